What follows belongs to an exercise in optimizing a design on an open flow for small area, a short achievable clock period and few clock cycles per item; a production flow would make more cautious choices. RTL that was checked went through simulation tests only; none was proved equivalent to the original. The runs stand in the order in which they began. Some may have run side by side, so a run need not build on the results above it, and the first need not be the original design. The series may have gaps, and a smaller design here may also do less where the tests do not look. The RTL of run 3 was laid out without a check of its function. Power is estimated from default activity; no workload was simulated.

### flow/config.mk
export PLATFORM = sky130hd
export DESIGN_NAME = masked_gaussian_system_multi_sigma
export DESIGN_NICKNAME = masked_gaussian_system_multi_sigma
export VERILOG_FILES = /design/flow/design.v
export SDC_FILE = /design/flow/constraint.sdc
export NUM_CORES = 8
export LEC_CHECK = 0
export CAP_MARGIN = 20
export CORE_MARGIN = 2
export CORE_UTILIZATION = 40
export SLEW_MARGIN = 20
### flow/constraint.sdc
create_clock -name core_clock -period 9.0 [get_ports {clk}]
set_input_delay 1.8000 -clock core_clock [delete_from_list [all_inputs] [get_ports {clk}]]
set_output_delay 1.8000 -clock core_clock [all_outputs]
set_load 0.01 [all_outputs]
### flow/design.v
`timescale 1ns / 1ps
module trng (
    input  wire       clk,
    input  wire        rst,
    input  wire        enable,       
    output reg  [7:0]  random_byte,  
    output reg         valid         
);
    reg [31:0] lfsr1;   
    reg [31:0] lfsr2;   
    wire feedback1 = lfsr1[31] ^ lfsr1[21] ^ lfsr1[1]  ^ lfsr1[0];
    wire feedback2 = lfsr2[31] ^ lfsr2[29] ^ lfsr2[25] ^ lfsr2[24];
    always @(posedge clk or posedge rst) begin
        if (rst) begin
            lfsr1 <= 32'hACE1BABE;
            lfsr2 <= 32'hDEADBEEF;
            random_byte <= 8'd0;
            valid <= 1'b0;
        end else begin
            if (enable) begin
                lfsr1 <= {lfsr1[30:0], feedback1};
                lfsr2 <= {lfsr2[30:0], feedback2};
                random_byte <= lfsr1[7:0] ^ lfsr2[23:16];  
                valid <= 1'b1;
            end else begin
                valid <= 1'b0;
            end
        end
    end
endmodule  
module seed_accumulator #(
    parameter SEED_WIDTH = 256,         
    parameter BYTES_PER_CYCLE = 1       
) (
    input wire clk,
    input wire rst,
    input wire start,                   
    input wire trng_valid,              
    input wire [7:0] trng_byte,         
    output reg [SEED_WIDTH-1:0] seed,   
    output reg seed_ready,              
    output reg collecting               
);
    localparam BYTES_NEEDED = SEED_WIDTH / 8;   
    localparam COUNTER_WIDTH = $clog2(BYTES_NEEDED) + 1;
    reg [COUNTER_WIDTH-1:0] byte_counter;
    reg [SEED_WIDTH-1:0] seed_buffer;
    always @(posedge clk or posedge rst) begin
        if (rst) begin
            seed <= {SEED_WIDTH{1'b0}};
            seed_ready <= 1'b0;
            collecting <= 1'b0;
            byte_counter <= 0;
            seed_buffer <= {SEED_WIDTH{1'b0}};
        end else begin
            if (start && !collecting && !seed_ready) begin
                collecting <= 1'b1;
                seed_ready <= 1'b0;
                byte_counter <= 0;
                seed_buffer <= {SEED_WIDTH{1'b0}};
            end else if (collecting) begin
                if (trng_valid) begin
                    seed_buffer <= {seed_buffer[SEED_WIDTH-9:0], trng_byte};
                    byte_counter <= byte_counter + 1;
                    if (byte_counter >= BYTES_NEEDED - 1) begin
                        seed <= {seed_buffer[SEED_WIDTH-9:0], trng_byte};
                        seed_ready <= 1'b1;
                        collecting <= 1'b0;
                        byte_counter <= 0;
                    end
                end
            end else if (seed_ready) begin
                if (!start) begin
                    seed_ready <= 1'b0;
                end
            end
        end
    end
endmodule  
`timescale 1ns / 1ps
module trng_system #(
    parameter SEED_WIDTH = 256  
) (
    input wire clk,
    input wire rst,
    input wire start_seed_collection,  
    output wire [SEED_WIDTH-1:0] seed,  
    output wire seed_ready,       
    output wire collecting      
);
    wire [7:0] trng_byte;  
    wire trng_valid;  
    wire trng_enable;  
    assign trng_enable = collecting;
    trng trng_inst (
        .clk(clk),
        .rst(rst),
        .enable(trng_enable),
        .random_byte(trng_byte),
        .valid(trng_valid)
    );
    seed_accumulator #(
        .SEED_WIDTH(SEED_WIDTH),
        .BYTES_PER_CYCLE(1) 
    ) accumulator_inst (
        .clk(clk),
        .rst(rst),
        .start(start_seed_collection),
        .trng_valid(trng_valid),
        .trng_byte(trng_byte),
        .seed(seed),
        .seed_ready(seed_ready),
        .collecting(collecting)
    ); 
endmodule
module keccak_core #(
    parameter ROUNDS = 24
) (
    input wire clk,
    input wire rst,
    input wire start,  
    input wire [1599:0] state_in,
    output reg [1599:0] state_out,
    output reg done
);
    reg [1599:0] state;
    reg [4:0] round_count;
    reg processing;
    function [63:0] RC;
        input [4:0] idx;
        case (idx)
            5'd0: RC = 64'h0000000000000001;
            5'd1: RC = 64'h0000000000008082;
            5'd2: RC = 64'h800000000000808A;
            5'd3: RC = 64'h8000000080008000;
            5'd4: RC = 64'h000000000000808B;
            5'd5: RC = 64'h0000000080000001;
            5'd6: RC = 64'h8000000080008081;
            5'd7: RC = 64'h8000000000008009;
            5'd8: RC = 64'h000000000000008A;
            5'd9: RC = 64'h0000000000000088;
            5'd10: RC = 64'h0000000080008009;
            5'd11: RC = 64'h000000008000000A;
            5'd12: RC = 64'h000000008000808B;
            5'd13: RC = 64'h800000000000008B;
            5'd14: RC = 64'h8000000000008089;
            5'd15: RC = 64'h8000000000008003;
            5'd16: RC = 64'h8000000000008002;
            5'd17: RC = 64'h8000000000000080;
            5'd18: RC = 64'h000000000000800A;
            5'd19: RC = 64'h800000008000000A;
            5'd20: RC = 64'h8000000080008081;
            5'd21: RC = 64'h8000000000008080;
            5'd22: RC = 64'h0000000080000001;
            5'd23: RC = 64'h8000000080008008;
            default: RC = 64'h0;
        endcase
    endfunction
    always @(posedge clk or posedge rst) begin
        if (rst) begin
            state <= 1600'd0;
            state_out <= 1600'd0;
            done <= 1'b0;
            round_count <= 5'd0;
            processing <= 1'b0;
        end else begin
            if (start && !processing) begin
                state <= state_in;
                round_count <= 5'd0;
                processing <= 1'b1;
                done <= 1'b0;
            end else if (processing) begin
                if (round_count < ROUNDS) begin
                    state <= state ^ 
                             {state[1535:0], state[1599:1536]} ^ 
                             {state[1471:0], state[1599:1472]} ^
                             {state[1279:0], state[1599:1280]} ^
                             RC(round_count);
                    round_count <= round_count + 1;
                end else begin
                    state_out <= state;
                    done <= 1'b1;
                    processing <= 1'b0;
                end
            end else begin
                done <= 1'b0;
            end
        end
    end
endmodule
module shake256_drbg #(
    parameter SEED_WIDTH = 256,
    parameter OUTPUT_WIDTH = 32,
    parameter RATE = 1088
) (
    input wire clk,
    input wire rst,
    input wire reseed,
    input wire [SEED_WIDTH-1:0] seed,
    input wire gen,
    output reg [OUTPUT_WIDTH-1:0] random_out,
    output reg valid
);
    localparam IDLE = 3'd0; 
    localparam ABSORB = 3'd1; 
    localparam PERMUTE = 3'd2; 
    localparam SQUEEZE = 3'd3; 
    localparam OUTPUT = 3'd4; 
    localparam WAIT_PERMUTE = 3'd5; 
    reg [2:0] state;
    reg [1599:0] keccak_state; 
    reg keccak_start;  
    wire [1599:0] keccak_state_out;
    wire keccak_done;  
    reg [1087:0] output_buffer;
    reg [10:0] bits_available;
    reg [31:0] output_counter;
    reg seeded;
    keccak_core #(
        .ROUNDS(24)
    ) keccak_inst (
        .clk(clk),
        .rst(rst),
        .start(keccak_start),
        .state_in(keccak_state),
        .state_out(keccak_state_out),
        .done(keccak_done)
    );
    always @(posedge clk or posedge rst) begin
        if (rst) begin
            state <= IDLE;
            keccak_state <= 1600'd0;
            keccak_start <= 1'b0;
            output_buffer <= 1088'd0;
            bits_available <= 11'd0;
            random_out <= 32'd0;
            valid <= 1'b0;
            output_counter <= 32'd0;
            seeded <= 1'b0;
        end else begin
            case (state)
                IDLE: begin
                    valid <= 1'b0;
                    keccak_start <= 1'b0;
                    if (reseed) begin
                        keccak_state <= 1600'd0;
                        keccak_state[SEED_WIDTH-1:0] <= seed;
                        keccak_state[SEED_WIDTH+7:SEED_WIDTH] <= 8'h1F;  
                        keccak_state[RATE-1:RATE-8] <= 8'h80; 
                        bits_available <= 11'd0;
                        output_counter <= 32'd0;
                        seeded <= 1'b1;
                        state <= ABSORB; 
                    end else if (gen && seeded) begin
                        if (bits_available >= OUTPUT_WIDTH)  
			 begin
                            random_out <= output_buffer[OUTPUT_WIDTH-1:0];
                            output_buffer <= output_buffer >> OUTPUT_WIDTH;
                            bits_available <= bits_available - OUTPUT_WIDTH;
                            output_counter <= output_counter + 1;
                            valid <= 1'b1;
                            state <= OUTPUT;
                        end else begin
                            state <= WAIT_PERMUTE;
                        end
                    end
                end
                ABSORB: begin
                    keccak_start <= 1'b1;
                    state <= PERMUTE;
                end
                WAIT_PERMUTE: begin
                    keccak_start <= 1'b1;
                    state <= PERMUTE;
                end
                PERMUTE: begin
                    keccak_start <= 1'b0;
                    if (keccak_done) begin
                        keccak_state <= keccak_state_out;
                        state <= SQUEEZE;
                    end
                end
                SQUEEZE: begin
                    random_out <= keccak_state_out[OUTPUT_WIDTH-1:0];
                    output_buffer <= keccak_state_out[RATE-1:OUTPUT_WIDTH];
                    bits_available <= RATE - OUTPUT_WIDTH;
                    output_counter <= output_counter + 1;
                    valid <= 1'b1;
                    state <= OUTPUT;
                end
                OUTPUT: begin
                    valid <= 1'b0;
                    state <= IDLE;
                end
                default: state <= IDLE;
            endcase
        end
    end
endmodule  
`timescale 1ns / 1ps
module drbg_system #(
    parameter SEED_WIDTH = 256,
    parameter MASK_WIDTH = 32
) (
    input wire clk,
    input wire rst,
    input wire start_reseed,
    input wire gen_mask,
    output wire [MASK_WIDTH-1:0] mask_out,
    output wire mask_valid,
    output wire reseeding
);
    wire [SEED_WIDTH-1:0] seed;
    wire seed_ready;
    wire collecting;
    wire [MASK_WIDTH-1:0] drbg_out;
    wire drbg_valid;
    reg absorbing;
    trng_system #(
        .SEED_WIDTH(SEED_WIDTH)
    ) trng_sys_inst (
        .clk(clk),
        .rst(rst),
        .start_seed_collection(start_reseed),
        .seed(seed),
        .seed_ready(seed_ready),
        .collecting(collecting)
    );
    shake256_drbg #(
        .SEED_WIDTH(SEED_WIDTH),
        .OUTPUT_WIDTH(MASK_WIDTH)
    ) drbg_inst (
        .clk(clk),
        .rst(rst),
        .reseed(seed_ready),
        .seed(seed),
        .gen(gen_mask),
        .random_out(drbg_out),
        .valid(drbg_valid)
    );
    always @(posedge clk or posedge rst) begin
        if (rst) begin
            absorbing <= 1'b0;
        end else if (seed_ready) begin
            absorbing <= 1'b1;
        end else if (drbg_valid) begin
            absorbing <= 1'b0;
        end
    end
    assign mask_out   = drbg_out;
    assign mask_valid = drbg_valid & ~absorbing;
    assign reseeding  = collecting | seed_ready | absorbing;
endmodule
`timescale 1ns / 1ps
module masked_gaussian_sampler_cdt_multi_sigma #(
    parameter PRECISION = 64,
    parameter TABLE_SIZE = 21,
    parameter X_MIN = -10,
    parameter X_MAX = 10,
    parameter SAMPLE_WIDTH = 16,
    parameter CENTER_WIDTH = 32,
    parameter CENTER_FRAC_BITS = 16,
    parameter MASK_WIDTH = 32,
    parameter NUM_SIGMA_TABLES = 4,
    parameter SIGMA_SEL_WIDTH = 2
) (
    input wire clk,
    input wire rst,
    input wire start,
    input wire [PRECISION-1:0] random_u,  
    input wire signed [CENTER_WIDTH-1:0] center,  
    input wire [SIGMA_SEL_WIDTH-1:0] sigma_sel,  
    input wire [MASK_WIDTH-1:0] mask_in, 
    input wire mask_valid, 
    output reg req_mask,
    output reg signed [SAMPLE_WIDTH-1:0] sample_share0,
    output reg signed [SAMPLE_WIDTH-1:0] sample_share1,
    output reg valid
);
    function [PRECISION-1:0] CDT_tables;
        input [SIGMA_SEL_WIDTH-1:0] tsel;
        input [7:0] tidx;
        case ({tsel, tidx})
            {2'd0, 8'd0}: CDT_tables = 64'h00000000000EE2BD;
            {2'd0, 8'd1}: CDT_tables = 64'h0000000010008171;
            {2'd0, 8'd2}: CDT_tables = 64'h0000000970EE458A;
            {2'd0, 8'd3}: CDT_tables = 64'h00000311062D9F70;
            {2'd0, 8'd4}: CDT_tables = 64'h00008CF77AB42DFF;
            {2'd0, 8'd5}: CDT_tables = 64'h000E14BA89683A83;
            {2'd0, 8'd6}: CDT_tables = 64'h00CA265B5AF726A0;
            {2'd0, 8'd7}: CDT_tables = 64'h0674F109D1541480;
            {2'd0, 8'd8}: CDT_tables = 64'h1EC915D5A762BC00;
            {2'd0, 8'd9}: CDT_tables = 64'h590A2916917F0000;
            {2'd0, 8'd10}: CDT_tables = 64'hA6F5D6E96E810000;
            {2'd0, 8'd11}: CDT_tables = 64'hE136EA2A589D4000;
            {2'd0, 8'd12}: CDT_tables = 64'hF98B0EF62EABE800;
            {2'd0, 8'd13}: CDT_tables = 64'hFF35D9A4A508D800;
            {2'd0, 8'd14}: CDT_tables = 64'hFFF1EB457697C800;
            {2'd0, 8'd15}: CDT_tables = 64'hFFFF7308854BD000;
            {2'd0, 8'd16}: CDT_tables = 64'hFFFFFCEEF9D26000;
            {2'd0, 8'd17}: CDT_tables = 64'hFFFFFFF68F11B800;
            {2'd0, 8'd18}: CDT_tables = 64'hFFFFFFFFEFFF8000;
            {2'd0, 8'd19}: CDT_tables = 64'hFFFFFFFFFFF12000;
            {2'd0, 8'd20}: CDT_tables = 64'hFFFFFFFFFFFFF800;
            {2'd1, 8'd0}: CDT_tables = 64'h000000000659B572;
            {2'd1, 8'd1}: CDT_tables = 64'h00000002B8F741D2;
            {2'd1, 8'd2}: CDT_tables = 64'h000000B590E72FEC;
            {2'd1, 8'd3}: CDT_tables = 64'h00001CD344A4FC69;
            {2'd1, 8'd4}: CDT_tables = 64'h0002CCD2B5B09B07;
            {2'd1, 8'd5}: CDT_tables = 64'h002AD9BD378C9A00;
            {2'd1, 8'd6}: CDT_tables = 64'h0196F4E57E49CE10;
            {2'd1, 8'd7}: CDT_tables = 64'h097D99CBA24F3A80;
            {2'd1, 8'd8}: CDT_tables = 64'h245959D1BF359400;
            {2'd1, 8'd9}: CDT_tables = 64'h5C493B6163AE2800;
            {2'd1, 8'd10}: CDT_tables = 64'hA3B6C49E9C51D800;
            {2'd1, 8'd11}: CDT_tables = 64'hDBA6A62E40CA7000;
            {2'd1, 8'd12}: CDT_tables = 64'hF68266345DB0C800;
            {2'd1, 8'd13}: CDT_tables = 64'hFE690B1A81B63000;
            {2'd1, 8'd14}: CDT_tables = 64'hFFD52642C8736800;
            {2'd1, 8'd15}: CDT_tables = 64'hFFFD332D4A4F6800;
            {2'd1, 8'd16}: CDT_tables = 64'hFFFFE32CBB5B0000;
            {2'd1, 8'd17}: CDT_tables = 64'hFFFFFF4A6F18D000;
            {2'd1, 8'd18}: CDT_tables = 64'hFFFFFFFD4708C000;
            {2'd1, 8'd19}: CDT_tables = 64'hFFFFFFFFF9A64800;
            {2'd1, 8'd20}: CDT_tables = 64'hFFFFFFFFFFF70800;
            {2'd2, 8'd0}: CDT_tables = 64'h00000001E6115527;
            {2'd2, 8'd1}: CDT_tables = 64'h000000595C58E8E5;
            {2'd2, 8'd2}: CDT_tables = 64'h00000AF66F2B0869;
            {2'd2, 8'd3}: CDT_tables = 64'h0000E65F278E0081;
            {2'd2, 8'd4}: CDT_tables = 64'h000CB368A46711A3;
            {2'd2, 8'd5}: CDT_tables = 64'h007906810C990728;
            {2'd2, 8'd6}: CDT_tables = 64'h03108502FC5AF4E0;
            {2'd2, 8'd7}: CDT_tables = 64'h0DAA7E3702BC8800;
            {2'd2, 8'd8}: CDT_tables = 64'h2AA56BF30A40DC00;
            {2'd2, 8'd9}: CDT_tables = 64'h5F9E1E001AFF9C00;
            {2'd2, 8'd10}: CDT_tables = 64'hA061E1FFE5006000;
            {2'd2, 8'd11}: CDT_tables = 64'hD55A940CF5BF2000;
            {2'd2, 8'd12}: CDT_tables = 64'hF25581C8FD437800;
            {2'd2, 8'd13}: CDT_tables = 64'hFCEF7AFD03A50800;
            {2'd2, 8'd14}: CDT_tables = 64'hFF86F97EF366F800;
            {2'd2, 8'd15}: CDT_tables = 64'hFFF34C975B98F000;
            {2'd2, 8'd16}: CDT_tables = 64'hFFFF19A0D8720000;
            {2'd2, 8'd17}: CDT_tables = 64'hFFFFF50990D4F800;
            {2'd2, 8'd18}: CDT_tables = 64'hFFFFFFA6A3A71800;
            {2'd2, 8'd19}: CDT_tables = 64'hFFFFFFFE19EEA800;
            {2'd2, 8'd20}: CDT_tables = 64'hFFFFFFFFF91F5800;
            {2'd3, 8'd0}: CDT_tables = 64'h0000025D76E74AF6;
            {2'd3, 8'd1}: CDT_tables = 64'h0000245F4DF3A3D8;
            {2'd3, 8'd2}: CDT_tables = 64'h0001A6431F8A6A6A;
            {2'd3, 8'd3}: CDT_tables = 64'h000E7DA056E72672;
            {2'd3, 8'd4}: CDT_tables = 64'h0060A48E8B33C8B4;
            {2'd3, 8'd5}: CDT_tables = 64'h01EB7293A6936DE0;
            {2'd3, 8'd6}: CDT_tables = 64'h077D1AC06D808F00;
            {2'd3, 8'd7}: CDT_tables = 64'h169A44CF1CF07C00;
            {2'd3, 8'd8}: CDT_tables = 64'h356FCC76C2E80C00;
            {2'd3, 8'd9}: CDT_tables = 64'h64BADAA817517C00;
            {2'd3, 8'd10}: CDT_tables = 64'h9B452557E8AE8800;
            {2'd3, 8'd11}: CDT_tables = 64'hCA9033893D17F000;
            {2'd3, 8'd12}: CDT_tables = 64'hE965BB30E30F8000;
            {2'd3, 8'd13}: CDT_tables = 64'hF882E53F927F7000;
            {2'd3, 8'd14}: CDT_tables = 64'hFE148D6C596C9000;
            {2'd3, 8'd15}: CDT_tables = 64'hFF9F5B7174CC3800;
            {2'd3, 8'd16}: CDT_tables = 64'hFFF1825FA918D800;
            {2'd3, 8'd17}: CDT_tables = 64'hFFFE59BCE0759800;
            {2'd3, 8'd18}: CDT_tables = 64'hFFFFDBA0B20C6000;
            {2'd3, 8'd19}: CDT_tables = 64'hFFFFFDA28918B800;
            {2'd3, 8'd20}: CDT_tables = 64'hFFFFFFE2558C1800;
            default: CDT_tables = {PRECISION{1'b1}};
        endcase
    endfunction
    localparam IDLE = 3'd0;
    localparam REQUEST_MASK = 3'd1;
    localparam WAIT_MASK = 3'd2;
    localparam SEARCH = 3'd3;
    localparam ADD_CENTER = 3'd4;
    localparam MASK_OUTPUT = 3'd5;
    localparam DONE = 3'd6;
    reg [2:0] state;
    reg [7:0] left, right, mid;
    wire [7:0] mid_w = (left + right) >> 1;
    reg [3:0] search_iter;
    reg signed [SAMPLE_WIDTH-1:0] sample_unmasked;
    reg signed [SAMPLE_WIDTH-1:0] sample_with_center;
    reg [SIGMA_SEL_WIDTH-1:0] current_sigma_sel;
    reg [MASK_WIDTH-1:0] current_mask;
    localparam SEARCH_DEPTH = 7;   
    always @(posedge clk or posedge rst) begin
        if (rst) begin
            state <= IDLE;
            sample_share0 <= 0;
            sample_share1 <= 0;
            valid <= 0;
            left <= 0;
            right <= 0;
            mid <= 0;
            search_iter <= 0;
            sample_unmasked <= 0;
            sample_with_center <= 0;
            current_mask <= 0;
            current_sigma_sel <= 0;
            req_mask <= 0;
        end else begin
            case (state)
                IDLE: begin
                    valid <= 0;
                    req_mask <= 0;
                    if (start) begin
                        current_sigma_sel <= sigma_sel;
                        req_mask <= 1;
                        state <= REQUEST_MASK;  
                    end
                end
                REQUEST_MASK: begin
                    req_mask <= 0;
                    state <= WAIT_MASK;
                end 
                WAIT_MASK: begin
                    if (mask_valid) begin
                        current_mask <= mask_in;
                        left <= 0;
                        right <= TABLE_SIZE - 1;
                        search_iter <= 0;
                        state <= SEARCH;
                    end
                end
                SEARCH: begin
                    if (left < right) begin
                        mid <= (left + right) >> 1;
if (random_u <= CDT_tables(current_sigma_sel, mid_w)) begin
                            right <= mid_w;
                        end else begin
                            left <= mid_w + 1;
                        end
                        search_iter <= search_iter + 1;
                        if (search_iter >= SEARCH_DEPTH) begin
                            state <= ADD_CENTER;
                        end
                    end else begin
                        sample_unmasked <= X_MIN + left;
                        state <= ADD_CENTER;
                    end
                end
                ADD_CENTER: begin
                    if (center >= 0) begin
                        sample_with_center <= sample_unmasked + 
                            ((center + (1 << (CENTER_FRAC_BITS-1))) >> CENTER_FRAC_BITS);
                    end else begin
                        sample_with_center <= sample_unmasked + 
                            ((center - (1 << (CENTER_FRAC_BITS-1))) >> CENTER_FRAC_BITS);
                    end
                    state <= MASK_OUTPUT;
                end
                MASK_OUTPUT: begin
                    sample_share0 <= sample_with_center ^ current_mask[SAMPLE_WIDTH-1:0];
                    sample_share1 <= current_mask[SAMPLE_WIDTH-1:0];
                    state <= DONE;  
                end
                DONE: begin
                    valid <= 1;
                    state <= IDLE;
                end
                default: state <= IDLE;
            endcase
        end
    end
endmodule
`timescale 1ns / 1ps
module masked_gaussian_system_multi_sigma #(
    parameter PRECISION = 64,
    parameter TABLE_SIZE = 21,
    parameter X_MIN = -10,
    parameter X_MAX = 10,
    parameter SAMPLE_WIDTH = 16,
    parameter CENTER_WIDTH = 32,
    parameter CENTER_FRAC_BITS = 16,
    parameter SEED_WIDTH = 256,
    parameter MASK_WIDTH = 32,
    parameter NUM_SIGMA_TABLES = 4,
    parameter SIGMA_SEL_WIDTH = 2
) (
    input wire clk,
    input wire rst,
    input wire start_reseed,
    input wire start_sample,
    input wire [PRECISION-1:0] random_u,
    input wire signed [CENTER_WIDTH-1:0] center,
    input wire [SIGMA_SEL_WIDTH-1:0] sigma_sel,   
    output wire signed [SAMPLE_WIDTH-1:0] sample_share0,
    output wire signed [SAMPLE_WIDTH-1:0] sample_share1,
    output wire sample_valid,
    output wire reseeding,
    output wire [SAMPLE_WIDTH-1:0] sample_reconstructed   
);
    wire [MASK_WIDTH-1:0] mask_out;
    wire mask_valid;
    wire req_mask;
    drbg_system #(
        .SEED_WIDTH(SEED_WIDTH),
        .MASK_WIDTH(MASK_WIDTH)
    ) drbg_inst (
        .clk(clk),
        .rst(rst),
        .start_reseed(start_reseed),
        .gen_mask(req_mask),
        .mask_out(mask_out),
        .mask_valid(mask_valid),
        .reseeding(reseeding)
    );
    masked_gaussian_sampler_cdt_multi_sigma #(
        .PRECISION(PRECISION),
        .TABLE_SIZE(TABLE_SIZE),
        .X_MIN(X_MIN),
        .X_MAX(X_MAX),
        .SAMPLE_WIDTH(SAMPLE_WIDTH),
        .CENTER_WIDTH(CENTER_WIDTH),
        .CENTER_FRAC_BITS(CENTER_FRAC_BITS),
        .MASK_WIDTH(MASK_WIDTH),
        .NUM_SIGMA_TABLES(NUM_SIGMA_TABLES),
        .SIGMA_SEL_WIDTH(SIGMA_SEL_WIDTH)
    ) sampler_inst (
        .clk(clk),
        .rst(rst),
        .start(start_sample),
        .random_u(random_u),
        .center(center),
        .sigma_sel(sigma_sel),
        .mask_in(mask_out),
        .mask_valid(mask_valid),
        .req_mask(req_mask),
        .sample_share0(sample_share0),
        .sample_share1(sample_share1),
        .valid(sample_valid)
    );
    assign sample_reconstructed = sample_share0 ^ sample_share1;
endmodule
### flow/run.sh
#!/bin/bash
# synth_recipe.tcl (not shown) runs the flow's synth.tcl, then flattens the netlist and writes it again
# the make line also repeats each setting of config.mk as NAME=value (left out here)
make -C /OpenROAD-flow-scripts/flow DESIGN_CONFIG=/design/flow/config.mk WORK_HOME=/design/flow/orfs CLKGATE_MAP_FILE= SYNTH_SCRIPT=/design/flow/synth_recipe.tcl finish
==> results.sh, run 1 <==
export IMPL_detail_route_drc_violations=0
export IMPL_postSynth_asyncResetShare_pct=100.0
export IMPL_total_number_of_nets_in_the_final_design=17324
export IMPL_post_cts_resize_count=0
export IMPL_synth_edff_count=0
export IMPL_post_route_cells_drive_above_1_share_pct=11.55
export IMPL_setup_tns_ns=0
export IMPL_overall_via_count_from_detail_route=119356
export IMPL_synth_largest_area_cell="dfrtp_1"
export IMPL_finClkSkew_ns=0.07564
export IMPL_drt_iter0_drc=8752
export IMPL_clockRootBuffer="clkbuf_16"
export IMPL_drt_antenna_violating_nets=0
export IMPL_vdd_drop_max_mv=0.3992
export IMPL_worstPathArrival_ns=8.79
export IMPL_clockBufferDepth=4
export IMPL_utilization_pct=44.26
export IMPL_finalWorstSetupSlack_ns=1.064
export IMPL_post_drt_via_cell_ratio=5.171
export IMPL_synthesis_instances=18164
export IMPL_synth_distinct_cells=94
export IMPL_period_needed_ns=7.936
export IMPL_ys_top_cells_by_area="dfrtp_1 (51%), xnor2_1 (8.6%), nand2_1 (7.3%)"
export IMPL_maximum_number_of_pins_on_one_net_before_global_route_repair=238
export IMPL_tritoncts="built"
export IMPL_hold_violations=0
export IMPL_slew_viol_final=0
export IMPL_global_routing_usage_summed_across_all_routing_layers_pct=20.18
export IMPL_power_static_leakage_uw=0.08600
export IMPL_synthesis_area_per_instance_um2=9.394
export IMPL_synth_compound_area_share_pct=7.719
export IMPL_place_port_buffers=136
export IMPL_critPathRequiredTime_ns=9.86
export IMPL_type_of_the_most_critical_hold_path="register to register"
export IMPL_max_cap_violations=0
export IMPL_synthesis_nets=18390
export IMPL_gpl_final_weighted_congestion=0.9327
export IMPL_fmaxAchievable_mhz=126.0
export IMPL_std_cell_rows=239
export IMPL_post_synth_simple_gate_area_pct=15.90
export IMPL_critical_path_slowest_cell="o21ai_1"
export IMPL_element_type_at_the_critical_path_start="register"
export IMPL_grt_ovfl_total=0
export IMPL_num_io_pins=152
export IMPL_slew_headroom_pct=16.10
export IMPL_netlist_area_leader_share_pct=50.83
export IMPL_drt_wl_total_um=439900
export IMPL_numCtsBuffers=386
export IMPL_synth_ff_latch_count=3509
export IMPL_fp_coreArea_um2=424300
export IMPL_die_height_um=657.1
export IMPL_dp_final_hpwl_um=270200
export IMPL_final_min_period_over_clock_period_pct=88.18
export IMPL_criticalPathCategory="register to register"
export IMPL_wire_length_of_the_first_global_routing_pass_um=707500
export IMPL_max_stage_delay_ns=0.83
export IMPL_clock_insertion_delay_worst_skew_ns=0.96
export IMPL_via_count_of_the_first_global_routing_pass=118837
export IMPL_floorplan_die_area_um2=431800
export IMPL_wl_per_cell_um=19.06
export IMPL_synthMuxAreaShare_pct=6.918
export IMPL_drtPass1Iterations=6
export IMPL_worst_setup_path_end_kind="register"
export IMPL_synth_seq_area_share_pct=51.49
export IMPL_cts_hold_bufs=0
export IMPL_synth_xor_xnor_area_share_pct=12.78
export IMPL_place_worst_setup_slack_ns=1.312
export IMPL_yosys_warnings=6
export IMPL_timing_final_setup_violations=0
export IMPL_clock_tree_htree_level_count=5
export IMPL_numClockSinks=3509
export IMPL_timing_worst_slew_pin_value_ns=1.258
export IMPL_top_cell_by_count_worst_path="buf_4"
export IMPL_syn_cell_area_um2=170600
export IMPL_flow_area_growth_from_synthesis_pct=10.06
export IMPL_largest_family_of_logic_cells_by_synthesized_area="simple AND/OR/NAND/NOR gates"
export IMPL_power_density_nw_per_um2=479.2
export IMPL_antenna_violations_before_repair=15
export IMPL_critPathMaxFanout=14
export IMPL_status="finished clean"
export IMPL_synth_adder_area_share_pct=0.9224
export IMPL_die_width_um=657.1
export IMPL_rsz0062_at_grt="no"
export IMPL_synthFlopType="dfrtp_1"
export IMPL_cts_post_setup_buffers_inserted=0
export IMPL_clk_pin_slew_worst_paths_ns=0.07
export IMPL_initial_core_util_pct=40.21
==> flip-flops by register name, summed over array words and instances, names as in the netlist, 14 cells and up <==
register                                              cells
drbg_inst.drbg_inst.keccak_inst.state                   800
drbg_inst.drbg_inst.keccak_inst.state_out               800
drbg_inst.drbg_inst.keccak_state                        800
drbg_inst.drbg_inst.output_buffer                       528
drbg_inst.drbg_inst.random_out                           16
drbg_inst.trng_sys_inst.accumulator_inst.seed           128
drbg_inst.trng_sys_inst.accumulator_inst.seed_buffer    232
drbg_inst.trng_sys_inst.trng_inst.lfsr1                  32
drbg_inst.trng_sys_inst.trng_inst.lfsr2                  32
sampler_inst.current_mask                                16
sampler_inst.sample_share0                               16
sampler_inst.sample_share1                               16
sampler_inst.sample_unmasked                             14
sampler_inst.sample_with_center                          16
==> report_power, final <==
| part | internal, uW | switching, uW | leakage, uW |
|---|---|---|---|
| registers | 22800 | 7320 | 0.0437 |
| logic | 20000 | 23900 | 0.0360 |
| clock network | 9300 | 6660 | 0.00626 |
| total | 52100 | 37900 | 0.0860 |
==> worst paths after layout <==
path                                                                              from                                                 end  slack, ns  cells after the start
hold reg to reg            drbg_inst.drbg_inst.keccak_inst.state_out[1280]$_DFFE_PP0P_  drbg_inst.drbg_inst.keccak_state[1280]$_DFFE_PP0P_       0.44                      2
hold / removal             drbg_inst.drbg_inst.keccak_inst.state_out[1280]$_DFFE_PP0P_  drbg_inst.drbg_inst.keccak_state[1280]$_DFFE_PP0P_       0.44                      2
max in group asynchronous                                                          rst  drbg_inst.drbg_inst.keccak_state[1102]$_DFFE_PP0P_       5.62                      4
setup / recovery                                      sampler_inst.left[0]$_DFFE_PP0P_                   sampler_inst.right[2]$_DFFE_PP0P_       1.06                     28
setup reg to reg                                      sampler_inst.left[0]$_DFFE_PP0P_                   sampler_inst.right[2]$_DFFE_PP0P_       1.06                     28
min in group asynchronous                                                          rst         sampler_inst.sample_unmasked[7]$_DFFE_PP0P_       1.85                      3
==> area by class of cell <==
cell class | count | area, um2
multi-input cells | 12733 | 75680
repair buffers | 422 | 4228
flip-flops and latches | 3509 | 87870
fillers | 40713 | 236500
inverters | 46 | 176.4
diodes | 10 | 25.02
well taps | 5663 | 7086
clock inverters | 126 | 1491
clock buffers | 573 | 11250
==> per-layer routing <==
layer	wire, um	vias up	share of wire [%]	GRT usage (%)
met4	11310	12	2.6	5.112
met3	14630	646	3.3	2.020
met1	213800	60060	49	29.53
met5	80	-	0.018	0
met2	200000	1731	45	32.03
li1	-	56907	-	-
==> synthesized netlist by cell type (7+ instances only) <==
| master | n |
|---|---|
| dfrtp_1 | 3466 |
| nand2_1 | 3306 |
| nor2_1 | 2435 |
| clkbuf_1 | 1762 |
| xnor2_1 | 1666 |
| a21oi_1 | 1173 |
| mux2_2 | 1027 |
| xor2_1 | 824 |
| nand3_1 | 720 |
| a31oi_1 | 683 |
| o21ai_0 | 175 |
| ha_1 | 121 |
| nor3_1 | 96 |
| buf_1 | 86 |
| a21o_1 | 53 |
| nor4_1 | 49 |
| nand4_1 | 47 |
| inv_1 | 45 |
| dfstp_2 | 43 |
| mux2i_1 | 24 |
| o22ai_1 | 21 |
| or3_1 | 19 |
| a22o_1 | 18 |
| buf_2 | 18 |
| o211ai_1 | 16 |
| a211oi_1 | 14 |
| o31ai_1 | 12 |
| or4_1 | 12 |
| a2111oi_0 | 11 |
| and3_1 | 11 |
| nand2b_1 | 10 |
| o21a_1 | 10 |
| a311oi_1 | 9 |
| nor2b_1 | 9 |
| o21ai_1 | 9 |
| a22oi_1 | 8 |
| and2_1 | 8 |
| o2111ai_1 | 8 |
| o21bai_1 | 8 |
| nor4b_1 | 7 |
==> placed cells by master (no fill, tap or decap), types with 22 or more instances in the layout <==
cell type and n:
nor2_1 2433, a21oi_1 1170, dfstp_2 43, clkbuf_16 392, nand4_1 47, inv_1 44, dfrtp_1 3465, nor4_1 49
nand2_1 3303, xnor2_1 1666, clkbuf_1 105, xor2_1 824, clkinv_2 68, buf_12 54, mux2_2 1027, nor3_1 88
bufinv_16 22, ha_1 121, buf_4 229, clkbuf_8 76, a31oi_1 683, nand3_1 717, o21ai_0 173, a21o_1 52
clkdlybuf4s50_1 136, mux2i_1 24
==> worst max-delay path, delay by kind of cell (launching register included) <==
| kind | cells | cell delay (ns) |
|---|---|---|
| DFF | 1 | 0.41 |
| adders and majority gates | 2 | 0.63 |
| muxes | 1 | 0.19 |
| and+or+nand+nor | 8 | 2.00 |
| AOI/OAI and AO/OA | 11 | 3.32 |
| buffers and inverters | 6 | 1.25 |
==> per-stage QoR <==
step	cells	hold slack [ns]	area, um2	power (uW)
4_1_cts	23070	0.4272	187700	90730
5_1_grt	23078	0.4788	187800	97170
3_3_place_gp	22370	0.4489	175000	73580
3_5_place_dp	22371	0.4557	175000	74280
2_1_floorplan	18164	0.3519	170600	63510
6_report	23082	0.4447	187800	89990
==> kinds of logic after synthesis <==
group / after synthesis
and+or+nand+nor: 6771
buffers and inverters: 1922
xor gates and xnor gates: 2490
AOI/OAI and AO/OA: 2297
adders and majority gates: 124
muxes: 1051
DFF: 3509
Testbench counts, summed over its fixed seeds: cycles 25,725, samples 2,048.
==> inputs of run 2 (changes only) <==
==> flow/design.v (replaced) <==
module trng (
    input  wire        clk,
    input  wire        rst,
    input  wire        step,
    output wire [36:0] z
);
    reg  [31:0] wa;
    reg  [31:0] wb;
    wire [42:0] ea;
    wire [42:0] eb;
    assign ea[31:0] = wa;
    assign eb[31:0] = wb;
    assign ea[32] = ea[0] ^ ea[10] ^ ea[30] ^ ea[31];
    assign ea[33] = ea[1] ^ ea[11] ^ ea[31] ^ ea[32];
    assign ea[34] = ea[2] ^ ea[12] ^ ea[32] ^ ea[33];
    assign ea[35] = ea[3] ^ ea[13] ^ ea[33] ^ ea[34];
    assign ea[36] = ea[4] ^ ea[14] ^ ea[34] ^ ea[35];
    assign ea[37] = ea[5] ^ ea[15] ^ ea[35] ^ ea[36];
    assign ea[38] = ea[6] ^ ea[16] ^ ea[36] ^ ea[37];
    assign ea[39] = ea[7] ^ ea[17] ^ ea[37] ^ ea[38];
    assign ea[40] = ea[8] ^ ea[18] ^ ea[38] ^ ea[39];
    assign ea[41] = ea[9] ^ ea[19] ^ ea[39] ^ ea[40];
    assign ea[42] = ea[10] ^ ea[20] ^ ea[40] ^ ea[41];
    assign eb[32] = eb[0] ^ eb[2] ^ eb[6] ^ eb[7];
    assign eb[33] = eb[1] ^ eb[3] ^ eb[7] ^ eb[8];
    assign eb[34] = eb[2] ^ eb[4] ^ eb[8] ^ eb[9];
    assign eb[35] = eb[3] ^ eb[5] ^ eb[9] ^ eb[10];
    assign eb[36] = eb[4] ^ eb[6] ^ eb[10] ^ eb[11];
    assign eb[37] = eb[5] ^ eb[7] ^ eb[11] ^ eb[12];
    assign eb[38] = eb[6] ^ eb[8] ^ eb[12] ^ eb[13];
    assign eb[39] = eb[7] ^ eb[9] ^ eb[13] ^ eb[14];
    assign eb[40] = eb[8] ^ eb[10] ^ eb[14] ^ eb[15];
    assign eb[41] = eb[9] ^ eb[11] ^ eb[15] ^ eb[16];
    assign eb[42] = eb[10] ^ eb[12] ^ eb[16] ^ eb[17];
    always @(posedge clk or posedge rst) begin
        if (rst) begin
            wa <= 32'hF5761CD6;
            wb <= 32'hBD9243BC;
        end else if (step) begin
            wa <= ea[42:11];
            wb <= eb[42:11];
        end
    end
    wire [62:26] a;
    wire [46:10] b;
    assign a[62:31] = wa;
    assign b[41:10] = wb;
    assign a[30] = a[62] ^ a[40] ^ a[60] ^ a[61];
    assign a[29] = a[61] ^ a[39] ^ a[59] ^ a[60];
    assign a[28] = a[60] ^ a[38] ^ a[58] ^ a[59];
    assign a[27] = a[59] ^ a[37] ^ a[57] ^ a[58];
    assign a[26] = a[58] ^ a[36] ^ a[56] ^ a[57];
    assign b[42] = b[10] ^ b[12] ^ b[16] ^ b[17];
    assign b[43] = b[11] ^ b[13] ^ b[17] ^ b[18];
    assign b[44] = b[12] ^ b[14] ^ b[18] ^ b[19];
    assign b[45] = b[13] ^ b[15] ^ b[19] ^ b[20];
    assign b[46] = b[14] ^ b[16] ^ b[20] ^ b[21];
    genvar d;
    generate for (d = 0; d < 37; d = d + 1) begin : zg
        assign z[d] = a[62-d] ^ b[46-d];
    end endgenerate
endmodule
module drbg (
    input  wire        clk,
    input  wire        load,         
    input  wire        adv,          
    input  wire [36:0] z,
    output wire [15:0] mask          
);
    reg [24:0] ah;
    reg [4:0]  lane;
    reg        h;                    
    wire [24:0] f0;
    assign f0[0] = ah[9] ^ ah[2];
    assign f0[1] = ah[10] ^ ah[3];
    assign f0[2] = ah[11] ^ ah[4];
    assign f0[3] = ah[12] ^ ah[5];
    assign f0[4] = ah[13] ^ ah[6];
    assign f0[5] = ah[14] ^ ah[7];
    assign f0[6] = ah[15] ^ ah[8];
    assign f0[7] = ah[16] ^ ah[9];
    assign f0[8] = ah[17] ^ ah[10];
    assign f0[9] = ah[18] ^ ah[11];
    assign f0[10] = ah[19] ^ ah[12];
    assign f0[11] = ah[20] ^ ah[13];
    assign f0[12] = ah[21] ^ ah[14];
    assign f0[13] = ah[22] ^ ah[15];
    assign f0[14] = ah[23] ^ ah[16];
    assign f0[15] = ah[24] ^ ah[17];
    assign f0[16] = ah[0] ^ ah[18];
    assign f0[17] = ah[1] ^ ah[19];
    assign f0[18] = ah[2] ^ ah[20];
    assign f0[19] = ah[3] ^ ah[21];
    assign f0[20] = ah[4] ^ ah[22];
    assign f0[21] = ah[5] ^ ah[23];
    assign f0[22] = ah[6] ^ ah[24];
    assign f0[23] = ah[7] ^ ah[0];
    assign f0[24] = ah[8] ^ ah[1];
    wire [24:0] f1;
    assign f1[0] = f0[0] ^ f0[9];
    assign f1[1] = f0[1] ^ f0[10];
    assign f1[2] = f0[2] ^ f0[11];
    assign f1[3] = f0[3] ^ f0[12];
    assign f1[4] = f0[4] ^ f0[13];
    assign f1[5] = f0[5] ^ f0[14];
    assign f1[6] = f0[6] ^ f0[15];
    assign f1[7] = f0[7] ^ f0[16];
    assign f1[8] = f0[8] ^ f0[17];
    assign f1[9] = f0[9] ^ f0[18];
    assign f1[10] = f0[10] ^ f0[19];
    assign f1[11] = f0[11] ^ f0[20];
    assign f1[12] = f0[12] ^ f0[21];
    assign f1[13] = f0[13] ^ f0[22];
    assign f1[14] = f0[14] ^ f0[23];
    assign f1[15] = f0[15] ^ f0[24];
    assign f1[16] = f0[16] ^ f0[0];
    assign f1[17] = f0[17] ^ f0[1];
    assign f1[18] = f0[18] ^ f0[2];
    assign f1[19] = f0[19] ^ f0[3];
    assign f1[20] = f0[20] ^ f0[4];
    assign f1[21] = f0[21] ^ f0[5];
    assign f1[22] = f0[22] ^ f0[6];
    assign f1[23] = f0[23] ^ f0[7];
    assign f1[24] = f0[24] ^ f0[8];
    wire [24:0] f2;
    assign f2[0] = f1[0] ^ f1[17] ^ f1[1];
    assign f2[1] = f1[1] ^ f1[18] ^ f1[2];
    assign f2[2] = f1[2] ^ f1[19] ^ f1[3];
    assign f2[3] = f1[3] ^ f1[20] ^ f1[4];
    assign f2[4] = f1[4] ^ f1[21] ^ f1[5];
    assign f2[5] = f1[5] ^ f1[22] ^ f1[6];
    assign f2[6] = f1[6] ^ f1[23] ^ f1[7];
    assign f2[7] = f1[7] ^ f1[24] ^ f1[8];
    assign f2[8] = f1[8] ^ f1[0] ^ f1[9];
    assign f2[9] = f1[9] ^ f1[1] ^ f1[10];
    assign f2[10] = f1[10] ^ f1[2] ^ f1[11];
    assign f2[11] = f1[11] ^ f1[3] ^ f1[12];
    assign f2[12] = f1[12] ^ f1[4] ^ f1[13];
    assign f2[13] = f1[13] ^ f1[5] ^ f1[14];
    assign f2[14] = f1[14] ^ f1[6] ^ f1[15];
    assign f2[15] = f1[15] ^ f1[7] ^ f1[16];
    assign f2[16] = f1[16] ^ f1[8] ^ f1[17];
    assign f2[17] = f1[17] ^ f1[9] ^ f1[18];
    assign f2[18] = f1[18] ^ f1[10] ^ f1[19];
    assign f2[19] = f1[19] ^ f1[11] ^ f1[20];
    assign f2[20] = f1[20] ^ f1[12] ^ f1[21];
    assign f2[21] = f1[21] ^ f1[13] ^ f1[22];
    assign f2[22] = f1[22] ^ f1[14] ^ f1[23];
    assign f2[23] = f1[23] ^ f1[15] ^ f1[24];
    assign f2[24] = f1[24] ^ f1[16] ^ f1[0];
    wire [24:0] f3;
    assign f3[0] = f2[0] ^ f2[9] ^ f2[2];
    assign f3[1] = f2[1] ^ f2[10] ^ f2[3];
    assign f3[2] = f2[2] ^ f2[11] ^ f2[4];
    assign f3[3] = f2[3] ^ f2[12] ^ f2[5];
    assign f3[4] = f2[4] ^ f2[13] ^ f2[6];
    assign f3[5] = f2[5] ^ f2[14] ^ f2[7];
    assign f3[6] = f2[6] ^ f2[15] ^ f2[8];
    assign f3[7] = f2[7] ^ f2[16] ^ f2[9];
    assign f3[8] = f2[8] ^ f2[17] ^ f2[10];
    assign f3[9] = f2[9] ^ f2[18] ^ f2[11];
    assign f3[10] = f2[10] ^ f2[19] ^ f2[12];
    assign f3[11] = f2[11] ^ f2[20] ^ f2[13];
    assign f3[12] = f2[12] ^ f2[21] ^ f2[14];
    assign f3[13] = f2[13] ^ f2[22] ^ f2[15];
    assign f3[14] = f2[14] ^ f2[23] ^ f2[16];
    assign f3[15] = f2[15] ^ f2[24] ^ f2[17];
    assign f3[16] = f2[16] ^ f2[0] ^ f2[18];
    assign f3[17] = f2[17] ^ f2[1] ^ f2[19];
    assign f3[18] = f2[18] ^ f2[2] ^ f2[20];
    assign f3[19] = f2[19] ^ f2[3] ^ f2[21];
    assign f3[20] = f2[20] ^ f2[4] ^ f2[22];
    assign f3[21] = f2[21] ^ f2[5] ^ f2[23];
    assign f3[22] = f2[22] ^ f2[6] ^ f2[24];
    assign f3[23] = f2[23] ^ f2[7] ^ f2[0];
    assign f3[24] = f2[24] ^ f2[8] ^ f2[1];
    always @(posedge clk) begin
        if (load) begin
            ah <= 25'h1F02161;
            lane <= 5'd0;
            h <= 1'b1;
        end else if (adv) begin
            if (!h) begin
                h <= 1'b1;
            end else if (lane != 5'd16) begin
                ah <= {ah[0], ah[24:1]};
                lane <= lane + 5'd1;
                h <= 1'b0;
            end else begin
                ah <= f3;
                lane <= 5'd0;
                h <= 1'b0;
            end
        end
    end
    wire [36:0] zs = h ? {4'd0, z[36:4]} : z;
    localparam [31:0] SG0 = 32'h00007480;
    localparam [31:0] SG1 = 32'h0000E3A7;
    localparam [31:0] SG3 = 32'h00004189;
    localparam [31:0] SG7 = 32'h000132D6;
    localparam [31:0] SG15 = 32'h000063AA;
    assign mask[0] = (zs[0] & ah[0]) ^ (zs[8] & ah[24]) ^ (zs[16] & ah[23]) ^ (zs[24] & ah[22]) ^ (~h & (ah[21] ^ ah[18] ^ ah[15] ^ ah[13] ^ ah[12] ^ ah[11] ^ ah[8] ^ ah[7] ^ ah[6] ^ ah[4] ^ ah[3] ^ SG0[lane]));
    assign mask[1] = (zs[1] & ah[0]) ^ (zs[9] & ah[24]) ^ (zs[17] & ah[23]) ^ (zs[25] & ah[22]) ^ (~h & (ah[0] ^ ah[24] ^ ah[23] ^ ah[21] ^ ah[20] ^ ah[18] ^ ah[17] ^ ah[16] ^ ah[12] ^ ah[11] ^ ah[10] ^ ah[8] ^ ah[7] ^ ah[4] ^ ah[3] ^ SG1[lane]));
    assign mask[2] = (zs[2] & ah[0]) ^ (zs[10] & ah[24]) ^ (zs[18] & ah[23]) ^ (zs[26] & ah[22]) ^ (~h & (ah[21]));
    assign mask[3] = (zs[3] & ah[0]) ^ (zs[11] & ah[24]) ^ (zs[19] & ah[23]) ^ (zs[27] & ah[22]) ^ (~h & (ah[0] ^ ah[22] ^ ah[21] ^ ah[18] ^ ah[17] ^ ah[11] ^ ah[8] ^ ah[7] ^ ah[4] ^ ah[3] ^ SG3[lane]));
    assign mask[4] = (zs[4] & ah[0]) ^ (zs[12] & ah[24]) ^ (zs[20] & ah[23]) ^ (zs[28] & ah[22]) ^ (~h & (ah[21]));
    assign mask[5] = (zs[5] & ah[0]) ^ (zs[13] & ah[24]) ^ (zs[21] & ah[23]) ^ (zs[29] & ah[22]);
    assign mask[6] = (zs[6] & ah[0]) ^ (zs[14] & ah[24]) ^ (zs[22] & ah[23]) ^ (zs[30] & ah[22]);
    assign mask[7] = (zs[7] & ah[0]) ^ (zs[15] & ah[24]) ^ (zs[23] & ah[23]) ^ (zs[31] & ah[22]) ^ (~h & (ah[24] ^ ah[23] ^ ah[21] ^ ah[19] ^ ah[18] ^ ah[16] ^ ah[13] ^ ah[12] ^ ah[9] ^ ah[8] ^ ah[6] ^ ah[3] ^ SG7[lane]));
    assign mask[8] = (zs[1] & ah[0]) ^ (zs[9] & ah[24]) ^ (zs[17] & ah[23]) ^ (zs[25] & ah[22]);
    assign mask[9] = (zs[2] & ah[0]) ^ (zs[10] & ah[24]) ^ (zs[18] & ah[23]) ^ (zs[26] & ah[22]);
    assign mask[10] = (zs[3] & ah[0]) ^ (zs[11] & ah[24]) ^ (zs[19] & ah[23]) ^ (zs[27] & ah[22]);
    assign mask[11] = (zs[4] & ah[0]) ^ (zs[12] & ah[24]) ^ (zs[20] & ah[23]) ^ (zs[28] & ah[22]);
    assign mask[12] = (zs[5] & ah[0]) ^ (zs[13] & ah[24]) ^ (zs[21] & ah[23]) ^ (zs[29] & ah[22]);
    assign mask[13] = (zs[6] & ah[0]) ^ (zs[14] & ah[24]) ^ (zs[22] & ah[23]) ^ (zs[30] & ah[22]);
    assign mask[14] = (zs[7] & ah[0]) ^ (zs[15] & ah[24]) ^ (zs[23] & ah[23]) ^ (zs[31] & ah[22]);
    assign mask[15] = (zs[8] & ah[0]) ^ (zs[16] & ah[24]) ^ (zs[24] & ah[23]) ^ (zs[32] & ah[22]) ^ (~h & (ah[24] ^ ah[22] ^ ah[20] ^ ah[18] ^ ah[17] ^ ah[16] ^ ah[12] ^ ah[11] ^ ah[8] ^ ah[6] ^ ah[5] ^ ah[3] ^ ah[2] ^ SG15[lane]));
endmodule
module cdt_fast (
    input  wire [11:0] uh,
    input  wire [1:0]  sel,
    output wire [4:0]  idx,
    output wire        amb
);
    wire [19:0] g0;
    wire [19:0] e0;
    assign g0[0] = uh > 12'd0;
    assign e0[0] = uh == 12'd0;
    assign g0[1] = uh > 12'd0;
    assign e0[1] = uh == 12'd0;
    assign g0[2] = uh > 12'd0;
    assign e0[2] = uh == 12'd0;
    assign g0[3] = uh > 12'd0;
    assign e0[3] = uh == 12'd0;
    assign g0[4] = uh > 12'd0;
    assign e0[4] = uh == 12'd0;
    assign g0[5] = uh > 12'd0;
    assign e0[5] = uh == 12'd0;
    assign g0[6] = uh > 12'd12;
    assign e0[6] = uh == 12'd12;
    assign g0[7] = uh > 12'd103;
    assign e0[7] = uh == 12'd103;
    assign g0[8] = uh > 12'd492;
    assign e0[8] = uh == 12'd492;
    assign g0[9] = uh > 12'd1424;
    assign e0[9] = uh == 12'd1424;
    assign g0[10] = uh > 12'd2671;
    assign e0[10] = uh == 12'd2671;
    assign g0[11] = uh > 12'd3603;
    assign e0[11] = uh == 12'd3603;
    assign g0[12] = uh > 12'd3992;
    assign e0[12] = uh == 12'd3992;
    assign g0[13] = uh > 12'd4083;
    assign e0[13] = uh == 12'd4083;
    assign g0[14] = uh > 12'd4095;
    assign e0[14] = uh == 12'd4095;
    assign g0[15] = uh > 12'd4095;
    assign e0[15] = uh == 12'd4095;
    assign g0[16] = uh > 12'd4095;
    assign e0[16] = uh == 12'd4095;
    assign g0[17] = uh > 12'd4095;
    assign e0[17] = uh == 12'd4095;
    assign g0[18] = uh > 12'd4095;
    assign e0[18] = uh == 12'd4095;
    assign g0[19] = uh > 12'd4095;
    assign e0[19] = uh == 12'd4095;
    wire [19:0] g1;
    wire [19:0] e1;
    assign g1[0] = uh > 12'd0;
    assign e1[0] = uh == 12'd0;
    assign g1[1] = uh > 12'd0;
    assign e1[1] = uh == 12'd0;
    assign g1[2] = uh > 12'd0;
    assign e1[2] = uh == 12'd0;
    assign g1[3] = uh > 12'd0;
    assign e1[3] = uh == 12'd0;
    assign g1[4] = uh > 12'd0;
    assign e1[4] = uh == 12'd0;
    assign g1[5] = uh > 12'd2;
    assign e1[5] = uh == 12'd2;
    assign g1[6] = uh > 12'd25;
    assign e1[6] = uh == 12'd25;
    assign g1[7] = uh > 12'd151;
    assign e1[7] = uh == 12'd151;
    assign g1[8] = uh > 12'd581;
    assign e1[8] = uh == 12'd581;
    assign g1[9] = uh > 12'd1476;
    assign e1[9] = uh == 12'd1476;
    assign g1[10] = uh > 12'd2619;
    assign e1[10] = uh == 12'd2619;
    assign g1[11] = uh > 12'd3514;
    assign e1[11] = uh == 12'd3514;
    assign g1[12] = uh > 12'd3944;
    assign e1[12] = uh == 12'd3944;
    assign g1[13] = uh > 12'd4070;
    assign e1[13] = uh == 12'd4070;
    assign g1[14] = uh > 12'd4093;
    assign e1[14] = uh == 12'd4093;
    assign g1[15] = uh > 12'd4095;
    assign e1[15] = uh == 12'd4095;
    assign g1[16] = uh > 12'd4095;
    assign e1[16] = uh == 12'd4095;
    assign g1[17] = uh > 12'd4095;
    assign e1[17] = uh == 12'd4095;
    assign g1[18] = uh > 12'd4095;
    assign e1[18] = uh == 12'd4095;
    assign g1[19] = uh > 12'd4095;
    assign e1[19] = uh == 12'd4095;
    wire [19:0] g2;
    wire [19:0] e2;
    assign g2[0] = uh > 12'd0;
    assign e2[0] = uh == 12'd0;
    assign g2[1] = uh > 12'd0;
    assign e2[1] = uh == 12'd0;
    assign g2[2] = uh > 12'd0;
    assign e2[2] = uh == 12'd0;
    assign g2[3] = uh > 12'd0;
    assign e2[3] = uh == 12'd0;
    assign g2[4] = uh > 12'd0;
    assign e2[4] = uh == 12'd0;
    assign g2[5] = uh > 12'd7;
    assign e2[5] = uh == 12'd7;
    assign g2[6] = uh > 12'd49;
    assign e2[6] = uh == 12'd49;
    assign g2[7] = uh > 12'd218;
    assign e2[7] = uh == 12'd218;
    assign g2[8] = uh > 12'd682;
    assign e2[8] = uh == 12'd682;
    assign g2[9] = uh > 12'd1529;
    assign e2[9] = uh == 12'd1529;
    assign g2[10] = uh > 12'd2566;
    assign e2[10] = uh == 12'd2566;
    assign g2[11] = uh > 12'd3413;
    assign e2[11] = uh == 12'd3413;
    assign g2[12] = uh > 12'd3877;
    assign e2[12] = uh == 12'd3877;
    assign g2[13] = uh > 12'd4046;
    assign e2[13] = uh == 12'd4046;
    assign g2[14] = uh > 12'd4088;
    assign e2[14] = uh == 12'd4088;
    assign g2[15] = uh > 12'd4095;
    assign e2[15] = uh == 12'd4095;
    assign g2[16] = uh > 12'd4095;
    assign e2[16] = uh == 12'd4095;
    assign g2[17] = uh > 12'd4095;
    assign e2[17] = uh == 12'd4095;
    assign g2[18] = uh > 12'd4095;
    assign e2[18] = uh == 12'd4095;
    assign g2[19] = uh > 12'd4095;
    assign e2[19] = uh == 12'd4095;
    wire [19:0] g3;
    wire [19:0] e3;
    assign g3[0] = uh > 12'd0;
    assign e3[0] = uh == 12'd0;
    assign g3[1] = uh > 12'd0;
    assign e3[1] = uh == 12'd0;
    assign g3[2] = uh > 12'd0;
    assign e3[2] = uh == 12'd0;
    assign g3[3] = uh > 12'd0;
    assign e3[3] = uh == 12'd0;
    assign g3[4] = uh > 12'd6;
    assign e3[4] = uh == 12'd6;
    assign g3[5] = uh > 12'd30;
    assign e3[5] = uh == 12'd30;
    assign g3[6] = uh > 12'd119;
    assign e3[6] = uh == 12'd119;
    assign g3[7] = uh > 12'd361;
    assign e3[7] = uh == 12'd361;
    assign g3[8] = uh > 12'd854;
    assign e3[8] = uh == 12'd854;
    assign g3[9] = uh > 12'd1611;
    assign e3[9] = uh == 12'd1611;
    assign g3[10] = uh > 12'd2484;
    assign e3[10] = uh == 12'd2484;
    assign g3[11] = uh > 12'd3241;
    assign e3[11] = uh == 12'd3241;
    assign g3[12] = uh > 12'd3734;
    assign e3[12] = uh == 12'd3734;
    assign g3[13] = uh > 12'd3976;
    assign e3[13] = uh == 12'd3976;
    assign g3[14] = uh > 12'd4065;
    assign e3[14] = uh == 12'd4065;
    assign g3[15] = uh > 12'd4089;
    assign e3[15] = uh == 12'd4089;
    assign g3[16] = uh > 12'd4095;
    assign e3[16] = uh == 12'd4095;
    assign g3[17] = uh > 12'd4095;
    assign e3[17] = uh == 12'd4095;
    assign g3[18] = uh > 12'd4095;
    assign e3[18] = uh == 12'd4095;
    assign g3[19] = uh > 12'd4095;
    assign e3[19] = uh == 12'd4095;
    wire [19:0] th = sel[1] ? (sel[0] ? g3 : g2) : (sel[0] ? g1 : g0);
    assign amb = sel[1] ? (sel[0] ? |e3 : |e2) : (sel[0] ? |e1 : |e0);
    assign idx[4] = th[15];
    assign idx[3] = th[7] & ~th[15];
    assign idx[2] = (th[3] & ~th[7]) | (th[11] & ~th[15]) | th[19];
    assign idx[1] = (th[1] & ~th[3]) | (th[5] & ~th[7]) | (th[9] & ~th[11]) | (th[13] & ~th[15]) | (th[17] & ~th[19]);
    assign idx[0] = (th[0] & ~th[1]) | (th[2] & ~th[3]) | (th[4] & ~th[5]) | (th[6] & ~th[7]) | (th[8] & ~th[9]) |
                    (th[10] & ~th[11]) | (th[12] & ~th[13]) | (th[14] & ~th[15]) | (th[16] & ~th[17]) | (th[18] & ~th[19]);
endmodule
module cdt_rom (
    input  wire [1:0]  sel,
    input  wire [4:0]  idx,
    output wire [51:0] k,
    output wire        last
);
    wire [127:0] dec = 128'd1 << {sel, idx};
    assign k[0] = |(dec & 128'h000000000000001F0000001800000033);
    assign k[1] = |(dec & 128'h0000000D000000110000001300000034);
    assign k[2] = |(dec & 128'h00000011000000030000001400000011);
    assign k[3] = |(dec & 128'h00000006000000240000000C00000015);
    assign k[4] = |(dec & 128'h0000001B00000000000000430000001B);
    assign k[5] = |(dec & 128'h0000003D000000770000000D0000005B);
    assign k[6] = |(dec & 128'h0000002F000000460000000F0000001A);
    assign k[7] = |(dec & 128'h000000330000005A00000086000000F5);
    assign k[8] = |(dec & 128'h0000006200000031000000170000001E);
    assign k[9] = |(dec & 128'h0000004F00000020000000F400000069);
    assign k[10] = |(dec & 128'h000003E8000003610000014D000001DC);
    assign k[11] = |(dec & 128'h000B87F5000E73860008D6FC00027138);
    assign k[12] = |(dec & 128'h000BEA800006D35100022DB90002A1A8);
    assign k[13] = |(dec & 128'h000CAAAE000ADC420000EA8D000B1171);
    assign k[14] = |(dec & 128'h00052AB50002D543000EDC4A0001F805);
    assign k[15] = |(dec & 128'h000B5C52000AC3C2000615790006F10B);
    assign k[16] = |(dec & 128'h00023A3B00043A350001C5C7000EDE48);
    assign k[17] = |(dec & 128'h00003C3F000D5A5C0009EA860005D345);
    assign k[18] = |(dec & 128'h0006FC09000E6A980008A3AE00044ADD);
    assign k[19] = |(dec & 128'h000DF50400088AEE00078AE10004BA2D);
    assign k[20] = |(dec & 128'h000B2AB200038AE300037513000F4AD0);
    assign k[21] = |(dec & 128'h0002659B000D6A940008731E000C137C);
    assign k[22] = |(dec & 128'h0002E38B000B53520001CCC7000D83E4);
    assign k[23] = |(dec & 128'h000085EF000EAAA800083A3E000D5C54);
    assign k[24] = |(dec & 128'h00095A56000CFC0C000F3330000FA3A0);
    assign k[25] = |(dec & 128'h0004333D0004E38D000783E1000E5558);
    assign k[26] = |(dec & 128'h00008AEF00001C7F00061579000EF508);
    assign k[27] = |(dec & 128'h00094CD600099366000BD542000F1C70);
    assign k[28] = |(dec & 128'h0004EA8D000BDA420009157600094AD6);
    assign k[29] = |(dec & 128'h00079C6100045C5D000B03F2000D7514);
    assign k[30] = |(dec & 128'h0002D54B0001DC47000EDA48000D4CD4);
    assign k[31] = |(dec & 128'h000F353000075C5100096596000FA3A0);
    assign k[32] = |(dec & 128'h0001ACA70002A5AB000C83EC000C45DC);
    assign k[33] = |(dec & 128'h000925B6000CC5CC000A6C9A000F1A70);
    assign k[34] = |(dec & 128'h00036593000CEC8C000D9C64000F7310);
    assign k[35] = |(dec & 128'h00036A93000A7C1A000FACA0000D8CE4);
    assign k[36] = |(dec & 128'h0003B5230008E58E000C353C000E1378);
    assign k[37] = |(dec & 128'h000EF308000D6594000D9A64000F3C30);
    assign k[38] = |(dec & 128'h0001C5C70008751E000E43D8000F5550);
    assign k[39] = |(dec & 128'h000E0AF8000DB524000C05FC000F3530);
    assign k[40] = |(dec & 128'h000EFC08000F5550000FA3A0000EE388);
    assign k[41] = |(dec & 128'h00059A65000C23BC000FFA00000EDC48);
    assign k[42] = |(dec & 128'h0008659E000E8AE8000E5C58000F1570);
    assign k[43] = |(dec & 128'h000ED348000DE384000E23B8000F7A10);
    assign k[44] = |(dec & 128'h000E9A68000F6A90000E83E8000FA5A0);
    assign k[45] = |(dec & 128'h00083C3E000E6598000FDA40000FCAC0);
    assign k[46] = |(dec & 128'h000EA3A8000EE588000F1570000FEC80);
    assign k[47] = |(dec & 128'h000D7314000E5C58000F0CF0000F6C90);
    assign k[48] = |(dec & 128'h000D9564000FB520000FE380000FF500);
    assign k[49] = |(dec & 128'h000EA3A8000FEA80000F1C70000F9A60);
    assign k[50] = |(dec & 128'h000ED548000F7310000FCCC0000FACA0);
    assign k[51] = |(dec & 128'h000E83E8000F2AB0000FA3A0000F9360);
    assign last = |(dec & 128'h0008FFF800087FF000087FF000083FE0);
endmodule
`timescale 1ns / 1ps
module masked_gaussian_system_multi_sigma #(
    parameter PRECISION = 64,
    parameter TABLE_SIZE = 21,
    parameter X_MIN = -10,
    parameter X_MAX = 10,
    parameter SAMPLE_WIDTH = 16,
    parameter CENTER_WIDTH = 32,
    parameter CENTER_FRAC_BITS = 16,
    parameter SEED_WIDTH = 256,
    parameter MASK_WIDTH = 32,
    parameter NUM_SIGMA_TABLES = 4,
    parameter SIGMA_SEL_WIDTH = 2
) (
    input wire clk,
    input wire rst,
    input wire start_reseed,
    input wire start_sample,
    input wire [PRECISION-1:0] random_u,
    input wire signed [CENTER_WIDTH-1:0] center,
    input wire [SIGMA_SEL_WIDTH-1:0] sigma_sel,
    output wire signed [SAMPLE_WIDTH-1:0] sample_share0,
    output wire signed [SAMPLE_WIDTH-1:0] sample_share1,
    output wire sample_valid,
    output wire reseeding,
    output wire [SAMPLE_WIDTH-1:0] sample_reconstructed
);
    reg        rs1;         
    reg        rs2;         
    reg        vld;
    reg        busy;        
    reg [4:0]  idx_r;
    reg [15:0] cb_r;
    reg [15:0] m_r;
    wire [36:0] z;
    wire [15:0] mask;
    wire [4:0]  idx_f;
    wire        amb;
    wire [52-1:0] k_lo;
    wire        k_last;
    trng trng_inst (
        .clk(clk),
        .rst(rst),
        .step(start_reseed | rs1 | rs2),
        .z(z)
    );
    drbg drbg_inst (
        .clk(clk),
        .load(start_reseed),
        .adv(start_sample),
        .z(z),
        .mask(mask)
    );
    cdt_fast fast_inst (
        .uh(random_u[63:52]),
        .sel(sigma_sel),
        .idx(idx_f),
        .amb(amb)
    );
    cdt_rom rom_inst (
        .sel(sigma_sel),
        .idx(idx_r),
        .k(k_lo),
        .last(k_last)
    );
    wire gt   = random_u[52-1:0] > k_lo;
    wire done = ~gt | k_last;
    wire [15:0] cbase = center[31:16] +
        (center[15] ? (center[31] ? 16'hFFF6 : 16'hFFF7) : (center[31] ? 16'hFFF5 : 16'hFFF6));
    always @(posedge clk or posedge rst) begin
        if (rst) begin
            rs1  <= 1'b0;
            rs2  <= 1'b0;
            vld  <= 1'b0;
            busy <= 1'b0;
        end else begin
            rs1  <= start_reseed;
            rs2  <= rs1;
            vld  <= (start_sample & ~amb) | (busy & done);
            busy <= (start_sample & amb) | (busy & ~done);
        end
    end
    always @(posedge clk) begin
        if (busy) begin
            if (gt) idx_r <= idx_r + 5'd1;
        end else begin
            idx_r <= idx_f;
        end
        if (!busy) m_r <= mask;
        cb_r <= cbase;
    end
    wire [15:0] samp = cb_r + {11'd0, idx_r};
    assign sample_share0 = samp ^ m_r;
    assign sample_share1 = m_r;
    assign sample_reconstructed = sample_share0 ^ sample_share1;
    assign sample_valid = vld;
    assign reseeding = rs1 | rs2;
endmodule
==> results.sh, run 2 <==
export IMPL_layout_common_cells="xnor2_1 (263), nor2_1 (193), nand2_1 (189), a21oi_1 (146), clkdlybuf4s50_1 (134)"
export IMPL_detailed_place_area_um2=18070
export IMPL_initial_core_util_pct=40.26
export IMPL_period_needed_ns=6.726
export IMPL_worstPathArrival_ns=7.09
export IMPL_criticalPathCategory="primary input to register"
export IMPL_setup_tns_ns=0
export IMPL_synth_seq_area_share_pct=19.96
export IMPL_drt_antenna_violating_nets=0
export IMPL_postSynth_asyncResetShare_pct=50.75
export IMPL_yosys_warnings=3
export IMPL_numClockSinks=134
export IMPL_syn_cell_area_um2=16330
export IMPL_power_density_nw_per_um2=389.5
export IMPL_wire_length_of_the_first_global_routing_pass_um=117200
export IMPL_synth_ff_latch_count=134
export IMPL_element_type_at_the_critical_path_start="primary input"
export IMPL_cts_post_setup_buffers_inserted=0
export IMPL_detailroute_wirelength_met2_um=36110
export IMPL_synthesis_area_per_instance_um2=7.665
export IMPL_power_consumption_uw=7280
export IMPL_slew_headroom_pct=23.08
export IMPL_rsz0062_at_grt="no"
export IMPL_maximum_number_of_pins_on_one_net_before_global_route_repair=77
export IMPL_drt_wl_total_um=81660
export IMPL_type_of_the_most_critical_hold_path="register to register"
export IMPL_timing_final_setup_violations=0
export IMPL_max_cap_violations=0
export IMPL_hold_violations=0
export IMPL_place_port_buffers=136
export IMPL_post_drt_via_cell_ratio=6.627
export IMPL_utilization_pct=46.08
export IMPL_dp_final_hpwl_um=62460
export IMPL_wl_per_cell_um=30.02
export IMPL_clk_pin_slew_worst_paths_ns=0.06
export IMPL_final_min_period_over_clock_period_pct=74.73
export IMPL_die_height_um=206.0
export IMPL_detail_route_drc_violations=0
export IMPL_synthFlopType="dfxtp_1"
export IMPL_clockBufferDepth=2
export IMPL_num_io_pins=152
export IMPL_critPathRequiredTime_ns=9.36
export IMPL_worst_setup_path_end_kind="register"
export IMPL_total_number_of_nets_in_the_final_design=2350
export IMPL_synth_edff_count=19
export IMPL_fp_coreArea_um2=40550
export IMPL_clock_insertion_delay_worst_skew_ns=0.44
export IMPL_postLayoutCellArea_um2=18690
export IMPL_drtPass1Iterations=8
export IMPL_post_synth_top_count_cell="xnor2_1"
export IMPL_global_routing_usage_summed_across_all_routing_layers_pct=38.04
export IMPL_fmaxAchievable_mhz=148.7
export IMPL_mostFrequentLayoutCell="xnor2_1"
export IMPL_tritoncts="built"
export IMPL_cts_hold_bufs=0
export IMPL_synthesis_nets=2307
export IMPL_clockRootBuffer="clkbuf_16"
export IMPL_overall_via_count_from_detail_route=18025
export IMPL_top_layer="met4"
export IMPL_floorplan_die_area_um2=42450
export IMPL_antenna_violations_before_repair=1
export IMPL_slew_viol_final=0
export IMPL_grt_ovfl_total=0
export IMPL_top_regs="trng_inst.wa: 32 flops, trng_inst.wb: 32 flops, drbg_inst.ah: 25 flops"
export IMPL_drt_iter0_drc=2563
export IMPL_die_width_um=206.0
export IMPL_via_count_of_the_first_global_routing_pass=17008
export IMPL_synth_largest_area_cell="xnor2_1"
export IMPL_status="finished clean"
export IMPL_std_cell_rows=74
export IMPL_post_cts_resize_count=0
export IMPL_met1_length_um=31540
export IMPL_vdd_drop_max_mv=0.7278
export IMPL_critPathMaxFanout=32
export IMPL_synth_distinct_cells=97
export IMPL_ys_top_cells_by_area="xnor2_1 (14%), dfstp_2 (5.8%), dfxtp_1 (5.8%)"
export IMPL_synthesis_instances=2130
export IMPL_post_route_cells_drive_above_1_share_pct=9.881
export IMPL_gpl_final_weighted_congestion=1.046
export IMPL_timing_worst_slew_pin_value_ns=1.151
export IMPL_yosys_top_cells_count="xnor2_1 (263), nor2_1 (195), nand2_1 (189), a21oi_1 (146), clkbuf_1 (103)"
export IMPL_numCtsBuffers=17
export IMPL_netlist_area_leader_share_pct=14.11
export IMPL_power_static_leakage_uw=0.007286
export IMPL_clock_tree_htree_level_count=4
export IMPL_met3_wirelength_um=9094
export IMPL_flow_area_growth_from_synthesis_pct=14.46
export IMPL_finClkSkew_ns=0.01159
[run 2: area by class of cell]
class	instances	area (um2)
inverter	26	97.59
timing repair buffer	189	1749
antenna	2	5.005
multi-input combinational	1805	12300
clock inverter	10	102.6
sequential	134	3258
tap	532	665.6
clock buffer	22	508.0
fill	4094	21870
[run 2: worst paths after layout]
check | cells past startpoint | to | startpoint | slack (ns)
max | 15 | vld$_DFF_PP0_ | sigma_sel[0] | 2.27
min | 0 | rs2$_DFF_PP0_ | rs1$_DFF_PP0_ | 0.37
max reg2reg | 19 | idx_r[4]$_DFFE_PP_ | idx_r[0]$_DFFE_PP_ | 2.59
min reg2reg | 0 | rs2$_DFF_PP0_ | rs1$_DFF_PP0_ | 0.37
max in group asynchronous | 3 | rs2$_DFF_PP0_ | rst | 6.43
min in group asynchronous | 3 | trng_inst.wb[19]$_DFFE_PP0P_ | rst | 2.00
[run 2: worst max-delay path, cell delays in order]
cell	delay [ns]
buf_2	0.58
nand2b_1	0.63
nor3_1	0.20
a31oi_1	0.85
and4b_1	0.32
o2111ai_1	0.13
nor3_1	0.27
ha_1	0.18
and4_1	0.20
nand4_1	0.15
or3_1	0.58
nor3_1	0.56
a211o_1	0.18
a21o_1	0.18
a22o_1	0.21
[run 2: per-layer routing]
layer  global-route usage, %  vias up
li1                        -     7785
met1                   47.67     8637
met2                   60.15     1285
met3                   9.808      318
met4                   19.57        0
met5                       0        -
[run 2: report_power, final]
group	total, uW	switching, uW	internal [uW]
Clock	713	279	434
Combinational	5210	3000	2210
Sequential	1360	341	1020
Total	7280	3620	3660
[run 2: metrics by stage]
stage | worst slack, ns | hold WS, ns | cells
final | 2.274 | 0.3714 | 2720
after floorplan | 3.508 | 0.3468 | 2130
after global routing | 2.227 | 0.3856 | 2718
after global placement | 1.983 | 0.3587 | 2686
after detailed placement | 2.186 | 0.3656 | 2686
after CTS | 2.632 | 0.3778 | 2718
[run 2: cell families (layout without fill, tap and decap cells)]
group,count (synthesis),count (layout),synth area share [%]
and+or+nand+nor,808,808,25.21
AOI/OAI and AO/OA,496,496,19.92
xor gates and xnor gates,365,365,19.91
buffers and inverters,191,247,5.027
DFF,134,134,19.96
adders and majority gates,75,75,5.840
muxes,61,61,4.146
other,0,2,0
Testbench counts for the RTL of run 2, summed over its fixed seeds: cycles 2,102, samples 2,048.
==> inputs of run 3 (changes only) <==
--- a/flow/design.v
+++ b/flow/design.v
@@ -12,14 +12,14 @@
     assign eb[31:0] = wb;
     assign ea[32] = ea[0] ^ ea[10] ^ ea[30] ^ ea[31];
-    assign ea[33] = ea[1] ^ ea[11] ^ ea[31] ^ ea[32];
-    assign ea[34] = ea[2] ^ ea[12] ^ ea[32] ^ ea[33];
-    assign ea[35] = ea[3] ^ ea[13] ^ ea[33] ^ ea[34];
-    assign ea[36] = ea[4] ^ ea[14] ^ ea[34] ^ ea[35];
-    assign ea[37] = ea[5] ^ ea[15] ^ ea[35] ^ ea[36];
-    assign ea[38] = ea[6] ^ ea[16] ^ ea[36] ^ ea[37];
-    assign ea[39] = ea[7] ^ ea[17] ^ ea[37] ^ ea[38];
-    assign ea[40] = ea[8] ^ ea[18] ^ ea[38] ^ ea[39];
-    assign ea[41] = ea[9] ^ ea[19] ^ ea[39] ^ ea[40];
-    assign ea[42] = ea[10] ^ ea[20] ^ ea[40] ^ ea[41];
+    assign ea[33] = ea[0] ^ ea[1] ^ ea[10] ^ ea[11] ^ ea[30];
+    assign ea[34] = ea[1] ^ ea[2] ^ ea[11] ^ ea[12] ^ ea[31];
+    assign ea[35] = ea[2] ^ ea[3] ^ ea[12] ^ ea[13] ^ ea[32];
+    assign ea[36] = ea[3] ^ ea[4] ^ ea[13] ^ ea[14] ^ ea[33];
+    assign ea[37] = ea[4] ^ ea[5] ^ ea[14] ^ ea[15] ^ ea[34];
+    assign ea[38] = ea[5] ^ ea[6] ^ ea[15] ^ ea[16] ^ ea[35];
+    assign ea[39] = ea[6] ^ ea[7] ^ ea[16] ^ ea[17] ^ ea[36];
+    assign ea[40] = ea[7] ^ ea[8] ^ ea[17] ^ ea[18] ^ ea[37];
+    assign ea[41] = ea[8] ^ ea[9] ^ ea[18] ^ ea[19] ^ ea[38];
+    assign ea[42] = ea[9] ^ ea[10] ^ ea[19] ^ ea[20] ^ ea[39];
     assign eb[32] = eb[0] ^ eb[2] ^ eb[6] ^ eb[7];
     assign eb[33] = eb[1] ^ eb[3] ^ eb[7] ^ eb[8];
@@ -221,4 +221,5 @@
     input  wire [1:0]  sel,
     output wire [4:0]  idx,
+    output wire [19:0] th,           
     output wire        amb
 );
@@ -391,5 +392,5 @@
     assign g3[19] = uh > 12'd4095;
     assign e3[19] = uh == 12'd4095;
-    wire [19:0] th = sel[1] ? (sel[0] ? g3 : g2) : (sel[0] ? g1 : g0);
+    assign th = sel[1] ? (sel[0] ? g3 : g2) : (sel[0] ? g1 : g0);
     assign amb = sel[1] ? (sel[0] ? |e3 : |e2) : (sel[0] ? |e1 : |e0);
     assign idx[4] = th[15];
@@ -406,58 +407,120 @@
     output wire        last
 );
-    wire [127:0] dec = 128'd1 << {sel, idx};
-    assign k[0] = |(dec & 128'h000000000000001F0000001800000033);
-    assign k[1] = |(dec & 128'h0000000D000000110000001300000034);
-    assign k[2] = |(dec & 128'h00000011000000030000001400000011);
-    assign k[3] = |(dec & 128'h00000006000000240000000C00000015);
-    assign k[4] = |(dec & 128'h0000001B00000000000000430000001B);
-    assign k[5] = |(dec & 128'h0000003D000000770000000D0000005B);
-    assign k[6] = |(dec & 128'h0000002F000000460000000F0000001A);
-    assign k[7] = |(dec & 128'h000000330000005A00000086000000F5);
-    assign k[8] = |(dec & 128'h0000006200000031000000170000001E);
-    assign k[9] = |(dec & 128'h0000004F00000020000000F400000069);
-    assign k[10] = |(dec & 128'h000003E8000003610000014D000001DC);
-    assign k[11] = |(dec & 128'h000B87F5000E73860008D6FC00027138);
-    assign k[12] = |(dec & 128'h000BEA800006D35100022DB90002A1A8);
-    assign k[13] = |(dec & 128'h000CAAAE000ADC420000EA8D000B1171);
-    assign k[14] = |(dec & 128'h00052AB50002D543000EDC4A0001F805);
-    assign k[15] = |(dec & 128'h000B5C52000AC3C2000615790006F10B);
-    assign k[16] = |(dec & 128'h00023A3B00043A350001C5C7000EDE48);
-    assign k[17] = |(dec & 128'h00003C3F000D5A5C0009EA860005D345);
-    assign k[18] = |(dec & 128'h0006FC09000E6A980008A3AE00044ADD);
-    assign k[19] = |(dec & 128'h000DF50400088AEE00078AE10004BA2D);
-    assign k[20] = |(dec & 128'h000B2AB200038AE300037513000F4AD0);
-    assign k[21] = |(dec & 128'h0002659B000D6A940008731E000C137C);
-    assign k[22] = |(dec & 128'h0002E38B000B53520001CCC7000D83E4);
-    assign k[23] = |(dec & 128'h000085EF000EAAA800083A3E000D5C54);
-    assign k[24] = |(dec & 128'h00095A56000CFC0C000F3330000FA3A0);
-    assign k[25] = |(dec & 128'h0004333D0004E38D000783E1000E5558);
-    assign k[26] = |(dec & 128'h00008AEF00001C7F00061579000EF508);
-    assign k[27] = |(dec & 128'h00094CD600099366000BD542000F1C70);
-    assign k[28] = |(dec & 128'h0004EA8D000BDA420009157600094AD6);
-    assign k[29] = |(dec & 128'h00079C6100045C5D000B03F2000D7514);
-    assign k[30] = |(dec & 128'h0002D54B0001DC47000EDA48000D4CD4);
-    assign k[31] = |(dec & 128'h000F353000075C5100096596000FA3A0);
-    assign k[32] = |(dec & 128'h0001ACA70002A5AB000C83EC000C45DC);
-    assign k[33] = |(dec & 128'h000925B6000CC5CC000A6C9A000F1A70);
-    assign k[34] = |(dec & 128'h00036593000CEC8C000D9C64000F7310);
-    assign k[35] = |(dec & 128'h00036A93000A7C1A000FACA0000D8CE4);
-    assign k[36] = |(dec & 128'h0003B5230008E58E000C353C000E1378);
-    assign k[37] = |(dec & 128'h000EF308000D6594000D9A64000F3C30);
-    assign k[38] = |(dec & 128'h0001C5C70008751E000E43D8000F5550);
-    assign k[39] = |(dec & 128'h000E0AF8000DB524000C05FC000F3530);
-    assign k[40] = |(dec & 128'h000EFC08000F5550000FA3A0000EE388);
-    assign k[41] = |(dec & 128'h00059A65000C23BC000FFA00000EDC48);
-    assign k[42] = |(dec & 128'h0008659E000E8AE8000E5C58000F1570);
-    assign k[43] = |(dec & 128'h000ED348000DE384000E23B8000F7A10);
-    assign k[44] = |(dec & 128'h000E9A68000F6A90000E83E8000FA5A0);
-    assign k[45] = |(dec & 128'h00083C3E000E6598000FDA40000FCAC0);
-    assign k[46] = |(dec & 128'h000EA3A8000EE588000F1570000FEC80);
-    assign k[47] = |(dec & 128'h000D7314000E5C58000F0CF0000F6C90);
-    assign k[48] = |(dec & 128'h000D9564000FB520000FE380000FF500);
-    assign k[49] = |(dec & 128'h000EA3A8000FEA80000F1C70000F9A60);
-    assign k[50] = |(dec & 128'h000ED548000F7310000FCCC0000FACA0);
-    assign k[51] = |(dec & 128'h000E83E8000F2AB0000FA3A0000F9360);
-    assign last = |(dec & 128'h0008FFF800087FF000087FF000083FE0);
+    wire [19:0] d;
+    genvar g;
+    generate
+        for (g = 0; g < 16; g = g + 1) begin : dlo
+            assign d[g] = ~idx[4] & (idx[3:0] == g);
+        end
+        for (g = 16; g < 20; g = g + 1) begin : dhi
+            assign d[g] = idx[4] & (idx[1:0] == g - 16);
+        end
+    endgenerate
+    assign k[0] = sel[1] ? (sel[0] ? (1'b0) : (d[0] | d[1] | d[2] | d[3] | d[4]))
+                   : (sel[0] ? (d[3] | d[4]) : (d[0] | d[1] | d[4] | d[5]));
+    assign k[1] = sel[1] ? (sel[0] ? (d[0] | d[2] | d[3]) : (d[0] | d[4]))
+                   : (sel[0] ? (d[0] | d[1] | d[4]) : (d[2] | d[4] | d[5]));
+    assign k[2] = sel[1] ? (sel[0] ? (d[0] | d[4]) : (d[0] | d[1]))
+                   : (sel[0] ? (d[2] | d[4]) : (d[0] | d[4]));
+    assign k[3] = sel[1] ? (sel[0] ? (d[1] | d[2]) : (d[2] | d[5]))
+                   : (sel[0] ? (d[2] | d[3]) : (d[0] | d[2] | d[4]));
+    assign k[4] = sel[1] ? (sel[0] ? (d[0] | d[1] | d[3] | d[4]) : (1'b0))
+                   : (sel[0] ? (d[0] | d[1] | d[6]) : (d[0] | d[1] | d[3] | d[4]));
+    assign k[5] = sel[1] ? (sel[0] ? (d[0] | d[2] | d[3] | d[4] | d[5]) : (d[0] | d[1] | d[2] | d[4] | d[5] | d[6]))
+                   : (sel[0] ? (d[0] | d[2] | d[3]) : (d[0] | d[1] | d[3] | d[4] | d[6]));
+    assign k[6] = sel[1] ? (sel[0] ? (d[0] | d[1] | d[2] | d[3] | d[5]) : (d[1] | d[2] | d[6]))
+                   : (sel[0] ? (d[0] | d[1] | d[2] | d[3]) : (d[1] | d[3] | d[4]));
+    assign k[7] = sel[1] ? (sel[0] ? (d[0] | d[1] | d[4] | d[5]) : (d[1] | d[3] | d[4] | d[6]))
+                   : (sel[0] ? (d[1] | d[2] | d[7]) : (d[0] | d[2] | d[4] | d[5] | d[6] | d[7]));
+    assign k[8] = sel[1] ? (sel[0] ? (d[1] | d[5] | d[6]) : (d[0] | d[4] | d[5]))
+                   : (sel[0] ? (d[0] | d[1] | d[2] | d[4]) : (d[1] | d[2] | d[3] | d[4]));
+    assign k[9] = sel[1] ? (sel[0] ? (d[0] | d[1] | d[2] | d[3] | d[6]) : (d[5]))
+                   : (sel[0] ? (d[2] | d[4] | d[5] | d[6] | d[7]) : (d[0] | d[3] | d[5] | d[6]));
+    assign k[10] = sel[1] ? (sel[0] ? (d[3] | d[5] | d[6] | d[7] | d[8] | d[9]) : (d[0] | d[5] | d[6] | d[8] | d[9]))
+                   : (sel[0] ? (d[0] | d[2] | d[3] | d[6] | d[8]) : (d[2] | d[3] | d[4] | d[6] | d[7] | d[8]));
+    assign k[11] = sel[1] ? (sel[0] ? (d[0] | d[2] | d[4] | d[5] | d[6] | d[7] | d[8] | d[9] | d[10] | d[15] | d[16] | d[17] | d[19]) : (d[1] | d[2] | d[7] | d[8] | d[9] | d[12] | d[13] | d[14] | d[17] | d[18] | d[19]))
+                   : (sel[0] ? (d[2] | d[3] | d[4] | d[5] | d[6] | d[7] | d[9] | d[10] | d[12] | d[14] | d[15] | d[19]) : (d[3] | d[4] | d[5] | d[8] | d[12] | d[13] | d[14] | d[17]));
+    assign k[12] = sel[1] ? (sel[0] ? (d[7] | d[9] | d[11] | d[13] | d[14] | d[15] | d[16] | d[17] | d[19]) : (d[0] | d[4] | d[6] | d[8] | d[9] | d[12] | d[14] | d[15] | d[17] | d[18]))
+                   : (sel[0] ? (d[0] | d[3] | d[4] | d[5] | d[7] | d[8] | d[10] | d[11] | d[13] | d[17]) : (d[3] | d[5] | d[7] | d[8] | d[13] | d[15] | d[17]));
+    assign k[13] = sel[1] ? (sel[0] ? (d[1] | d[2] | d[3] | d[5] | d[7] | d[9] | d[11] | d[13] | d[15] | d[18] | d[19]) : (d[1] | d[6] | d[10] | d[11] | d[12] | d[14] | d[15] | d[17] | d[19]))
+                   : (sel[0] ? (d[0] | d[2] | d[3] | d[7] | d[9] | d[11] | d[13] | d[14] | d[15]) : (d[0] | d[4] | d[5] | d[6] | d[8] | d[12] | d[16] | d[17] | d[19]));
+    assign k[14] = sel[1] ? (sel[0] ? (d[0] | d[2] | d[4] | d[5] | d[7] | d[9] | d[11] | d[13] | d[16] | d[18]) : (d[0] | d[1] | d[6] | d[8] | d[10] | d[12] | d[14] | d[15] | d[17]))
+                   : (sel[0] ? (d[1] | d[3] | d[6] | d[10] | d[11] | d[12] | d[14] | d[15] | d[17] | d[18] | d[19]) : (d[0] | d[2] | d[11] | d[12] | d[13] | d[14] | d[15] | d[16]));
+    assign k[15] = sel[1] ? (sel[0] ? (d[1] | d[4] | d[6] | d[10] | d[11] | d[12] | d[14] | d[16] | d[17] | d[19]) : (d[1] | d[6] | d[7] | d[8] | d[9] | d[14] | d[15] | d[17] | d[19]))
+                   : (sel[0] ? (d[0] | d[3] | d[4] | d[5] | d[6] | d[8] | d[10] | d[12] | d[17] | d[18]) : (d[0] | d[1] | d[3] | d[8] | d[12] | d[13] | d[14] | d[15] | d[17] | d[18]));
+    assign k[16] = sel[1] ? (sel[0] ? (d[0] | d[1] | d[3] | d[4] | d[5] | d[9] | d[11] | d[12] | d[13] | d[17]) : (d[0] | d[2] | d[4] | d[5] | d[9] | d[11] | d[12] | d[13] | d[18]))
+                   : (sel[0] ? (d[0] | d[1] | d[2] | d[6] | d[7] | d[8] | d[10] | d[14] | d[15] | d[16]) : (d[3] | d[6] | d[9] | d[10] | d[11] | d[12] | d[14] | d[15] | d[17] | d[18] | d[19]));
+    assign k[17] = sel[1] ? (sel[0] ? (d[0] | d[1] | d[2] | d[3] | d[4] | d[5] | d[10] | d[11] | d[12] | d[13]) : (d[2] | d[3] | d[4] | d[6] | d[9] | d[11] | d[12] | d[14] | d[16] | d[18] | d[19]))
+                   : (sel[0] ? (d[1] | d[2] | d[7] | d[9] | d[11] | d[13] | d[14] | d[15] | d[16] | d[19]) : (d[0] | d[2] | d[6] | d[8] | d[9] | d[12] | d[14] | d[15] | d[16] | d[18]));
+    assign k[18] = sel[1] ? (sel[0] ? (d[0] | d[3] | d[10] | d[11] | d[12] | d[13] | d[14] | d[15] | d[17] | d[18]) : (d[3] | d[4] | d[7] | d[9] | d[11] | d[13] | d[14] | d[17] | d[18] | d[19]))
+                   : (sel[0] ? (d[1] | d[2] | d[3] | d[5] | d[7] | d[8] | d[9] | d[13] | d[15] | d[19]) : (d[0] | d[2] | d[3] | d[4] | d[6] | d[7] | d[9] | d[11] | d[14] | d[18]));
+    assign k[19] = sel[1] ? (sel[0] ? (d[2] | d[8] | d[10] | d[12] | d[13] | d[14] | d[15] | d[16] | d[18] | d[19]) : (d[1] | d[2] | d[3] | d[5] | d[6] | d[7] | d[9] | d[11] | d[15] | d[19]))
+                   : (sel[0] ? (d[0] | d[5] | d[6] | d[7] | d[9] | d[11] | d[15] | d[16] | d[17] | d[18]) : (d[0] | d[2] | d[3] | d[5] | d[9] | d[11] | d[12] | d[13] | d[15] | d[18]));
+    assign k[20] = sel[1] ? (sel[0] ? (d[1] | d[4] | d[5] | d[7] | d[9] | d[11] | d[13] | d[16] | d[17] | d[19]) : (d[0] | d[1] | d[5] | d[6] | d[7] | d[9] | d[11] | d[15] | d[16] | d[17]))
+                   : (sel[0] ? (d[0] | d[1] | d[4] | d[8] | d[10] | d[12] | d[13] | d[14] | d[16] | d[17]) : (d[4] | d[6] | d[7] | d[9] | d[11] | d[14] | d[16] | d[17] | d[18] | d[19]));
+    assign k[21] = sel[1] ? (sel[0] ? (d[0] | d[1] | d[3] | d[4] | d[7] | d[8] | d[10] | d[13] | d[14] | d[17]) : (d[2] | d[4] | d[7] | d[9] | d[11] | d[13] | d[14] | d[16] | d[18] | d[19]))
+                   : (sel[0] ? (d[1] | d[2] | d[3] | d[4] | d[8] | d[9] | d[12] | d[13] | d[14] | d[19]) : (d[2] | d[3] | d[4] | d[5] | d[6] | d[8] | d[9] | d[12] | d[18] | d[19]));
+    assign k[22] = sel[1] ? (sel[0] ? (d[0] | d[1] | d[3] | d[7] | d[8] | d[9] | d[13] | d[14] | d[15] | d[17]) : (d[1] | d[4] | d[6] | d[8] | d[9] | d[12] | d[14] | d[16] | d[17] | d[19]))
+                   : (sel[0] ? (d[0] | d[1] | d[2] | d[6] | d[7] | d[10] | d[11] | d[14] | d[15] | d[16]) : (d[2] | d[5] | d[6] | d[7] | d[8] | d[9] | d[15] | d[16] | d[18] | d[19]));
+    assign k[23] = sel[1] ? (sel[0] ? (d[0] | d[1] | d[2] | d[3] | d[5] | d[6] | d[7] | d[8] | d[10] | d[15]) : (d[3] | d[5] | d[7] | d[9] | d[11] | d[13] | d[15] | d[17] | d[18] | d[19]))
+                   : (sel[0] ? (d[1] | d[2] | d[3] | d[4] | d[5] | d[9] | d[11] | d[12] | d[13] | d[19]) : (d[2] | d[4] | d[6] | d[10] | d[11] | d[12] | d[14] | d[16] | d[18] | d[19]));
+    assign k[24] = sel[1] ? (sel[0] ? (d[1] | d[2] | d[4] | d[6] | d[9] | d[11] | d[12] | d[14] | d[16] | d[19]) : (d[2] | d[3] | d[10] | d[11] | d[12] | d[13] | d[14] | d[15] | d[18] | d[19]))
+                   : (sel[0] ? (d[4] | d[5] | d[8] | d[9] | d[12] | d[13] | d[16] | d[17] | d[18] | d[19]) : (d[5] | d[7] | d[8] | d[9] | d[13] | d[15] | d[16] | d[17] | d[18] | d[19]));
+    assign k[25] = sel[1] ? (sel[0] ? (d[0] | d[2] | d[3] | d[4] | d[5] | d[8] | d[9] | d[12] | d[13] | d[18]) : (d[0] | d[2] | d[3] | d[7] | d[8] | d[9] | d[13] | d[14] | d[15] | d[18]))
+                   : (sel[0] ? (d[0] | d[5] | d[6] | d[7] | d[8] | d[9] | d[15] | d[16] | d[17] | d[18]) : (d[3] | d[4] | d[6] | d[8] | d[10] | d[12] | d[14] | d[17] | d[18] | d[19]));
+    assign k[26] = sel[1] ? (sel[0] ? (d[0] | d[1] | d[2] | d[3] | d[5] | d[6] | d[7] | d[9] | d[11] | d[15]) : (d[0] | d[1] | d[2] | d[3] | d[4] | d[5] | d[6] | d[10] | d[11] | d[12]))
+                   : (sel[0] ? (d[0] | d[3] | d[4] | d[5] | d[6] | d[8] | d[10] | d[12] | d[17] | d[18]) : (d[3] | d[8] | d[10] | d[12] | d[13] | d[14] | d[15] | d[17] | d[18] | d[19]));
+    assign k[27] = sel[1] ? (sel[0] ? (d[1] | d[2] | d[4] | d[6] | d[7] | d[10] | d[11] | d[14] | d[16] | d[19]) : (d[1] | d[2] | d[5] | d[6] | d[8] | d[9] | d[12] | d[15] | d[16] | d[19]))
+                   : (sel[0] ? (d[1] | d[6] | d[8] | d[10] | d[12] | d[14] | d[15] | d[16] | d[17] | d[19]) : (d[4] | d[5] | d[6] | d[10] | d[11] | d[12] | d[16] | d[17] | d[18] | d[19]));
+    assign k[28] = sel[1] ? (sel[0] ? (d[0] | d[2] | d[3] | d[7] | d[9] | d[11] | d[13] | d[14] | d[15] | d[18]) : (d[1] | d[6] | d[9] | d[11] | d[12] | d[14] | d[15] | d[16] | d[17] | d[19]))
+                   : (sel[0] ? (d[1] | d[2] | d[4] | d[5] | d[6] | d[8] | d[10] | d[12] | d[16] | d[19]) : (d[1] | d[2] | d[4] | d[6] | d[7] | d[9] | d[11] | d[14] | d[16] | d[19]));
+    assign k[29] = sel[1] ? (sel[0] ? (d[0] | d[5] | d[6] | d[10] | d[11] | d[12] | d[15] | d[16] | d[17] | d[18]) : (d[0] | d[2] | d[3] | d[4] | d[6] | d[10] | d[11] | d[12] | d[14] | d[18]))
+                   : (sel[0] ? (d[1] | d[4] | d[5] | d[6] | d[7] | d[8] | d[9] | d[16] | d[17] | d[19]) : (d[2] | d[4] | d[8] | d[10] | d[12] | d[13] | d[14] | d[16] | d[18] | d[19]));
+    assign k[30] = sel[1] ? (sel[0] ? (d[0] | d[1] | d[3] | d[6] | d[8] | d[10] | d[12] | d[14] | d[15] | d[17]) : (d[0] | d[1] | d[2] | d[6] | d[10] | d[11] | d[12] | d[14] | d[15] | d[16]))
+                   : (sel[0] ? (d[3] | d[6] | d[9] | d[11] | d[12] | d[14] | d[15] | d[17] | d[18] | d[19]) : (d[2] | d[4] | d[6] | d[7] | d[10] | d[11] | d[14] | d[16] | d[18] | d[19]));
+    assign k[31] = sel[1] ? (sel[0] ? (d[4] | d[5] | d[8] | d[10] | d[12] | d[13] | d[16] | d[17] | d[18] | d[19]) : (d[0] | d[4] | d[6] | d[10] | d[11] | d[12] | d[14] | d[16] | d[17] | d[18]))
+                   : (sel[0] ? (d[1] | d[2] | d[4] | d[7] | d[8] | d[10] | d[13] | d[14] | d[16] | d[19]) : (d[5] | d[7] | d[8] | d[9] | d[13] | d[15] | d[16] | d[17] | d[18] | d[19]));
+    assign k[32] = sel[1] ? (sel[0] ? (d[0] | d[1] | d[2] | d[5] | d[7] | d[10] | d[11] | d[13] | d[15] | d[16]) : (d[0] | d[1] | d[3] | d[5] | d[7] | d[8] | d[10] | d[13] | d[15] | d[17]))
+                   : (sel[0] ? (d[2] | d[3] | d[5] | d[6] | d[7] | d[8] | d[9] | d[15] | d[18] | d[19]) : (d[2] | d[3] | d[4] | d[6] | d[7] | d[8] | d[10] | d[14] | d[18] | d[19]));
+    assign k[33] = sel[1] ? (sel[0] ? (d[1] | d[2] | d[4] | d[5] | d[7] | d[8] | d[10] | d[13] | d[16] | d[19]) : (d[2] | d[3] | d[6] | d[7] | d[8] | d[10] | d[14] | d[15] | d[18] | d[19]))
+                   : (sel[0] ? (d[1] | d[3] | d[4] | d[7] | d[10] | d[11] | d[13] | d[14] | d[17] | d[19]) : (d[4] | d[5] | d[6] | d[9] | d[11] | d[12] | d[16] | d[17] | d[18] | d[19]));
+    assign k[34] = sel[1] ? (sel[0] ? (d[0] | d[1] | d[4] | d[7] | d[8] | d[10] | d[13] | d[14] | d[16] | d[17]) : (d[2] | d[3] | d[7] | d[10] | d[11] | d[13] | d[14] | d[15] | d[18] | d[19]))
+                   : (sel[0] ? (d[2] | d[5] | d[6] | d[10] | d[11] | d[12] | d[15] | d[16] | d[18] | d[19]) : (d[4] | d[8] | d[9] | d[12] | d[13] | d[14] | d[16] | d[17] | d[18] | d[19]));
+    assign k[35] = sel[1] ? (sel[0] ? (d[0] | d[1] | d[4] | d[7] | d[9] | d[11] | d[13] | d[14] | d[16] | d[17]) : (d[1] | d[3] | d[4] | d[10] | d[11] | d[12] | d[13] | d[14] | d[17] | d[19]))
+                   : (sel[0] ? (d[5] | d[7] | d[10] | d[11] | d[13] | d[15] | d[16] | d[17] | d[18] | d[19]) : (d[2] | d[5] | d[6] | d[7] | d[10] | d[11] | d[15] | d[16] | d[18] | d[19]));
+    assign k[36] = sel[1] ? (sel[0] ? (d[0] | d[1] | d[5] | d[8] | d[10] | d[12] | d[13] | d[15] | d[16] | d[17]) : (d[1] | d[2] | d[3] | d[7] | d[8] | d[10] | d[13] | d[14] | d[15] | d[19]))
+                   : (sel[0] ? (d[2] | d[3] | d[4] | d[5] | d[8] | d[10] | d[12] | d[13] | d[18] | d[19]) : (d[3] | d[4] | d[5] | d[6] | d[8] | d[9] | d[12] | d[17] | d[18] | d[19]));
+    assign k[37] = sel[1] ? (sel[0] ? (d[3] | d[8] | d[9] | d[12] | d[13] | d[14] | d[15] | d[17] | d[18] | d[19]) : (d[2] | d[4] | d[7] | d[8] | d[10] | d[13] | d[14] | d[16] | d[18] | d[19]))
+                   : (sel[0] ? (d[2] | d[5] | d[6] | d[9] | d[11] | d[12] | d[15] | d[16] | d[18] | d[19]) : (d[4] | d[5] | d[10] | d[11] | d[12] | d[13] | d[16] | d[17] | d[18] | d[19]));
+    assign k[38] = sel[1] ? (sel[0] ? (d[0] | d[1] | d[2] | d[6] | d[7] | d[8] | d[10] | d[14] | d[15] | d[16]) : (d[1] | d[2] | d[3] | d[4] | d[8] | d[10] | d[12] | d[13] | d[14] | d[19]))
+                   : (sel[0] ? (d[3] | d[4] | d[6] | d[7] | d[8] | d[9] | d[14] | d[17] | d[18] | d[19]) : (d[4] | d[6] | d[8] | d[10] | d[12] | d[14] | d[16] | d[17] | d[18] | d[19]));
+    assign k[39] = sel[1] ? (sel[0] ? (d[3] | d[4] | d[5] | d[6] | d[7] | d[9] | d[11] | d[17] | d[18] | d[19]) : (d[2] | d[5] | d[8] | d[10] | d[12] | d[13] | d[15] | d[16] | d[18] | d[19]))
+                   : (sel[0] ? (d[2] | d[3] | d[4] | d[5] | d[6] | d[7] | d[8] | d[10] | d[18] | d[19]) : (d[4] | d[5] | d[8] | d[10] | d[12] | d[13] | d[16] | d[17] | d[18] | d[19]));
+    assign k[40] = sel[1] ? (sel[0] ? (d[3] | d[10] | d[11] | d[12] | d[13] | d[14] | d[15] | d[17] | d[18] | d[19]) : (d[4] | d[6] | d[8] | d[10] | d[12] | d[14] | d[16] | d[17] | d[18] | d[19]))
+                   : (sel[0] ? (d[5] | d[7] | d[8] | d[9] | d[13] | d[15] | d[16] | d[17] | d[18] | d[19]) : (d[3] | d[7] | d[8] | d[9] | d[13] | d[14] | d[15] | d[17] | d[18] | d[19]));
+    assign k[41] = sel[1] ? (sel[0] ? (d[0] | d[2] | d[5] | d[6] | d[9] | d[11] | d[12] | d[15] | d[16] | d[18]) : (d[2] | d[3] | d[4] | d[5] | d[7] | d[8] | d[9] | d[13] | d[18] | d[19]))
+                   : (sel[0] ? (d[9] | d[11] | d[12] | d[13] | d[14] | d[15] | d[16] | d[17] | d[18] | d[19]) : (d[3] | d[6] | d[10] | d[11] | d[12] | d[14] | d[15] | d[17] | d[18] | d[19]));
+    assign k[42] = sel[1] ? (sel[0] ? (d[1] | d[2] | d[3] | d[4] | d[7] | d[8] | d[10] | d[13] | d[14] | d[19]) : (d[3] | d[5] | d[6] | d[7] | d[9] | d[11] | d[15] | d[17] | d[18] | d[19]))
+                   : (sel[0] ? (d[3] | d[4] | d[6] | d[10] | d[11] | d[12] | d[14] | d[17] | d[18] | d[19]) : (d[4] | d[5] | d[6] | d[8] | d[10] | d[12] | d[16] | d[17] | d[18] | d[19]));
+    assign k[43] = sel[1] ? (sel[0] ? (d[3] | d[6] | d[8] | d[9] | d[12] | d[14] | d[15] | d[17] | d[18] | d[19]) : (d[2] | d[7] | d[8] | d[9] | d[13] | d[14] | d[15] | d[16] | d[18] | d[19]))
+                   : (sel[0] ? (d[3] | d[4] | d[5] | d[7] | d[8] | d[9] | d[13] | d[17] | d[18] | d[19]) : (d[4] | d[9] | d[11] | d[12] | d[13] | d[14] | d[16] | d[17] | d[18] | d[19]));
+    assign k[44] = sel[1] ? (sel[0] ? (d[3] | d[5] | d[6] | d[9] | d[11] | d[12] | d[15] | d[17] | d[18] | d[19]) : (d[4] | d[7] | d[9] | d[11] | d[13] | d[14] | d[16] | d[17] | d[18] | d[19]))
+                   : (sel[0] ? (d[3] | d[5] | d[6] | d[7] | d[8] | d[9] | d[15] | d[17] | d[18] | d[19]) : (d[5] | d[7] | d[8] | d[10] | d[13] | d[15] | d[16] | d[17] | d[18] | d[19]));
+    assign k[45] = sel[1] ? (sel[0] ? (d[1] | d[2] | d[3] | d[4] | d[5] | d[10] | d[11] | d[12] | d[13] | d[19]) : (d[3] | d[4] | d[7] | d[8] | d[10] | d[13] | d[14] | d[17] | d[18] | d[19]))
+                   : (sel[0] ? (d[6] | d[9] | d[11] | d[12] | d[14] | d[15] | d[16] | d[17] | d[18] | d[19]) : (d[6] | d[7] | d[9] | d[11] | d[14] | d[15] | d[16] | d[17] | d[18] | d[19]));
+    assign k[46] = sel[1] ? (sel[0] ? (d[3] | d[5] | d[7] | d[8] | d[9] | d[13] | d[15] | d[17] | d[18] | d[19]) : (d[3] | d[7] | d[8] | d[10] | d[13] | d[14] | d[15] | d[17] | d[18] | d[19]))
+                   : (sel[0] ? (d[4] | d[5] | d[6] | d[8] | d[10] | d[12] | d[16] | d[17] | d[18] | d[19]) : (d[7] | d[10] | d[11] | d[13] | d[14] | d[15] | d[16] | d[17] | d[18] | d[19]));
+    assign k[47] = sel[1] ? (sel[0] ? (d[2] | d[4] | d[8] | d[9] | d[12] | d[13] | d[14] | d[16] | d[18] | d[19]) : (d[3] | d[4] | d[6] | d[10] | d[11] | d[12] | d[14] | d[17] | d[18] | d[19]))
+                   : (sel[0] ? (d[4] | d[5] | d[6] | d[7] | d[10] | d[11] | d[16] | d[17] | d[18] | d[19]) : (d[4] | d[7] | d[10] | d[11] | d[13] | d[14] | d[16] | d[17] | d[18] | d[19]));
+    assign k[48] = sel[1] ? (sel[0] ? (d[2] | d[5] | d[6] | d[8] | d[10] | d[12] | d[15] | d[16] | d[18] | d[19]) : (d[5] | d[8] | d[10] | d[12] | d[13] | d[15] | d[16] | d[17] | d[18] | d[19]))
+                   : (sel[0] ? (d[7] | d[8] | d[9] | d[13] | d[14] | d[15] | d[16] | d[17] | d[18] | d[19]) : (d[8] | d[10] | d[12] | d[13] | d[14] | d[15] | d[16] | d[17] | d[18] | d[19]));
+    assign k[49] = sel[1] ? (sel[0] ? (d[3] | d[5] | d[7] | d[8] | d[9] | d[13] | d[15] | d[17] | d[18] | d[19]) : (d[7] | d[9] | d[11] | d[13] | d[14] | d[15] | d[16] | d[17] | d[18] | d[19]))
+                   : (sel[0] ? (d[4] | d[5] | d[6] | d[10] | d[11] | d[12] | d[16] | d[17] | d[18] | d[19]) : (d[5] | d[6] | d[9] | d[11] | d[12] | d[15] | d[16] | d[17] | d[18] | d[19]));
+    assign k[50] = sel[1] ? (sel[0] ? (d[3] | d[6] | d[8] | d[10] | d[12] | d[14] | d[15] | d[17] | d[18] | d[19]) : (d[4] | d[8] | d[9] | d[12] | d[13] | d[14] | d[16] | d[17] | d[18] | d[19]))
+                   : (sel[0] ? (d[6] | d[7] | d[10] | d[11] | d[14] | d[15] | d[16] | d[17] | d[18] | d[19]) : (d[5] | d[7] | d[10] | d[11] | d[13] | d[15] | d[16] | d[17] | d[18] | d[19]));
+    assign k[51] = sel[1] ? (sel[0] ? (d[3] | d[5] | d[6] | d[7] | d[8] | d[9] | d[15] | d[17] | d[18] | d[19]) : (d[4] | d[5] | d[7] | d[9] | d[11] | d[13] | d[16] | d[17] | d[18] | d[19]))
+                   : (sel[0] ? (d[5] | d[7] | d[8] | d[9] | d[13] | d[15] | d[16] | d[17] | d[18] | d[19]) : (d[5] | d[6] | d[8] | d[9] | d[12] | d[15] | d[16] | d[17] | d[18] | d[19]));
+    assign last = sel[1] ? (sel[0] ? (d[3] | d[4] | d[5] | d[6] | d[7] | d[8] | d[9] | d[10] | d[11] | d[12] | d[13] | d[14] | d[15] | d[19]) : (d[4] | d[5] | d[6] | d[7] | d[8] | d[9] | d[10] | d[11] | d[12] | d[13] | d[14] | d[19]))
+                   : (sel[0] ? (d[4] | d[5] | d[6] | d[7] | d[8] | d[9] | d[10] | d[11] | d[12] | d[13] | d[14] | d[19]) : (d[5] | d[6] | d[7] | d[8] | d[9] | d[10] | d[11] | d[12] | d[13] | d[19]));
 endmodule
 `timescale 1ns / 1ps
@@ -492,10 +555,17 @@
     reg        vld;
     reg        busy;        
+    reg        ph;          
+    reg        last_r;
     reg [4:0]  idx_r;
-    reg [15:0] cb_r;
+    reg [10:0] cbh_r;       
+    reg [10:0] cbh1_r;      
+    reg [4:0]  cbl_r;       
+    reg        c5_r;        
     reg [15:0] m_r;
+    reg [1:0]  sel_r;       
     wire [36:0] z;
     wire [15:0] mask;
     wire [4:0]  idx_f;
+    wire [19:0] th_f;
     wire        amb;
     wire [52-1:0] k_lo;
@@ -518,16 +588,24 @@
         .sel(sigma_sel),
         .idx(idx_f),
+        .th(th_f),
         .amb(amb)
     );
     cdt_rom rom_inst (
-        .sel(sigma_sel),
+        .sel(sel_r),
         .idx(idx_r),
         .k(k_lo),
         .last(k_last)
     );
-    wire gt   = random_u[52-1:0] > k_lo;
-    wire done = ~gt | k_last;
-    wire [15:0] cbase = center[31:16] +
-        (center[15] ? (center[31] ? 16'hFFF6 : 16'hFFF7) : (center[31] ? 16'hFFF5 : 16'hFFF6));
+    localparam RH = 52 / 2;
+    wire gt_hi, eq_hi, gt_lo, eq_lo;
+    cmp_gt #(.N(52 - RH)) cmp_hi (.a(random_u[52-1:RH]), .b(k_lo[52-1:RH]), .gt(gt_hi), .eq(eq_hi));
+    cmp_gt #(.N(RH)) cmp_lo (.a(random_u[RH-1:0]), .b(k_lo[RH-1:0]), .gt(gt_lo), .eq(eq_lo));
+    reg gth_r, eqh_r, gtl_r;
+    wire gt_r = gth_r | (eqh_r & gtl_r);
+    wire done = ~gt_r | last_r;
+    wire [4:0]  cbase_lo;
+    wire [10:0] cbh_f;
+    wire [10:0] cbh1_f;
+    cbase_calc cbase_inst (.c(center), .lo(cbase_lo), .hi(cbh_f), .hi1(cbh1_f));
     always @(posedge clk or posedge rst) begin
         if (rst) begin
@@ -536,25 +614,155 @@
             vld  <= 1'b0;
             busy <= 1'b0;
+            ph   <= 1'b0;
         end else begin
             rs1  <= start_reseed;
             rs2  <= rs1;
-            vld  <= (start_sample & ~amb) | (busy & done);
-            busy <= (start_sample & amb) | (busy & ~done);
+            vld  <= (start_sample & ~amb) | (busy & ph & done);
+            busy <= (start_sample & amb) | (busy & ~(ph & done));
+            ph   <= busy & ~ph;
         end
     end
+    wire [31:12] cbl_dec;
+    genvar v;
+    generate
+        for (v = 12; v < 32; v = v + 1) begin : cdec
+            assign cbl_dec[v] = (cbase_lo == v) & th_f[31 - v];
+        end
+    endgenerate
+    wire       c5_f = |cbl_dec;
+    wire [5:0] idx_inc = {1'b0, idx_r} + {5'd0, ph & gt_r};
+    wire [5:0] lo_inc;
+    ks_add #(.N(6)) add_inc (.a({1'b0, cbl_r}), .b(idx_inc), .s(lo_inc));
     always @(posedge clk) begin
         if (busy) begin
-            if (gt) idx_r <= idx_r + 5'd1;
+            idx_r <= idx_inc[4:0];
+            c5_r  <= lo_inc[5];
         end else begin
             idx_r <= idx_f;
+            c5_r  <= c5_f;
         end
         if (!busy) m_r <= mask;
-        cb_r <= cbase;
+        cbl_r <= cbase_lo;
+        cbh_r <= cbh_f;
+        cbh1_r <= cbh1_f;
+        gth_r <= gt_hi;
+        eqh_r <= eq_hi;
+        gtl_r <= gt_lo;
+        last_r <= k_last;
+        sel_r <= sigma_sel;
     end
-    wire [15:0] samp = cb_r + {11'd0, idx_r};
-    assign sample_share0 = samp ^ m_r;
+    out_stage out_inst (
+        .cbl(cbl_r),
+        .idx(idx_r),
+        .c5(c5_r),
+        .cbh(cbh_r),
+        .cbh1(cbh1_r),
+        .m(m_r),
+        .share0(sample_share0),
+        .recon(sample_reconstructed)
+    );
     assign sample_share1 = m_r;
-    assign sample_reconstructed = sample_share0 ^ sample_share1;
     assign sample_valid = vld;
     assign reseeding = rs1 | rs2;
 endmodule
+module ks_add #(parameter N = 16) (
+    input  wire [N-1:0] a,
+    input  wire [N-1:0] b,
+    output wire [N-1:0] s
+);
+    localparam L = $clog2(N);
+    wire [N-1:0] g [0:L];
+    wire [N-1:0] p [0:L];
+    assign g[0] = a & b;
+    assign p[0] = a | b;
+    genvar i, j;
+    generate
+        for (i = 0; i < L; i = i + 1) begin : lvl
+            for (j = 0; j < N; j = j + 1) begin : bt
+                if (j >= (1 << i)) begin : comb
+                    assign g[i+1][j] = g[i][j] | (p[i][j] & g[i][j-(1<<i)]);
+                    assign p[i+1][j] = p[i][j] & p[i][j-(1<<i)];
+                end else begin : pass
+                    assign g[i+1][j] = g[i][j];
+                    assign p[i+1][j] = p[i][j];
+                end
+            end
+        end
+    endgenerate
+    assign s = a ^ b ^ {g[L][N-2:0], 1'b0};
+endmodule
+module cmp_gt #(parameter N = 52) (
+    input  wire [N-1:0] a,
+    input  wire [N-1:0] b,
+    output wire         gt,
+    output wire         eq
+);
+    localparam L = $clog2(N);
+    localparam M = 1 << L;
+    wire [M-1:0] g [0:L];
+    wire [M-1:0] e [0:L];
+    assign g[0] = {{(M-N){1'b0}}, a & ~b};
+    assign e[0] = {{(M-N){1'b1}}, ~(a ^ b)};
+    genvar i, j;
+    generate
+        for (i = 0; i < L; i = i + 1) begin : lvl
+            for (j = 0; j < (M >> (i + 1)); j = j + 1) begin : node
+                assign g[i+1][j] = g[i][2*j+1] | (e[i][2*j+1] & g[i][2*j]);
+                assign e[i+1][j] = e[i][2*j+1] & e[i][2*j];
+            end
+            if ((M >> (i + 1)) < M) begin : pad
+                assign g[i+1][M-1:(M >> (i + 1))] = {(M - (M >> (i + 1))){1'b0}};
+                assign e[i+1][M-1:(M >> (i + 1))] = {(M - (M >> (i + 1))){1'b0}};
+            end
+        end
+    endgenerate
+    assign gt = g[L][0];
+    assign eq = e[L][0];
+endmodule
+module incdec #(parameter N = 11) (
+    input  wire [N-1:0] a,
+    input  wire         c,
+    input  wire         dec,
+    output wire [N-1:0] s
+);
+    wire [N-1:0] q = dec ? ~a : a;      
+    wire [N:0]   r;                      
+    assign r[0] = c;
+    genvar i;
+    generate
+        for (i = 0; i < N; i = i + 1) begin : pre
+            assign r[i+1] = c & (&q[i:0]);
+        end
+    endgenerate
+    assign s = a ^ r[N-1:0];
+endmodule
+module cbase_calc (
+    input  wire [31:0] c,
+    output wire [4:0]  lo,       
+    output wire [10:0] hi,       
+    output wire [10:0] hi1       
+);
+    wire [4:0]  t5 = (c[15] == c[31]) ? {1'b0, c[19:16]} + 5'd6 :
+                     c[15] ? {1'b0, c[19:16]} + 5'd7 : {1'b0, c[19:16]} + 5'd5;
+    wire        c4 = t5[4];
+    assign lo = {c[20] ~^ c4, t5[3:0]};
+    wire        bin = ~c4 & ~c[20];             
+    wire        cin = c4 | c[20];               
+    incdec #(.N(11)) dec0 (.a(c[31:21]), .c(bin), .dec(1'b1), .s(hi));
+    incdec #(.N(11)) inc0 (.a(c[31:21]), .c(cin), .dec(1'b0), .s(hi1));
+endmodule
+module out_stage (
+    input  wire [4:0]  cbl,
+    input  wire [4:0]  idx,
+    input  wire        c5,       
+    input  wire [10:0] cbh,
+    input  wire [10:0] cbh1,
+    input  wire [15:0] m,
+    output wire [15:0] share0,
+    output wire [15:0] recon
+);
+    wire [4:0]  lo;
+    ks_add #(.N(5)) add2 (.a(cbl), .b(idx), .s(lo));
+    assign recon  = {c5 ? cbh1 : cbh, lo};
+    assign share0 = recon ^ m;
+endmodule
==> flow/flow/run.sh (new file) <==
#!/bin/bash
# Layout flow: the standard ORFS flow (standard.sh) with three changes:
#  - synthesis is the standard flow's own script (synth_recipe.tcl) with ABC's mapping
#    script replaced by flow/abc_map.script (registers are mapped before ABC
#    and are the same as in the standard synthesis);
#  - the port buffers are sky130_fd_sc_hd__buf_2 cells;
#  - timing repair aims for the setup slack margin given below.
set -euo pipefail
HERE="$(cd "$(dirname "${BASH_SOURCE[0]}")" && pwd)"
WORK="$(dirname "$HERE")"
cd "$WORK"
export MY_ABC_SCRIPT="$HERE/abc_map.script"
cat > "$WORK/flow_synth.tcl" <<'TCL'
proc abc {args} {
  set i [lsearch $args -script]
  if {$i >= 0} { set args [lreplace $args $i [expr {$i + 1}] -script $::env(MY_ABC_SCRIPT)] }
  yosys abc {*}$args
}
TCL
echo "source $WORK/synth_recipe.tcl" >> "$WORK/flow_synth.tcl"
bash standard.sh "SYNTH_SCRIPT=$WORK/flow_synth.tcl" \
  "BUFFER_PORTS_ARGS=-buffer_cell sky130_fd_sc_hd__buf_2" \
  "SETUP_SLACK_MARGIN=${FLOW_SETUP_MARGIN:-5}" \
  finish > "$WORK/flow_make.log" 2>&1
==> flow/flow/abc_map.script (new file) <==
strash
&get -n
&fraig -x
&put
dc2
strash
&get -n
&dch -f
&nf -D 1500
&put
buffer -c
upsize -D 1500 -c
dnsize -D 1500 -c
stime -p
==> flow/standard.sh (new file) <==
#!/bin/bash
# synth_recipe.tcl (not shown) runs the flow's synth.tcl, then flattens the netlist and writes it again
# the make line also repeats each setting of config.mk as NAME=value (left out here)
make -C /OpenROAD-flow-scripts/flow DESIGN_CONFIG=/design/flow/config.mk WORK_HOME=/design/flow/orfs CLKGATE_MAP_FILE= SYNTH_SCRIPT=/design/flow/synth_recipe.tcl "${@:-finish}"
--- a/flow/config.mk
+++ b/flow/config.mk
@@ -9,3 +9,4 @@
 export CORE_MARGIN = 2
 export CORE_UTILIZATION = 40
+export SETUP_SLACK_MARGIN = 5
 export SLEW_MARGIN = 20
removed: flow/run.sh
==> results.sh, run 3 <==
export IMPL_status="finished clean"
export IMPL_place_port_buffers=136
export IMPL_mostFrequentLayoutCell="nand2_1"
export IMPL_flow_area_growth_from_synthesis_pct=15.30
export IMPL_initial_core_util_pct=40.70
export IMPL_clock_tree_htree_level_count=4
export IMPL_overall_via_count_from_detail_route=17530
export IMPL_cts_hold_bufs=0
export IMPL_wl_per_cell_um=25.90
export IMPL_period_needed_ns=4.063
export IMPL_detailed_place_area_um2=17160
export IMPL_dp_final_hpwl_um=53580
export IMPL_power_density_nw_per_um2=402.8
export IMPL_clock_insertion_delay_worst_skew_ns=0.49
export IMPL_type_of_the_most_critical_hold_path="register to register"
export IMPL_syn_cell_area_um2=16250
export IMPL_fp_coreArea_um2=39910
export IMPL_power_consumption_uw=7545
export IMPL_vdd_drop_max_mv=0.2664
export IMPL_cp_top_family="compound AO/OA/AOI/OAI gates"
export IMPL_timing_final_setup_violations=0
export IMPL_numCtsBuffers=17
export IMPL_tritoncts="built"
export IMPL_rsz0062_at_grt="yes"
export IMPL_setup_tns_ns=0
export IMPL_synthFlopType="dfxtp_1"
export IMPL_maximum_number_of_pins_on_one_net_before_global_route_repair=73
export IMPL_synthesis_nets=2350
export IMPL_clockBufferDepth=2
export IMPL_cp_num_buf_inv=2
export IMPL_postSynth_asyncResetShare_pct=45.10
export IMPL_crit_chain="buf_12 > nor3b_4 > nand2_4 > nor2_4 > buf_4 > nor3_2 > nand2_1 > o21ai_0 > a32o_1 > ha_1 > nand2_1 > nor2_1 > a211oi_1 > o21ai_0 > a21o_1 > a21oi_1 > o21ai_0 > a21o_1"
export IMPL_std_cell_rows=73
export IMPL_criticalPathCategory="register to register"
export IMPL_final_min_period_over_clock_period_pct=45.15
export IMPL_slew_headroom_pct=29.30
export IMPL_top_regs="trng_inst.wa: 32 flops, trng_inst.wb: 32 flops, drbg_inst.ah: 25 flops"
export IMPL_yosys_warnings=6
export IMPL_synth_ff_latch_count=153
export IMPL_drt_wl_total_um=72270
export IMPL_postLayoutCellArea_um2=18730
export IMPL_synth_distinct_cells=96
export IMPL_numClockSinks=153
export IMPL_detail_route_drc_violations=0
export IMPL_worst_setup_path_end_kind="register"
export IMPL_critPathRequiredTime_ns=9.39
export IMPL_fmaxAchievable_mhz=246.1
export IMPL_die_width_um=205.5
export IMPL_layout_common_cells="nand2_1 (311), xnor2_1 (246), nor2_1 (169), xor2_1 (130), buf_2 (125)"
export IMPL_post_synth_top_count_cell="nand2_1"
export IMPL_synth_largest_area_cell="xnor2_1"
export IMPL_global_routing_usage_summed_across_all_routing_layers_pct=34.11
export IMPL_post_route_cells_drive_above_1_share_pct=19.09
export IMPL_grt_ovfl_total=0
export IMPL_drt_iter0_drc=2185
export IMPL_total_number_of_nets_in_the_final_design=2426
export IMPL_worstPathArrival_ns=4.45
export IMPL_synth_seq_area_share_pct=22.12
export IMPL_netlist_area_leader_share_pct=13.42
export IMPL_antenna_violations_before_repair=1
export IMPL_clk_pin_slew_worst_paths_ns=0.08
export IMPL_clockRootBuffer="clkbuf_16"
export IMPL_power_static_leakage_uw=0.007591
export IMPL_drtPass1Iterations=6
export IMPL_max_stage_delay_ns=0.41
export IMPL_element_type_at_the_critical_path_start="register"
export IMPL_num_io_pins=152
export IMPL_critical_path_slowest_cell="nor3_2"
export IMPL_die_height_um=205.5
export IMPL_wire_length_of_the_first_global_routing_pass_um=106800
export IMPL_gpl_final_weighted_congestion=1.057
export IMPL_slew_viol_final=0
export IMPL_ys_top_cells_by_area="xnor2_1 (13%), dfxtp_1 (8.6%), nand2_1 (7.7%)"
export IMPL_finClkSkew_ns=0.02335
export IMPL_post_drt_via_cell_ratio=6.283
export IMPL_synthesis_area_per_instance_um2=7.473
export IMPL_synthesis_instances=2174
export IMPL_synth_edff_count=14
export IMPL_max_cap_violations=0
export IMPL_drt_antenna_violating_nets=0
export IMPL_floorplan_die_area_um2=42240
export IMPL_yosys_top_cells_count="nand2_1 (333), xnor2_1 (249), nor2_1 (192), xor2_1 (130), a21oi_1 (124)"
export IMPL_timing_worst_slew_pin_value_ns=1.058
export IMPL_hold_violations=0
export IMPL_via_count_of_the_first_global_routing_pass=16768
export IMPL_utilization_pct=46.93
export IMPL_top_cell_by_count_worst_path="o21ai_0"
export IMPL_critPathMaxFanout=32
-- run 3: power by group --
group,internal (uW),switching [uW]
clock,383,365
sequential,1090,371
combinational,2100,3240
-- run 3: path summary, 6_finish.rpt --
kind                                       start                          end  slack [ns]  cells after the start
min in group asynchronous                    rst  trng_inst.wa[9]$_DFFE_PP0P_        1.58                      3
worst min-delay path               rs1$_DFF_PP0_                rs2$_DFF_PP0_        0.39                      0
worst min register to register     rs1$_DFF_PP0_                rs2$_DFF_PP0_        0.39                      0
worst max register to register  idx_r[4]$_DFF_P_                gth_r$_DFF_P_        4.94                     18
max in group asynchronous                    rst                 ph$_DFF_PP0_        6.84                      3
worst max-delay path            idx_r[4]$_DFF_P_                gth_r$_DFF_P_        4.94                     18
-- run 3: timing repair --
item,4_1_cts,5_1_grt
endpoints found under the setup margin,16,16
hold endpoints to repair,0,0
buffers inserted,24,22
resized for setup,84,49
pin swaps,10,12
cloned,1,1
-- run 3: per-stage QoR --
stage	hold slack, ns	instances	setup slack (ns)
after floorplan	0.3608	2174	4.920
after global placement	0.3725	2706	3.625
after detailed placement	0.3830	2706	3.719
after CTS	0.3989	2763	4.858
after global routing	0.4114	2788	4.828
final	0.3949	2790	4.937
-- run 3: cell families (layout without fill, tap and decap cells) --
| group | after synthesis | count (layout) | synth area share (%) |
|---|---|---|---|
| other | 0 | 2 | 0 |
| flip-flops | 153 | 153 | 22.12 |
| buffers and inverters | 195 | 284 | 5.237 |
| AO/OA/AOI/OAI | 470 | 470 | 18.68 |
| multiplexers | 13 | 13 | 0.9010 |
| XOR/XNOR | 385 | 385 | 21.03 |
| adder cells (fa/ha/maj) | 75 | 75 | 5.853 |
| AND/OR/NAND/NOR | 883 | 883 | 26.18 |
-- run 3: area by class of cell --
cell class	instances	area [um2]
Clock buffer	18	439.2
Tap cell	525	656.9
Multi-Input combinational cell	1826	12280
Timing Repair Buffer	215	1418
Antenna cell	2	5.005
Clock inverter	14	172.7
Inverter	37	152.6
Fill cell	4000	21180
Sequential cell	153	3611
-- run 3: per-layer routing --
metal / up-vias / track usage, % / part of all wire, %
li1: 7896 / - / -
met1: 8432 / 43.08 / 41
met2: 954 / 54.37 / 45
met3: 248 / 9.249 / 9.1
met4: 0 / 15.01 / 4.8
met5: - / 0 / 0
==> inputs of run 4 (changes only) <==
--- a/flow/design.v
+++ b/flow/design.v
@@ -71,108 +71,137 @@
     reg [4:0]  lane;
     reg        h;                    
-    wire [24:0] f0;
-    assign f0[0] = ah[9] ^ ah[2];
-    assign f0[1] = ah[10] ^ ah[3];
-    assign f0[2] = ah[11] ^ ah[4];
-    assign f0[3] = ah[12] ^ ah[5];
-    assign f0[4] = ah[13] ^ ah[6];
-    assign f0[5] = ah[14] ^ ah[7];
-    assign f0[6] = ah[15] ^ ah[8];
-    assign f0[7] = ah[16] ^ ah[9];
-    assign f0[8] = ah[17] ^ ah[10];
-    assign f0[9] = ah[18] ^ ah[11];
-    assign f0[10] = ah[19] ^ ah[12];
-    assign f0[11] = ah[20] ^ ah[13];
-    assign f0[12] = ah[21] ^ ah[14];
-    assign f0[13] = ah[22] ^ ah[15];
-    assign f0[14] = ah[23] ^ ah[16];
-    assign f0[15] = ah[24] ^ ah[17];
-    assign f0[16] = ah[0] ^ ah[18];
-    assign f0[17] = ah[1] ^ ah[19];
-    assign f0[18] = ah[2] ^ ah[20];
-    assign f0[19] = ah[3] ^ ah[21];
-    assign f0[20] = ah[4] ^ ah[22];
-    assign f0[21] = ah[5] ^ ah[23];
-    assign f0[22] = ah[6] ^ ah[24];
-    assign f0[23] = ah[7] ^ ah[0];
-    assign f0[24] = ah[8] ^ ah[1];
-    wire [24:0] f1;
-    assign f1[0] = f0[0] ^ f0[9];
-    assign f1[1] = f0[1] ^ f0[10];
-    assign f1[2] = f0[2] ^ f0[11];
-    assign f1[3] = f0[3] ^ f0[12];
-    assign f1[4] = f0[4] ^ f0[13];
-    assign f1[5] = f0[5] ^ f0[14];
-    assign f1[6] = f0[6] ^ f0[15];
-    assign f1[7] = f0[7] ^ f0[16];
-    assign f1[8] = f0[8] ^ f0[17];
-    assign f1[9] = f0[9] ^ f0[18];
-    assign f1[10] = f0[10] ^ f0[19];
-    assign f1[11] = f0[11] ^ f0[20];
-    assign f1[12] = f0[12] ^ f0[21];
-    assign f1[13] = f0[13] ^ f0[22];
-    assign f1[14] = f0[14] ^ f0[23];
-    assign f1[15] = f0[15] ^ f0[24];
-    assign f1[16] = f0[16] ^ f0[0];
-    assign f1[17] = f0[17] ^ f0[1];
-    assign f1[18] = f0[18] ^ f0[2];
-    assign f1[19] = f0[19] ^ f0[3];
-    assign f1[20] = f0[20] ^ f0[4];
-    assign f1[21] = f0[21] ^ f0[5];
-    assign f1[22] = f0[22] ^ f0[6];
-    assign f1[23] = f0[23] ^ f0[7];
-    assign f1[24] = f0[24] ^ f0[8];
-    wire [24:0] f2;
-    assign f2[0] = f1[0] ^ f1[17] ^ f1[1];
-    assign f2[1] = f1[1] ^ f1[18] ^ f1[2];
-    assign f2[2] = f1[2] ^ f1[19] ^ f1[3];
-    assign f2[3] = f1[3] ^ f1[20] ^ f1[4];
-    assign f2[4] = f1[4] ^ f1[21] ^ f1[5];
-    assign f2[5] = f1[5] ^ f1[22] ^ f1[6];
-    assign f2[6] = f1[6] ^ f1[23] ^ f1[7];
-    assign f2[7] = f1[7] ^ f1[24] ^ f1[8];
-    assign f2[8] = f1[8] ^ f1[0] ^ f1[9];
-    assign f2[9] = f1[9] ^ f1[1] ^ f1[10];
-    assign f2[10] = f1[10] ^ f1[2] ^ f1[11];
-    assign f2[11] = f1[11] ^ f1[3] ^ f1[12];
-    assign f2[12] = f1[12] ^ f1[4] ^ f1[13];
-    assign f2[13] = f1[13] ^ f1[5] ^ f1[14];
-    assign f2[14] = f1[14] ^ f1[6] ^ f1[15];
-    assign f2[15] = f1[15] ^ f1[7] ^ f1[16];
-    assign f2[16] = f1[16] ^ f1[8] ^ f1[17];
-    assign f2[17] = f1[17] ^ f1[9] ^ f1[18];
-    assign f2[18] = f1[18] ^ f1[10] ^ f1[19];
-    assign f2[19] = f1[19] ^ f1[11] ^ f1[20];
-    assign f2[20] = f1[20] ^ f1[12] ^ f1[21];
-    assign f2[21] = f1[21] ^ f1[13] ^ f1[22];
-    assign f2[22] = f1[22] ^ f1[14] ^ f1[23];
-    assign f2[23] = f1[23] ^ f1[15] ^ f1[24];
-    assign f2[24] = f1[24] ^ f1[16] ^ f1[0];
-    wire [24:0] f3;
-    assign f3[0] = f2[0] ^ f2[9] ^ f2[2];
-    assign f3[1] = f2[1] ^ f2[10] ^ f2[3];
-    assign f3[2] = f2[2] ^ f2[11] ^ f2[4];
-    assign f3[3] = f2[3] ^ f2[12] ^ f2[5];
-    assign f3[4] = f2[4] ^ f2[13] ^ f2[6];
-    assign f3[5] = f2[5] ^ f2[14] ^ f2[7];
-    assign f3[6] = f2[6] ^ f2[15] ^ f2[8];
-    assign f3[7] = f2[7] ^ f2[16] ^ f2[9];
-    assign f3[8] = f2[8] ^ f2[17] ^ f2[10];
-    assign f3[9] = f2[9] ^ f2[18] ^ f2[11];
-    assign f3[10] = f2[10] ^ f2[19] ^ f2[12];
-    assign f3[11] = f2[11] ^ f2[20] ^ f2[13];
-    assign f3[12] = f2[12] ^ f2[21] ^ f2[14];
-    assign f3[13] = f2[13] ^ f2[22] ^ f2[15];
-    assign f3[14] = f2[14] ^ f2[23] ^ f2[16];
-    assign f3[15] = f2[15] ^ f2[24] ^ f2[17];
-    assign f3[16] = f2[16] ^ f2[0] ^ f2[18];
-    assign f3[17] = f2[17] ^ f2[1] ^ f2[19];
-    assign f3[18] = f2[18] ^ f2[2] ^ f2[20];
-    assign f3[19] = f2[19] ^ f2[3] ^ f2[21];
-    assign f3[20] = f2[20] ^ f2[4] ^ f2[22];
-    assign f3[21] = f2[21] ^ f2[5] ^ f2[23];
-    assign f3[22] = f2[22] ^ f2[6] ^ f2[24];
-    assign f3[23] = f2[23] ^ f2[7] ^ f2[0];
-    assign f3[24] = f2[24] ^ f2[8] ^ f2[1];
+    wire [154:0] fx;
+    assign fx[24:0] = ah;
+    assign fx[25] = fx[13] ^ fx[14];
+    assign fx[26] = fx[10] ^ fx[11];
+    assign fx[27] = fx[5] ^ fx[6];
+    assign fx[28] = fx[7] ^ fx[8];
+    assign fx[29] = fx[1] ^ fx[2];
+    assign fx[30] = fx[20] ^ fx[21];
+    assign fx[31] = fx[0] ^ fx[24];
+    assign fx[32] = fx[16] ^ fx[17];
+    assign fx[33] = fx[22] ^ fx[23];
+    assign fx[34] = fx[18] ^ fx[19];
+    assign fx[35] = fx[3] ^ fx[4];
+    assign fx[36] = fx[15] ^ fx[32];
+    assign fx[37] = fx[12] ^ fx[25];
+    assign fx[38] = fx[9] ^ fx[26];
+    assign fx[39] = fx[30] ^ fx[34];
+    assign fx[40] = fx[15] ^ fx[33];
+    assign fx[41] = fx[27] ^ fx[28];
+    assign fx[42] = fx[29] ^ fx[35];
+    assign fx[43] = fx[12] ^ fx[38];
+    assign fx[44] = fx[2] ^ fx[22];
+    assign fx[45] = fx[12] ^ fx[17];
+    assign fx[46] = fx[4] ^ fx[24];
+    assign fx[47] = fx[11] ^ fx[16];
+    assign fx[48] = fx[17] ^ fx[31];
+    assign fx[49] = fx[1] ^ fx[38];
+    assign fx[50] = fx[7] ^ fx[14];
+    assign fx[51] = fx[3] ^ fx[23];
+    assign fx[52] = fx[1] ^ fx[8];
+    assign fx[53] = fx[3] ^ fx[8];
+    assign fx[54] = fx[9] ^ fx[34];
+    assign fx[55] = fx[2] ^ fx[20];
+    assign fx[56] = fx[9] ^ fx[22];
+    assign fx[57] = fx[31] ^ fx[40];
+    assign fx[58] = fx[21] ^ fx[35];
+    assign fx[59] = fx[18] ^ fx[28];
+    assign fx[60] = fx[19] ^ fx[24];
+    assign fx[61] = fx[10] ^ fx[48];
+    assign fx[62] = fx[7] ^ fx[36];
+    assign fx[63] = fx[16] ^ fx[21];
+    assign fx[64] = fx[15] ^ fx[51];
+    assign fx[65] = fx[0] ^ fx[59];
+    assign fx[66] = fx[37] ^ fx[49];
+    assign fx[67] = fx[66] ^ fx[58];
+    assign fx[68] = fx[4] ^ fx[5];
+    assign fx[69] = fx[68] ^ fx[15];
+    assign fx[70] = fx[69] ^ fx[26];
+    assign fx[71] = fx[70] ^ fx[37];
+    assign fx[72] = fx[71] ^ fx[44];
+    assign fx[73] = fx[27] ^ fx[37];
+    assign fx[74] = fx[73] ^ fx[47];
+    assign fx[75] = fx[74] ^ fx[64];
+    assign fx[76] = fx[6] ^ fx[37];
+    assign fx[77] = fx[76] ^ fx[46];
+    assign fx[78] = fx[77] ^ fx[62];
+    assign fx[79] = fx[5] ^ fx[25];
+    assign fx[80] = fx[79] ^ fx[36];
+    assign fx[81] = fx[80] ^ fx[65];
+    assign fx[82] = fx[6] ^ fx[14];
+    assign fx[83] = fx[82] ^ fx[36];
+    assign fx[84] = fx[83] ^ fx[52];
+    assign fx[85] = fx[84] ^ fx[54];
+    assign fx[86] = fx[10] ^ fx[54];
+    assign fx[87] = fx[86] ^ fx[55];
+    assign fx[88] = fx[87] ^ fx[62];
+    assign fx[89] = fx[26] ^ fx[32];
+    assign fx[90] = fx[89] ^ fx[39];
+    assign fx[91] = fx[90] ^ fx[53];
+    assign fx[92] = fx[4] ^ fx[11];
+    assign fx[93] = fx[92] ^ fx[39];
+    assign fx[94] = fx[93] ^ fx[45];
+    assign fx[95] = fx[94] ^ fx[56];
+    assign fx[96] = fx[5] ^ fx[10];
+    assign fx[97] = fx[96] ^ fx[12];
+    assign fx[98] = fx[97] ^ fx[13];
+    assign fx[99] = fx[98] ^ fx[33];
+    assign fx[100] = fx[99] ^ fx[39];
+    assign fx[101] = fx[6] ^ fx[11];
+    assign fx[102] = fx[101] ^ fx[25];
+    assign fx[103] = fx[102] ^ fx[30];
+    assign fx[104] = fx[103] ^ fx[33];
+    assign fx[105] = fx[104] ^ fx[60];
+    assign fx[106] = fx[12] ^ fx[30];
+    assign fx[107] = fx[106] ^ fx[50];
+    assign fx[108] = fx[107] ^ fx[57];
+    assign fx[109] = fx[13] ^ fx[52];
+    assign fx[110] = fx[109] ^ fx[57];
+    assign fx[111] = fx[110] ^ fx[63];
+    assign fx[112] = fx[9] ^ fx[14];
+    assign fx[113] = fx[112] ^ fx[29];
+    assign fx[114] = fx[113] ^ fx[31];
+    assign fx[115] = fx[114] ^ fx[32];
+    assign fx[116] = fx[115] ^ fx[33];
+    assign fx[117] = fx[18] ^ fx[29];
+    assign fx[118] = fx[117] ^ fx[61];
+    assign fx[119] = fx[118] ^ fx[64];
+    assign fx[120] = fx[31] ^ fx[34];
+    assign fx[121] = fx[120] ^ fx[42];
+    assign fx[122] = fx[121] ^ fx[47];
+    assign fx[123] = fx[0] ^ fx[5];
+    assign fx[124] = fx[123] ^ fx[19];
+    assign fx[125] = fx[124] ^ fx[20];
+    assign fx[126] = fx[125] ^ fx[42];
+    assign fx[127] = fx[126] ^ fx[45];
+    assign fx[128] = fx[13] ^ fx[18];
+    assign fx[129] = fx[128] ^ fx[27];
+    assign fx[130] = fx[129] ^ fx[30];
+    assign fx[131] = fx[130] ^ fx[42];
+    assign fx[132] = fx[19] ^ fx[27];
+    assign fx[133] = fx[132] ^ fx[44];
+    assign fx[134] = fx[133] ^ fx[50];
+    assign fx[135] = fx[134] ^ fx[58];
+    assign fx[136] = fx[20] ^ fx[35];
+    assign fx[137] = fx[136] ^ fx[40];
+    assign fx[138] = fx[137] ^ fx[41];
+    assign fx[139] = fx[9] ^ fx[23];
+    assign fx[140] = fx[139] ^ fx[41];
+    assign fx[141] = fx[140] ^ fx[46];
+    assign fx[142] = fx[141] ^ fx[63];
+    assign fx[143] = fx[41] ^ fx[56];
+    assign fx[144] = fx[143] ^ fx[61];
+    assign fx[145] = fx[6] ^ fx[23];
+    assign fx[146] = fx[145] ^ fx[49];
+    assign fx[147] = fx[146] ^ fx[65];
+    assign fx[148] = fx[28] ^ fx[29];
+    assign fx[149] = fx[148] ^ fx[43];
+    assign fx[150] = fx[149] ^ fx[60];
+    assign fx[151] = fx[0] ^ fx[13];
+    assign fx[152] = fx[151] ^ fx[43];
+    assign fx[153] = fx[152] ^ fx[53];
+    assign fx[154] = fx[153] ^ fx[55];
+    wire [24:0] ah_f = {fx[154], fx[150], fx[147], fx[144], fx[142], fx[138], fx[135], fx[131], fx[127], fx[122], fx[119], fx[116], fx[111], fx[108], fx[105], fx[100], fx[95], fx[91], fx[88], fx[85], fx[81], fx[78], fx[75], fx[72], fx[67]};
     always @(posedge clk) begin
         if (load) begin
@@ -188,5 +217,5 @@
                 h <= 1'b0;
             end else begin
-                ah <= f3;
+                ah <= ah_f;
                 lane <= 5'd0;
                 h <= 1'b0;
@@ -200,12 +229,45 @@
     localparam [31:0] SG7 = 32'h000132D6;
     localparam [31:0] SG15 = 32'h000063AA;
-    assign mask[0] = (zs[0] & ah[0]) ^ (zs[8] & ah[24]) ^ (zs[16] & ah[23]) ^ (zs[24] & ah[22]) ^ (~h & (ah[21] ^ ah[18] ^ ah[15] ^ ah[13] ^ ah[12] ^ ah[11] ^ ah[8] ^ ah[7] ^ ah[6] ^ ah[4] ^ ah[3] ^ SG0[lane]));
-    assign mask[1] = (zs[1] & ah[0]) ^ (zs[9] & ah[24]) ^ (zs[17] & ah[23]) ^ (zs[25] & ah[22]) ^ (~h & (ah[0] ^ ah[24] ^ ah[23] ^ ah[21] ^ ah[20] ^ ah[18] ^ ah[17] ^ ah[16] ^ ah[12] ^ ah[11] ^ ah[10] ^ ah[8] ^ ah[7] ^ ah[4] ^ ah[3] ^ SG1[lane]));
-    assign mask[2] = (zs[2] & ah[0]) ^ (zs[10] & ah[24]) ^ (zs[18] & ah[23]) ^ (zs[26] & ah[22]) ^ (~h & (ah[21]));
-    assign mask[3] = (zs[3] & ah[0]) ^ (zs[11] & ah[24]) ^ (zs[19] & ah[23]) ^ (zs[27] & ah[22]) ^ (~h & (ah[0] ^ ah[22] ^ ah[21] ^ ah[18] ^ ah[17] ^ ah[11] ^ ah[8] ^ ah[7] ^ ah[4] ^ ah[3] ^ SG3[lane]));
-    assign mask[4] = (zs[4] & ah[0]) ^ (zs[12] & ah[24]) ^ (zs[20] & ah[23]) ^ (zs[28] & ah[22]) ^ (~h & (ah[21]));
+    wire [55:0] tx;
+    assign tx[24:0] = ah;
+    assign tx[25] = tx[3] ^ tx[8];
+    assign tx[26] = tx[18] ^ tx[25];
+    assign tx[27] = tx[11] ^ tx[26];
+    assign tx[28] = tx[4] ^ tx[7];
+    assign tx[29] = tx[6] ^ tx[12];
+    assign tx[30] = tx[16] ^ tx[24];
+    assign tx[31] = tx[17] ^ tx[27];
+    assign tx[32] = tx[21] ^ tx[28];
+    assign tx[33] = tx[0] ^ tx[31];
+    assign tx[34] = tx[13] ^ tx[29];
+    assign tx[35] = tx[20] ^ tx[30];
+    assign tx[36] = tx[32] ^ tx[33];
+    assign tx[37] = tx[15] ^ tx[27];
+    assign tx[38] = tx[37] ^ tx[32];
+    assign tx[39] = tx[38] ^ tx[34];
+    assign tx[40] = tx[10] ^ tx[12];
+    assign tx[41] = tx[40] ^ tx[23];
+    assign tx[42] = tx[41] ^ tx[35];
+    assign tx[43] = tx[42] ^ tx[36];
+    assign tx[44] = tx[22] ^ tx[36];
+    assign tx[45] = tx[9] ^ tx[19];
+    assign tx[46] = tx[45] ^ tx[21];
+    assign tx[47] = tx[46] ^ tx[23];
+    assign tx[48] = tx[47] ^ tx[26];
+    assign tx[49] = tx[48] ^ tx[30];
+    assign tx[50] = tx[49] ^ tx[34];
+    assign tx[51] = tx[2] ^ tx[5];
+    assign tx[52] = tx[51] ^ tx[22];
+    assign tx[53] = tx[52] ^ tx[29];
+    assign tx[54] = tx[53] ^ tx[31];
+    assign tx[55] = tx[54] ^ tx[35];
+    assign mask[0] = (zs[0] & ah[0]) ^ (zs[8] & ah[24]) ^ (zs[16] & ah[23]) ^ (zs[24] & ah[22]) ^ (~h & (tx[39] ^ SG0[lane]));
+    assign mask[1] = (zs[1] & ah[0]) ^ (zs[9] & ah[24]) ^ (zs[17] & ah[23]) ^ (zs[25] & ah[22]) ^ (~h & (tx[43] ^ SG1[lane]));
+    assign mask[2] = (zs[2] & ah[0]) ^ (zs[10] & ah[24]) ^ (zs[18] & ah[23]) ^ (zs[26] & ah[22]) ^ (~h & (tx[21]));
+    assign mask[3] = (zs[3] & ah[0]) ^ (zs[11] & ah[24]) ^ (zs[19] & ah[23]) ^ (zs[27] & ah[22]) ^ (~h & (tx[44] ^ SG3[lane]));
+    assign mask[4] = (zs[4] & ah[0]) ^ (zs[12] & ah[24]) ^ (zs[20] & ah[23]) ^ (zs[28] & ah[22]) ^ (~h & (tx[21]));
     assign mask[5] = (zs[5] & ah[0]) ^ (zs[13] & ah[24]) ^ (zs[21] & ah[23]) ^ (zs[29] & ah[22]);
     assign mask[6] = (zs[6] & ah[0]) ^ (zs[14] & ah[24]) ^ (zs[22] & ah[23]) ^ (zs[30] & ah[22]);
-    assign mask[7] = (zs[7] & ah[0]) ^ (zs[15] & ah[24]) ^ (zs[23] & ah[23]) ^ (zs[31] & ah[22]) ^ (~h & (ah[24] ^ ah[23] ^ ah[21] ^ ah[19] ^ ah[18] ^ ah[16] ^ ah[13] ^ ah[12] ^ ah[9] ^ ah[8] ^ ah[6] ^ ah[3] ^ SG7[lane]));
+    assign mask[7] = (zs[7] & ah[0]) ^ (zs[15] & ah[24]) ^ (zs[23] & ah[23]) ^ (zs[31] & ah[22]) ^ (~h & (tx[50] ^ SG7[lane]));
     assign mask[8] = (zs[1] & ah[0]) ^ (zs[9] & ah[24]) ^ (zs[17] & ah[23]) ^ (zs[25] & ah[22]);
     assign mask[9] = (zs[2] & ah[0]) ^ (zs[10] & ah[24]) ^ (zs[18] & ah[23]) ^ (zs[26] & ah[22]);
@@ -215,5 +277,5 @@
     assign mask[13] = (zs[6] & ah[0]) ^ (zs[14] & ah[24]) ^ (zs[22] & ah[23]) ^ (zs[30] & ah[22]);
     assign mask[14] = (zs[7] & ah[0]) ^ (zs[15] & ah[24]) ^ (zs[23] & ah[23]) ^ (zs[31] & ah[22]);
-    assign mask[15] = (zs[8] & ah[0]) ^ (zs[16] & ah[24]) ^ (zs[24] & ah[23]) ^ (zs[32] & ah[22]) ^ (~h & (ah[24] ^ ah[22] ^ ah[20] ^ ah[18] ^ ah[17] ^ ah[16] ^ ah[12] ^ ah[11] ^ ah[8] ^ ah[6] ^ ah[5] ^ ah[3] ^ ah[2] ^ SG15[lane]));
+    assign mask[15] = (zs[8] & ah[0]) ^ (zs[16] & ah[24]) ^ (zs[24] & ah[23]) ^ (zs[32] & ah[22]) ^ (~h & (tx[55] ^ SG15[lane]));
 endmodule
 module cdt_fast (
==> results.sh, run 4 <==
export IMPL_synthFlopType="dfxtp_1"
export IMPL_max_cap_violations=0
export IMPL_synth_edff_count=14
export IMPL_slew_viol_final=0
export IMPL_antenna_violations_before_repair=2
export IMPL_synth_seq_area_share_pct=22.85
export IMPL_clock_insertion_delay_worst_skew_ns=0.46
export IMPL_yosys_warnings=6
export IMPL_total_number_of_nets_in_the_final_design=2369
export IMPL_worst_setup_path_end_kind="output pin"
export IMPL_std_cell_rows=72
export IMPL_post_synth_top_count_cell="nand2_1"
export IMPL_post_drt_via_cell_ratio=6.373
export IMPL_mostFrequentLayoutCell="nand2_1"
export IMPL_synthesis_instances=2148
export IMPL_comb_power_share_pct=70.5
export IMPL_final_cell_count_no_fill=2724
export IMPL_critical_path_slowest_cell="fa_2"
export IMPL_drtPass1Iterations=8
export IMPL_crit_chain="buf_12 > ha_4 > fa_2 > a21oi_2 > nor2_1 > nor2_2 > xnor2_4 > xor2_1 > buf_2"
export IMPL_antennaDiodeCount=0
export IMPL_finClkSkew_ns=0.02522
export IMPL_num_io_pins=152
export IMPL_timing_worst_slew_pin_value_ns=1.165
export IMPL_final_min_period_over_clock_period_pct=46.61
export IMPL_fmaxAchievable_mhz=238.4
export IMPL_die_height_um=202.3
export IMPL_vdd_drop_max_mv=0.2844
export IMPL_ys_top_cells_by_area="xnor2_1 (13%), dfxtp_1 (8.9%), nand2_1 (8.3%)"
export IMPL_initial_core_util_pct=40.60
export IMPL_wire_length_of_the_first_global_routing_pass_um=108600
export IMPL_place_port_buffers=136
export IMPL_fp_coreArea_um2=38740
export IMPL_timing_final_setup_violations=0
export IMPL_place_detailed_instances=2666
export IMPL_power_frac_seq_pct=19.9
export IMPL_post_route_cells_drive_above_1_share_pct=18.27
export IMPL_drt_wl_total_um=72570
export IMPL_maximum_number_of_pins_on_one_net_before_global_route_repair=76
export IMPL_clk_pin_slew_worst_paths_ns=0.07
export IMPL_hold_violations=0
export IMPL_slew_headroom_pct=22.06
export IMPL_gpl_final_weighted_congestion=1.030
export IMPL_met3_wirelength_um=6882
export IMPL_critPathRequiredTime_ns=7.20
export IMPL_detailroute_wirelength_met2_um=32370
export IMPL_clockRootBuffer="clkbuf_16"
export IMPL_synth_ff_latch_count=153
export IMPL_synthesis_area_per_instance_um2=7.321
export IMPL_layout_common_cells="nand2_1 (332), xnor2_1 (238), nor2_1 (174), a21oi_1 (132), buf_2 (122)"
export IMPL_power_report_internal_total_uw=3438
export IMPL_switching_share_of_power_pct=53.06
export IMPL_worstPathArrival_ns=2.39
export IMPL_period_needed_ns=4.195
export IMPL_type_of_the_most_critical_hold_path="register to register"
export IMPL_power_net_switching_uw=3886
export IMPL_clock_power_share_pct=9.6
export IMPL_critPathMaxFanout=7
export IMPL_clock_tree_htree_level_count=4
export IMPL_yosys_top_cells_count="nand2_1 (348), xnor2_1 (240), nor2_1 (197), clkbuf_1 (136), a21oi_1 (135)"
export IMPL_synth_distinct_cells=87
export IMPL_met1_length_um=29640
export IMPL_drt_iter0_drc=2096
export IMPL_cts_hold_bufs=0
export IMPL_flow_area_growth_from_synthesis_pct=15.35
export IMPL_global_routing_usage_summed_across_all_routing_layers_pct=35.14
export IMPL_via_count_of_the_first_global_routing_pass=16987
export IMPL_status="finished clean"
export IMPL_grt_ovfl_total=0
export IMPL_synthesis_nets=2324
export IMPL_syn_cell_area_um2=15730
export IMPL_tritoncts="built"
export IMPL_setup_tns_ns=0
export IMPL_criticalPathCategory="register to output pin"
export IMPL_floorplan_die_area_um2=40920
export IMPL_wl_per_cell_um=26.64
export IMPL_numCtsBuffers=17
export IMPL_postSynth_asyncResetShare_pct=45.10
export IMPL_element_type_at_the_critical_path_start="register"
export IMPL_overall_via_count_from_detail_route=17361
export IMPL_die_width_um=202.3
export IMPL_detail_route_drc_violations=0
export IMPL_dp_final_hpwl_um=53910
export IMPL_rsz0062_at_grt="yes"
export IMPL_top_layer="met5"
export IMPL_drt_antenna_violating_nets=0
export IMPL_power_static_leakage_uw=0.007304
export IMPL_clockBufferDepth=2
export IMPL_numClockSinks=153
export IMPL_synth_largest_area_cell="xnor2_1"
export IMPL_max_stage_delay_ns=0.37
export IMPL_netlist_area_leader_share_pct=13.37
export IMPL_power_density_nw_per_um2=403.8
export IMPL_top_regs="trng_inst.wa: 32 flops, trng_inst.wb: 32 flops, drbg_inst.ah: 25 flops"
run 4: cell type report:
| cell class | count | area, um2 |
|---|---|---|
| fillers | 3906 | 20600 |
| multi-input cells | 1795 | 11890 |
| flip-flops and latches | 153 | 3607 |
| repair buffers | 193 | 1289 |
| well taps | 518 | 648.1 |
| clock buffers | 18 | 429.2 |
| inverters | 33 | 140.1 |
| clock inverters | 14 | 132.6 |
run 4: stage by stage:
step                      power [uW]  utilization, %  setup slack [ns]  hold slack (ns)  instance area [um2]
final                           7324           46.83             4.805           0.4150                18140
after CTS                       7127           45.95             4.761           0.4138                17800
after detailed placement        6181           42.98             3.852           0.3812                16650
after global routing            7756           46.83             4.690           0.4144                18140
after floorplan                 4556               -             4.859           0.3608                15740
after global placement          6172           42.98             3.723           0.3657                16650
run 4: power by group through the flow:
stage | Clock, uW | Sequential, uW | Combinational, uW
final | 704 | 1460 | 5160
after detailed placement | 0 | 1450 | 4730
after CTS | 719 | 1450 | 4960
after floorplan | 0 | 1240 | 3310
after global routing | 744 | 1490 | 5520
after global placement | 0 | 1450 | 4720
run 4: worst paths after layout:
check / slack [ns] / to / cells past startpoint / from
setup / recovery: 4.81 / sample_share0[4] / 9 / idx_r[0]$_DFF_P_
hold / removal: 0.41 / rs2$_DFF_PP0_ / 0 / rs1$_DFF_PP0_
min in group asynchronous: 1.61 / trng_inst.wa[9]$_DFFE_PP0P_ / 3 / rst
setup reg to reg: 4.88 / gtl_r$_DFF_P_ / 16 / idx_r[1]$_DFF_P_
hold reg to reg: 0.41 / rs2$_DFF_PP0_ / 0 / rs1$_DFF_PP0_
max in group asynchronous: 6.84 / ph$_DFF_PP0_ / 3 / rst
run 4: per-layer routing:
layer	vias up	GRT usage (%)
met1	8373	45.54
met5	-	0
met2	1025	55.50
li1	7726	-
met3	235	8.159
met4	2	15.88
run 4: repair_timing:
item	4_1_cts	5_1_grt
setup endpoints to repair	17	16
gates resized for setup	88	76
gates cloned	2	0
setup buffers	16	7
pin swaps	13	14
run 4: cell families (layout without fill, tap and decap cells):
group	after synthesis	in the layout	synth area share [%]
AOI/OAI and AO/OA	466	466	19.01
adders and majority gates	75	75	6.047
and+or+nand+nor	887	887	26.35
DFF	153	153	22.85
muxes	15	15	1.122
xor gates and xnor gates	352	352	19.60
buffers and inverters	200	258	5.020
run 4: critical path, delay by kind of cell, from the launching register on:
family	cells	cell delay, ns
adder cells (fa/ha/maj)	2	0.53
XOR/XNOR	2	0.38
AO/OA/AOI/OAI	1	0.14
AND/OR/NAND/NOR	2	0.23
flip-flops	1	0.36
buffers and inverters	2	0.29
Testbench counts for the RTL of run 4, summed over its fixed seeds: cycles 2,108, samples 2,048.
==> inputs of run 5 (changes only) <==
--- a/flow/design.v
+++ b/flow/design.v
@@ -286,172 +286,236 @@
     output wire        amb
 );
+    wire gt0_0 = uh[11:9] > 3'd0;
+    wire eq0_0 = uh[11:9] == 3'd0;
+    wire gt1_0 = uh[8:6] > 3'd0;
+    wire eq1_0 = uh[8:6] == 3'd0;
+    wire gt2_0 = uh[5:3] > 3'd0;
+    wire eq2_0 = uh[5:3] == 3'd0;
+    wire gt3_0 = uh[2:0] > 3'd0;
+    wire eq3_0 = uh[2:0] == 3'd0;
+    wire gt2_1 = uh[5:3] > 3'd1;
+    wire eq2_1 = uh[5:3] == 3'd1;
+    wire gt3_4 = uh[2:0] > 3'd4;
+    wire eq3_4 = uh[2:0] == 3'd4;
+    wire gt1_1 = uh[8:6] > 3'd1;
+    wire eq1_1 = uh[8:6] == 3'd1;
+    wire gt2_4 = uh[5:3] > 3'd4;
+    wire eq2_4 = uh[5:3] == 3'd4;
+    wire gt3_7 = uh[2:0] > 3'd7;
+    wire eq3_7 = uh[2:0] == 3'd7;
+    wire gt1_7 = uh[8:6] > 3'd7;
+    wire eq1_7 = uh[8:6] == 3'd7;
+    wire gt2_5 = uh[5:3] > 3'd5;
+    wire eq2_5 = uh[5:3] == 3'd5;
+    wire gt0_2 = uh[11:9] > 3'd2;
+    wire eq0_2 = uh[11:9] == 3'd2;
+    wire gt1_6 = uh[8:6] > 3'd6;
+    wire eq1_6 = uh[8:6] == 3'd6;
+    wire gt2_2 = uh[5:3] > 3'd2;
+    wire eq2_2 = uh[5:3] == 3'd2;
+    wire gt0_5 = uh[11:9] > 3'd5;
+    wire eq0_5 = uh[11:9] == 3'd5;
+    wire gt0_7 = uh[11:9] > 3'd7;
+    wire eq0_7 = uh[11:9] == 3'd7;
+    wire gt3_3 = uh[2:0] > 3'd3;
+    wire eq3_3 = uh[2:0] == 3'd3;
+    wire gt2_3 = uh[5:3] > 3'd3;
+    wire eq2_3 = uh[5:3] == 3'd3;
+    wire gt2_6 = uh[5:3] > 3'd6;
+    wire eq2_6 = uh[5:3] == 3'd6;
+    wire gt2_7 = uh[5:3] > 3'd7;
+    wire eq2_7 = uh[5:3] == 3'd7;
+    wire gt3_2 = uh[2:0] > 3'd2;
+    wire eq3_2 = uh[2:0] == 3'd2;
+    wire gt3_1 = uh[2:0] > 3'd1;
+    wire eq3_1 = uh[2:0] == 3'd1;
+    wire gt1_2 = uh[8:6] > 3'd2;
+    wire eq1_2 = uh[8:6] == 3'd2;
+    wire gt0_1 = uh[11:9] > 3'd1;
+    wire eq0_1 = uh[11:9] == 3'd1;
+    wire gt3_5 = uh[2:0] > 3'd5;
+    wire eq3_5 = uh[2:0] == 3'd5;
+    wire gt0_6 = uh[11:9] > 3'd6;
+    wire eq0_6 = uh[11:9] == 3'd6;
+    wire gt1_5 = uh[8:6] > 3'd5;
+    wire eq1_5 = uh[8:6] == 3'd5;
+    wire gt3_6 = uh[2:0] > 3'd6;
+    wire eq3_6 = uh[2:0] == 3'd6;
+    wire gt1_3 = uh[8:6] > 3'd3;
+    wire eq1_3 = uh[8:6] == 3'd3;
+    wire gt1_4 = uh[8:6] > 3'd4;
+    wire eq1_4 = uh[8:6] == 3'd4;
+    wire gt0_3 = uh[11:9] > 3'd3;
+    wire eq0_3 = uh[11:9] == 3'd3;
+    wire gt0_4 = uh[11:9] > 3'd4;
+    wire eq0_4 = uh[11:9] == 3'd4;
     wire [19:0] g0;
     wire [19:0] e0;
-    assign g0[0] = uh > 12'd0;
-    assign e0[0] = uh == 12'd0;
-    assign g0[1] = uh > 12'd0;
-    assign e0[1] = uh == 12'd0;
-    assign g0[2] = uh > 12'd0;
-    assign e0[2] = uh == 12'd0;
-    assign g0[3] = uh > 12'd0;
-    assign e0[3] = uh == 12'd0;
-    assign g0[4] = uh > 12'd0;
-    assign e0[4] = uh == 12'd0;
-    assign g0[5] = uh > 12'd0;
-    assign e0[5] = uh == 12'd0;
-    assign g0[6] = uh > 12'd12;
-    assign e0[6] = uh == 12'd12;
-    assign g0[7] = uh > 12'd103;
-    assign e0[7] = uh == 12'd103;
-    assign g0[8] = uh > 12'd492;
-    assign e0[8] = uh == 12'd492;
-    assign g0[9] = uh > 12'd1424;
-    assign e0[9] = uh == 12'd1424;
-    assign g0[10] = uh > 12'd2671;
-    assign e0[10] = uh == 12'd2671;
-    assign g0[11] = uh > 12'd3603;
-    assign e0[11] = uh == 12'd3603;
-    assign g0[12] = uh > 12'd3992;
-    assign e0[12] = uh == 12'd3992;
-    assign g0[13] = uh > 12'd4083;
-    assign e0[13] = uh == 12'd4083;
-    assign g0[14] = uh > 12'd4095;
-    assign e0[14] = uh == 12'd4095;
-    assign g0[15] = uh > 12'd4095;
-    assign e0[15] = uh == 12'd4095;
-    assign g0[16] = uh > 12'd4095;
-    assign e0[16] = uh == 12'd4095;
-    assign g0[17] = uh > 12'd4095;
-    assign e0[17] = uh == 12'd4095;
-    assign g0[18] = uh > 12'd4095;
-    assign e0[18] = uh == 12'd4095;
-    assign g0[19] = uh > 12'd4095;
-    assign e0[19] = uh == 12'd4095;
+    assign g0[0] = (gt0_0 | (eq0_0 & (gt1_0 | (eq1_0 & (gt2_0 | (eq2_0 & gt3_0))))));
+    assign e0[0] = eq0_0 & eq1_0 & eq2_0 & eq3_0;
+    assign g0[1] = (gt0_0 | (eq0_0 & (gt1_0 | (eq1_0 & (gt2_0 | (eq2_0 & gt3_0))))));
+    assign e0[1] = eq0_0 & eq1_0 & eq2_0 & eq3_0;
+    assign g0[2] = (gt0_0 | (eq0_0 & (gt1_0 | (eq1_0 & (gt2_0 | (eq2_0 & gt3_0))))));
+    assign e0[2] = eq0_0 & eq1_0 & eq2_0 & eq3_0;
+    assign g0[3] = (gt0_0 | (eq0_0 & (gt1_0 | (eq1_0 & (gt2_0 | (eq2_0 & gt3_0))))));
+    assign e0[3] = eq0_0 & eq1_0 & eq2_0 & eq3_0;
+    assign g0[4] = (gt0_0 | (eq0_0 & (gt1_0 | (eq1_0 & (gt2_0 | (eq2_0 & gt3_0))))));
+    assign e0[4] = eq0_0 & eq1_0 & eq2_0 & eq3_0;
+    assign g0[5] = (gt0_0 | (eq0_0 & (gt1_0 | (eq1_0 & (gt2_0 | (eq2_0 & gt3_0))))));
+    assign e0[5] = eq0_0 & eq1_0 & eq2_0 & eq3_0;
+    assign g0[6] = (gt0_0 | (eq0_0 & (gt1_0 | (eq1_0 & (gt2_1 | (eq2_1 & gt3_4))))));
+    assign e0[6] = eq0_0 & eq1_0 & eq2_1 & eq3_4;
+    assign g0[7] = (gt0_0 | (eq0_0 & (gt1_1 | (eq1_1 & (gt2_4 | (eq2_4 & gt3_7))))));
+    assign e0[7] = eq0_0 & eq1_1 & eq2_4 & eq3_7;
+    assign g0[8] = (gt0_0 | (eq0_0 & (gt1_7 | (eq1_7 & (gt2_5 | (eq2_5 & gt3_4))))));
+    assign e0[8] = eq0_0 & eq1_7 & eq2_5 & eq3_4;
+    assign g0[9] = (gt0_2 | (eq0_2 & (gt1_6 | (eq1_6 & (gt2_2 | (eq2_2 & gt3_0))))));
+    assign e0[9] = eq0_2 & eq1_6 & eq2_2 & eq3_0;
+    assign g0[10] = (gt0_5 | (eq0_5 & (gt1_1 | (eq1_1 & (gt2_5 | (eq2_5 & gt3_7))))));
+    assign e0[10] = eq0_5 & eq1_1 & eq2_5 & eq3_7;
+    assign g0[11] = (gt0_7 | (eq0_7 & (gt1_0 | (eq1_0 & (gt2_2 | (eq2_2 & gt3_3))))));
+    assign e0[11] = eq0_7 & eq1_0 & eq2_2 & eq3_3;
+    assign g0[12] = (gt0_7 | (eq0_7 & (gt1_6 | (eq1_6 & (gt2_3 | (eq2_3 & gt3_0))))));
+    assign e0[12] = eq0_7 & eq1_6 & eq2_3 & eq3_0;
+    assign g0[13] = (gt0_7 | (eq0_7 & (gt1_7 | (eq1_7 & (gt2_6 | (eq2_6 & gt3_3))))));
+    assign e0[13] = eq0_7 & eq1_7 & eq2_6 & eq3_3;
+    assign g0[14] = (gt0_7 | (eq0_7 & (gt1_7 | (eq1_7 & (gt2_7 | (eq2_7 & gt3_7))))));
+    assign e0[14] = eq0_7 & eq1_7 & eq2_7 & eq3_7;
+    assign g0[15] = (gt0_7 | (eq0_7 & (gt1_7 | (eq1_7 & (gt2_7 | (eq2_7 & gt3_7))))));
+    assign e0[15] = eq0_7 & eq1_7 & eq2_7 & eq3_7;
+    assign g0[16] = (gt0_7 | (eq0_7 & (gt1_7 | (eq1_7 & (gt2_7 | (eq2_7 & gt3_7))))));
+    assign e0[16] = eq0_7 & eq1_7 & eq2_7 & eq3_7;
+    assign g0[17] = (gt0_7 | (eq0_7 & (gt1_7 | (eq1_7 & (gt2_7 | (eq2_7 & gt3_7))))));
+    assign e0[17] = eq0_7 & eq1_7 & eq2_7 & eq3_7;
+    assign g0[18] = (gt0_7 | (eq0_7 & (gt1_7 | (eq1_7 & (gt2_7 | (eq2_7 & gt3_7))))));
+    assign e0[18] = eq0_7 & eq1_7 & eq2_7 & eq3_7;
+    assign g0[19] = (gt0_7 | (eq0_7 & (gt1_7 | (eq1_7 & (gt2_7 | (eq2_7 & gt3_7))))));
+    assign e0[19] = eq0_7 & eq1_7 & eq2_7 & eq3_7;
     wire [19:0] g1;
     wire [19:0] e1;
-    assign g1[0] = uh > 12'd0;
-    assign e1[0] = uh == 12'd0;
-    assign g1[1] = uh > 12'd0;
-    assign e1[1] = uh == 12'd0;
-    assign g1[2] = uh > 12'd0;
-    assign e1[2] = uh == 12'd0;
-    assign g1[3] = uh > 12'd0;
-    assign e1[3] = uh == 12'd0;
-    assign g1[4] = uh > 12'd0;
-    assign e1[4] = uh == 12'd0;
-    assign g1[5] = uh > 12'd2;
-    assign e1[5] = uh == 12'd2;
-    assign g1[6] = uh > 12'd25;
-    assign e1[6] = uh == 12'd25;
-    assign g1[7] = uh > 12'd151;
-    assign e1[7] = uh == 12'd151;
-    assign g1[8] = uh > 12'd581;
-    assign e1[8] = uh == 12'd581;
-    assign g1[9] = uh > 12'd1476;
-    assign e1[9] = uh == 12'd1476;
-    assign g1[10] = uh > 12'd2619;
-    assign e1[10] = uh == 12'd2619;
-    assign g1[11] = uh > 12'd3514;
-    assign e1[11] = uh == 12'd3514;
-    assign g1[12] = uh > 12'd3944;
-    assign e1[12] = uh == 12'd3944;
-    assign g1[13] = uh > 12'd4070;
-    assign e1[13] = uh == 12'd4070;
-    assign g1[14] = uh > 12'd4093;
-    assign e1[14] = uh == 12'd4093;
-    assign g1[15] = uh > 12'd4095;
-    assign e1[15] = uh == 12'd4095;
-    assign g1[16] = uh > 12'd4095;
-    assign e1[16] = uh == 12'd4095;
-    assign g1[17] = uh > 12'd4095;
-    assign e1[17] = uh == 12'd4095;
-    assign g1[18] = uh > 12'd4095;
-    assign e1[18] = uh == 12'd4095;
-    assign g1[19] = uh > 12'd4095;
-    assign e1[19] = uh == 12'd4095;
+    assign g1[0] = (gt0_0 | (eq0_0 & (gt1_0 | (eq1_0 & (gt2_0 | (eq2_0 & gt3_0))))));
+    assign e1[0] = eq0_0 & eq1_0 & eq2_0 & eq3_0;
+    assign g1[1] = (gt0_0 | (eq0_0 & (gt1_0 | (eq1_0 & (gt2_0 | (eq2_0 & gt3_0))))));
+    assign e1[1] = eq0_0 & eq1_0 & eq2_0 & eq3_0;
+    assign g1[2] = (gt0_0 | (eq0_0 & (gt1_0 | (eq1_0 & (gt2_0 | (eq2_0 & gt3_0))))));
+    assign e1[2] = eq0_0 & eq1_0 & eq2_0 & eq3_0;
+    assign g1[3] = (gt0_0 | (eq0_0 & (gt1_0 | (eq1_0 & (gt2_0 | (eq2_0 & gt3_0))))));
+    assign e1[3] = eq0_0 & eq1_0 & eq2_0 & eq3_0;
+    assign g1[4] = (gt0_0 | (eq0_0 & (gt1_0 | (eq1_0 & (gt2_0 | (eq2_0 & gt3_0))))));
+    assign e1[4] = eq0_0 & eq1_0 & eq2_0 & eq3_0;
+    assign g1[5] = (gt0_0 | (eq0_0 & (gt1_0 | (eq1_0 & (gt2_0 | (eq2_0 & gt3_2))))));
+    assign e1[5] = eq0_0 & eq1_0 & eq2_0 & eq3_2;
+    assign g1[6] = (gt0_0 | (eq0_0 & (gt1_0 | (eq1_0 & (gt2_3 | (eq2_3 & gt3_1))))));
+    assign e1[6] = eq0_0 & eq1_0 & eq2_3 & eq3_1;
+    assign g1[7] = (gt0_0 | (eq0_0 & (gt1_2 | (eq1_2 & (gt2_2 | (eq2_2 & gt3_7))))));
+    assign e1[7] = eq0_0 & eq1_2 & eq2_2 & eq3_7;
+    assign g1[8] = (gt0_1 | (eq0_1 & (gt1_1 | (eq1_1 & (gt2_0 | (eq2_0 & gt3_5))))));
+    assign e1[8] = eq0_1 & eq1_1 & eq2_0 & eq3_5;
+    assign g1[9] = (gt0_2 | (eq0_2 & (gt1_7 | (eq1_7 & (gt2_0 | (eq2_0 & gt3_4))))));
+    assign e1[9] = eq0_2 & eq1_7 & eq2_0 & eq3_4;
+    assign g1[10] = (gt0_5 | (eq0_5 & (gt1_0 | (eq1_0 & (gt2_7 | (eq2_7 & gt3_3))))));
+    assign e1[10] = eq0_5 & eq1_0 & eq2_7 & eq3_3;
+    assign g1[11] = (gt0_6 | (eq0_6 & (gt1_6 | (eq1_6 & (gt2_7 | (eq2_7 & gt3_2))))));
+    assign e1[11] = eq0_6 & eq1_6 & eq2_7 & eq3_2;
+    assign g1[12] = (gt0_7 | (eq0_7 & (gt1_5 | (eq1_5 & (gt2_5 | (eq2_5 & gt3_0))))));
+    assign e1[12] = eq0_7 & eq1_5 & eq2_5 & eq3_0;
+    assign g1[13] = (gt0_7 | (eq0_7 & (gt1_7 | (eq1_7 & (gt2_4 | (eq2_4 & gt3_6))))));
+    assign e1[13] = eq0_7 & eq1_7 & eq2_4 & eq3_6;
+    assign g1[14] = (gt0_7 | (eq0_7 & (gt1_7 | (eq1_7 & (gt2_7 | (eq2_7 & gt3_5))))));
+    assign e1[14] = eq0_7 & eq1_7 & eq2_7 & eq3_5;
+    assign g1[15] = (gt0_7 | (eq0_7 & (gt1_7 | (eq1_7 & (gt2_7 | (eq2_7 & gt3_7))))));
+    assign e1[15] = eq0_7 & eq1_7 & eq2_7 & eq3_7;
+    assign g1[16] = (gt0_7 | (eq0_7 & (gt1_7 | (eq1_7 & (gt2_7 | (eq2_7 & gt3_7))))));
+    assign e1[16] = eq0_7 & eq1_7 & eq2_7 & eq3_7;
+    assign g1[17] = (gt0_7 | (eq0_7 & (gt1_7 | (eq1_7 & (gt2_7 | (eq2_7 & gt3_7))))));
+    assign e1[17] = eq0_7 & eq1_7 & eq2_7 & eq3_7;
+    assign g1[18] = (gt0_7 | (eq0_7 & (gt1_7 | (eq1_7 & (gt2_7 | (eq2_7 & gt3_7))))));
+    assign e1[18] = eq0_7 & eq1_7 & eq2_7 & eq3_7;
+    assign g1[19] = (gt0_7 | (eq0_7 & (gt1_7 | (eq1_7 & (gt2_7 | (eq2_7 & gt3_7))))));
+    assign e1[19] = eq0_7 & eq1_7 & eq2_7 & eq3_7;
     wire [19:0] g2;
     wire [19:0] e2;
-    assign g2[0] = uh > 12'd0;
-    assign e2[0] = uh == 12'd0;
-    assign g2[1] = uh > 12'd0;
-    assign e2[1] = uh == 12'd0;
-    assign g2[2] = uh > 12'd0;
-    assign e2[2] = uh == 12'd0;
-    assign g2[3] = uh > 12'd0;
-    assign e2[3] = uh == 12'd0;
-    assign g2[4] = uh > 12'd0;
-    assign e2[4] = uh == 12'd0;
-    assign g2[5] = uh > 12'd7;
-    assign e2[5] = uh == 12'd7;
-    assign g2[6] = uh > 12'd49;
-    assign e2[6] = uh == 12'd49;
-    assign g2[7] = uh > 12'd218;
-    assign e2[7] = uh == 12'd218;
-    assign g2[8] = uh > 12'd682;
-    assign e2[8] = uh == 12'd682;
-    assign g2[9] = uh > 12'd1529;
-    assign e2[9] = uh == 12'd1529;
-    assign g2[10] = uh > 12'd2566;
-    assign e2[10] = uh == 12'd2566;
-    assign g2[11] = uh > 12'd3413;
-    assign e2[11] = uh == 12'd3413;
-    assign g2[12] = uh > 12'd3877;
-    assign e2[12] = uh == 12'd3877;
-    assign g2[13] = uh > 12'd4046;
-    assign e2[13] = uh == 12'd4046;
-    assign g2[14] = uh > 12'd4088;
-    assign e2[14] = uh == 12'd4088;
-    assign g2[15] = uh > 12'd4095;
-    assign e2[15] = uh == 12'd4095;
-    assign g2[16] = uh > 12'd4095;
-    assign e2[16] = uh == 12'd4095;
-    assign g2[17] = uh > 12'd4095;
-    assign e2[17] = uh == 12'd4095;
-    assign g2[18] = uh > 12'd4095;
-    assign e2[18] = uh == 12'd4095;
-    assign g2[19] = uh > 12'd4095;
-    assign e2[19] = uh == 12'd4095;
+    assign g2[0] = (gt0_0 | (eq0_0 & (gt1_0 | (eq1_0 & (gt2_0 | (eq2_0 & gt3_0))))));
+    assign e2[0] = eq0_0 & eq1_0 & eq2_0 & eq3_0;
+    assign g2[1] = (gt0_0 | (eq0_0 & (gt1_0 | (eq1_0 & (gt2_0 | (eq2_0 & gt3_0))))));
+    assign e2[1] = eq0_0 & eq1_0 & eq2_0 & eq3_0;
+    assign g2[2] = (gt0_0 | (eq0_0 & (gt1_0 | (eq1_0 & (gt2_0 | (eq2_0 & gt3_0))))));
+    assign e2[2] = eq0_0 & eq1_0 & eq2_0 & eq3_0;
+    assign g2[3] = (gt0_0 | (eq0_0 & (gt1_0 | (eq1_0 & (gt2_0 | (eq2_0 & gt3_0))))));
+    assign e2[3] = eq0_0 & eq1_0 & eq2_0 & eq3_0;
+    assign g2[4] = (gt0_0 | (eq0_0 & (gt1_0 | (eq1_0 & (gt2_0 | (eq2_0 & gt3_0))))));
+    assign e2[4] = eq0_0 & eq1_0 & eq2_0 & eq3_0;
+    assign g2[5] = (gt0_0 | (eq0_0 & (gt1_0 | (eq1_0 & (gt2_0 | (eq2_0 & gt3_7))))));
+    assign e2[5] = eq0_0 & eq1_0 & eq2_0 & eq3_7;
+    assign g2[6] = (gt0_0 | (eq0_0 & (gt1_0 | (eq1_0 & (gt2_6 | (eq2_6 & gt3_1))))));
+    assign e2[6] = eq0_0 & eq1_0 & eq2_6 & eq3_1;
+    assign g2[7] = (gt0_0 | (eq0_0 & (gt1_3 | (eq1_3 & (gt2_3 | (eq2_3 & gt3_2))))));
+    assign e2[7] = eq0_0 & eq1_3 & eq2_3 & eq3_2;
+    assign g2[8] = (gt0_1 | (eq0_1 & (gt1_2 | (eq1_2 & (gt2_5 | (eq2_5 & gt3_2))))));
+    assign e2[8] = eq0_1 & eq1_2 & eq2_5 & eq3_2;
+    assign g2[9] = (gt0_2 | (eq0_2 & (gt1_7 | (eq1_7 & (gt2_7 | (eq2_7 & gt3_1))))));
+    assign e2[9] = eq0_2 & eq1_7 & eq2_7 & eq3_1;
+    assign g2[10] = (gt0_5 | (eq0_5 & (gt1_0 | (eq1_0 & (gt2_0 | (eq2_0 & gt3_6))))));
+    assign e2[10] = eq0_5 & eq1_0 & eq2_0 & eq3_6;
+    assign g2[11] = (gt0_6 | (eq0_6 & (gt1_5 | (eq1_5 & (gt2_2 | (eq2_2 & gt3_5))))));
+    assign e2[11] = eq0_6 & eq1_5 & eq2_2 & eq3_5;
+    assign g2[12] = (gt0_7 | (eq0_7 & (gt1_4 | (eq1_4 & (gt2_4 | (eq2_4 & gt3_5))))));
+    assign e2[12] = eq0_7 & eq1_4 & eq2_4 & eq3_5;
+    assign g2[13] = (gt0_7 | (eq0_7 & (gt1_7 | (eq1_7 & (gt2_1 | (eq2_1 & gt3_6))))));
+    assign e2[13] = eq0_7 & eq1_7 & eq2_1 & eq3_6;
+    assign g2[14] = (gt0_7 | (eq0_7 & (gt1_7 | (eq1_7 & (gt2_7 | (eq2_7 & gt3_0))))));
+    assign e2[14] = eq0_7 & eq1_7 & eq2_7 & eq3_0;
+    assign g2[15] = (gt0_7 | (eq0_7 & (gt1_7 | (eq1_7 & (gt2_7 | (eq2_7 & gt3_7))))));
+    assign e2[15] = eq0_7 & eq1_7 & eq2_7 & eq3_7;
+    assign g2[16] = (gt0_7 | (eq0_7 & (gt1_7 | (eq1_7 & (gt2_7 | (eq2_7 & gt3_7))))));
+    assign e2[16] = eq0_7 & eq1_7 & eq2_7 & eq3_7;
+    assign g2[17] = (gt0_7 | (eq0_7 & (gt1_7 | (eq1_7 & (gt2_7 | (eq2_7 & gt3_7))))));
+    assign e2[17] = eq0_7 & eq1_7 & eq2_7 & eq3_7;
+    assign g2[18] = (gt0_7 | (eq0_7 & (gt1_7 | (eq1_7 & (gt2_7 | (eq2_7 & gt3_7))))));
+    assign e2[18] = eq0_7 & eq1_7 & eq2_7 & eq3_7;
+    assign g2[19] = (gt0_7 | (eq0_7 & (gt1_7 | (eq1_7 & (gt2_7 | (eq2_7 & gt3_7))))));
+    assign e2[19] = eq0_7 & eq1_7 & eq2_7 & eq3_7;
     wire [19:0] g3;
     wire [19:0] e3;
-    assign g3[0] = uh > 12'd0;
-    assign e3[0] = uh == 12'd0;
-    assign g3[1] = uh > 12'd0;
-    assign e3[1] = uh == 12'd0;
-    assign g3[2] = uh > 12'd0;
-    assign e3[2] = uh == 12'd0;
-    assign g3[3] = uh > 12'd0;
-    assign e3[3] = uh == 12'd0;
-    assign g3[4] = uh > 12'd6;
-    assign e3[4] = uh == 12'd6;
-    assign g3[5] = uh > 12'd30;
-    assign e3[5] = uh == 12'd30;
-    assign g3[6] = uh > 12'd119;
-    assign e3[6] = uh == 12'd119;
-    assign g3[7] = uh > 12'd361;
-    assign e3[7] = uh == 12'd361;
-    assign g3[8] = uh > 12'd854;
-    assign e3[8] = uh == 12'd854;
-    assign g3[9] = uh > 12'd1611;
-    assign e3[9] = uh == 12'd1611;
-    assign g3[10] = uh > 12'd2484;
-    assign e3[10] = uh == 12'd2484;
-    assign g3[11] = uh > 12'd3241;
-    assign e3[11] = uh == 12'd3241;
-    assign g3[12] = uh > 12'd3734;
-    assign e3[12] = uh == 12'd3734;
-    assign g3[13] = uh > 12'd3976;
-    assign e3[13] = uh == 12'd3976;
-    assign g3[14] = uh > 12'd4065;
-    assign e3[14] = uh == 12'd4065;
-    assign g3[15] = uh > 12'd4089;
-    assign e3[15] = uh == 12'd4089;
-    assign g3[16] = uh > 12'd4095;
-    assign e3[16] = uh == 12'd4095;
-    assign g3[17] = uh > 12'd4095;
-    assign e3[17] = uh == 12'd4095;
-    assign g3[18] = uh > 12'd4095;
-    assign e3[18] = uh == 12'd4095;
-    assign g3[19] = uh > 12'd4095;
-    assign e3[19] = uh == 12'd4095;
+    assign g3[0] = (gt0_0 | (eq0_0 & (gt1_0 | (eq1_0 & (gt2_0 | (eq2_0 & gt3_0))))));
+    assign e3[0] = eq0_0 & eq1_0 & eq2_0 & eq3_0;
+    assign g3[1] = (gt0_0 | (eq0_0 & (gt1_0 | (eq1_0 & (gt2_0 | (eq2_0 & gt3_0))))));
+    assign e3[1] = eq0_0 & eq1_0 & eq2_0 & eq3_0;
+    assign g3[2] = (gt0_0 | (eq0_0 & (gt1_0 | (eq1_0 & (gt2_0 | (eq2_0 & gt3_0))))));
+    assign e3[2] = eq0_0 & eq1_0 & eq2_0 & eq3_0;
+    assign g3[3] = (gt0_0 | (eq0_0 & (gt1_0 | (eq1_0 & (gt2_0 | (eq2_0 & gt3_0))))));
+    assign e3[3] = eq0_0 & eq1_0 & eq2_0 & eq3_0;
+    assign g3[4] = (gt0_0 | (eq0_0 & (gt1_0 | (eq1_0 & (gt2_0 | (eq2_0 & gt3_6))))));
+    assign e3[4] = eq0_0 & eq1_0 & eq2_0 & eq3_6;
+    assign g3[5] = (gt0_0 | (eq0_0 & (gt1_0 | (eq1_0 & (gt2_3 | (eq2_3 & gt3_6))))));
+    assign e3[5] = eq0_0 & eq1_0 & eq2_3 & eq3_6;
+    assign g3[6] = (gt0_0 | (eq0_0 & (gt1_1 | (eq1_1 & (gt2_6 | (eq2_6 & gt3_7))))));
+    assign e3[6] = eq0_0 & eq1_1 & eq2_6 & eq3_7;
+    assign g3[7] = (gt0_0 | (eq0_0 & (gt1_5 | (eq1_5 & (gt2_5 | (eq2_5 & gt3_1))))));
+    assign e3[7] = eq0_0 & eq1_5 & eq2_5 & eq3_1;
+    assign g3[8] = (gt0_1 | (eq0_1 & (gt1_5 | (eq1_5 & (gt2_2 | (eq2_2 & gt3_6))))));
+    assign e3[8] = eq0_1 & eq1_5 & eq2_2 & eq3_6;
+    assign g3[9] = (gt0_3 | (eq0_3 & (gt1_1 | (eq1_1 & (gt2_1 | (eq2_1 & gt3_3))))));
+    assign e3[9] = eq0_3 & eq1_1 & eq2_1 & eq3_3;
+    assign g3[10] = (gt0_4 | (eq0_4 & (gt1_6 | (eq1_6 & (gt2_6 | (eq2_6 & gt3_4))))));
+    assign e3[10] = eq0_4 & eq1_6 & eq2_6 & eq3_4;
+    assign g3[11] = (gt0_6 | (eq0_6 & (gt1_2 | (eq1_2 & (gt2_5 | (eq2_5 & gt3_1))))));
+    assign e3[11] = eq0_6 & eq1_2 & eq2_5 & eq3_1;
+    assign g3[12] = (gt0_7 | (eq0_7 & (gt1_2 | (eq1_2 & (gt2_2 | (eq2_2 & gt3_6))))));
+    assign e3[12] = eq0_7 & eq1_2 & eq2_2 & eq3_6;
+    assign g3[13] = (gt0_7 | (eq0_7 & (gt1_6 | (eq1_6 & (gt2_1 | (eq2_1 & gt3_0))))));
+    assign e3[13] = eq0_7 & eq1_6 & eq2_1 & eq3_0;
+    assign g3[14] = (gt0_7 | (eq0_7 & (gt1_7 | (eq1_7 & (gt2_4 | (eq2_4 & gt3_1))))));
+    assign e3[14] = eq0_7 & eq1_7 & eq2_4 & eq3_1;
+    assign g3[15] = (gt0_7 | (eq0_7 & (gt1_7 | (eq1_7 & (gt2_7 | (eq2_7 & gt3_1))))));
+    assign e3[15] = eq0_7 & eq1_7 & eq2_7 & eq3_1;
+    assign g3[16] = (gt0_7 | (eq0_7 & (gt1_7 | (eq1_7 & (gt2_7 | (eq2_7 & gt3_7))))));
+    assign e3[16] = eq0_7 & eq1_7 & eq2_7 & eq3_7;
+    assign g3[17] = (gt0_7 | (eq0_7 & (gt1_7 | (eq1_7 & (gt2_7 | (eq2_7 & gt3_7))))));
+    assign e3[17] = eq0_7 & eq1_7 & eq2_7 & eq3_7;
+    assign g3[18] = (gt0_7 | (eq0_7 & (gt1_7 | (eq1_7 & (gt2_7 | (eq2_7 & gt3_7))))));
+    assign e3[18] = eq0_7 & eq1_7 & eq2_7 & eq3_7;
+    assign g3[19] = (gt0_7 | (eq0_7 & (gt1_7 | (eq1_7 & (gt2_7 | (eq2_7 & gt3_7))))));
+    assign e3[19] = eq0_7 & eq1_7 & eq2_7 & eq3_7;
     assign th = sel[1] ? (sel[0] ? g3 : g2) : (sel[0] ? g1 : g0);
     assign amb = sel[1] ? (sel[0] ? |e3 : |e2) : (sel[0] ? |e1 : |e0);
--- a/flow/config.mk
+++ b/flow/config.mk
@@ -8,5 +8,5 @@
 export CAP_MARGIN = 20
 export CORE_MARGIN = 2
-export CORE_UTILIZATION = 40
+export CORE_UTILIZATION = 60
 export SETUP_SLACK_MARGIN = 5
 export SLEW_MARGIN = 20
==> results.sh, run 5 <==
export IMPL_period_needed_ns=4.193
export IMPL_synthesis_instances=2109
export IMPL_power_consumption_uw=7229
export IMPL_total_number_of_nets_in_the_final_design=2320
export IMPL_via_count_of_the_first_global_routing_pass=17378
export IMPL_critPathMaxFanout=36
export IMPL_met2_usage_pct=77.42
export IMPL_maximum_number_of_pins_on_one_net_before_global_route_repair=73
export IMPL_type_of_the_most_critical_hold_path="register to register"
export IMPL_drt_antenna_violating_nets=0
export IMPL_layout_common_cells="nand2_1 (317), xnor2_1 (225), a21oi_1 (173), nor2_1 (170), buf_2 (131)"
export IMPL_timing_worst_slew_pin_value_ns=0.9393
export IMPL_worstPathArrival_ns=4.53
export IMPL_floorplan_die_area_um2=27120
export IMPL_synth_distinct_cells=92
export IMPL_drtPass1Iterations=10
export IMPL_slew_headroom_pct=37.38
export IMPL_place_port_buffers=136
export IMPL_wire_length_of_the_first_global_routing_pass_um=101600
export IMPL_fmaxAchievable_mhz=238.5
export IMPL_synth_seq_area_share_pct=23.19
export IMPL_worst_setup_path_end_kind="register"
export IMPL_yosys_top_cells_count="nand2_1 (323), xnor2_1 (228), nor2_1 (183), a21oi_1 (177), o21ai_0 (121)"
export IMPL_numCtsBuffers=17
export IMPL_vdd_drop_max_mv=0.4261
export IMPL_clockRootBuffer="clkbuf_16"
export IMPL_overall_via_count_from_detail_route=18411
export IMPL_gpl_final_weighted_congestion=1.148
export IMPL_synth_largest_area_cell="xnor2_1"
export IMPL_tritoncts="built"
export IMPL_grt_util_met1_pct=57.67
export IMPL_area_sequential_um2=3607
export IMPL_synthesis_area_per_instance_um2=7.346
export IMPL_drt_wl_total_um=68500
export IMPL_clock_tree_htree_level_count=4
export IMPL_synthesis_nets=2285
export IMPL_synth_ff_latch_count=153
export IMPL_hold_violations=0
export IMPL_grt_busiest_layer="met2"
export IMPL_clockBufferDepth=2
export IMPL_slew_viol_final=0
export IMPL_max_cap_violations=0
export IMPL_critPathRequiredTime_ns=9.33
export IMPL_detail_route_drc_violations=0
export IMPL_post_drt_via_cell_ratio=7.400
export IMPL_place_detailed_instances=2440
export IMPL_wl_per_cell_um=27.53
export IMPL_power_density_nw_per_um2=418.9
export IMPL_fp_coreArea_um2=25250
export IMPL_clock_insertion_delay_worst_skew_ns=0.45
export IMPL_die_width_um=164.7
export IMPL_global_routing_usage_summed_across_all_routing_layers_pct=49.41
export IMPL_filler_cell_count=1944
export IMPL_antenna_violations_before_repair=1
export IMPL_flow_area_growth_from_synthesis_pct=11.39
export IMPL_std_cell_rows=58
export IMPL_yosys_warnings=6
export IMPL_setup_tns_ns=0
export IMPL_mostFrequentLayoutCell="nand2_1"
export IMPL_grt_ovfl_total=0
export IMPL_postSynth_asyncResetShare_pct=45.10
export IMPL_die_height_um=164.7
export IMPL_global_route_usage_met3_pct=18.28
export IMPL_ys_top_cells_by_area="xnor2_1 (13%), dfxtp_1 (9.0%), nand2_1 (7.8%)"
export IMPL_final_cell_count_no_fill=2488
export IMPL_timing_final_setup_violations=0
export IMPL_drt_iter0_drc=3271
export IMPL_numClockSinks=153
export IMPL_clk_pin_slew_worst_paths_ns=0.08
export IMPL_num_io_pins=152
export IMPL_finClkSkew_ns=0.02694
export IMPL_synth_edff_count=14
export IMPL_syn_cell_area_um2=15490
export IMPL_criticalPathCategory="register to register"
export IMPL_final_min_period_over_clock_period_pct=46.59
export IMPL_post_synth_top_count_cell="nand2_1"
export IMPL_initial_core_util_pct=61.35
export IMPL_synthFlopType="dfxtp_1"
export IMPL_top_regs="trng_inst.wa: 32 flops, trng_inst.wb: 32 flops, drbg_inst.ah: 25 flops"
export IMPL_rsz0062_at_grt="yes"
export IMPL_netlist_area_leader_share_pct=12.89
export IMPL_dp_final_hpwl_um=46620
export IMPL_power_static_leakage_uw=0.007139
export IMPL_multi_input_comb_area_um2=11480
export IMPL_post_route_cells_drive_above_1_share_pct=15.72
export IMPL_status="finished clean"
export IMPL_element_type_at_the_critical_path_start="register"
==> run 5: through the flow <==
stage	hold slack [ns]	cell area, um2	setup WS (ns)	util (%)
CTS	0.3975	16980	4.927	67.24
global route	0.4177	17260	4.805	68.33
global placement	0.3700	16190	4.145	64.09
detailed placement	0.3833	16190	4.221	64.13
floorplan	0.3608	15540	4.911	-
finish	0.3964	17260	4.807	68.34
==> run 5: final cells by class <==
| cell class | instances | area share (%) |
|---|---|---|
| tap | 330 | 2.393 |
| timing repair buffer | 173 | 6.134 |
| clock inverter | 14 | 0.7323 |
| inverter | 32 | 0.7468 |
| antenna | 1 | 0.01450 |
| clock buffer | 18 | 2.545 |
| sequential | 153 | 20.90 |
| multi-input combinational | 1767 | 66.53 |
==> run 5: cells by family (layout without fill, tap and decap cells) <==
| kind of cell | Yosys count | count (layout) | synth area share [%] |
|---|---|---|---|
| flops | 153 | 153 | 23.19 |
| compound gates | 521 | 521 | 20.58 |
| simple gates | 822 | 822 | 25.14 |
| xor+xnor | 337 | 337 | 19.19 |
| mux | 12 | 12 | 0.8641 |
| other cells | 0 | 1 | 0 |
| fa+ha+maj | 75 | 75 | 6.137 |
| buf+inv | 189 | 237 | 4.902 |
==> run 5: worst paths after layout <==
check / startpoint / end / slack, ns / cells after the start
setup / recovery: idx_r[4]$_DFF_P_ / gth_r$_DFF_P_ / 4.81 / 18
hold / removal: rs1$_DFF_PP0_ / rs2$_DFF_PP0_ / 0.40 / 0
setup reg to reg: idx_r[4]$_DFF_P_ / gth_r$_DFF_P_ / 4.81 / 18
hold reg to reg: rs1$_DFF_PP0_ / rs2$_DFF_PP0_ / 0.40 / 0
max in group asynchronous: rst / ph$_DFF_PP0_ / 6.77 / 3
min in group asynchronous: rst / trng_inst.wb[6]$_DFFE_PP0P_ / 1.64 / 3
==> run 5: report_power, final <==
part           switching, uW  internal (uW)
Sequential               413           1090
Combinational           3110           1880
Clock                    364            373
==> run 5: timing repair <==
action                     in CTS  in global routing
setup buffers                   5                  8
pin swaps                       7                 16
setup endpoints to repair      13                 17
hold buffers                    0                  0
resized for setup              38                 44
cloned                          1                  1
==> run 5: critical path: stages, from the launching register on <==
cell and delay (ns):
dfxtp_2 0.54, buf_12 0.30, nor4b_4 0.10, buf_4 0.17, a31oi_1 0.63, nand2_1 0.22
nor2_1 0.28, nand2_1 0.09, o31ai_1 0.23, a21oi_1 0.10, a21oi_1 0.28, ha_1 0.29
nand2_1 0.09, o21ai_0 0.09, a21o_1 0.18, a21oi_1 0.15, o21ai_0 0.09, o21ai_0 0.15
nand3_1 0.09
==> run 5: per-layer routing <==
metal	wire (um)	up-vias
met1	23130	8455
met3	9536	614
li1	-	7528
met2	29710	1809
met5	55	-
met4	6065	5
Testbench counts for the RTL of run 5, summed over its fixed seeds: cycles 2,108, samples 2,048.
==> inputs of run 6 (changes only) <==
--- a/flow/design.v
+++ b/flow/design.v
@@ -723,10 +723,14 @@
         .last(k_last)
     );
-    localparam RH = 52 / 2;
-    wire gt_hi, eq_hi, gt_lo, eq_lo;
-    cmp_gt #(.N(52 - RH)) cmp_hi (.a(random_u[52-1:RH]), .b(k_lo[52-1:RH]), .gt(gt_hi), .eq(eq_hi));
-    cmp_gt #(.N(RH)) cmp_lo (.a(random_u[RH-1:0]), .b(k_lo[RH-1:0]), .gt(gt_lo), .eq(eq_lo));
-    reg gth_r, eqh_r, gtl_r;
-    wire gt_r = gth_r | (eqh_r & gtl_r);
+    localparam RC = 52 / 4;
+    wire [3:0] gtc, eqc;
+    genvar ck;
+    generate
+        for (ck = 0; ck < 4; ck = ck + 1) begin : cmpc
+            cmp_gt #(.N(RC)) cmp_i (.a(random_u[RC*ck +: RC]), .b(k_lo[RC*ck +: RC]), .gt(gtc[ck]), .eq(eqc[ck]));
+        end
+    endgenerate
+    reg [3:0] gtc_r, eqc_r;
+    wire gt_r = gtc_r[3] | (eqc_r[3] & (gtc_r[2] | (eqc_r[2] & (gtc_r[1] | (eqc_r[1] & gtc_r[0])))));
     wire done = ~gt_r | last_r;
     wire [4:0]  cbase_lo;
@@ -772,7 +776,6 @@
         cbh_r <= cbh_f;
         cbh1_r <= cbh1_f;
-        gth_r <= gt_hi;
-        eqh_r <= eq_hi;
-        gtl_r <= gt_lo;
+        gtc_r <= gtc;
+        eqc_r <= eqc;
         last_r <= k_last;
         sel_r <= sigma_sel;
@@ -869,7 +872,12 @@
     output wire [10:0] hi1       
 );
-    wire [4:0]  t5 = (c[15] == c[31]) ? {1'b0, c[19:16]} + 5'd6 :
-                     c[15] ? {1'b0, c[19:16]} + 5'd7 : {1'b0, c[19:16]} + 5'd5;
-    wire        c4 = t5[4];
+    wire [3:0]  x = c[19:16];
+    wire        b0 = c[15] ^ c[31];              
+    wire        b1 = c[15] | ~c[31];
+    wire        k1 = x[0] & b0;                  
+    wire        k2 = (x[1] & b1) | ((x[1] | b1) & k1);
+    wire        k3 = x[2] | k2;                  
+    wire        c4 = x[3] & k3;                  
+    wire [4:0]  t5 = {c4, x[3] ^ k3, ~(x[2] ^ k2), x[1] ^ b1 ^ k1, x[0] ^ b0};
     assign lo = {c[20] ~^ c4, t5[3:0]};
     wire        bin = ~c4 & ~c[20];             
==> flow/flow/run.sh (replaced) <==
#!/bin/bash
# Layout flow: the standard ORFS flow (standard.sh) with these changes:
#  - synthesis is the standard flow's own script (synth_recipe.tcl) with Yosys's full-adder
#    extraction and ABC mapping steps wrapped by flow/synth_cones.tcl: the
#    logic between the ports and the registers is mapped for delay, the rest
#    for area (the registers come out of synthesis as in the standard flow);
#  - the port buffers are sky130_fd_sc_hd__buf_2 cells.
# Settings such as the utilization and the repair margin come from config.mk.
set -euo pipefail
HERE="$(cd "$(dirname "${BASH_SOURCE[0]}")" && pwd)"
WORK="$(dirname "$HERE")"
cd "$WORK"
export MY_ABC_FAST="$HERE/abc_fast.script"
export MY_ABC_AREA="$HERE/abc_area.script"
export MY_CONES="cbh_r*,cbh1_r*,cbl_r* idx_r*,c5_r*,busy*,vld* outputs gtc_r*,eqc_r*"
{
  echo "source $HERE/synth_cones.tcl"
  echo "source $WORK/synth_recipe.tcl"
} > "$WORK/flow_synth.tcl"
bash standard.sh "SYNTH_SCRIPT=$WORK/flow_synth.tcl" \
  "BUFFER_PORTS_ARGS=-buffer_cell sky130_fd_sc_hd__buf_2" \
  finish > "$WORK/flow_make.log" 2>&1
==> flow/flow/abc_area.script (new file) <==
strash
&get -n
&fraig -x
&put
dc2
strash
&get -n
&dch -f
&nf -D 1500
&put
buffer -c
upsize -D 1500 -c
dnsize -D 1500 -c
stime -p
==> flow/flow/abc_fast.script (new file) <==
strash
&get -n
&fraig -x
&put
dc2
strash
&get -n
&dch -f
&nf -D 100
&put
==> flow/flow/synth_cones.tcl (new file) <==
# Sourced before synth_recipe.tcl (the standard flow's synthesis script, unchanged). It
# wraps two Yosys steps of ORFS's synth.tcl:
#  - extract_fa: full/half-adder extraction, skipped for the logic that feeds
#    the registers named in MY_CONES and for the logic that drives the outputs;
#  - abc: that same logic is mapped first, group by group, with a
#    delay-oriented ABC script (MY_ABC_FAST), then the rest of the design with
#    an area-oriented one (MY_ABC_AREA).
# Registers are mapped before both steps and are not touched by them.
proc cone_args {cone} {
  if {$cone eq "outputs"} { return [list o:* %cie*] }
  set sel {}
  set n 0
  foreach r [split $cone ","] {
    lappend sel c:$r
    if {$n > 0} { lappend sel %u }
    incr n
  }
  return [list {*}$sel %ci1:+\[D\] %cie*]
}
proc extract_fa {args} {
  set all {}
  set n 0
  foreach cone $::env(MY_CONES) {
    lappend all {*}[cone_args $cone]
    if {$n > 0} { lappend all %u }
    incr n
  }
  yosys select -set iocones {*}$all
  yosys select -set nocone * @iocones %d
  yosys extract_fa {*}$args @nocone
}
proc abc {args} {
  set i [lsearch $args -script]
  set fast [lreplace $args $i [expr {$i + 1}] -script $::env(MY_ABC_FAST)]
  set area [lreplace $args $i [expr {$i + 1}] -script $::env(MY_ABC_AREA)]
  foreach cone $::env(MY_CONES) {
    yosys select -set cone {*}[cone_args $cone]
    yosys abc {*}$fast @cone
  }
  yosys abc {*}$area
}
--- a/flow/config.mk
+++ b/flow/config.mk
@@ -8,5 +8,5 @@
 export CAP_MARGIN = 20
 export CORE_MARGIN = 2
-export CORE_UTILIZATION = 60
+export CORE_UTILIZATION = 50
 export SETUP_SLACK_MARGIN = 5
 export SLEW_MARGIN = 20
removed: flow/flow/abc_map.script
==> results.sh, run 6 <==
export IMPL_crit_chain="buf_2 > nand2b_1 > o211ai_1 > a31oi_2 > nor4_4 > nor4b_4 > or4b_1 > o21ai_0 > nand2b_1"
export IMPL_comb_power_share_pct=68.4
export IMPL_mostFrequentLayoutCell="nand2_1"
export IMPL_numClockSinks=157
export IMPL_max_cap_violations=0
export IMPL_netlist_area_leader_share_pct=13.44
export IMPL_numCtsBuffers=17
export IMPL_detail_route_drc_violations=0
export IMPL_global_routing_usage_summed_across_all_routing_layers_pct=41.49
export IMPL_wl_per_cell_um=26.47
export IMPL_max_stage_delay_ns=0.55
export IMPL_drt_antenna_violating_nets=0
export IMPL_synth_largest_area_cell="xnor2_1"
export IMPL_drtPass1Iterations=8
export IMPL_place_detailed_instances=2565
export IMPL_timing_hold_ws_ns=0.4422
export IMPL_place_port_buffers=136
export IMPL_worstPathArrival_ns=4.36
export IMPL_filler_cell_count=2698
export IMPL_fp_coreArea_um2=30590
export IMPL_power_report_internal_total_uw=3428
export IMPL_timing_critical_path_to="cbh_r[9]$_DFF_P_"
export IMPL_setup_tns_ns=0
export IMPL_critical_path_depth=9
export IMPL_worstReg2RegStart="idx_r[4]$_DFF_P_"
export IMPL_power_density_nw_per_um2=402.7
export IMPL_power_net_switching_uw=3722
export IMPL_clock_insertion_delay_worst_skew_ns=0.46
export IMPL_critPathMaxFanout=5
export IMPL_top_regs="trng_inst.wa: 32 flops, trng_inst.wb: 32 flops, drbg_inst.ah: 25 flops"
export IMPL_maximum_number_of_pins_on_one_net_before_global_route_repair=70
export IMPL_drt_iter0_drc=3056
export IMPL_multi_input_comb_area_um2=11560
export IMPL_type_of_the_most_critical_hold_path="register to register"
export IMPL_die_width_um=180.1
export IMPL_via_count_of_the_first_global_routing_pass=17224
export IMPL_top_cell_by_count_worst_path="nand2b_1"
export IMPL_critical_path_slowest_cell="or4b_1"
export IMPL_num_io_pins=152
export IMPL_r2r_worst_path_cells=12
export IMPL_syn_cell_area_um2=15510
export IMPL_post_drt_via_cell_ratio=6.895
export IMPL_synthesis_instances=2084
export IMPL_clockBufferDepth=2
export IMPL_hold_violations=0
export IMPL_synth_edff_count=14
export IMPL_criticalPathCategory="primary input to register"
export IMPL_wire_length_of_the_first_global_routing_pass_um=104200
export IMPL_post_route_cells_drive_above_1_share_pct=15.10
export IMPL_worst_setup_path_end_kind="register"
export IMPL_area_sequential_um2=3694
export IMPL_clockRootBuffer="clkbuf_16"
export IMPL_element_type_at_the_critical_path_start="primary input"
export IMPL_period_needed_ns=4.008
export IMPL_grt_ovfl_total=0
export IMPL_vdd_drop_max_mv=0.3678
export IMPL_layout_common_cells="nand2_1 (322), xnor2_1 (236), nor2_1 (174), buf_2 (135), a21oi_1 (128)"
export IMPL_synth_distinct_cells=86
export IMPL_synth_seq_area_share_pct=23.68
export IMPL_ys_top_cells_by_area="xnor2_1 (13%), dfxtp_1 (9.6%), nand2_1 (7.8%)"
export IMPL_clock_power_share_pct=10.4
export IMPL_rrSetupSlack_ns=5.01
export IMPL_slew_headroom_pct=26.45
export IMPL_utilization_pct=58.04
export IMPL_flow_area_growth_from_synthesis_pct=14.46
export IMPL_yosys_warnings=6
export IMPL_setup_worst_path_start="center[15]"
export IMPL_critPathRequiredTime_ns=9.35
export IMPL_initial_core_util_pct=50.71
export IMPL_cts_hold_bufs=0
export IMPL_std_cell_rows=64
export IMPL_tritoncts="built"
export IMPL_timing_worst_slew_pin_value_ns=1.099
export IMPL_clock_tree_htree_level_count=4
export IMPL_synthesis_nets=2193
export IMPL_rsz0062_at_grt="yes"
export IMPL_status="finished clean"
export IMPL_clk_pin_slew_worst_paths_ns=0.07
export IMPL_switching_share_of_power_pct=52.06
export IMPL_cp_num_buf_inv=1
export IMPL_overall_via_count_from_detail_route=18043
export IMPL_yosys_top_cells_count="nand2_1 (323), xnor2_1 (238), nor2_1 (181), o21ai_0 (131), a21oi_1 (129)"
export IMPL_finClkSkew_ns=0.01255
export IMPL_timing_final_setup_violations=0
export IMPL_slew_viol_final=0
export IMPL_r2r_end="eqc_r[1]$_DFF_P_"
export IMPL_power_frac_seq_pct=21.2
export IMPL_final_min_period_over_clock_period_pct=44.53
export IMPL_dp_final_hpwl_um=48970
export IMPL_synthesis_area_per_instance_um2=7.443
export IMPL_post_synth_top_count_cell="nand2_1"
export IMPL_synth_ff_latch_count=157
export IMPL_die_height_um=180.1
export IMPL_final_cell_count_no_fill=2617
export IMPL_synthFlopType="dfxtp_1"
export IMPL_antenna_violations_before_repair=2
export IMPL_postSynth_asyncResetShare_pct=43.95
export IMPL_floorplan_die_area_um2=32450
export IMPL_fmaxAchievable_mhz=249.5
export IMPL_gpl_final_weighted_congestion=1.042
export IMPL_power_static_leakage_uw=0.006894
export IMPL_total_number_of_nets_in_the_final_design=2315
export IMPL_drt_wl_total_um=69280
export IMPL_cp_top_family="simple AND/OR/NAND/NOR gates"
-- run 6: repair_timing --
| item | 4_1_cts | 5_1_grt |
|---|---|---|
| gates resized for setup | 37 | 51 |
| gates cloned | 2 | 1 |
| endpoints found under the setup margin | 13 | 16 |
| buffers inserted | 3 | 12 |
| pin swaps | 3 | 6 |
-- run 6: cell type report --
| type | count | share of cell area (%) |
|---|---|---|
| Antenna cell | 2 | 0.02819 |
| Clock buffer | 19 | 2.439 |
| Inverter | 51 | 1.184 |
| Clock inverter | 13 | 0.8457 |
| Sequential cell | 157 | 20.80 |
| Tap cell | 396 | 2.791 |
| Multi-Input combinational cell | 1791 | 65.14 |
| Timing Repair Buffer | 188 | 6.766 |
-- run 6: worst reg2reg max path, cell delays in order (launching register included) --
cell and delay [ns]:
dfxtp_4 0.45, inv_8 0.22, or4b_1 0.49, buf_4 0.25, o22ai_2 0.53, nor2_1 0.16, nand3_1 0.24, a21oi_1 0.10
o21ai_0 0.37, o21ai_0 0.34, nand2_1 0.17, nand4b_1 0.14, nor4_1 0.40
-- run 6: worst min-delay path by stage --
stage	start	to	slack, ns	cells after the start
detailed placement	rs1$_DFF_PP0_	rs2$_DFF_PP0_	0.42	0
floorplan	rs1$_DFF_PP0_	rs2$_DFF_PP0_	0.38	0
CTS	rs1$_DFF_PP0_	rs2$_DFF_PP0_	0.44	0
finish	rs1$_DFF_PP0_	rs2$_DFF_PP0_	0.44	0
global placement	rs1$_DFF_PP0_	rs2$_DFF_PP0_	0.41	0
global route	rs1$_DFF_PP0_	rs2$_DFF_PP0_	0.46	0
-- run 6: per-stage QoR --
step	setup WS, ns	area (um2)	power, uW
after global placement	3.338	16590	5893
after detailed placement	3.492	16590	5942
after CTS	4.975	17420	6829
after floorplan	5.044	15530	4505
after global routing	4.820	17750	7473
final	4.992	17750	7149
-- run 6: cell families after synthesis --
| kind of cell | after synthesis | share of synthesized area [%] |
|---|---|---|
| AOI/OAI and AO/OA | 523 | 21.41 |
| xor gates and xnor gates | 348 | 20.82 |
| adders and majority gates | 11 | 0.8228 |
| buffers and inverters | 136 | 3.856 |
| DFF | 157 | 23.68 |
| muxes | 16 | 1.202 |
| and+or+nand+nor | 893 | 28.21 |
-- run 6: per-layer routing --
metal / part of all wire, % / global-route usage [%] / wire, um
met3: 12 / 13.00 / 8289
met1: 37 / 51.28 / 25960
met2: 43 / 64.12 / 30020
met4: 7.2 / 23.45 / 5009
met5: 0 / 0 / 0
-- run 6: power groups by stage --
stage / sequential (uW) / clock (uW) / combinational, uW
after floorplan: 1360 / 0 / 3140
after global placement: 1490 / 0 / 4410
after detailed placement: 1500 / 0 / 4440
after CTS: 1500 / 742 / 4590
after global routing: 1550 / 776 / 5150
final: 1510 / 743 / 4890
Testbench counts for the RTL of run 6, summed over its fixed seeds: cycles 2,108, samples 2,048.
==> inputs of run 7 (changes only) <==
--- a/flow/flow/run.sh
+++ b/flow/flow/run.sh
@@ -13,4 +13,5 @@
 export MY_ABC_FAST="$HERE/abc_fast.script"
 export MY_ABC_AREA="$HERE/abc_area.script"
+export MY_FAST_DONT_USE="$HERE/fast_dont_use.txt"
 export MY_CONES="cbh_r*,cbh1_r*,cbl_r* idx_r*,c5_r*,busy*,vld* outputs gtc_r*,eqc_r*"
 {
==> flow/flow/abc_area.script (replaced) <==
strash
dch -f
amap
==> flow/flow/fast_dont_use.txt (new file) <==
sky130_fd_sc_hd__a2111o_1
sky130_fd_sc_hd__a2111o_2
sky130_fd_sc_hd__a2111o_4
sky130_fd_sc_hd__a2111oi_0
sky130_fd_sc_hd__a2111oi_1
sky130_fd_sc_hd__a2111oi_2
sky130_fd_sc_hd__a2111oi_4
sky130_fd_sc_hd__a21boi_0
sky130_fd_sc_hd__a221o_1
sky130_fd_sc_hd__a221o_2
sky130_fd_sc_hd__a221o_4
sky130_fd_sc_hd__a221oi_1
sky130_fd_sc_hd__a221oi_2
sky130_fd_sc_hd__a221oi_4
sky130_fd_sc_hd__a222oi_1
sky130_fd_sc_hd__a311o_1
sky130_fd_sc_hd__a311o_2
sky130_fd_sc_hd__a311o_4
sky130_fd_sc_hd__a311oi_1
sky130_fd_sc_hd__a311oi_2
sky130_fd_sc_hd__a311oi_4
sky130_fd_sc_hd__a32o_1
sky130_fd_sc_hd__a32o_2
sky130_fd_sc_hd__a32o_4
sky130_fd_sc_hd__a32oi_1
sky130_fd_sc_hd__a32oi_2
sky130_fd_sc_hd__a32oi_4
sky130_fd_sc_hd__a41o_1
sky130_fd_sc_hd__a41o_2
sky130_fd_sc_hd__a41o_4
sky130_fd_sc_hd__a41oi_1
sky130_fd_sc_hd__a41oi_2
sky130_fd_sc_hd__a41oi_4
sky130_fd_sc_hd__and2_0
sky130_fd_sc_hd__and4_1
sky130_fd_sc_hd__and4_2
sky130_fd_sc_hd__and4_4
sky130_fd_sc_hd__and4b_1
sky130_fd_sc_hd__and4b_2
sky130_fd_sc_hd__and4b_4
sky130_fd_sc_hd__and4bb_1
sky130_fd_sc_hd__and4bb_2
sky130_fd_sc_hd__and4bb_4
sky130_fd_sc_hd__einvn_0
sky130_fd_sc_hd__mux4_1
sky130_fd_sc_hd__mux4_2
sky130_fd_sc_hd__mux4_4
sky130_fd_sc_hd__nand4_1
sky130_fd_sc_hd__nand4_2
sky130_fd_sc_hd__nand4_4
sky130_fd_sc_hd__nand4b_1
sky130_fd_sc_hd__nand4b_2
sky130_fd_sc_hd__nand4b_4
sky130_fd_sc_hd__nand4bb_1
sky130_fd_sc_hd__nand4bb_2
sky130_fd_sc_hd__nand4bb_4
sky130_fd_sc_hd__nor4_1
sky130_fd_sc_hd__nor4_2
sky130_fd_sc_hd__nor4_4
sky130_fd_sc_hd__nor4b_1
sky130_fd_sc_hd__nor4b_2
sky130_fd_sc_hd__nor4b_4
sky130_fd_sc_hd__nor4bb_1
sky130_fd_sc_hd__nor4bb_2
sky130_fd_sc_hd__nor4bb_4
sky130_fd_sc_hd__o2111a_1
sky130_fd_sc_hd__o2111a_2
sky130_fd_sc_hd__o2111a_4
sky130_fd_sc_hd__o2111ai_1
sky130_fd_sc_hd__o2111ai_2
sky130_fd_sc_hd__o2111ai_4
sky130_fd_sc_hd__o21ai_0
sky130_fd_sc_hd__o221a_1
sky130_fd_sc_hd__o221a_2
sky130_fd_sc_hd__o221a_4
sky130_fd_sc_hd__o221ai_1
sky130_fd_sc_hd__o221ai_2
sky130_fd_sc_hd__o221ai_4
sky130_fd_sc_hd__o311a_1
sky130_fd_sc_hd__o311a_2
sky130_fd_sc_hd__o311a_4
sky130_fd_sc_hd__o311ai_0
sky130_fd_sc_hd__o311ai_1
sky130_fd_sc_hd__o311ai_2
sky130_fd_sc_hd__o311ai_4
sky130_fd_sc_hd__o32a_1
sky130_fd_sc_hd__o32a_2
sky130_fd_sc_hd__o32a_4
sky130_fd_sc_hd__o32ai_1
sky130_fd_sc_hd__o32ai_2
sky130_fd_sc_hd__o32ai_4
sky130_fd_sc_hd__o41a_1
sky130_fd_sc_hd__o41a_2
sky130_fd_sc_hd__o41a_4
sky130_fd_sc_hd__o41ai_1
sky130_fd_sc_hd__o41ai_2
sky130_fd_sc_hd__o41ai_4
sky130_fd_sc_hd__or2_0
sky130_fd_sc_hd__or4_1
sky130_fd_sc_hd__or4_2
sky130_fd_sc_hd__or4_4
sky130_fd_sc_hd__or4b_1
sky130_fd_sc_hd__or4b_2
sky130_fd_sc_hd__or4b_4
sky130_fd_sc_hd__or4bb_1
sky130_fd_sc_hd__or4bb_2
sky130_fd_sc_hd__or4bb_4
--- a/flow/flow/synth_cones.tcl
+++ b/flow/flow/synth_cones.tcl
@@ -4,6 +4,8 @@
 #    the registers named in MY_CONES and for the logic that drives the outputs;
 #  - abc: that same logic is mapped first, group by group, with a
-#    delay-oriented ABC script (MY_ABC_FAST), then the rest of the design with
-#    an area-oriented one (MY_ABC_AREA).
+#    delay-oriented ABC script (MY_ABC_FAST) that may not use the cells listed
+#    in MY_FAST_DONT_USE (slow cells with four-high stacks and the weakest
+#    drive strengths), then the rest of the design with an area-oriented one
+#    (MY_ABC_AREA).
 # Registers are mapped before both steps and are not touched by them.
 proc cone_args {cone} {
@@ -33,4 +35,7 @@
   set i [lsearch $args -script]
   set fast [lreplace $args $i [expr {$i + 1}] -script $::env(MY_ABC_FAST)]
+  set f [open $::env(MY_FAST_DONT_USE)]
+  foreach c [split [string trim [read $f]] "\n"] { lappend fast -dont_use $c }
+  close $f
   set area [lreplace $args $i [expr {$i + 1}] -script $::env(MY_ABC_AREA)]
   foreach cone $::env(MY_CONES) {
--- a/flow/config.mk
+++ b/flow/config.mk
@@ -9,4 +9,5 @@
 export CORE_MARGIN = 2
 export CORE_UTILIZATION = 50
+export PLACE_DENSITY = 0.65
 export SETUP_SLACK_MARGIN = 5
 export SLEW_MARGIN = 20
==> results.sh, run 7 <==
export IMPL_setup_worst_path_start="idx_r[3]$_DFF_P_"
export IMPL_clock_tree_htree_level_count=4
export IMPL_synthFlopType="dfxtp_1"
export IMPL_via_count_of_the_first_global_routing_pass=18394
export IMPL_synth_adder_area_share_pct=1.147
export IMPL_power_consumption_uw=6452
export IMPL_synth_edff_count=14
export IMPL_postLayoutCellArea_um2=17020
export IMPL_synthesis_nets=2275
export IMPL_wl_per_cell_um=25.86
export IMPL_place_port_buffers=136
export IMPL_global_routing_usage_summed_across_all_routing_layers_pct=44.70
export IMPL_worstHoldPathCells=0
export IMPL_dp_final_hpwl_um=50380
export IMPL_timing_final_setup_violations=0
export IMPL_drt_antenna_violating_nets=0
export IMPL_rrSetupSlack_ns=5.02
export IMPL_worstReg2RegStart="idx_r[3]$_DFF_P_"
export IMPL_synthMuxAreaShare_pct=0.8471
export IMPL_num_io_pins=152
export IMPL_clockRootBuffer="clkbuf_16"
export IMPL_criticalPathCategory="register to register"
export IMPL_wire_length_of_the_first_global_routing_pass_um=106600
export IMPL_critical_path_depth=12
export IMPL_hold_violations=0
export IMPL_type_of_the_most_critical_hold_path="register to register"
export IMPL_largest_family_of_logic_cells_by_synthesized_area="compound AO/OA/AOI/OAI gates"
export IMPL_worst_setup_path_end_kind="register"
export IMPL_synthesis_instances=2166
export IMPL_antenna_violations_before_repair=2
export IMPL_r2r_worst_path_cells=12
export IMPL_maximum_number_of_pins_on_one_net_before_global_route_repair=75
export IMPL_post_synth_simple_gate_area_pct=26.96
export IMPL_critPathRequiredTime_ns=9.40
export IMPL_detail_route_drc_violations=0
export IMPL_detailed_place_area_um2=15990
export IMPL_r2r_end="gtc_r[3]$_DFF_P_"
export IMPL_synth_compound_area_share_pct=36.89
export IMPL_yosys_warnings=6
export IMPL_synthesis_area_per_instance_um2=6.751
export IMPL_flow_area_growth_from_synthesis_pct=16.42
export IMPL_numCtsBuffers=17
export IMPL_status="finished clean"
export IMPL_syn_cell_area_um2=14620
export IMPL_synth_distinct_cells=54
export IMPL_die_width_um=175.0
export IMPL_drt_wl_total_um=71410
export IMPL_final_min_period_over_clock_period_pct=44.22
export IMPL_synth_xor_xnor_area_share_pct=4.287
export IMPL_clock_insertion_delay_worst_skew_ns=0.47
export IMPL_post_synth_top_count_cell="nor2_1"
export IMPL_tritoncts="built"
export IMPL_critPathMaxFanout=14
export IMPL_initial_core_util_pct=50.81
export IMPL_grt_ovfl_total=0
export IMPL_setup_tns_ns=0
export IMPL_overall_via_count_from_detail_route=20044
export IMPL_element_type_at_the_critical_path_start="register"
export IMPL_fp_coreArea_um2=28780
export IMPL_critical_path_slowest_cell="nor2_1"
export IMPL_layout_common_cells="nor2_1 (272), o22ai_1 (253), nand2_1 (210), a21oi_1 (199), clkinv_1 (175)"
export IMPL_fmaxAchievable_mhz=251.3
export IMPL_max_cap_violations=0
export IMPL_clockBufferDepth=2
export IMPL_drt_iter0_drc=3596
export IMPL_yosys_top_cells_count="nor2_1 (278), o22ai_1 (255), nand2_1 (214), a21oi_1 (199), clkinv_1 (181)"
export IMPL_rsz0062_at_grt="yes"
export IMPL_vdd_drop_max_mv=0.2975
export IMPL_synth_largest_area_cell="o22ai_1"
export IMPL_netlist_area_leader_share_pct=10.91
export IMPL_synth_ff_latch_count=157
export IMPL_std_cell_rows=62
export IMPL_clk_pin_slew_worst_paths_ns=0.07
export IMPL_floorplan_die_area_um2=30630
export IMPL_total_number_of_nets_in_the_final_design=2472
export IMPL_max_stage_delay_ns=0.82
export IMPL_power_density_nw_per_um2=379.0
export IMPL_crit_chain="nand3b_1 > nor2_1 > nand3b_1 > nor2_1 > a21o_1 > a31o_1 > a31oi_1 > nor3b_1 > and3_1 > nand3_1 > a21oi_1 > a211o_1"
export IMPL_die_height_um=175.0
export IMPL_postSynth_asyncResetShare_pct=43.95
export IMPL_cp_top_family="simple AND/OR/NAND/NOR gates"
export IMPL_cp_num_buf_inv=0
export IMPL_drtPass1Iterations=11
export IMPL_power_static_leakage_uw=0.006601
export IMPL_top_regs="trng_inst.wa: 32 flops, trng_inst.wb: 32 flops, drbg_inst.ah: 25 flops"
export IMPL_gpl_final_weighted_congestion=1.103
export IMPL_worstPathArrival_ns=4.38
export IMPL_slew_viol_final=0
export IMPL_synth_seq_area_share_pct=25.12
export IMPL_timing_critical_path_to="gtc_r[3]$_DFF_P_"
export IMPL_period_needed_ns=3.980
export IMPL_finClkSkew_ns=0.03072
export IMPL_slew_headroom_pct=23.97
export IMPL_post_drt_via_cell_ratio=7.260
export IMPL_ys_top_cells_by_area="o22ai_1 (11%), dfxtp_1 (10%), nor2_1 (7.1%)"
export IMPL_timing_worst_slew_pin_value_ns=1.136
export IMPL_mostFrequentLayoutCell="nor2_1"
export IMPL_post_route_cells_drive_above_1_share_pct=12.54
export IMPL_numClockSinks=157
==> run 7: stage by stage <==
step / worst slack, ns / util [%] / hold WS (ns) / instances
final: 5.020 / 59.15 / 0.4492 / 2761
after CTS: 4.984 / 58.01 / 0.4514 / 2744
after floorplan: 3.963 / - / 0.4212 / 2166
after global placement: 3.817 / 55.54 / 0.4326 / 2710
after detailed placement: 3.918 / 55.54 / 0.4432 / 2710
after global routing: 4.883 / 59.14 / 0.4621 / 2760
==> run 7: cell type report <==
cell class	instances	area, um2
fill	2640	11760
timing repair buffer	180	1109
clock buffer	19	442.9
sequential	157	3686
antenna	1	2.502
tap	384	480.5
clock inverter	13	130.1
inverter	181	705.7
multi-input combinational	1826	10470
==> run 7: per-layer routing <==
layer  track usage (%)  share of wire (%)  up-vias
met2             68.41                 42     1817
met4             24.55                7.3        4
met1             55.18                 36     9072
met5            0.3205              0.034        -
li1                  -                  -     8648
met3             15.30                 14      503
==> run 7: worst min path at each step <==
| stage | startpoint | to | slack (ns) |
|---|---|---|---|
| finish | rs1$_DFF_PP0_ | rs2$_DFF_PP0_ | 0.45 |
| global route | rs1$_DFF_PP0_ | rs2$_DFF_PP0_ | 0.46 |
| floorplan | rs1$_DFF_PP0_ | rs2$_DFF_PP0_ | 0.42 |
| CTS | rs1$_DFF_PP0_ | rs2$_DFF_PP0_ | 0.45 |
| global placement | rs1$_DFF_PP0_ | rs2$_DFF_PP0_ | 0.43 |
| detailed placement | rs1$_DFF_PP0_ | rs2$_DFF_PP0_ | 0.44 |
==> run 7: where the power goes <==
group          total [uW]  leakage, uW  switching [uW]  internal (uW)
Clock                 741     0.000281             344            397
Sequential           1340      0.00153             296           1040
Combinational        4370      0.00479            2930           1440
Total                6450      0.00660            3570           2890
==> run 7: what timing repair did <==
item | CTS | global route
pin swaps | 3 | 8
endpoints found under the setup margin | 15 | 21
hold buffers | 0 | 0
resized for setup | 27 | 35
cloned | 0 | 3
buffers inserted | 2 | 13
==> run 7: worst register-to-register path: cells and delay by family, from the launching register on <==
kind	cells	cell delay, ns
AND/OR/NAND/NOR	7	2.37
AO/OA/AOI/OAI	5	0.98
flip-flops	1	0.58
==> run 7: logic make-up after synthesis <==
logic type                 count (synthesis)
AOI/OAI and AO/OA                        868
xor gates and xnor gates                  70
adders and majority gates                 15
buffers and inverters                    183
DFF                                      157
muxes                                     11
and+or+nand+nor                          862
==> inputs of run 8 (changes only) <==
--- a/flow/design.v
+++ b/flow/design.v
@@ -529,18 +529,8 @@
 module cdt_rom (
     input  wire [1:0]  sel,
-    input  wire [4:0]  idx,
+    input  wire [19:0] d,            
     output wire [51:0] k,
     output wire        last
 );
-    wire [19:0] d;
-    genvar g;
-    generate
-        for (g = 0; g < 16; g = g + 1) begin : dlo
-            assign d[g] = ~idx[4] & (idx[3:0] == g);
-        end
-        for (g = 16; g < 20; g = g + 1) begin : dhi
-            assign d[g] = idx[4] & (idx[1:0] == g - 16);
-        end
-    endgenerate
     assign k[0] = sel[1] ? (sel[0] ? (1'b0) : (d[0] | d[1] | d[2] | d[3] | d[4]))
                    : (sel[0] ? (d[3] | d[4]) : (d[0] | d[1] | d[4] | d[5]));
@@ -684,4 +674,5 @@
     reg        last_r;
     reg [4:0]  idx_r;
+    reg [19:0] oh_r;        
     reg [10:0] cbh_r;       
     reg [10:0] cbh1_r;      
@@ -719,18 +710,21 @@
     cdt_rom rom_inst (
         .sel(sel_r),
-        .idx(idx_r),
+        .d(oh_r),
         .k(k_lo),
         .last(k_last)
     );
-    localparam RC = 52 / 4;
-    wire [3:0] gtc, eqc;
+    localparam NC = 4;
+    wire [NC-1:0] gtc, eqc;
     genvar ck;
     generate
-        for (ck = 0; ck < 4; ck = ck + 1) begin : cmpc
-            cmp_gt #(.N(RC)) cmp_i (.a(random_u[RC*ck +: RC]), .b(k_lo[RC*ck +: RC]), .gt(gtc[ck]), .eq(eqc[ck]));
+        for (ck = 0; ck < NC; ck = ck + 1) begin : cmpc
+            localparam LO = (52 * ck) / NC;
+            localparam HI = (52 * (ck + 1)) / NC;
+            cmp_gt #(.N(HI - LO)) cmp_i (.a(random_u[HI-1:LO]), .b(k_lo[HI-1:LO]), .gt(gtc[ck]), .eq(eqc[ck]));
         end
     endgenerate
-    reg [3:0] gtc_r, eqc_r;
-    wire gt_r = gtc_r[3] | (eqc_r[3] & (gtc_r[2] | (eqc_r[2] & (gtc_r[1] | (eqc_r[1] & gtc_r[0])))));
+    reg [NC-1:0] gtc_r, eqc_r;
+    wire gt_r;
+    cmp_join #(.N(NC)) join_inst (.g(gtc_r), .e(eqc_r), .gt(gt_r));
     wire done = ~gt_r | last_r;
     wire [4:0]  cbase_lo;
@@ -764,4 +758,12 @@
     wire [5:0] lo_inc;
     ks_add #(.N(6)) add_inc (.a({1'b0, cbl_r}), .b(idx_inc), .s(lo_inc));
+    wire [19:0] oh_f = {th_f[18:0], 1'b1} & ~th_f;
+    always @(posedge clk) begin
+        if (busy) begin
+            if (ph & gt_r) oh_r <= {oh_r[18:0], 1'b0};
+        end else begin
+            oh_r <= oh_f;
+        end
+    end
     always @(posedge clk) begin
         if (busy) begin
@@ -901,2 +903,19 @@
     assign share0 = recon ^ m;
 endmodule
+module cmp_join #(parameter N = 8) (
+    input  wire [N-1:0] g,
+    input  wire [N-1:0] e,
+    output wire         gt
+);
+    generate
+        if (N == 1) begin : leaf
+            assign gt = g[0];
+        end else begin : node
+            localparam H = N / 2;
+            wire gt_hi, gt_lo;
+            cmp_join #(.N(N - H)) hi (.g(g[N-1:H]), .e(e[N-1:H]), .gt(gt_hi));
+            cmp_join #(.N(H)) lo (.g(g[H-1:0]), .e(e[H-1:0]), .gt(gt_lo));
+            assign gt = gt_hi | ((&e[N-1:H]) & gt_lo);
+        end
+    endgenerate
+endmodule
--- a/flow/flow/run.sh
+++ b/flow/flow/run.sh
@@ -5,6 +5,5 @@
 #    logic between the ports and the registers is mapped for delay, the rest
 #    for area (the registers come out of synthesis as in the standard flow);
-#  - the port buffers are sky130_fd_sc_hd__buf_2 cells.
-# Settings such as the utilization and the repair margin come from config.mk.
+#  - the port buffers are sky130_fd_sc_hd__buf_2 cells;
 set -euo pipefail
 HERE="$(cd "$(dirname "${BASH_SOURCE[0]}")" && pwd)"
@@ -14,5 +13,6 @@
 export MY_ABC_AREA="$HERE/abc_area.script"
 export MY_FAST_DONT_USE="$HERE/fast_dont_use.txt"
-export MY_CONES="cbh_r*,cbh1_r*,cbl_r* idx_r*,c5_r*,busy*,vld* outputs gtc_r*,eqc_r*"
+SETUP_MARGIN=5.2
+export MY_CONES="cbh_r*,cbh1_r*,cbl_r* idx_r*,oh_r*,c5_r*,busy*,vld* outputs gtc_r*,eqc_r*"
 {
   echo "source $HERE/synth_cones.tcl"
@@ -21,3 +21,4 @@
 bash standard.sh "SYNTH_SCRIPT=$WORK/flow_synth.tcl" \
   "BUFFER_PORTS_ARGS=-buffer_cell sky130_fd_sc_hd__buf_2" \
+  "SETUP_SLACK_MARGIN=$SETUP_MARGIN" \
   finish > "$WORK/flow_make.log" 2>&1
==> results.sh, run 8 <==
export IMPL_status="finished clean"
export IMPL_synth_compound_area_share_pct=33.75
export IMPL_wl_per_cell_um=23.32
export IMPL_vdd_drop_max_mv=0.3103
export IMPL_antenna_violations_before_repair=0
export IMPL_synth_largest_area_cell="o22ai_1"
export IMPL_total_number_of_nets_in_the_final_design=2483
export IMPL_synthesis_nets=2304
export IMPL_mostFrequentLayoutCell="nor2_1"
export IMPL_clockBufferDepth=2
export IMPL_synth_distinct_cells=52
export IMPL_floorplan_die_area_um2=31930
export IMPL_layout_common_cells="nor2_1 (297), o22ai_1 (255), a21oi_1 (203), nand2_1 (193), clkinv_1 (177)"
export IMPL_power_static_leakage_uw=0.006197
export IMPL_clock_tree_htree_level_count=4
export IMPL_worstPathArrival_ns=4.13
export IMPL_post_route_cells_drive_above_1_share_pct=11.35
export IMPL_postSynth_asyncResetShare_pct=38.98
export IMPL_via_count_of_the_first_global_routing_pass=17595
export IMPL_power_consumption_uw=5752
export IMPL_die_height_um=178.7
export IMPL_synth_seq_area_share_pct=28.01
export IMPL_numCtsBuffers=17
export IMPL_type_of_the_most_critical_hold_path="register to register"
export IMPL_maximum_number_of_pins_on_one_net_before_global_route_repair=75
export IMPL_dp_final_hpwl_um=46150
export IMPL_synth_ff_latch_count=177
export IMPL_timing_worst_slew_pin_value_ns=1.045
export IMPL_setup_tns_ns=0
export IMPL_synthesis_instances=2195
export IMPL_place_port_buffers=136
export IMPL_slew_viol_final=0
export IMPL_post_drt_via_cell_ratio=6.952
export IMPL_synthesis_area_per_instance_um2=6.951
export IMPL_drt_iter0_drc=3396
export IMPL_critPathMaxFanout=12
export IMPL_cts_hold_bufs=0
export IMPL_synth_adder_area_share_pct=0.8365
export IMPL_flow_area_growth_from_synthesis_pct=14.15
export IMPL_std_cell_rows=63
export IMPL_top_regs="trng_inst.wa: 32 flops, trng_inst.wb: 32 flops, drbg_inst.ah: 25 flops"
export IMPL_worst_setup_path_end_kind="register"
export IMPL_yosys_top_cells_count="nor2_1 (302), o22ai_1 (256), a21oi_1 (204), nand2_1 (194), clkinv_1 (179)"
export IMPL_critPathRequiredTime_ns=9.37
export IMPL_wire_length_of_the_first_global_routing_pass_um=98750
export IMPL_tritoncts="built"
export IMPL_drt_antenna_violating_nets=0
export IMPL_numClockSinks=177
export IMPL_hold_violations=0
export IMPL_synthMuxAreaShare_pct=0.8119
export IMPL_drt_wl_total_um=64760
export IMPL_drtPass1Iterations=9
export IMPL_initial_core_util_pct=51.07
export IMPL_ys_top_cells_by_area="o22ai_1 (10%), dfxtp_1 (9.7%), nor2_1 (7.4%)"
export IMPL_synth_xor_xnor_area_share_pct=3.994
export IMPL_criticalPathCategory="primary input to register"
export IMPL_gpl_final_weighted_congestion=1.068
export IMPL_clk_pin_slew_worst_paths_ns=0.07
export IMPL_synthFlopType="dfxtp_1"
export IMPL_synth_edff_count=34
export IMPL_detail_route_drc_violations=0
export IMPL_finClkSkew_ns=0.01187
export IMPL_grt_ovfl_total=0
export IMPL_overall_via_count_from_detail_route=19305
export IMPL_netlist_area_leader_share_pct=10.50
export IMPL_element_type_at_the_critical_path_start="primary input"
export IMPL_clockRootBuffer="clkbuf_16"
export IMPL_rsz0062_at_grt="yes"
export IMPL_post_synth_simple_gate_area_pct=28.10
export IMPL_post_synth_top_count_cell="nor2_1"
export IMPL_timing_final_setup_violations=0
export IMPL_largest_family_of_logic_cells_by_synthesized_area="compound AO/OA/AOI/OAI gates"
export IMPL_clock_insertion_delay_worst_skew_ns=0.45
export IMPL_global_routing_usage_summed_across_all_routing_layers_pct=40.07
export IMPL_max_cap_violations=0
export IMPL_fp_coreArea_um2=29870
export IMPL_fmaxAchievable_mhz=266.4
export IMPL_period_needed_ns=3.753
export IMPL_power_density_nw_per_um2=330.3
export IMPL_yosys_warnings=6
export IMPL_die_width_um=178.7
export IMPL_antennaDiodeCount=0
export IMPL_slew_headroom_pct=29.80
export IMPL_syn_cell_area_um2=15260
export IMPL_num_io_pins=152
export IMPL_final_min_period_over_clock_period_pct=41.70
run 8: final cells by class:
cell class,count,area [um2]
fill,2859,12460
clock inverter,12,116.4
multi-input combinational,1837,10530
sequential,177,4280
clock buffer,20,436.7
timing repair buffer,162,894.6
tap,390,488.0
inverter,179,671.9
run 8: kinds of logic after synthesis:
family	after synthesis
AOI/OAI and AO/OA	827
xor gates and xnor gates	68
adders and majority gates	11
buffers and inverters	181
DFF	177
muxes	11
and+or+nand+nor	920
run 8: where the power goes:
group	internal [uW]	switching, uW
Combinational	1080	2270
Clock	366	371
Sequential	1200	460
run 8: what timing repair did:
| item | CTS | global route |
|---|---|---|
| pin swaps | 1 | 7 |
| hold endpoints to repair | 0 | 0 |
| setup buffers | 0 | 2 |
| resized for setup | 11 | 34 |
| endpoints found under the setup margin | 8 | 15 |
run 8: per-stage QoR:
step / cell area, um2 / hold slack (ns) / setup slack, ns / utilization [%] / std cells
2_1_floorplan: 15320 / 0.4212 / 3.963 / - / 2195
3_3_place_gp: 16670 / 0.4325 / 4.108 / 55.79 / 2743
3_5_place_dp: 16670 / 0.4537 / 4.174 / 55.79 / 2743
4_1_cts: 17260 / 0.4732 / 5.195 / 57.77 / 2775
5_1_grt: 17420 / 0.4796 / 5.153 / 58.29 / 2777
6_report: 17420 / 0.4731 / 5.247 / 58.29 / 2777
run 8: worst paths after layout:
check                                 start                     endpoint  slack [ns]  cells past startpoint
max in group asynchronous               rst               busy$_DFF_PP0_        6.76                      3
hold reg to reg               rs1$_DFF_PP0_                rs2$_DFF_PP0_        0.47                      0
setup reg to reg           sel_r[0]$_DFF_P_             gtc_r[0]$_DFF_P_        5.48                     11
setup / recovery               sigma_sel[1]                 c5_r$_DFF_P_        5.25                      8
min in group asynchronous               rst  trng_inst.wa[3]$_DFFE_PP0P_        1.60                      3
hold / removal                rs1$_DFF_PP0_                rs2$_DFF_PP0_        0.47                      0
run 8: per-layer routing:
metal	routed length, um	track usage, %
met2	28450	62.16
met4	4171	22.49
met1	24720	51.36
met3	7392	9.245
met5	25	0.6410
run 8: worst max-delay path, cell delays in order:
cell and delay, ns:
buf_2 0.24, clkinv_1 0.39, nor2_1 0.40, a21oi_1 0.07, nor3_1 0.62, nor3b_1 0.33, o21bai_1 0.12, a22oi_1 0.14
Testbench counts for the RTL of run 8, summed over its fixed seeds: cycles 2,108, samples 2,048.

-- port drivers added, routing unchanged --
In the flow no input, the clock included, has a driving cell. The finished layouts below were timed again as built, in two steps.
Step 1 assumes that a clkbuf_16 drives the clock port and a buf_2 every other input.
Step 2 moves the port delays by t, midway between the first and last clock arrival at a register: inputs arrive t later, outputs are due t later. That takes back most of the time a late clock gives input paths.
Three values: no drivers, after step 1, after step 2; two values: the first two.
run	t (ns)	slack for setup (ns)	worst setup path at the end	clock arrival spread, ns
run 1	1.038	1.064 / 1.064 / 1.064	register to register	0.087 / 0.087
run 2	0.478	2.274 / 2.286 / 1.808	input to register	0.011 / 0.012
run 3	0.536	4.937 / 4.899 / 4.534	input to register	0.029 / 0.029
run 4	0.510	4.805 / 4.747 / 4.542	input to register	0.027 / 0.027
run 5	0.489	4.807 / 4.799 / 4.520	input to register	0.028 / 0.027
run 6	0.510	4.992 / 4.957 / 4.495	input to register	0.013 / 0.014
run 7	0.504	5.020 / 4.974 / 4.618	input to register	0.037 / 0.037
run 8	0.499	5.247 / 5.211 / 4.773	input to register	0.014 / 0.014
After both steps setup and hold are still met in every run listed. The setup slack of run 6, which loses most, moves by -0.035 ns with the drivers and by -0.497 ns with both steps.
